Background: an optimization exercise with open tools, aiming at small area. Do not read the settings as production practice.
At most, simulation tests tie the RTL to the original design; equivalence was not proved.
Order is by start time. A run may have started before the one above it ended, and the first run may already hold edits.
Some runs may be left out. An edit can pass the tests and still lose a function that they never use.
Only the layout flow was run in runs 1, 10, 11, 15, 16 and 21; the RTL was not checked for function there.
No activity file was given, so power comes from the tool's default toggle rates.

==> design/flow/design.v <==
module eclsensor (clk, rst, txd, rxd, ir_tx, ir_rx, led);
	parameter kClockHz = 25_000_000;	 
	parameter kSerialInvert = 1;		 
	parameter kBaudRate = 921600;		 
	parameter kModulationHz = 38000;	 
	parameter kBurstMicrosec = 2500;     
	parameter kQuietMicrosec = 500;      
	parameter kTxCount = 12;
	parameter kRxCount = 20;
	parameter kRxTimerNybbles = 4;
	parameter kRxTimerBits = kRxTimerNybbles * 4;
	output reg [kTxCount-1:0] ir_tx;
	input [kRxCount-1:0] ir_rx;
	output led;
	input clk;
	input rst;						 
	output reg txd;
	input rxd;
	assign led = 0;
	reg text_busy;
	reg [6:0] text_counter;
	reg [8:0] modulation_timer;
	reg modulation_state;
	wire modulation_next = !modulation_state;
	wire modulation_edge = modulation_timer == kClockHz / kModulationHz / 2;
	always @(posedge clk) begin
		if (rst) begin
			modulation_timer <= 0;
			modulation_state <= 0;
		end
		else if (modulation_edge) begin
			modulation_timer <= 0;
			modulation_state <= modulation_next;
		end
		else
			modulation_timer <= modulation_timer + 1'b1;
	end
	reg [11:0] cycle_timer;
	wire state_tx_modulating = cycle_timer < kBurstMicrosec * 2 * kModulationHz / 1000000;
	wire state_tx_end = modulation_edge && cycle_timer == (kBurstMicrosec + kQuietMicrosec) * 2 * kModulationHz / 1000000;
	always @(posedge clk)
		if (rst)
			cycle_timer <= 0;
		else if (modulation_edge) begin
			if (text_busy || state_tx_end)
				cycle_timer <= 1'b0;
			else
				cycle_timer <= cycle_timer + 1'b1;
		end
	reg [3:0] current_tx;
	wire [3:0] prev_tx = ~|current_tx ? kTxCount-1'b1 : current_tx-1'b1;
	wire state_tx_end_last = state_tx_end && current_tx == kTxCount-1;
	always @(posedge clk)
		if (rst)
			current_tx <= 0;
		else if (state_tx_end_last)
			current_tx <= 0;
		else if (state_tx_end)
			current_tx <= current_tx + 1'b1;
	always @(posedge clk)
		if (rst)
			ir_tx <= 0;
		else
			ir_tx <= (state_tx_modulating && !text_busy && modulation_state) << current_tx;
	reg [kRxCount-1:0] ir_rx_reg;
	always @(posedge clk)
		ir_rx_reg <= ir_rx;
	reg [kRxTimerBits-1:0] rx_counter[0:kRxCount-1];
	wire [kRxTimerBits-1:0] rx_counter_next[0:kRxCount-1];
	reg rx_nybble_strobe;   
	reg rx_clear;           
    wire [3:0] rx_nybble = rx_counter[0][kRxTimerBits-1:kRxTimerBits-4];
	genvar rx_i, bit_i;	
	generate
		for (rx_i = 0; rx_i < kRxCount; rx_i = rx_i + 1) begin: rx_i_block
			assign rx_counter_next[rx_i] = rx_counter[rx_i] + (!text_busy && !ir_rx_reg[rx_i]);
			for (bit_i = 0; bit_i < kRxTimerBits; bit_i = bit_i + 1) begin: bit_i_block
				always @(posedge clk)
					rx_counter[rx_i][bit_i] <=
						(rst || rx_clear) ? 1'b0 :
						rx_nybble_strobe ?
							(bit_i >= 4 ? rx_counter[rx_i][bit_i - 4] :
								(rx_i + 1 >= kRxCount) ? 1'b0 : rx_counter[rx_i + 1][bit_i + kRxTimerBits - 4]) :
						rx_counter_next[rx_i][bit_i];
			end
		end
	endgenerate
	reg [7:0] baud_timer;
	reg baud_edge;
	always @(posedge clk)
		if (rst) begin
			baud_edge <= 0;
			baud_timer <= 0;
		end
		else if (baud_timer == kClockHz / kBaudRate) begin
			baud_edge <= 1;
			baud_timer <= 0;
		end
		else begin
			baud_edge <= 0;
			baud_timer <= baud_timer + 1'b1;
		end
	reg [9:0] async_tx_reg;
	reg [3:0] async_tx_state;
	reg async_tx_busy;
	wire [7:0] async_tx_next_byte;      
	wire async_tx_request;  		    
	always @(posedge clk) begin
		if (rst) begin
			txd <= kSerialInvert[0] ^ 1'b1;
			async_tx_reg <= 0;
			async_tx_state <= 4'h0;
			async_tx_busy <= 1'b0;
		end
		else begin
		if (baud_edge) begin
			txd <= kSerialInvert[0] ^ (async_tx_busy ? async_tx_reg[0] : 1'b1);
		end
		if (!async_tx_busy && async_tx_request) begin
			async_tx_reg <= { 1'b1, async_tx_next_byte, 1'b0 };
			async_tx_state <= 4'h0;
			async_tx_busy <= 1'b1;
		end		
		else if (async_tx_busy && baud_edge) begin
			async_tx_reg <= { 1'b1, async_tx_reg[9:1] };
			async_tx_state <= async_tx_state + 1'b1;
			async_tx_busy <= async_tx_state != 9;
		end
		end
	end
	assign async_tx_request = !async_tx_busy && text_busy;
	assign async_tx_next_byte =
		text_counter == 2 + kRxTimerNybbles * kRxCount ? "A" + {3'b0, prev_tx} :
		text_counter == 0 ? "\n" :
		(rx_nybble < 8'd10 ?
			"0" + {4'b0, rx_nybble} :
			("a" - 8'd10) + {4'b0, rx_nybble});
	always @(posedge clk) begin
		if (rst) begin
			text_busy <= 1'b0;
			rx_nybble_strobe <= 0;
			rx_clear <= 0;
		end
		else if (!text_busy) begin
			if (state_tx_end) begin
				text_busy <= 1'b1;
			end
			text_counter <= 2 + kRxTimerNybbles * kRxCount;
			rx_nybble_strobe <= 0;
			rx_clear <= 0;
		end
		else if (text_counter != 0) begin
			if (async_tx_request) begin
				text_counter <= text_counter - 1'b1;
				rx_nybble_strobe <= 1;
			end
			else
				rx_nybble_strobe <= 0;
			rx_clear <= 0;
		end
 		else begin
			if (async_tx_request) begin
				text_busy <= 0;
				rx_clear <= 1;
			end
			rx_nybble_strobe <= 0;
		end
	end
endmodule
==> design/flow/run.sh <==
#!/bin/bash
# synth_recipe.tcl (not shown) runs the flow's synth.tcl, then flattens the netlist and writes it again
# the make line also repeats each setting of config.mk as NAME=value (left out here)
make -C /OpenROAD-flow-scripts/flow DESIGN_CONFIG=/design/flow/config.mk WORK_HOME=/design/flow/orfs CLKGATE_MAP_FILE= SYNTH_SCRIPT=/design/flow/synth_recipe.tcl finish
==> design/flow/config.mk <==
export PLATFORM = sky130hd
export DESIGN_NAME = eclsensor
export DESIGN_NICKNAME = eclsensor
export VERILOG_FILES = /design/flow/design.v
export SDC_FILE = /design/flow/constraint.sdc
export NUM_CORES = 4
export LEC_CHECK = 0
export CAP_MARGIN = 20
export CORE_MARGIN = 2
export CORE_UTILIZATION = 45
export PLACE_DENSITY = 0.6
export SLEW_MARGIN = 20
==> design/flow/constraint.sdc <==
create_clock -name core_clock -period 10.0 [get_ports {clk}]
set_input_delay 2.0000 -clock core_clock [delete_from_list [all_inputs] [get_ports {clk}]]
set_output_delay 2.0000 -clock core_clock [all_outputs]
set_load 0.01 [all_outputs]
==> results of run 1 <==
==> logic make-up after synthesis <==
family,after synthesis,share of synthesized area
AND/OR/NAND/NOR,836,0.210
AO/OA/AOI/OAI,584,0.161
flip-flops,413,0.421
XOR/XNOR,257,0.114
buffers and inverters,198,0.0378
adder cells (fa/ha/maj),53,0.0335
multiplexers,44,0.0224
other,1,0.000189
==> power breakdown <==
part	leakage (nW)	switching [mW]	internal (mW)
combinational	3.38	0.0667	0.0464
sequential	3.35	0.0214	1.68
clock	0.819	0.680	1.15
==> synth_stat cells, types with 14 or more instances <==
| cell | number |
|---|---|
| nor2_1 | 254 |
| xor2_1 | 142 |
| or3_1 | 16 |
| nor3b_1 | 19 |
| a31oi_1 | 14 |
| ha_1 | 53 |
| nand3_1 | 134 |
| and4_1 | 28 |
| o21ai_0 | 215 |
| dfxtp_1 | 406 |
| mux2i_1 | 42 |
| clkbuf_1 | 124 |
| a21oi_1 | 275 |
| nor3_1 | 58 |
| nor4_1 | 14 |
| and3_1 | 44 |
| nand4_1 | 64 |
| xnor2_1 | 115 |
| and2_1 | 19 |
| a211oi_1 | 24 |
| inv_1 | 59 |
| nand2_1 | 138 |
==> final cells by class <==
class	instances	area [sq um]	share of cell area
clock buffers	72	1450	0.0657
clock inverters	12	213	0.00962
inverters	59	229	0.0104
multi-input cells	1775	10700	0.486
flip-flops and latches	413	8340	0.377
well taps	585	732	0.0331
repair buffers	43	408	0.0184
==> layer usage <==
layer | global-route usage | vias up | share of wire
li1 | - | 8320 | -
met1 | 0.232 | 7448 | 0.50
met2 | 0.295 | 195 | 0.45
met3 | 0.0252 | 58 | 0.032
met4 | 0.0570 | 0 | 0.020
met5 | 0 | - | 0
==> through the flow <==
stage	std cells	hold WS, ps	worst slack (ps)
finish	2959	449	5630
global placement	2875	430	5040
detailed placement	2875	442	5010
floorplan	2386	418	6710
CTS	2959	452	5610
global route	2959	476	5390
==> cells in the final DEF, fill, tap and decap left out, types with 34 or more instances in the layout <==
| cell | netlist | routed |
|---|---|---|
| a21oi_1 | 275 | 275 |
| and3_1 | 44 | 44 |
| clkbuf_16 | 0 | 50 |
| clkdlybuf4s50_1 | 0 | 34 |
| dfxtp_1 | 406 | 404 |
| ha_1 | 53 | 53 |
| inv_1 | 59 | 58 |
| mux2i_1 | 42 | 42 |
| nand2_1 | 138 | 138 |
| nand3_1 | 134 | 134 |
| nand4_1 | 64 | 64 |
| nor2_1 | 254 | 253 |
| nor3_1 | 58 | 58 |
| o21ai_0 | 215 | 215 |
| xnor2_1 | 115 | 115 |
| xor2_1 | 142 | 142 |
==> path summary, 6_finish.rpt <==
kind | endpoint | slack, ps | cells past startpoint
max | rx_counter[9][10] | 5630 | 6
min | baud_timer[0] | 450 | 1
max reg2reg | rx_counter[13][10] | 6470 | 5
min reg2reg | baud_timer[0] | 450 | 1
==> run_results.csv, run 1 <==
group,metric,value,unit
cts,cts_num_sinks,413,
status,status,"timing/DRC/antenna clean",
cts,cts.path.max_buffers,3,
floorplanning,die_area,0.0457,sq mm
worst_setup_path,crit_path_start,"rst",
cts,insertion_delay,570,ps
logic_synthesis,yosysWarnings,2,
route,dr_total_vias,16000,
global_routing,grt_pass1_vias,15100,
timing,tns,0,ps
logic_synthesis,ys.flop_type,"dfxtp_1",
logic_synthesis,netlist_instances,2386,
finish,drive_gt1_frac,0.0425,
floorplanning,initial_utilization,0.458,
worst_setup_path,cp_slowest_stage_delay,890,ps
cts,post-cts-setup-buffer-count,0,
floorplanning,core.rowCount,76,
floorplanning,die_y,214,um
worst_setup_path,path_max_fanout,84,
cts,clk_pin_slew_worst_paths,60,ps
floorplanning,io_pins,37,
logic_synthesis,synth_area,0.0198,sq mm
global_routing,grt_max_degree,219,
worst_setup_path,critPathTopFamily,"buffers and inverters",
worst_setup_path,crit_arrival,4820,ps
cts,root_buffer,"clkbuf_16",
route,first_pass_iters,4,
worst_setup_path,crit_path_top_delay_cell,"or2_4",
worst_setup_path,timing.critical_path.mode_cell,"buf_4",
logic_synthesis,ys_seq_elements,413,
route,first_iter_violations,766,
timing,worst_slew_pin_slew,1080,ps
route,viasPerCell,5.41,
place,place_congestion,0.764,
worst_hold_path,min_path_type,"flip-flop to flip-flop",
timing,finalMaxSlewViolations,0,
worst_setup_path,path_buf_inv,3,
cts,ctsHoldBuffers,0,
worst_setup_path,required,10450,ps
global_routing,grt_overflow,0,
logic_synthesis,netlist_top_cells_area,"dfxtp_1 41%, a21oi_1 6.9%, xor2_1 6.3%",
worst_setup_path,worstSetupPathType,"input port to flip-flop",
logic_synthesis,syn_nets,2462,
route,remaining_drc_errors,0,
worst_setup_path,crit_chain,"clkdlybuf4s50_1 -> buf_4 -> or2_4 -> buf_4 -> a21oi_1 -> o21a_1",
worst_setup_path,r2r_start,"rx_nybble_strobe",
route,wl_per_cell,13.5,um
logic_synthesis,synth_cell_type_count,65,
timing,rsz0062_at_grt,"no",
finish,fill_cells,4113,
logic_synthesis,avgSynthCellArea,8.30,sq um
run,maxCapViolations,0,
global_routing,antenna_found_initial,0,
place,dp_hpwl,24300,um
timing,max_freq,229,MHz
floorplanning,dieWidth,214,um
timing,max-slew-margin-rel,0.280,
global_routing,track_usage,0.176,
logic_synthesis,synth_area_leader_cell,"dfxtp_1",
route,finalWirelength,40100,um
power,p_per_area,165,mW/mm^2
worst_hold_path,worstHoldStart,"baud_timer[0]",
finish,num_antenna_cells,0,
power,vdd_ir_drop_max,0.119,mV
power,p_total,3.64,mW
route,ant_nets,0,
worst_setup_path,start_kind,"input port",
finish,nNetsFinal,2416,
timing,setup_violations,0,
cts,cts_tree,"done",
timing,hold_violations,0,
timing,fin_crit,4370,ps
global_routing,grt_pass1_wl,68700,um
logic_synthesis,ys_seq_area_frac,0.421,
place,dpl_cell_area,0.0204,sq mm
finish,largest_reg_flops,320,
floorplanning,core,0.0433,sq mm
timing,clock_skew,16.1,ps
cts,cts.htree.levels,2,
finish,utilization,0.511,
logic_synthesis,async_flop_share,0,
place,io_buffers,34,
finish,area_delta_synth_final,11.6,%
worst_setup_path,critical_path.endpoint_type,"flip-flop",
cts,cts_resized,0,
finish,postLayoutCellArea,0.0221,sq mm
logic_synthesis,synth-edff-count,7,
timing,min_period_over_period,0.437,
cts,cts_made_buffers,48,
logic_synthesis,netlist.area_leader.share,0.410,
power,power_leakage,7.55,nW
==> inputs of run 2 (changes only) <==
==> design/flow/design.v (replaced) <==
module eclsensor (clk, rst, txd, rxd, ir_tx, ir_rx, led);
	output [11:0] ir_tx;
	input [19:0] ir_rx;
	output led;
	input clk;
	input rst;
	output reg txd;
	input rxd;
	assign led = 1'b0;
	reg [2:0] pre;
	reg [1:0] bdiv;
	reg [5:0] mdiv;
	wire pre_end = pre == 3'd6;
	wire modulation_edge = pre_end && mdiv == 6'd46;
	always @(posedge clk)
		if (rst) begin
			pre <= 3'd0;
			bdiv <= 2'd0;
			mdiv <= 6'd0;
		end else begin
			pre <= pre_end ? 3'd0 : pre + 1'b1;
			if (pre_end) begin
				bdiv <= bdiv + 1'b1;
				mdiv <= (mdiv == 6'd46) ? 6'd0 : mdiv + 1'b1;
			end
		end
	reg baud_edge;
	always @(posedge clk)
		baud_edge <= !rst && pre_end && bdiv == 2'd3;
	reg modulation_state;
	always @(posedge clk)
		if (rst)
			modulation_state <= 1'b0;
		else if (modulation_edge)
			modulation_state <= !modulation_state;
	reg text_busy;
	reg [7:0] cycle_timer;
	wire state_tx_modulating = cycle_timer < 8'd190;
	wire state_tx_end = modulation_edge && cycle_timer == 8'd228;
	always @(posedge clk)
		if (rst)
			cycle_timer <= 8'd0;
		else if (modulation_edge)
			cycle_timer <= (text_busy || state_tx_end) ? 8'd0 : cycle_timer + 1'b1;
	reg [3:0] current_tx;
	always @(posedge clk)
		if (rst)
			current_tx <= 4'd0;
		else if (state_tx_end)
			current_tx <= (current_tx == 4'd11) ? 4'd0 : current_tx + 1'b1;
	reg ir_on;
	always @(posedge clk)
		ir_on <= !rst && state_tx_modulating && !text_busy && modulation_state;
	genvar gi;
	generate
		for (gi = 0; gi < 12; gi = gi + 1) begin: tx_dec
			assign ir_tx[gi] = ir_on && current_tx == gi;
		end
	endgenerate
	reg [3:0] bs;
	reg [6:0] ci;         
	reg [3:0] dreg;       
	wire req = text_busy && bs == 4'd0;
	wire line_end = req && ci == 7'd82;
	wire is_letter = ci == 7'd1;
	wire [3:0] letter_lo = (current_tx == 4'd0) ? 4'd12 : current_tx;
	wire dig_alpha = dreg[3] && (dreg[2] || dreg[1]);
	wire [7:0] ch =
		!text_busy ? 8'h0a :
		is_letter ? {4'h4, letter_lo} :
		dig_alpha ? {4'h6, dreg - 4'd9} :
		{4'h3, dreg};
	reg bitval;
	always @(*)
		case (bs)
			4'd1: bitval = 1'b0;
			4'd2: bitval = ch[0];
			4'd3: bitval = ch[1];
			4'd4: bitval = ch[2];
			4'd5: bitval = ch[3];
			4'd6: bitval = ch[4];
			4'd7: bitval = ch[5];
			4'd8: bitval = ch[6];
			4'd9: bitval = ch[7];
			default: bitval = 1'b1;
		endcase
	always @(posedge clk)
		if (rst) begin
			bs <= 4'd0;
			txd <= 1'b0;
		end else begin
			if (baud_edge)
				txd <= !bitval;
			if (req)
				bs <= 4'd1;
			else if (baud_edge && bs != 4'd0)
				bs <= (bs == 4'd10) ? 4'd0 : bs + 1'b1;
		end
	always @(posedge clk)
		if (rst)
			text_busy <= 1'b0;
		else if (!text_busy)
			text_busy <= state_tx_end;
		else if (line_end)
			text_busy <= 1'b0;
	always @(posedge clk)
		if (!text_busy)
			ci <= 7'd0;
		else if (req)
			ci <= ci + 1'b1;
	wire cnt_en = !text_busy && !state_tx_end;
	wire lclr = text_busy && line_end;
	reg [3:0] ptr;
	reg clr;
	wire ptr_end = ptr == 4'd9;
	always @(posedge clk)
		if (rst || lclr) begin
			ptr <= 4'd0;
			clr <= 1'b1;
		end else begin
			ptr <= ptr_end ? 4'd0 : ptr + 1'b1;
			if (ptr_end)
				clr <= 1'b0;
		end
	reg [3:0] lcnt [0:19];
	reg [19:0] flag;
	genvar ri;
	generate
		for (ri = 0; ri < 20; ri = ri + 1) begin: rx
			wire ev = cnt_en && !ir_rx[ri];
			wire svc = ptr == (ri >> 1);
			always @(posedge clk) begin
				if (rst)
					lcnt[ri] <= {3'b000, !ir_rx[ri]};
				else if (lclr)
					lcnt[ri] <= 4'd0;
				else
					lcnt[ri] <= lcnt[ri] + ev;
				flag[ri] <= !rst && ((ev && lcnt[ri] == 4'hf) || (flag[ri] && !svc));
			end
		end
	endgenerate
	reg [11:0] ring_a [0:9];
	reg [11:0] ring_b [0:9];
	wire carry_a = flag[{ptr, 1'b0}];
	wire carry_b = flag[{ptr, 1'b1}];
	integer k;
	always @(posedge clk) begin
		for (k = 0; k < 9; k = k + 1) begin
			ring_a[k] <= ring_a[k + 1];
			ring_b[k] <= ring_b[k + 1];
		end
		ring_a[9] <= clr ? 12'd0 : ring_a[0] + carry_a;
		ring_b[9] <= clr ? 12'd0 : ring_b[0] + carry_b;
	end
	wire [15:0] word = ci[2] ? {ring_b[0], lcnt[{ptr, 1'b1}]} : {ring_a[0], lcnt[{ptr, 1'b0}]};
	reg [3:0] nyb;
	always @(*)
		case (ci[1:0])
			2'd0: nyb = word[15:12];
			2'd1: nyb = word[11:8];
			2'd2: nyb = word[7:4];
			default: nyb = word[3:0];
		endcase
	always @(posedge clk)
		if (text_busy && bs == 4'd10) begin
			if (ci[6] && ci[4])
				dreg <= 4'd0;
			else if (ptr == ci[6:3])
				dreg <= nyb;
		end
endmodule
==> run 2 against run 1 <==
Via count down 46%. Non-clock buffer count down 2. Total power is 9.6% lower. Final area is 31% lower. Global-route usage down 0.25 points. Setup slack better by 290 ps. Fmax up 7.1%. Clock power down 14%. Sequential share of layout area grew 14 points. Critical path depth decreased by 1. Largest cell class is now sequential cells. Largest power group is now sequential cells.
==> run_results.csv, run 2 <==
group,metric,value,unit
floorplanning,die_area,0.0307,sq mm
place,dp_hpwl,17400,um
worst_setup_path,worstSetupPathType,"flip-flop to output port",
floorplanning,die_y,175,um
power,power_leakage,5.71,nW
floorplanning,core.rowCount,62,
place,dpl_cell_area,0.0138,sq mm
worst_setup_path,rrSetupSlack,6740,ps
timing,max-slew-margin-rel,0.368,
timing,min_period_over_period,0.408,
logic_synthesis,syn_nets,1321,
logic_synthesis,synth.cells.most_frequent,"384 x dfxtp_1, 138 x nor2_1, 103 x nand2_1",
worst_hold_path,whs_endpoint,"ring_b[3][0]",
timing,rsz0062_at_grt,"no",
logic_synthesis,netlist_top_cells_area,"dfxtp_1 58%, ha_1 6.1%, nor2_1 3.9%",
cts,cts_num_sinks,388,
timing,hold_violations,0,
logic_synthesis,synth_area,0.0132,sq mm
logic_synthesis,avgSynthCellArea,10.7,sq um
logic_synthesis,async_flop_share,0,
logic_synthesis,yosysMostFrequentCell,"dfxtp_1",
worst_hold_path,min_path_type,"flip-flop to flip-flop",
logic_synthesis,synth_cell_type_count,64,
global_routing,grt_pass1_wl,42700,um
timing,fin_crit,4080,ps
finish,drive_gt1_frac,0.0659,
route,dr_total_vias,8616,
worst_setup_path,critical_path.endpoint_type,"output port",
route,first_pass_iters,5,
worst_setup_path,path_max_fanout,5,
timing,setup_violations,0,
finish,utilization,0.529,
floorplanning,core,0.0288,sq mm
logic_synthesis,yosysWarnings,4,
global_routing,track_usage,0.173,
worst_setup_path,path_buf_inv,2,
finish,mostFrequentLayoutCell,"dfxtp_1",
finish,num_antenna_cells,0,
cts,clk_pin_slew_worst_paths,60,ps
floorplanning,io_pins,37,
cts,cts_made_buffers,39,
worst_setup_path,cp_slowest_stage_delay,560,ps
place,place_congestion,0.879,
run,maxCapViolations,0,
timing,tns,0,ps
place,io_buffers,34,
timing,finalMaxSlewViolations,0,
global_routing,grt_max_degree,48,
timing,max_freq,245,MHz
cts,root_buffer,"clkbuf_16",
finish,fill_cells,2555,
worst_hold_path,min_path_cells,0,
global_routing,antenna_found_initial,0,
finish,nNetsFinal,1348,
route,remaining_drc_errors,0,
cts,post-cts-setup-buffer-count,0,
status,status,"timing/DRC/antenna clean",
timing,worst_slew_pin_slew,946,ps
cts,cts.htree.levels,2,
logic_synthesis,netlist_instances,1234,
logic_synthesis,netlist.area_leader.share,0.583,
cts,ctsHoldBuffers,0,
worst_setup_path,crit_path_top_delay_cell,"clkdlybuf4s50_1",
global_routing,grt_pass1_vias,8251,
power,p_per_area,216,mW/mm^2
logic_synthesis,ys_seq_elements,388,
floorplanning,initial_utilization,0.458,
finish,final_cell_mix,"384 x dfxtp_1, 138 x nor2_1, 103 x nand2_1, 64 x ha_1, 51 x nand3_1",
worst_setup_path,reg2regPathDepth,10,
finish,postLayoutCellArea,0.0152,sq mm
power,p_total,3.29,mW
route,wl_per_cell,15.7,um
worst_hold_path,worstHoldStart,"ring_b[4][0]",
worst_setup_path,r2r_end,"ring_b[9][10]",
route,first_iter_violations,471,
logic_synthesis,ys_seq_area_frac,0.592,
logic_synthesis,synth_area_leader_cell,"dfxtp_1",
floorplanning,dieWidth,175,um
worst_setup_path,start_kind,"flip-flop",
cts,cts_resized,0,
route,finalWirelength,26300,um
worst_setup_path,critPathTopFamily,"buffers and inverters",
worst_setup_path,crit_arrival,2080,ps
logic_synthesis,ys.flop_type,"dfxtp_1",
worst_setup_path,crit_chain,"inv_1 -> ha_1 -> nand2_1 -> nor3_1 -> clkdlybuf4s50_1",
route,ant_nets,0,
worst_setup_path,r2r_start,"ptr[0]",
route,viasPerCell,5.15,
worst_setup_path,required,8000,ps
power,vdd_ir_drop_max,0.168,mV
cts,insertion_delay,540,ps
timing,clock_skew,21.7,ps
cts,cts.path.max_buffers,3,
cts,cts_tree,"done",
global_routing,grt_overflow,0,
finish,area_delta_synth_final,15.5,%
logic_synthesis,synth-edff-count,4,
-- run 2: per-stage QoR --
| stage | setup slack [ps] | hold slack, ps | cells |
|---|---|---|---|
| global placement | 6290 | 310 | 1604 |
| global route | 5800 | 312 | 1673 |
| finish | 5920 | 310 | 1673 |
| detailed placement | 6300 | 312 | 1604 |
| CTS | 5900 | 311 | 1673 |
| floorplan | 7010 | 310 | 1234 |
-- run 2: area by class of cell --
cell class / instances / area (sq um) / share of cell area
Sequential cell: 388 / 7810 / 0.513
Timing Repair Buffer: 41 / 388 / 0.0255
Inverter: 19 / 71.3 / 0.00468
Multi-Input combinational cell: 772 / 5070 / 0.333
Clock inverter: 16 / 304 / 0.0200
Tap cell: 384 / 480 / 0.0315
Clock buffer: 53 / 1110 / 0.0729
-- run 2: cell families (layout without fill, tap and decap cells) --
kind of cell | count (synthesis) | in the layout | share of synthesized area
flip-flops | 388 | 388 | 0.592
multiplexers | 17 | 17 | 0.0168
other | 1 | 1 | 0.000284
XOR/XNOR | 86 | 86 | 0.0571
buffers and inverters | 74 | 129 | 0.0244
AO/OA/AOI/OAI | 165 | 165 | 0.0867
AND/OR/NAND/NOR | 439 | 439 | 0.162
adder cells (fa/ha/maj) | 64 | 64 | 0.0607
-- run 2: power by group --
| part | internal (mW) | switching [mW] |
|---|---|---|
| clock network | 0.967 | 0.599 |
| logic | 0.0506 | 0.0658 |
| registers | 1.57 | 0.0344 |
| total | 2.59 | 0.699 |
-- run 2: worst reg2reg max path, stage by stage (launching register included) --
cell	delay (ps)
dfxtp_1	830
mux4_2	640
mux2i_1	210
o22ai_1	170
ha_1	260
ha_1	210
and3_1	210
and3_1	230
nand3_1	110
xor2_1	160
nor2_1	80
-- run 2: routing by layer --
metal  global-route usage  vias up  wire length [um]
met5                    0        -                 0
met4               0.0569        0               578
met3               0.0313       41              1200
met2                0.261      176             11200
met1                0.251     4104             13300
li1                     -     4295                 -
-- run 2: worst max path at each step --
stage          slack [ps]  depth (start not counted)        end          start
2_1_floorplan        7010                          4   ir_tx[0]  current_tx[0]
3_3_place_gp         6290                          5        txd            rst
3_5_place_dp         6300                          4  baud_edge            rst
4_1_cts              5900                          5   ir_tx[0]  current_tx[0]
5_1_grt              5800                          5   ir_tx[0]  current_tx[0]
6_report             5920                          5   ir_tx[0]  current_tx[0]
==> inputs of run 3 (changes only) <==
--- a/design/flow/config.mk
+++ b/design/flow/config.mk
@@ -10,2 +10,3 @@
 export CORE_UTILIZATION = 45
+export CTS_BUF_LIST = sky130_fd_sc_hd__clkbuf_4
 export PLACE_DENSITY = 0.6
==> run 3 against run 2 <==
Highest routed layer unchanged. Clock-buffer cell count rose by 85. Register-to-register slack got worse by 20 ps. Utilization fell by 0.84 points. Synthesized cell count did not move. Setup slack got worse by 150 ps. Final area fell by 1.6%. Final cell count rose by 5.1%. Die area did not move. Via count rose by 3.7%. Critical path depth did not move. Largest power group unchanged.
==> run_results.csv, run 3 <==
group,metric,value,unit
global_routing,grt_max_degree,48,
timing,max_freq,236,MHz
global_routing,track_usage,0.178,
logic_synthesis,synth_cell_type_count,64,
worst_setup_path,reg2regPathDepth,10,
place,dpl_cell_area,0.0138,sq mm
finish,fill_cells,2623,
power,power_leakage,5.73,nW
logic_synthesis,async_flop_share,0,
floorplanning,die_y,175,um
logic_synthesis,avgSynthCellArea,10.7,sq um
logic_synthesis,syn_nets,1321,
global_routing,antenna_found_initial,1,
finish,nNetsFinal,1406,
worst_setup_path,critical_path.endpoint_type,"output port",
logic_synthesis,synth_area_leader_cell,"dfxtp_1",
cts,cts.htree.levels,3,
route,viasPerCell,5.08,
timing,fin_ws,5770,ps
worst_setup_path,start_kind,"flip-flop",
logic_synthesis,yosysMostFrequentCell,"dfxtp_1",
worst_hold_path,min_path_cells,0,
finish,postLayoutCellArea,0.0150,sq mm
finish,mostFrequentLayoutCell,"dfxtp_1",
worst_setup_path,r2r_start,"ptr[0]",
timing,hold_violations,0,
floorplanning,dieWidth,175,um
worst_hold_path,worstHoldStart,"ring_b[6][1]",
cts,clk_pin_slew_worst_paths,60,ps
run,maxCapViolations,0,
global_routing,grt_overflow,0,
cts,insertion_delay,720,ps
logic_synthesis,netlist_top_cells_area,"dfxtp_1 58%, ha_1 6.1%, nor2_1 3.9%",
route,wl_per_cell,15.1,um
worst_setup_path,rrSetupSlack,6720,ps
timing,finalMaxSlewViolations,0,
cts,cts_resized,0,
worst_setup_path,worstSetupPathType,"flip-flop to output port",
worst_setup_path,crit_arrival,2230,ps
timing,tns,0,ps
power,vdd_ir_drop_max,0.165,mV
route,first_iter_violations,461,
route,first_pass_iters,5,
timing,max-slew-margin-rel,0.371,
logic_synthesis,ys.flop_type,"dfxtp_1",
cts,cts.path.max_buffers,3,
floorplanning,core.rowCount,62,
logic_synthesis,netlist_instances,1234,
cts,cts_tree,"done",
logic_synthesis,synth-edff-count,4,
timing,setup_violations,0,
floorplanning,die_area,0.0307,sq mm
cts,cts_made_buffers,97,
route,dr_total_vias,8931,
place,dp_hpwl,17400,um
place,place_congestion,0.879,
place,placedCellCount,1604,
status,status,"timing/DRC/antenna clean",
worst_hold_path,whs_endpoint,"ring_b[5][1]",
cts,ctsHoldBuffers,0,
global_routing,grt_pass1_wl,43700,um
logic_synthesis,yosysWarnings,4,
floorplanning,core,0.0288,sq mm
timing,clock_skew,32.2,ps
worst_setup_path,path_max_fanout,5,
cts,post-cts-setup-buffer-count,0,
worst_setup_path,r2r_end,"ring_b[9][10]",
timing,min_period_over_period,0.423,
cts,root_buffer,"clkbuf_4",
finish,regArea,0.00781,sq mm
place,post-place-ws,6300,ps
power,p_total,2.97,mW
route,finalWirelength,26500,um
global_routing,grt_pass1_vias,8868,
timing,fin_crit,4230,ps
logic_synthesis,netlist.area_leader.share,0.583,
logic_synthesis,synth_area,0.0132,sq mm
logic_synthesis,synth.cells.most_frequent,"384 x dfxtp_1, 138 x nor2_1, 103 x nand2_1",
finish,final_cell_mix,"384 x dfxtp_1, 138 x nor2_1, 138 x clkbuf_4, 103 x nand2_1, 64 x ha_1",
finish,utilization,0.521,
worst_hold_path,min_path_type,"flip-flop to flip-flop",
logic_synthesis,ys_seq_elements,388,
cts,cts_num_sinks,388,
finish,area_delta_synth_final,13.7,%
worst_setup_path,required,8000,ps
timing,rsz0062_at_grt,"no",
timing,whs,313,ps
floorplanning,io_pins,37,
power,p_per_area,198,mW/mm^2
timing,worst_slew_pin_slew,942,ps
route,ant_nets,0,
logic_synthesis,ys_seq_area_frac,0.592,
finish,stdcell_count,1758,
route,remaining_drc_errors,0,
finish,drive_gt1_frac,0.124,
floorplanning,initial_utilization,0.458,
place,io_buffers,34,
finish,multi_input_area,0.00507,sq mm
run 3: per-layer routing:
| layer | global-route usage | share of wire | vias up |
|---|---|---|---|
| met4 | 0.0760 | 0.021 | 0 |
| li1 | - | - | 4459 |
| met1 | 0.246 | 0.49 | 4210 |
| met5 | 0 | 0 | - |
| met2 | 0.267 | 0.44 | 217 |
| met3 | 0.0396 | 0.053 | 45 |
run 3: worst max-delay path by stage:
| stage | startpoint | end | slack [ps] | depth (start not counted) |
|---|---|---|---|---|
| 4_1_cts | current_tx[0] | ir_tx[0] | 5690 | 5 |
| 6_report | current_tx[0] | ir_tx[0] | 5770 | 5 |
| 2_1_floorplan | current_tx[0] | ir_tx[0] | 7010 | 4 |
| 3_5_place_dp | rst | baud_edge | 6300 | 4 |
| 3_3_place_gp | rst | txd | 6290 | 5 |
| 5_1_grt | current_tx[0] | ir_tx[0] | 5590 | 5 |
run 3: kinds of logic (layout without fill, tap and decap cells):
family,Yosys count,after routing,share of synthesized area
XOR/XNOR,86,86,0.0571
buffers and inverters,74,213,0.0244
AO/OA/AOI/OAI,165,165,0.0867
AND/OR/NAND/NOR,439,439,0.162
flip-flops,388,388,0.592
adder cells (fa/ha/maj),64,64,0.0607
other,1,2,0.000284
multiplexers,17,17,0.0168
run 3: cell type report:
class	count	share of cell area
antenna	1	0.000167
clock inverter	15	0.00885
multi-input combinational	772	0.338
inverter	19	0.00476
tap	384	0.0321
clock buffer	138	0.0691
timing repair buffer	41	0.0259
sequential	388	0.521
run 3: where the power goes:
part           internal [mW]  switching, mW  total [mW]  leakage (nW)
Clock                  0.660          0.587        1.25         0.699
Sequential              1.57         0.0342        1.61          3.14
Combinational         0.0506         0.0656       0.116          1.90
Total                   2.29          0.686        2.97          5.73
run 3: worst max-delay path, stage by stage (launching register included):
cell,delay [ps]
dfxtp_1,350
inv_1,130
ha_1,240
nand2_1,120
nor3_1,140
clkdlybuf4s50_1,560
==> inputs of run 4 (changes only) <==
--- a/design/flow/config.mk
+++ b/design/flow/config.mk
@@ -10,3 +10,3 @@
 export CORE_UTILIZATION = 45
-export CTS_BUF_LIST = sky130_fd_sc_hd__clkbuf_4
+export CTS_BUF_LIST = sky130_fd_sc_hd__clkbuf_2
 export PLACE_DENSITY = 0.6
==> run 4 against run 3 <==
Sequential share of layout area up 1.1 points. Final area down 2.0%. Synthesized cell count unchanged. Critical path type unchanged. Largest cell class unchanged. Highest routed layer unchanged.
==> run_results.csv, run 4 <==
group,metric,value,unit
status,status,"timing/DRC/antenna clean",
cts,cts.htree.levels,3,
floorplanning,initial_utilization,0.458,
worst_setup_path,required,8000,ps
power,p_sw_frac,0.261,
logic_synthesis,synth_area_leader_cell,"dfxtp_1",
global_routing,track_usage,0.178,
logic_synthesis,syn_nets,1321,
worst_setup_path,worstSetupPathType,"flip-flop to output port",
logic_synthesis,avgSynthCellArea,10.7,sq um
finish,drive_gt1_frac,0.128,
logic_synthesis,ys_seq_area_frac,0.592,
worst_setup_path,critical_path.endpoint_type,"output port",
cts,root_buffer,"clkbuf_2",
logic_synthesis,netlist.area_leader.share,0.583,
logic_synthesis,ys.flop_type,"dfxtp_1",
timing,worst_slew_pin_slew,948,ps
route,ant_nets,0,
run,maxCapViolations,0,
logic_synthesis,synth-edff-count,4,
power,p_per_area,186,mW/mm^2
worst_hold_path,min_path_cells,0,
global_routing,grt_pass1_vias,8822,
logic_synthesis,netlist_instances,1234,
route,remaining_drc_errors,0,
floorplanning,core,0.0288,sq mm
worst_setup_path,r2r_end,"ring_b[9][10]",
logic_synthesis,netlist_top_cells_area,"dfxtp_1 58%, ha_1 6.1%, nor2_1 3.9%",
floorplanning,io_pins,37,
worst_setup_path,crit_chain,"inv_1 -> ha_1 -> nand2_1 -> nor3_1 -> clkdlybuf4s50_1",
route,viasPerCell,5.08,
logic_synthesis,synth.cells.most_frequent,"384 x dfxtp_1, 138 x nor2_1, 103 x nand2_1",
worst_setup_path,cp_slowest_stage_delay,560,ps
finish,final_cell_mix,"384 x dfxtp_1, 145 x clkbuf_2, 138 x nor2_1, 103 x nand2_1, 64 x ha_1",
route,dr_total_vias,8992,
global_routing,grt_max_degree,48,
cts,cts_tree,"done",
global_routing,grt_overflow,0,
logic_synthesis,synth_area,0.0132,sq mm
worst_hold_path,min_path_type,"flip-flop to flip-flop",
worst_setup_path,critPathTopFamily,"buffers and inverters",
finish,postLayoutCellArea,0.0147,sq mm
worst_setup_path,path_max_fanout,5,
power,combPwrFrac,0.043,
route,finalWirelength,26700,um
logic_synthesis,synth_cell_type_count,64,
cts,cts_resized,0,
finish,mostFrequentLayoutCell,"dfxtp_1",
worst_hold_path,whs_endpoint,"ring_a[5][7]",
worst_setup_path,rrSetupSlack,6730,ps
timing,clock_skew,60.2,ps
worst_setup_path,r2r_start,"ptr[0]",
power,vdd_ir_drop_max,0.122,mV
cts,cts_num_sinks,388,
global_routing,grt_pass1_wl,43700,um
timing,hold_violations,0,
timing,min_period_over_period,0.444,
power,internal_power,2.02,mW
floorplanning,die_area,0.0307,sq mm
worst_setup_path,reg2regPathDepth,10,
power,power_leakage,5.70,nW
power,switching_power,714,uW
power,power.share.clock,0.370,
cts,ctsHoldBuffers,0,
finish,area_delta_synth_final,11.4,%
timing,setup_violations,0,
cts,post-cts-setup-buffer-count,0,
logic_synthesis,yosysMostFrequentCell,"dfxtp_1",
finish,fill_cells,2698,
logic_synthesis,yosysWarnings,4,
place,dp_hpwl,17400,um
logic_synthesis,ys_seq_elements,388,
finish,multi_input_area,0.00507,sq mm
place,place_congestion,0.879,
route,first_pass_iters,5,
place,io_buffers,34,
floorplanning,die_y,175,um
global_routing,antenna_found_initial,1,
worst_setup_path,crit_path_top_delay_cell,"clkdlybuf4s50_1",
timing,rsz0062_at_grt,"no",
cts,insertion_delay,910,ps
logic_synthesis,async_flop_share,0,
floorplanning,dieWidth,175,um
cts,cts_made_buffers,96,
worst_hold_path,worstHoldStart,"ring_a[6][7]",
cts,cts.path.max_buffers,3,
finish,nNetsFinal,1405,
timing,fin_crit,4440,ps
route,first_iter_violations,453,
worst_setup_path,start_kind,"flip-flop",
timing,max_freq,225,MHz
timing,tns,0,ps
cts,clk_pin_slew_worst_paths,100,ps
timing,finalMaxSlewViolations,0,
worst_setup_path,path_buf_inv,2,
timing,max-slew-margin-rel,0.367,
route,wl_per_cell,15.1,um
floorplanning,core.rowCount,62,
finish,regArea,0.00781,sq mm
power,seqPwrFrac,0.587,
worst_setup_path,crit_arrival,2440,ps
place,dpl_cell_area,0.0138,sq mm
run 4: layout make-up:
class	count	area share
Sequential cell	388	0.531
Multi-Input combinational cell	772	0.345
Clock buffer	145	0.0494
Tap cell	384	0.0327
Timing Repair Buffer	41	0.0264
Clock inverter	21	0.00996
Inverter	19	0.00485
Antenna cell	1	0.000170
run 4: logic make-up (layout without fill, tap and decap cells):
kind of cell	Yosys count	in the layout	share of synthesized area
mux	17	17	0.0168
compound gates	165	165	0.0867
other cells	1	2	0.000284
xor+xnor	86	86	0.0571
simple gates	439	439	0.162
fa+ha+maj	64	64	0.0607
buf+inv	74	226	0.0244
flops	388	388	0.592
run 4: power by group through the flow:
stage | registers, mW | clock network [mW] | logic, mW
2_1_floorplan | 1.63 | 0 | 0.0848
3_3_place_gp | 1.64 | 0 | 0.113
3_5_place_dp | 1.64 | 0 | 0.116
4_1_cts | 1.61 | 1.06 | 0.118
5_1_grt | 1.61 | 1.15 | 0.134
6_report | 1.61 | 1.01 | 0.117
run 4: metal layers:
layer / GRT usage / vias to the layer above / routed length (um)
met4: 0.0740 / 0 / 676
met1: 0.248 / 4239 / 13100
met5: 0 / - / 0
met2: 0.267 / 238 / 11500
met3: 0.0370 / 57 / 1350
li1: - / 4458 / -
run 4: metrics by stage:
stage | std cells | hold WS (ps) | total power, mW | util | setup WS [ps]
after detailed placement | 1604 | 312 | 1.76 | 0.480 | 6300
after floorplan | 1234 | 310 | 1.71 | - | 7010
after global routing | 1771 | 268 | 2.89 | 0.510 | 5350
after CTS | 1770 | 268 | 2.79 | 0.510 | 5460
after global placement | 1604 | 310 | 1.75 | 0.480 | 6290
final | 1771 | 298 | 2.74 | 0.510 | 5560
run 4: worst max path at each step:
stage / cells past startpoint / endpoint / start / slack [ps]
after floorplan: 4 / ir_tx[0] / current_tx[0] / 7010
after global placement: 5 / txd / rst / 6290
after CTS: 5 / ir_tx[0] / current_tx[0] / 5460
after global routing: 5 / ir_tx[0] / current_tx[0] / 5350
after detailed placement: 4 / baud_edge / rst / 6300
final: 5 / ir_tx[0] / current_tx[0] / 5560
==> inputs of run 5 (changes only) <==
--- a/design/flow/config.mk
+++ b/design/flow/config.mk
@@ -9,5 +9,7 @@
 export CORE_MARGIN = 2
-export CORE_UTILIZATION = 45
-export CTS_BUF_LIST = sky130_fd_sc_hd__clkbuf_2
-export PLACE_DENSITY = 0.6
+export CORE_UTILIZATION = 65
+export CTS_BUF_LIST = sky130_fd_sc_hd__clkbuf_4 sky130_fd_sc_hd__clkbuf_8
+export CTS_CLUSTER_DIAMETER = 40
+export CTS_CLUSTER_SIZE = 12
+export PLACE_DENSITY = 0.75
 export SLEW_MARGIN = 20
==> run 5 against run 4 <==
Still clean. First-iteration DRC count rose by 33%. Routed wire length decreased by 4.3%. Total power up 0.23%. Combinational power is essentially flat. Utilization up 21 points. Synthesized cell count unchanged.
==> run_results.csv, run 5 <==
group,metric,value,unit
floorplanning,initial_utilization,0.656,
cts,cts_made_buffers,45,
logic_synthesis,synth_area_leader_cell,"dfxtp_1",
power,power_leakage,5.46,nW
timing,whs,316,ps
cts,cts_tree,"done",
logic_synthesis,synth_area,0.0132,sq mm
finish,drive_gt1_frac,0.0707,
cts,cts_num_sinks,388,
cts,ctsHoldBuffers,0,
logic_synthesis,avgSynthCellArea,10.7,sq um
finish,mostFrequentLayoutCell,"dfxtp_1",
floorplanning,core,0.0201,sq mm
timing,max-slew-margin-rel,0.384,
worst_setup_path,path_max_fanout,5,
worst_setup_path,crit_chain,"inv_1 -> ha_1 -> nand2_1 -> nor3_1 -> clkdlybuf4s50_1",
global_routing,grt_pass1_vias,8450,
route,dr_total_vias,8690,
finish,final_cell_mix,"384 x dfxtp_1, 138 x nor2_1, 103 x nand2_1, 64 x ha_1, 51 x nand3_1",
cts,insertion_delay,570,ps
logic_synthesis,syn_nets,1321,
route,first_pass_iters,5,
worst_setup_path,crit_arrival,2120,ps
timing,max_freq,243,MHz
route,top_layer_used,"met4",
cts,cts_resized,0,
logic_synthesis,netlist.area_leader.share,0.583,
cts,clk_pin_slew_worst_paths,70,ps
timing,setup_violations,0,
route,first_iter_violations,601,
worst_setup_path,crit_path_top_delay_cell,"clkdlybuf4s50_1",
run,maxCapViolations,0,
floorplanning,io_pins,37,
finish,num_antenna_cells,0,
floorplanning,die_y,146,um
power,power.share.clock,0.372,
timing,finalMaxSlewViolations,0,
place,dp_hpwl,16900,um
logic_synthesis,ys_seq_area_frac,0.592,
global_routing,grt_max_degree,48,
worst_setup_path,critical_path.endpoint_type,"output port",
route,remaining_drc_errors,0,
timing,min_period_over_period,0.412,
finish,nNetsFinal,1355,
place,post-place-ws,6380,ps
worst_setup_path,start_kind,"flip-flop",
timing,hold_violations,0,
route,finalWirelength,25500,um
floorplanning,die_area,0.0214,sq mm
logic_synthesis,yosysWarnings,4,
route,wl_per_cell,16.4,um
timing,fin_crit,4120,ps
worst_setup_path,required,8000,ps
power,combPwrFrac,0.043,
global_routing,track_usage,0.242,
timing,worst_slew_pin_slew,923,ps
power,p_sw_frac,0.230,
logic_synthesis,async_flop_share,0,
logic_synthesis,netlist_top_cells_area,"dfxtp_1 58%, ha_1 6.1%, nor2_1 3.9%",
power,p_per_area,189,mW/mm^2
finish,utilization,0.721,
logic_synthesis,yosysMostFrequentCell,"dfxtp_1",
place,place_congestion,0.922,
logic_synthesis,synth_cell_type_count,64,
route,met3_length,1490,um
power,seqPwrFrac,0.586,
power,vdd_ir_drop_max,0.189,mV
global_routing,grt_pass1_wl,42000,um
route,viasPerCell,5.58,
worst_setup_path,worstSetupPathType,"flip-flop to output port",
route,wl_met2,11400,um
cts,post-cts-setup-buffer-count,0,
timing,clock_skew,21.9,ps
timing,fin_ws,5880,ps
cts,cts.htree.levels,2,
timing,rsz0062_at_grt,"no",
floorplanning,dieWidth,146,um
timing,tns,0,ps
place,io_buffers,34,
finish,area_delta_synth_final,9.98,%
floorplanning,core.rowCount,52,
logic_synthesis,ys_seq_elements,388,
global_routing,grt_overflow,0,
power,internal_power,2.11,mW
power,switching_power,631,uW
route,ant_nets,0,
route,wl_met1,12000,um
global_routing,antenna_found_initial,1,
worst_setup_path,cp_slowest_stage_delay,570,ps
cts,cts.path.max_buffers,3,
finish,fill_cells,1452,
logic_synthesis,synth-edff-count,4,
logic_synthesis,netlist_instances,1234,
worst_hold_path,min_path_type,"flip-flop to flip-flop",
logic_synthesis,synth.cells.most_frequent,"384 x dfxtp_1, 138 x nor2_1, 103 x nand2_1",
logic_synthesis,ys.flop_type,"dfxtp_1",
cts,root_buffer,"clkbuf_8",
status,status,"timing/DRC/antenna clean",
==> run 5: cell types whose count changed in the layout (fill, tap and decap cells not counted), sizes merged <==
cell,change
buf,+1
diode,-1
clkinv,-10
bufinv,+1
clkinvlp,+3
clkbuf,-93
==> run 5: area by class of cell <==
class,instances,area (sq um),share of cell area
Clock buffer,52,684,0.0472
Inverter,19,71.3,0.00492
Clock inverter,15,149,0.0103
Tap cell,270,338,0.0233
Sequential cell,388,7810,0.538
Timing Repair Buffer,42,395,0.0273
Multi-Input combinational cell,772,5060,0.349
==> run 5: cells by family after synthesis <==
family | after synthesis | synth area share
flip-flops | 388 | 0.592
adder cells (fa/ha/maj) | 64 | 0.0607
AND/OR/NAND/NOR | 439 | 0.162
XOR/XNOR | 86 | 0.0571
other | 1 | 0.000284
AO/OA/AOI/OAI | 165 | 0.0867
multiplexers | 17 | 0.0168
buffers and inverters | 74 | 0.0244
==> run 5: critical path, delay by kind of cell (launching register included) <==
family / cells / cell delay [ps]
adder cells (fa/ha/maj): 1 / 240
AND/OR/NAND/NOR: 2 / 260
flip-flops: 1 / 360
buffers and inverters: 2 / 710
==> run 5: path summary, 6_finish.rpt <==
kind	start	endpoint	slack, ps	cells past startpoint
setup / recovery	current_tx[0]	ir_tx[0]	5880	5
hold / removal	ring_b[4][6]	ring_b[3][6]	320	0
setup reg to reg	ptr[0]	ring_a[9][8]	6780	10
hold reg to reg	ring_b[4][6]	ring_b[3][6]	320	0
==> run 5: power groups by stage <==
| stage | clock network (mW) | logic (mW) | registers [mW] |
|---|---|---|---|
| 3_3_place_gp | 0 | 0.112 | 1.64 |
| 3_5_place_dp | 0 | 0.116 | 1.64 |
| 4_1_cts | 1.05 | 0.117 | 1.61 |
| 2_1_floorplan | 0 | 0.0848 | 1.63 |
| 5_1_grt | 1.11 | 0.134 | 1.61 |
| 6_report | 1.02 | 0.117 | 1.61 |
==> run 5: per-layer routing <==
layer,GRT usage,vias to the layer above
met5,0,-
met2,0.380,217
met3,0.0478,49
met1,0.337,4120
met4,0.0888,0
li1,-,4304
==> run 5: stage by stage <==
step           std cells  area (sq um)  total power [mW]
3_5_place_dp        1491         13700              1.76
4_1_cts             1558         14500              2.77
6_report            1558         14500              2.74
2_1_floorplan       1234         13200              1.71
3_3_place_gp        1491         13700              1.75
5_1_grt             1558         14500              2.86
==> inputs of run 6 (changes only) <==
==> design/flow/config.mk (replaced) <==
export PLATFORM = sky130hd
export DESIGN_NAME = eclsensor
export DESIGN_NICKNAME = eclsensor
export VERILOG_FILES = /design/flow/design.v
export SDC_FILE = /design/flow/constraint.sdc
export NUM_CORES = 4
export LEC_CHECK = 0
export CAP_MARGIN = 20
export CORE_MARGIN = 2
export CORE_UTILIZATION = 45
export CTS_BUF_LIST = sky130_fd_sc_hd__clkbuf_8 sky130_fd_sc_hd__clkbuf_16
export CTS_CLUSTER_DIAMETER = 50
export CTS_CLUSTER_SIZE = 16
export PLACE_DENSITY = 0.6
export SLEW_MARGIN = 20
==> run 6 against run 5 <==
Still clean on timing, DRC and antenna. Global-route usage is 6.9 points lower. Via count is 0.87% lower. Setup slack better by 59 ps. Clock power is 33% higher. Non-clock buffer count is 1 lower. Sequential cell count stayed put. Final area is 3.4% higher.
==> run_results.csv, run 6 <==
group,metric,value,unit
status,status,"timing/DRC/antenna clean",
finish,drive_gt1_frac,0.0625,
global_routing,track_usage,0.173,
global_routing,grt_pass1_wl,42800,um
worst_hold_path,min_path_type,"flip-flop to flip-flop",
timing,rsz0062_at_grt,"no",
power,seqPwrFrac,0.522,
cts,root_buffer,"clkbuf_16",
place,dp_hpwl,17400,um
timing,worst_slew_pin_slew,967,ps
logic_synthesis,yosysMostFrequentCell,"dfxtp_1",
worst_setup_path,worstSetupPathType,"flip-flop to output port",
run,maxCapViolations,0,
timing,fin_ws,5940,ps
worst_setup_path,crit_arrival,2060,ps
place,placedCellCount,1604,
timing,fin_crit,4060,ps
route,ant_nets,0,
worst_setup_path,critical_path.endpoint_type,"output port",
timing,clock_skew,20.3,ps
global_routing,antenna_found_initial,0,
worst_setup_path,required,8000,ps
logic_synthesis,netlist.area_leader.share,0.583,
power,internal_power,2.37,mW
route,dr_total_vias,8614,
timing,max_freq,246,MHz
finish,multi_input_area,0.00507,sq mm
timing,tns,0,ps
route,first_iter_violations,444,
timing,hold_violations,0,
timing,max-slew-margin-rel,0.355,
worst_setup_path,start_kind,"flip-flop",
finish,num_antenna_cells,0,
route,finalWirelength,26100,um
place,post-place-ws,6300,ps
cts,cts.htree.levels,2,
power,vdd_ir_drop_max,0.149,mV
global_routing,grt_max_degree,48,
logic_synthesis,yosysWarnings,4,
cts,ctsHoldBuffers,0,
floorplanning,io_pins,37,
power,switching_power,715,uW
route,wl_per_cell,15.7,um
logic_synthesis,ys.flop_type,"dfxtp_1",
finish,nNetsFinal,1347,
cts,cts.path.max_buffers,3,
cts,clk_pin_slew_worst_paths,60,ps
finish,area_delta_synth_final,13.7,%
logic_synthesis,async_flop_share,0,
power,power_leakage,5.61,nW
global_routing,grt_pass1_vias,8248,
cts,cts_resized,0,
logic_synthesis,synth-edff-count,4,
power,p_total,3.08,mW
power,power.share.clock,0.441,
logic_synthesis,ys_seq_area_frac,0.592,
finish,final_cell_mix,"384 x dfxtp_1, 138 x nor2_1, 103 x nand2_1, 64 x ha_1, 51 x nand3_1",
logic_synthesis,synth_area,0.0132,sq mm
logic_synthesis,synth_cell_type_count,64,
floorplanning,die_area,0.0307,sq mm
floorplanning,die_y,175,um
global_routing,grt_overflow,0,
power,combPwrFrac,0.038,
floorplanning,dieWidth,175,um
logic_synthesis,netlist_top_cells_area,"dfxtp_1 58%, ha_1 6.1%, nor2_1 3.9%",
cts,cts_tree,"done",
place,place_congestion,0.879,
worst_hold_path,min_path_cells,0,
finish,regArea,0.00781,sq mm
timing,min_period_over_period,0.406,
finish,fill_cells,2571,
power,p_per_area,206,mW/mm^2
floorplanning,initial_utilization,0.458,
route,remaining_drc_errors,0,
worst_setup_path,reg2regPathDepth,10,
finish,mostFrequentLayoutCell,"dfxtp_1",
power,p_sw_frac,0.232,
route,first_pass_iters,5,
timing,finalMaxSlewViolations,0,
finish,stdcell_count,1663,
worst_setup_path,path_max_fanout,5,
logic_synthesis,syn_nets,1321,
cts,post-cts-setup-buffer-count,0,
logic_synthesis,synth_area_leader_cell,"dfxtp_1",
place,io_buffers,34,
logic_synthesis,netlist_instances,1234,
cts,cts_num_sinks,388,
route,viasPerCell,5.18,
logic_synthesis,synth.cells.most_frequent,"384 x dfxtp_1, 138 x nor2_1, 103 x nand2_1",
cts,insertion_delay,530,ps
cts,cts_made_buffers,38,
floorplanning,core,0.0288,sq mm
logic_synthesis,ys_seq_elements,388,
logic_synthesis,avgSynthCellArea,10.7,sq um
floorplanning,core.rowCount,62,
timing,setup_violations,0,
run 6: cell counts after synthesis:
Identical to the previous run, type by type.
run 6: metrics by stage:
stage / area (sq um) / hold slack (ps) / util
2_1_floorplan: 13200 / 310 / -
3_3_place_gp: 13800 / 310 / 0.480
3_5_place_dp: 13800 / 312 / 0.480
4_1_cts: 15000 / 309 / 0.521
5_1_grt: 15000 / 313 / 0.521
6_report: 15000 / 316 / 0.521
run 6: final cells by class:
class                      instances  share of cell area
timing repair buffer              41              0.0259
multi-input combinational        772               0.338
clock buffer                      38              0.0634
clock inverter                    21              0.0155
inverter                          19             0.00475
sequential                       388               0.520
tap                              384              0.0320
run 6: final timing paths:
| path | end | from | slack, ps |
|---|---|---|---|
| max | ir_tx[0] | current_tx[0] | 5940 |
| min | ring_b[3][0] | ring_b[4][0] | 320 |
| max reg2reg | ring_b[9][10] | ptr[0] | 6750 |
| min reg2reg | ring_b[3][0] | ring_b[4][0] | 320 |
run 6: power by group through the flow:
stage	Sequential (mW)	Combinational (mW)	Clock (mW)
3_3_place_gp	1.64	0.113	0
5_1_grt	1.61	0.134	1.46
2_1_floorplan	1.63	0.0848	0
4_1_cts	1.61	0.117	1.40
3_5_place_dp	1.64	0.116	0
6_report	1.61	0.116	1.36
run 6: metal layers:
| layer | routed length [um] | global-route usage |
|---|---|---|
| met2 | 11300 | 0.266 |
| met4 | 576 | 0.0514 |
| met1 | 13100 | 0.250 |
| met5 | 0 | 0 |
| met3 | 1190 | 0.0298 |
run 6: worst max-delay path: stages, from the launching register on:
cell	delay [ps]
dfxtp_1	350
inv_1	130
ha_1	240
nand2_1	120
nor3_1	150
clkdlybuf4s50_1	560
run 6: kinds of logic after synthesis:
group | count (synthesis) | synth area share
multiplexers | 17 | 0.0168
XOR/XNOR | 86 | 0.0571
AO/OA/AOI/OAI | 165 | 0.0867
AND/OR/NAND/NOR | 439 | 0.162
other | 1 | 0.000284
buffers and inverters | 74 | 0.0244
adder cells (fa/ha/maj) | 64 | 0.0607
flip-flops | 388 | 0.592
==> inputs of run 7 (changes only) <==
==> design/flow/flow/run.sh (new file) <==
#!/bin/bash
# Standard ORFS layout with two changes: clock tree synthesis without dummy
# load cells and with small clock buffers, and the smallest buffer on ports.
set -euo pipefail
export CTS_ARGS="-sink_clustering_enable -repair_clock_nets -dont_use_dummy_load -buf_list sky130_fd_sc_hd__clkbuf_2"
export BUFFER_PORTS_ARGS="-buffer_cell sky130_fd_sc_hd__buf_1"
bash standard.sh > standard.log 2>&1
==> design/flow/standard.sh (new file) <==
#!/bin/bash
# synth_recipe.tcl (not shown) runs the flow's synth.tcl, then flattens the netlist and writes it again
# the make line also repeats each setting of config.mk as NAME=value (left out here)
make -C /OpenROAD-flow-scripts/flow DESIGN_CONFIG=/design/flow/config.mk WORK_HOME=/design/flow/orfs CLKGATE_MAP_FILE= SYNTH_SCRIPT=/design/flow/synth_recipe.tcl "${@:-finish}"
--- a/design/flow/config.mk
+++ b/design/flow/config.mk
@@ -10,5 +10,2 @@
 export CORE_UTILIZATION = 45
-export CTS_BUF_LIST = sky130_fd_sc_hd__clkbuf_8 sky130_fd_sc_hd__clkbuf_16
-export CTS_CLUSTER_DIAMETER = 50
-export CTS_CLUSTER_SIZE = 16
 export PLACE_DENSITY = 0.6
removed: design/flow/run.sh
==> run 7 against run 6 <==
Still clean. Sequential cell count stayed put. Critical path depth stayed put. Global-route usage is 0.084 points lower. Utilization is 3.2 points lower. Final area is 6.1% lower. Setup slack better by 150 ps. Clock-buffer cell count is 55 higher.
==> run_results.csv, run 7 <==
group,metric,value,unit
cts,cts_num_sinks,388,
worst_setup_path,crit_arrival,1910,ps
route,wl_per_cell,15.3,um
timing,hold_violations,0,
timing,max-slew-margin-rel,0.354,
logic_synthesis,synth-compound-area-share,0.0867,
logic_synthesis,synth_cell_type_count,64,
logic_synthesis,ys.flop_type,"dfxtp_1",
cts,root_buffer,"clkbuf_2",
cts,ctsHoldBuffers,0,
floorplanning,initial_utilization,0.458,
logic_synthesis,ys_seq_elements,388,
logic_synthesis,synth_fa_ha_area_frac,0.0607,
finish,area_delta_synth_final,6.77,%
worst_setup_path,required,8000,ps
timing,fin_ws,6090,ps
power,p_per_area,175,mW/mm^2
global_routing,track_usage,0.172,
finish,utilization,0.489,
finish,fill_cells,2723,
cts,insertion_delay,880,ps
worst_hold_path,min_path_type,"flip-flop to flip-flop",
logic_synthesis,async_flop_share,0,
cts,cts.path.max_buffers,3,
floorplanning,dieWidth,175,um
floorplanning,die_area,0.0307,sq mm
place,io_buffers,34,
floorplanning,core,0.0288,sq mm
timing,setup_violations,0,
logic_synthesis,yosysWarnings,4,
global_routing,grt_pass1_wl,42000,um
timing,worst_slew_pin_slew,970,ps
global_routing,antenna_found_initial,1,
floorplanning,core.rowCount,62,
logic_synthesis,ys_seq_area_frac,0.592,
logic_synthesis,synth.cells.most_frequent,"384 x dfxtp_1, 138 x nor2_1, 103 x nand2_1",
finish,drive_gt1_frac,0.0883,
status,status,"timing/DRC/antenna clean",
cts,post-cts-setup-buffer-count,0,
floorplanning,io_pins,37,
route,viasPerCell,5.16,
route,first_iter_violations,403,
cts,cts_made_buffers,93,
power,vdd_ir_drop_max,0.121,mV
timing,clock_skew,120,ps
logic_synthesis,synth_area_leader_cell,"dfxtp_1",
logic_synthesis,yosysMostFrequentCell,"dfxtp_1",
route,first_pass_iters,6,
logic_synthesis,muxShareOfSynthArea,0.0168,
finish,nNetsFinal,1402,
logic_synthesis,synth_area,0.0132,sq mm
worst_setup_path,critical_path.endpoint_type,"output port",
power,power_leakage,5.34,nW
global_routing,grt_overflow,0,
route,ant_nets,0,
global_routing,grt_max_degree,48,
logic_synthesis,synth_xor_area_frac,0.0571,
cts,cts.htree.levels,3,
cts,cts_resized,0,
logic_synthesis,netlist_instances,1234,
place,place_congestion,0.879,
cts,cts_tree,"done",
finish,final_cell_mix,"384 x dfxtp_1, 138 x nor2_1, 103 x nand2_1, 94 x clkbuf_2, 64 x ha_1",
worst_hold_path,min_path_cells,0,
global_routing,grt_pass1_vias,8450,
route,finalWirelength,26000,um
timing,max_freq,256,MHz
route,dr_total_vias,8762,
logic_synthesis,synth-simple-area-share,0.162,
logic_synthesis,netlist_top_cells_area,"dfxtp_1 58%, ha_1 6.1%, nor2_1 3.9%",
timing,fin_crit,3910,ps
worst_setup_path,start_kind,"flip-flop",
timing,tns,0,ps
timing,whs,258,ps
timing,finalMaxSlewViolations,0,
logic_synthesis,netlist.area_leader.share,0.583,
finish,mostFrequentLayoutCell,"dfxtp_1",
floorplanning,die_y,175,um
logic_synthesis,synth_top_family_by_area,"simple AND/OR/NAND/NOR gates",
timing,min_period_over_period,0.391,
place,dp_hpwl,17100,um
route,remaining_drc_errors,0,
run,maxCapViolations,0,
worst_setup_path,reg2regPathDepth,10,
worst_setup_path,worstSetupPathType,"flip-flop to output port",
logic_synthesis,avgSynthCellArea,10.7,sq um
timing,rsz0062_at_grt,"no",
worst_setup_path,path_max_fanout,5,
cts,clk_pin_slew_worst_paths,90,ps
logic_synthesis,synth-edff-count,4,
logic_synthesis,syn_nets,1321,
place,post-place-ws,6330,ps
run 7: cell types whose count changed in the layout (fill, tap and decap cells not counted), moves of 3 or more:
cell / previous run / this run
clkbuf_2: 0 / 94
buf_1: 0 / 33
clkbuf_16: 38 / 0
inv_6: 4 / 0
inv_8: 4 / 0
clkdlybuf4s50_1: 33 / 0
clkinvlp_4: 3 / 0
run 7: critical path, stage by stage (launching register included):
cell and delay, ps:
dfxtp_1 350, inv_1 130, ha_1 240, nand2_1 120, nor3_1 140, buf_1 170
run 7: per-stage QoR:
| step | std cells | cell area (sq um) | power (mW) |
|---|---|---|---|
| detailed placement | 1604 | 13600 | 1.75 |
| CTS | 1697 | 14100 | 2.52 |
| global route | 1699 | 14100 | 2.60 |
| floorplan | 1234 | 13200 | 1.71 |
| global placement | 1604 | 13600 | 1.75 |
| finish | 1699 | 14100 | 2.47 |
run 7: cell type report:
cell class / instances / area, sq um / area share
antenna: 2 / 5.00 / 0.000355
multi-input combinational: 772 / 5070 / 0.360
sequential: 388 / 7810 / 0.554
inverter: 19 / 71.3 / 0.00506
clock buffer: 93 / 465 / 0.0331
tap: 384 / 480 / 0.0341
timing repair buffer: 41 / 181 / 0.0129
run 7: report_power, final:
part | total (mW) | switching (mW) | internal, mW
clock | 0.750 | 0.510 | 0.241
combinational | 0.110 | 0.0650 | 0.0453
sequential | 1.61 | 0.0339 | 1.57
total | 2.47 | 0.609 | 1.86
run 7: kinds of logic (layout without fill, tap and decap cells):
group | Yosys count | in the layout
buffers and inverters | 74 | 153
xor gates and xnor gates | 86 | 86
and+or+nand+nor | 439 | 439
DFF | 388 | 388
muxes | 17 | 17
AOI/OAI and AO/OA | 165 | 165
adders and majority gates | 64 | 64
other | 1 | 3
run 7: final timing paths:
| path | start | end | slack (ps) |
|---|---|---|---|
| min | ring_a[2][8] | ring_a[1][8] | 260 |
| min reg2reg | ring_a[2][8] | ring_a[1][8] | 260 |
| max reg2reg | ptr[0] | ring_b[9][10] | 6730 |
| max | current_tx[0] | ir_tx[0] | 6090 |
run 7: per-layer routing:
layer  global-route usage  up-vias  wire, um
met5                    0        -         0
met4               0.0733        0       639
met3               0.0442       58      1220
met2                0.255      187     11300
met1                0.238     4130     12900
li1                     -     4387         -
==> inputs of run 8 (changes only) <==
--- a/design/flow/flow/run.sh
+++ b/design/flow/flow/run.sh
@@ -4,3 +4,3 @@
 set -euo pipefail
-export CTS_ARGS="-sink_clustering_enable -repair_clock_nets -dont_use_dummy_load -buf_list sky130_fd_sc_hd__clkbuf_2"
+export CTS_ARGS="-sink_clustering_enable -repair_clock_nets -dont_use_dummy_load -buf_list sky130_fd_sc_hd__clkbuf_4 -sink_clustering_size 10 -sink_clustering_max_diameter 40"
 export BUFFER_PORTS_ARGS="-buffer_cell sky130_fd_sc_hd__buf_1"
==> run 8 against run 7 <==
Final cell count down 2.4%. Sequential cell count unchanged. First-iteration DRC count up 21%. Critical path type unchanged. Worst hold slack better by 11 ps. Largest power group unchanged. Critical path depth unchanged. Non-clock buffer count unchanged. Total power down 1.7%. Fmax up 2.7%. Setup slack better by 100 ps. Largest cell class unchanged. Clock power down 5.6%. Clock skew down 23 ps.
==> run_results.csv, run 8 <==
group,metric,value,unit
status,status,"timing/DRC/antenna clean",
timing,hold_violations,0,
cts,clk_pin_slew_worst_paths,90,ps
cts,cts.path.max_buffers,3,
worst_setup_path,required,8000,ps
worst_setup_path,crit_arrival,1810,ps
global_routing,track_usage,0.169,
floorplanning,io_pins,37,
global_routing,grt_overflow,0,
global_routing,grt_pass1_vias,8135,
worst_setup_path,path_max_fanout,5,
cts,post-cts-setup-buffer-count,0,
finish,fill_cells,2699,
logic_synthesis,synth_area,0.0132,sq mm
place,post-place-ws,6330,ps
floorplanning,dieWidth,175,um
place,dp_hpwl,17100,um
timing,finalMaxSlewViolations,0,
logic_synthesis,synth-edff-count,4,
place,dpl_cell_area,0.0136,sq mm
finish,multi_input_area,0.00507,sq mm
timing,min_period_over_period,0.381,
cts,cts.htree.levels,2,
timing,rsz0062_at_grt,"no",
finish,nNetsFinal,1362,
route,finalWirelength,25700,um
cts,insertion_delay,700,ps
power,vdd_ir_drop_max,0.124,mV
route,remaining_drc_errors,0,
worst_hold_path,min_path_type,"flip-flop to flip-flop",
logic_synthesis,yosysWarnings,4,
floorplanning,die_y,175,um
power,power_leakage,5.19,nW
timing,max_freq,263,MHz
cts,cts_num_sinks,388,
logic_synthesis,synth.cells.most_frequent,"384 x dfxtp_1, 138 x nor2_1, 103 x nand2_1",
global_routing,grt_pass1_wl,41400,um
logic_synthesis,netlist_instances,1234,
floorplanning,core,0.0288,sq mm
logic_synthesis,async_flop_share,0,
finish,regArea,0.00781,sq mm
cts,cts_tree,"done",
worst_setup_path,start_kind,"flip-flop",
route,first_pass_iters,5,
floorplanning,die_area,0.0307,sq mm
route,viasPerCell,5.17,
run,maxCapViolations,0,
global_routing,antenna_found_initial,1,
finish,mostFrequentLayoutCell,"dfxtp_1",
logic_synthesis,synth_cell_type_count,64,
floorplanning,initial_utilization,0.458,
finish,area_delta_synth_final,6.26,%
power,p_total,2.43,mW
worst_setup_path,worstSetupPathType,"flip-flop to output port",
place,io_buffers,34,
cts,cts_made_buffers,53,
logic_synthesis,synth_area_leader_cell,"dfxtp_1",
timing,setup_violations,0,
finish,drive_gt1_frac,0.0597,
finish,final_cell_mix,"384 x dfxtp_1, 138 x nor2_1, 103 x nand2_1, 64 x ha_1, 53 x clkbuf_4",
logic_synthesis,yosysMostFrequentCell,"dfxtp_1",
timing,fin_crit,3810,ps
timing,fin_ws,6190,ps
logic_synthesis,netlist_top_cells_area,"dfxtp_1 58%, ha_1 6.1%, nor2_1 3.9%",
global_routing,grt_max_degree,48,
timing,max-slew-margin-rel,0.366,
cts,ctsHoldBuffers,0,
finish,postLayoutCellArea,0.0140,sq mm
route,wl_per_cell,15.5,um
logic_synthesis,syn_nets,1321,
logic_synthesis,ys_seq_elements,388,
logic_synthesis,netlist.area_leader.share,0.583,
cts,root_buffer,"clkbuf_4",
place,place_congestion,0.879,
logic_synthesis,ys.flop_type,"dfxtp_1",
power,p_per_area,173,mW/mm^2
timing,clock_skew,96.1,ps
route,dr_total_vias,8574,
timing,tns,0,ps
timing,worst_slew_pin_slew,951,ps
logic_synthesis,avgSynthCellArea,10.7,sq um
cts,cts_resized,0,
floorplanning,core.rowCount,62,
route,ant_nets,0,
route,first_iter_violations,487,
logic_synthesis,ys_seq_area_frac,0.592,
worst_setup_path,critical_path.endpoint_type,"output port",
run 8: cell types whose count changed in the layout (fill, tap and decap cells not counted):
cell and delta:
clkbuf_2 -93, clkbuf_4 +53
run 8: where the power goes:
group / internal [mW] / switching [mW] / total (mW) / leakage [nW]
Sequential: 1.57 / 0.0339 / 1.61 / 3.14
Combinational: 0.0453 / 0.0647 / 0.110 / 1.81
Clock: 0.242 / 0.466 / 0.708 / 0.244
run 8: metrics by stage:
stage               utilization  hold slack [ps]  std cells
finish                    0.487              269       1659
global route              0.487              257       1659
CTS                       0.487              267       1657
detailed placement        0.473              312       1604
global placement          0.473              310       1604
floorplan                     -              310       1234
run 8: path summary, 6_finish.rpt:
path,from,slack (ps),depth (start not counted),to
worst max-delay path,current_tx[0],6190,5,ir_tx[0]
worst max register to register,ptr[0],6810,10,ring_a[9][8]
worst min-delay path,ring_a[8][4],270,0,ring_a[7][4]
worst min register to register,ring_a[8][4],270,0,ring_a[7][4]
run 8: area by class of cell:
| class | instances | share of cell area |
|---|---|---|
| Timing Repair Buffer | 41 | 0.0129 |
| Antenna cell | 2 | 0.000357 |
| Tap cell | 384 | 0.0343 |
| Multi-Input combinational cell | 772 | 0.362 |
| Clock buffer | 53 | 0.0284 |
| Sequential cell | 388 | 0.557 |
| Inverter | 19 | 0.00509 |
run 8: routing by layer:
metal  track usage  up-vias  wire (um)
met5             0        -          0
met3        0.0313       58       1170
li1              -     4297          -
met1         0.243     4046      12900
met2         0.251      173      10900
met4        0.0653        0        728
run 8: cell families (layout without fill, tap and decap cells):
kind of cell             after synthesis  count (layout)  synth area share
AND/OR/NAND/NOR                      439             439             0.162
flip-flops                           388             388             0.592
AO/OA/AOI/OAI                        165             165            0.0867
XOR/XNOR                              86              86            0.0571
buffers and inverters                 74             113            0.0244
adder cells (fa/ha/maj)               64              64            0.0607
multiplexers                          17              17            0.0168
other                                  1               3          0.000284
run 8: critical path: stages, from the launching register on:
cell and delay [ps]:
dfxtp_1 350, inv_1 130, ha_1 250, nand2_1 120, nor3_1 140, buf_1 170
==> inputs of run 9 (changes only) <==
==> design/flow/flow/run.sh (replaced) <==
#!/bin/bash
# Standard ORFS layout with these changes: clock tree synthesis without dummy
# load cells and with small clock buffers, the smallest buffer on ports,
# and downsizing of non-critical cells after global routing.
set -euo pipefail
export CTS_ARGS="-sink_clustering_enable -repair_clock_nets -dont_use_dummy_load -buf_list sky130_fd_sc_hd__clkbuf_4 -sink_clustering_size 10 -sink_clustering_max_diameter 40"
export BUFFER_PORTS_ARGS="-buffer_cell sky130_fd_sc_hd__buf_1"
export RECOVER_POWER=100
bash standard.sh > standard.log 2>&1
==> run 9 against run 8 <==
Clock power is essentially flat. Non-clock buffer count is the same. Die area is the same. Clock-buffer cell count is the same. Now fails the layout checks on max-capacitance violations, max-slew violations. Synthesized cell count is the same. Final area shrank 0.27%. Highest routed layer unchanged. Via count shrank 0.17%. Critical endpoint is now lcnt[7][2]. Sequential power is essentially flat.
==> run_results.csv, run 9 <==
group,metric,value,unit
finish,mostFrequentLayoutCell,"dfxtp_1",
worst_setup_path,crit_arrival,5720,ps
route,viasPerCell,5.16,
place,placedCellCount,1604,
route,top_layer_used,"met4",
logic_synthesis,avgSynthCellArea,10.7,sq um
finish,final_cell_mix,"384 x dfxtp_1, 138 x nor2_1, 103 x nand2_1, 64 x ha_1, 53 x clkbuf_4",
logic_synthesis,yosysMostFrequentCell,"dfxtp_1",
route,first_iter_violations,504,
cts,clk_pin_slew_worst_paths,90,ps
route,dr_total_vias,8559,
route,wl_met2,10900,um
place,io_buffers,34,
logic_synthesis,netlist.area_leader.share,0.583,
cts,cts_tree,"done",
worst_setup_path,cp_slowest_stage_delay,1740,ps
route,finalWirelength,25700,um
route,wl_met1,13100,um
logic_synthesis,async_flop_share,0,
global_routing,grt_overflow,0,
logic_synthesis,synth-edff-count,4,
power,vdd_ir_drop_max,0.124,mV
logic_synthesis,syn_nets,1321,
place,place_congestion,0.879,
run,maxCapViolations,3,
power,p_per_area,173,mW/mm^2
timing,fin_crit,5280,ps
finish,area_delta_synth_final,5.98,%
floorplanning,dieWidth,175,um
route,ant_nets,0,
timing,tns,0,ps
logic_synthesis,synth_area,0.0132,sq mm
route,wl_per_cell,15.5,um
timing,max_freq,189,MHz
finish,drive_gt1_frac,0.0550,
route,first_pass_iters,6,
worst_setup_path,critical_path.endpoint_type,"flip-flop",
finish,nNetsFinal,1362,
timing,clock_skew,95.3,ps
power,p_total,2.42,mW
worst_setup_path,crit_path_top_delay_cell,"clkbuf_1",
logic_synthesis,synth.cells.most_frequent,"384 x dfxtp_1, 138 x nor2_1, 103 x nand2_1",
logic_synthesis,netlist_top_cells_area,"dfxtp_1 58%, ha_1 6.1%, nor2_1 3.9%",
logic_synthesis,ys.flop_type,"dfxtp_1",
floorplanning,die_area,0.0307,sq mm
floorplanning,core.rowCount,62,
floorplanning,core,0.0288,sq mm
cts,cts.htree.levels,2,
status,status,"complete, but fails checks",
cts,cts_resized,0,
cts,root_buffer,"clkbuf_4",
logic_synthesis,ys_seq_elements,388,
global_routing,track_usage,0.169,
route,remaining_drc_errors,0,
finish,utilization,0.486,
finish,stdcell_count,1659,
timing,min_period_over_period,0.528,
worst_setup_path,crit_chain,"clkbuf_2 -> clkbuf_1 -> a41o_1 -> clkbuf_1 -> nor2_1",
worst_setup_path,required,10430,ps
logic_synthesis,yosysWarnings,4,
place,dp_hpwl,17100,um
timing,max-slew-margin-rel,-0.654,
power,power_leakage,5.17,nW
floorplanning,die_y,175,um
status,failed_checks,"max-capacitance violations, max-slew violations",
logic_synthesis,ys_seq_area_frac,0.592,
cts,insertion_delay,700,ps
worst_setup_path,timing.critical_path.mode_cell,"clkbuf_1",
logic_synthesis,synth_cell_type_count,64,
cts,ctsHoldBuffers,0,
timing,worst_slew_pin_slew,2480,ps
cts,cts_made_buffers,53,
floorplanning,initial_utilization,0.458,
timing,finalMaxSlewViolations,134,
cts,cts.path.max_buffers,3,
worst_setup_path,path_max_fanout,47,
route,met3_length,1060,um
worst_hold_path,min_path_type,"flip-flop to flip-flop",
global_routing,grt_pass1_vias,8135,
place,dpl_cell_area,0.0136,sq mm
cts,cts_num_sinks,388,
worst_setup_path,rrSetupSlack,6080,ps
logic_synthesis,synth_area_leader_cell,"dfxtp_1",
cts,post-cts-setup-buffer-count,0,
global_routing,grt_pass1_wl,41400,um
global_routing,grt_max_degree,48,
worst_setup_path,start_kind,"input port",
finish,postLayoutCellArea,0.0140,sq mm
worst_setup_path,worstSetupPathType,"input port to flip-flop",
timing,setup_violations,0,
logic_synthesis,netlist_instances,1234,
timing,rsz0062_at_grt,"no",
timing,hold_violations,0,
global_routing,antenna_found_initial,1,
floorplanning,io_pins,37,
==> run 9: changes by cell type in the layout (fill, tap and decap cells not counted), sizes merged <==
cell    before  now
clkbuf      54   58
buf         40   36
==> run 9: kinds of logic (layout without fill, tap and decap cells) <==
| logic type | after synthesis | count (layout) | synth area share |
|---|---|---|---|
| fa+ha+maj | 64 | 64 | 0.0607 |
| mux | 17 | 17 | 0.0168 |
| simple gates | 439 | 439 | 0.162 |
| other cells | 1 | 3 | 0.000284 |
| xor+xnor | 86 | 86 | 0.0571 |
| flops | 388 | 388 | 0.592 |
| buf+inv | 74 | 113 | 0.0244 |
| compound gates | 165 | 165 | 0.0867 |
==> run 9: critical path: cells and delay by family <==
family | cells | cell delay [ps]
AND/OR/NAND/NOR | 1 | 140
buffers and inverters | 3 | 3330
AO/OA/AOI/OAI | 1 | 220
==> run 9: where the power goes <==
| group | leakage, nW | internal (mW) | total [mW] | switching, mW |
|---|---|---|---|---|
| logic | 1.79 | 0.0448 | 0.109 | 0.0646 |
| clock network | 0.244 | 0.243 | 0.707 | 0.465 |
| registers | 3.14 | 1.57 | 1.61 | 0.0340 |
==> run 9: final timing paths <==
path	startpoint	to	depth (start not counted)
setup / recovery	rst	lcnt[7][2]	5
hold / removal	ring_a[8][4]	ring_a[7][4]	0
setup reg to reg	bs[1]	lcnt[7][2]	5
hold reg to reg	ring_a[8][4]	ring_a[7][4]	0
==> run 9: per-stage QoR <==
step           setup slack (ps)  hold slack, ps
2_1_floorplan              7010             310
3_3_place_gp               6330             310
3_5_place_dp               6330             312
4_1_cts                    6130             267
5_1_grt                    4310             257
6_report                   4720             269
==> run 9: metal layers <==
metal  GRT usage  up-vias
li1            -     4309
met1       0.243     4043
met2       0.251      149
met3      0.0313       58
met4      0.0653        0
met5           0        -
==> run 9: layout make-up <==
class	instances	area, sq um
Antenna cell	2	5.00
Clock buffer	53	398
Inverter	19	71.3
Tap cell	384	480
Fill cell	2707	14800
Sequential cell	388	7810
Multi-Input combinational cell	772	5050
Timing Repair Buffer	41	166
==> inputs of run 10 (changes only) <==
--- a/design/flow/design.v
+++ b/design/flow/design.v
@@ -111,13 +111,12 @@
 	wire cnt_en = !text_busy && !state_tx_end;
-	wire lclr = text_busy && line_end;
-	reg [3:0] ptr;
+	wire lclr = line_end;
+	reg [2:0] ptr;
 	reg clr;
-	wire ptr_end = ptr == 4'd9;
 	always @(posedge clk)
 		if (rst || lclr) begin
-			ptr <= 4'd0;
+			ptr <= 3'd0;
 			clr <= 1'b1;
 		end else begin
-			ptr <= ptr_end ? 4'd0 : ptr + 1'b1;
-			if (ptr_end)
+			ptr <= ptr + 1'b1;
+			if (ptr == 3'd7)
 				clr <= 1'b0;
@@ -125,3 +124,2 @@
 	reg [3:0] lcnt [0:19];
-	reg [19:0] flag;
 	genvar ri;
@@ -130,4 +128,3 @@
 			wire ev = cnt_en && !ir_rx[ri];
-			wire svc = ptr == (ri >> 1);
-			always @(posedge clk) begin
+			always @(posedge clk)
 				if (rst)
@@ -138,13 +135,13 @@
 					lcnt[ri] <= lcnt[ri] + ev;
-				flag[ri] <= !rst && ((ev && lcnt[ri] == 4'hf) || (flag[ri] && !svc));
-			end
 		end
 	endgenerate
-	reg [11:0] ring_a [0:9];
-	reg [11:0] ring_b [0:9];
-	wire carry_a = flag[{ptr, 1'b0}];
-	wire carry_b = flag[{ptr, 1'b1}];
+	reg [12:0] ring_a [0:7];
+	reg [12:0] ring_b [0:7];
+	reg [12:0] ring_c [0:3];
+	wire la = lcnt[{2'b00, ptr}][3];
+	wire lb = lcnt[{2'b01, ptr}][3];
+	wire lc = lcnt[{3'b100, ptr[1:0]}][3];
 	integer k;
 	always @(posedge clk) begin
-		for (k = 0; k < 9; k = k + 1) begin
+		for (k = 0; k < 7; k = k + 1) begin
 			ring_a[k] <= ring_a[k + 1];
@@ -152,6 +149,11 @@
 		end
-		ring_a[9] <= clr ? 12'd0 : ring_a[0] + carry_a;
-		ring_b[9] <= clr ? 12'd0 : ring_b[0] + carry_b;
+		for (k = 0; k < 3; k = k + 1)
+			ring_c[k] <= ring_c[k + 1];
+		ring_a[7] <= {clr ? 12'd0 : ring_a[0][12:1] + (ring_a[0][0] && !la), la};
+		ring_b[7] <= {clr ? 12'd0 : ring_b[0][12:1] + (ring_b[0][0] && !lb), lb};
+		ring_c[3] <= {clr ? 12'd0 : ring_c[0][12:1] + (ring_c[0][0] && !lc), lc};
 	end
-	wire [15:0] word = ci[2] ? {ring_b[0], lcnt[{ptr, 1'b1}]} : {ring_a[0], lcnt[{ptr, 1'b0}]};
+	wire [4:0] rsel = ci[6:2];
+	wire [12:0] rword = rsel[4] ? ring_c[0] : rsel[3] ? ring_b[0] : ring_a[0];
+	wire [15:0] word = {rword[12:1], lcnt[rsel]};
 	reg [3:0] nyb;
@@ -168,3 +170,3 @@
 				dreg <= 4'd0;
-			else if (ptr == ci[6:3])
+			else if (ptr == rsel[2:0])
 				dreg <= nyb;
==> design/flow/flow/run.sh (replaced) <==
#!/bin/bash
# Standard ORFS layout with two changes: clock tree synthesis without dummy
# load cells and with small clock buffers, and the smallest buffer on ports.
set -euo pipefail
export CTS_ARGS="-sink_clustering_enable -repair_clock_nets -dont_use_dummy_load -buf_list sky130_fd_sc_hd__clkbuf_4 -sink_clustering_size 10 -sink_clustering_max_diameter 40"
export BUFFER_PORTS_ARGS="-buffer_cell sky130_fd_sc_hd__buf_1"
bash standard.sh > standard.log 2>&1
==> run 10 against run 9 <==
Now clean on timing, DRC and antenna. Utilization shrank 0.060 points. Final cell count shrank 1.3%. Combinational power shrank 26%. Highest routed layer unchanged.
==> run_results.csv, run 10 <==
group,metric,value,unit
power,power.share.clock,0.288,
timing,tns,0,ps
logic_synthesis,yosysWarnings,5,
timing,min_period_over_period,0.381,
route,finalWirelength,23900,um
timing,hold_violations,0,
cts,cts_resized,0,
global_routing,grt_overflow,0,
finish,mostFrequentLayoutCell,"dfxtp_1",
cts,cts_made_buffers,51,
worst_setup_path,critical_path.endpoint_type,"output port",
finish,final_cell_mix,"383 x dfxtp_1, 153 x nor2_1, 73 x nand2_1, 68 x ha_1, 53 x nand3_1",
logic_synthesis,synth_cell_type_count,65,
route,first_pass_iters,6,
timing,fin_crit,3810,ps
global_routing,antenna_found_initial,2,
timing,setup_violations,0,
finish,area_delta_synth_final,6.39,%
timing,max_freq,263,MHz
finish,regArea,0.00779,sq mm
run,maxCapViolations,0,
route,dr_total_vias,8115,
logic_synthesis,ys.flop_type,"dfxtp_1",
logic_synthesis,synth-edff-count,4,
floorplanning,core.rowCount,62,
logic_synthesis,netlist.area_leader.share,0.588,
power,vdd_ir_drop_max,0.0699,mV
route,remaining_drc_errors,0,
timing,worst_slew_pin_slew,963,ps
route,wl_per_cell,14.6,um
timing,max-slew-margin-rel,0.357,
cts,cts.path.max_buffers,3,
cts,ctsHoldBuffers,0,
worst_setup_path,path_max_fanout,6,
logic_synthesis,avgSynthCellArea,10.8,sq um
floorplanning,io_pins,37,
logic_synthesis,ys_seq_area_frac,0.597,
floorplanning,die_y,174,um
status,status,"timing/DRC/antenna clean",
finish,drive_gt1_frac,0.0798,
logic_synthesis,synth_area,0.0131,sq mm
place,placedCellCount,1586,
logic_synthesis,yosysMostFrequentCell,"dfxtp_1",
finish,stdcell_count,1638,
route,ant_nets,0,
logic_synthesis,syn_nets,1300,
floorplanning,die_area,0.0304,sq mm
power,p_sw_frac,0.217,
logic_synthesis,async_flop_share,0,
place,io_buffers,34,
global_routing,track_usage,0.162,
cts,cts.htree.levels,2,
floorplanning,initial_utilization,0.456,
power,p_per_area,170,mW/mm^2
timing,rsz0062_at_grt,"no",
global_routing,grt_pass1_wl,39900,um
finish,fill_cells,2613,
logic_synthesis,netlist_top_cells_area,"dfxtp_1 59%, ha_1 6.5%, nor2_1 4.4%",
worst_setup_path,required,8000,ps
power,internal_power,1.85,mW
cts,clk_pin_slew_worst_paths,90,ps
place,dp_hpwl,16200,um
logic_synthesis,netlist_instances,1209,
global_routing,grt_pass1_vias,7833,
power,switching_power,512,uW
place,place_congestion,0.846,
finish,multi_input_area,0.00490,sq mm
route,first_iter_violations,497,
cts,cts_tree,"done",
cts,cts_num_sinks,387,
global_routing,grt_max_degree,43,
logic_synthesis,synth.cells.most_frequent,"383 x dfxtp_1, 153 x nor2_1, 73 x nand2_1",
worst_setup_path,crit_arrival,1810,ps
timing,finalMaxSlewViolations,0,
logic_synthesis,synth_area_leader_cell,"dfxtp_1",
logic_synthesis,ys_seq_elements,387,
timing,clock_skew,93.1,ps
route,viasPerCell,4.95,
worst_setup_path,crit_chain,"inv_1 -> ha_1 -> nand2_1 -> nor3_1 -> buf_1",
cts,insertion_delay,670,ps
worst_setup_path,start_kind,"flip-flop",
floorplanning,core,0.0286,sq mm
cts,post-cts-setup-buffer-count,0,
power,p_total,2.36,mW
power,combPwrFrac,0.034,
floorplanning,dieWidth,174,um
power,seqPwrFrac,0.678,
power,power_leakage,5.36,nW
worst_setup_path,worstSetupPathType,"flip-flop to output port",
cts,root_buffer,"clkbuf_4",
worst_setup_path,crit_path_top_delay_cell,"dfxtp_1",
finish,nNetsFinal,1346,
worst_hold_path,min_path_type,"flip-flop to flip-flop",
worst_setup_path,cp_slowest_stage_delay,360,ps
## run 10: cell count changes after synthesis, sizes merged, moves of 8 or more
cell | before | now
clkbuf | 32 | 22
inv | 19 | 31
mux2 | 1 | 22
nand2 | 104 | 75
nand4 | 31 | 15
nor2 | 138 | 155
o21ai | 33 | 41
o31a | 15 | 1
## run 10: cell type report
| type | count | area share |
|---|---|---|
| inverters | 31 | 0.00838 |
| multi-input cells | 739 | 0.353 |
| well taps | 384 | 0.0346 |
| clock buffers | 51 | 0.0276 |
| flip-flops and latches | 387 | 0.561 |
| repair buffers | 45 | 0.0157 |
| diodes | 1 | 0.000180 |
## run 10: power by group through the flow
stage | Sequential (mW) | Clock [mW] | Combinational (mW)
floorplan | 1.62 | 0 | 0.0637
global placement | 1.63 | 0 | 0.0787
detailed placement | 1.63 | 0 | 0.0812
CTS | 1.60 | 0.724 | 0.0818
global route | 1.60 | 0.782 | 0.0966
finish | 1.60 | 0.679 | 0.0803
## run 10: cell families (layout without fill, tap and decap cells)
kind of cell,count (synthesis),after routing,share of synthesized area
and+or+nand+nor,395,395,0.144
buffers and inverters,83,127,0.0281
other,1,2,0.000287
DFF,387,387,0.597
adders and majority gates,68,68,0.0652
xor gates and xnor gates,94,94,0.0631
AOI/OAI and AO/OA,144,144,0.0695
muxes,37,37,0.0334
## run 10: critical path, delay by kind of cell, from the launching register on
kind          cells  cell delay [ps]
flops             1              360
buf+inv           2              290
simple gates      2              280
fa+ha+maj         1              240
## run 10: final timing paths
| check | from | to | slack (ps) | cells after the start |
|---|---|---|---|---|
| setup / recovery | current_tx[0] | ir_tx[0] | 6190 | 5 |
| hold / removal | ring_c[2][4] | ring_c[1][4] | 300 | 0 |
| setup reg to reg | ptr[1] | ring_a[7][11] | 7000 | 14 |
| hold reg to reg | ring_c[2][4] | ring_c[1][4] | 300 | 0 |
## run 10: layer usage
| metal | up-vias | GRT usage | routed length (um) |
|---|---|---|---|
| li1 | 4161 | - | - |
| met1 | 3737 | 0.230 | 12000 |
| met2 | 170 | 0.250 | 10300 |
| met3 | 47 | 0.0311 | 1170 |
| met4 | 0 | 0.0518 | 476 |
| met5 | - | 0 | 0 |
## run 10: metrics by stage
stage	utilization	hold slack (ps)	worst slack, ps	area [sq um]
detailed placement	0.472	312	6530	13500
global route	0.485	306	6050	13900
floorplan	-	310	7000	13100
finish	0.485	298	6190	13900
CTS	0.485	303	6140	13900
global placement	0.471	309	6590	13500
==> inputs of run 11 (changes only) <==
--- a/design/flow/design.v
+++ b/design/flow/design.v
@@ -44,8 +44,8 @@
 			cycle_timer <= (text_busy || state_tx_end) ? 8'd0 : cycle_timer + 1'b1;
-	reg [3:0] current_tx;
+	reg [3:0] tx_num;
 	always @(posedge clk)
 		if (rst)
-			current_tx <= 4'd0;
+			tx_num <= 4'd12;
 		else if (state_tx_end)
-			current_tx <= (current_tx == 4'd11) ? 4'd0 : current_tx + 1'b1;
+			tx_num <= (tx_num == 4'd12) ? 4'd1 : tx_num + 1'b1;
 	reg ir_on;
@@ -56,3 +56,3 @@
 		for (gi = 0; gi < 12; gi = gi + 1) begin: tx_dec
-			assign ir_tx[gi] = ir_on && current_tx == gi;
+			assign ir_tx[gi] = ir_on && tx_num == (gi == 0 ? 12 : gi);
 		end
@@ -65,3 +65,2 @@
 	wire is_letter = ci == 7'd1;
-	wire [3:0] letter_lo = (current_tx == 4'd0) ? 4'd12 : current_tx;
 	wire dig_alpha = dreg[3] && (dreg[2] || dreg[1]);
@@ -69,3 +68,3 @@
 		!text_busy ? 8'h0a :
-		is_letter ? {4'h4, letter_lo} :
+		is_letter ? {4'h4, tx_num} :
 		dig_alpha ? {4'h6, dreg - 4'd9} :
@@ -111,15 +110,20 @@
 	wire cnt_en = !text_busy && !state_tx_end;
-	wire lclr = line_end;
-	reg [2:0] ptr;
+	wire lclr = text_busy && line_end;
+	reg [3:0] ptr;
+	reg h;
 	reg clr;
+	wire ptr_end = ptr == 4'd9;
 	always @(posedge clk)
 		if (rst || lclr) begin
-			ptr <= 3'd0;
+			ptr <= 4'd0;
+			h <= 1'b0;
 			clr <= 1'b1;
 		end else begin
-			ptr <= ptr + 1'b1;
-			if (ptr == 3'd7)
+			ptr <= ptr_end ? 4'd0 : ptr + 1'b1;
+			if (ptr_end) begin
+				h <= !h;
 				clr <= 1'b0;
+			end
 		end
-	reg [3:0] lcnt [0:19];
+	reg [4:0] lcnt [0:19];
 	genvar ri;
@@ -130,5 +134,5 @@
 				if (rst)
-					lcnt[ri] <= {3'b000, !ir_rx[ri]};
+					lcnt[ri] <= {4'b0000, !ir_rx[ri]};
 				else if (lclr)
-					lcnt[ri] <= 4'd0;
+					lcnt[ri] <= 5'd0;
 				else
@@ -137,23 +141,16 @@
 	endgenerate
-	reg [12:0] ring_a [0:7];
-	reg [12:0] ring_b [0:7];
-	reg [12:0] ring_c [0:3];
-	wire la = lcnt[{2'b00, ptr}][3];
-	wire lb = lcnt[{2'b01, ptr}][3];
-	wire lc = lcnt[{3'b100, ptr[1:0]}][3];
+	reg [11:0] ring [0:19];
+	wire le = lcnt[{ptr, 1'b0}][4];
+	wire lo = lcnt[{ptr, 1'b1}][4];
+	wire l0 = h ? lo : le;
+	wire l1 = h ? le : lo;
 	integer k;
 	always @(posedge clk) begin
-		for (k = 0; k < 7; k = k + 1) begin
-			ring_a[k] <= ring_a[k + 1];
-			ring_b[k] <= ring_b[k + 1];
-		end
-		for (k = 0; k < 3; k = k + 1)
-			ring_c[k] <= ring_c[k + 1];
-		ring_a[7] <= {clr ? 12'd0 : ring_a[0][12:1] + (ring_a[0][0] && !la), la};
-		ring_b[7] <= {clr ? 12'd0 : ring_b[0][12:1] + (ring_b[0][0] && !lb), lb};
-		ring_c[3] <= {clr ? 12'd0 : ring_c[0][12:1] + (ring_c[0][0] && !lc), lc};
+		for (k = 0; k < 19; k = k + 1)
+			if (k != 9)
+				ring[k] <= ring[k + 1];
+		ring[19] <= clr ? 12'd0 : {ring[0][11:1] + (ring[0][0] && !l0), l0};
+		ring[9] <= clr ? 12'd0 : {ring[10][11:1] + (ring[10][0] && !l1), l1};
 	end
-	wire [4:0] rsel = ci[6:2];
-	wire [12:0] rword = rsel[4] ? ring_c[0] : rsel[3] ? ring_b[0] : ring_a[0];
-	wire [15:0] word = {rword[12:1], lcnt[rsel]};
+	wire [15:0] word = {ring[0], lcnt[{ptr, h}][3:0]};
 	reg [3:0] nyb;
@@ -170,3 +167,3 @@
 				dreg <= 4'd0;
-			else if (ptr == rsel[2:0])
+			else if ({ptr, h} == ci[6:2])
 				dreg <= nyb;
==> run 11 against run 10 <==
Still clean on timing, DRC and antenna. Sequential power barely moved. Clock-buffer cell count did not move. Register-to-register slack got worse by 860 ps. Sequential cell count rose by 2. Setup slack got worse by 51 ps. Utilization fell by 0.13 points. Synthesized cell count rose by 1.2%. Final cell count rose by 0.85%.
==> run_results.csv, run 11 <==
group,metric,value,unit
logic_synthesis,yosysMostFrequentCell,"dfxtp_1",
place,place_congestion,0.917,
power,p_per_area,174,mW/mm^2
logic_synthesis,synth_area_leader_cell,"dfxtp_1",
timing,worst_slew_pin_slew,1010,ps
timing,min_period_over_period,0.386,
worst_setup_path,crit_arrival,4400,ps
finish,stdcell_count,1652,
logic_synthesis,ys_seq_area_frac,0.599,
logic_synthesis,netlist_top_cells_area,"dfxtp_1 59%, ha_1 6.1%, nor2_1 4.3%",
logic_synthesis,async_flop_share,0,
timing,max_freq,259,MHz
logic_synthesis,syn_nets,1311,
route,dr_total_vias,8299,
route,wl_per_cell,15.0,um
finish,mostFrequentLayoutCell,"dfxtp_1",
cts,cts.htree.levels,2,
timing,whs,262,ps
finish,postLayoutCellArea,0.0138,sq mm
floorplanning,core,0.0286,sq mm
logic_synthesis,netlist_instances,1224,
cts,cts_num_sinks,389,
power,power_leakage,5.21,nW
finish,nNetsFinal,1355,
route,remaining_drc_errors,0,
floorplanning,io_pins,37,
route,first_iter_violations,549,
route,first_pass_iters,5,
timing,tns,0,ps
route,finalWirelength,24700,um
worst_setup_path,critical_path.endpoint_type,"flip-flop",
global_routing,antenna_found_initial,1,
logic_synthesis,avgSynthCellArea,10.7,sq um
floorplanning,die_area,0.0304,sq mm
place,placedCellCount,1599,
cts,post-cts-setup-buffer-count,0,
cts,cts_tree,"done",
place,dp_hpwl,16500,um
cts,insertion_delay,700,ps
place,post-place-ws,6090,ps
global_routing,grt_pass1_wl,41000,um
finish,largest-register,"ring",
power,p_total,2.41,mW
timing,clock_skew,102,ps
floorplanning,die_y,174,um
floorplanning,initial_utilization,0.456,
global_routing,grt_max_degree,65,
finish,largest_reg_flops,240,
worst_hold_path,min_path_type,"flip-flop to flip-flop",
cts,cts_resized,0,
worst_setup_path,path_max_fanout,31,
place,io_buffers,34,
route,top_layer_used,"met4",
route,wl_met2,10700,um
logic_synthesis,synth_area,0.0131,sq mm
floorplanning,core.rowCount,62,
cts,ctsHoldBuffers,0,
finish,final_cell_mix,"385 x dfxtp_1, 149 x nor2_1, 77 x nand2_1, 70 x nand3_1, 64 x ha_1",
route,wl_met1,12300,um
timing,finalMaxSlewViolations,0,
cts,cts.path.max_buffers,3,
global_routing,grt_overflow,0,
cts,cts_made_buffers,51,
worst_setup_path,required,10540,ps
logic_synthesis,netlist.area_leader.share,0.590,
cts,root_buffer,"clkbuf_4",
finish,drive_gt1_frac,0.0624,
global_routing,grt_pass1_vias,7974,
cts,clk_pin_slew_worst_paths,100,ps
place,dpl_cell_area,0.0135,sq mm
route,ant_nets,0,
run,maxCapViolations,0,
timing,fin_ws,6140,ps
finish,area_delta_synth_final,6.03,%
logic_synthesis,ys_seq_elements,389,
finish,fill_cells,2687,
global_routing,track_usage,0.166,
logic_synthesis,synth.cells.most_frequent,"385 x dfxtp_1, 149 x nor2_1, 78 x nand2_1",
route,met3_length,1050,um
finish,utilization,0.484,
floorplanning,dieWidth,174,um
logic_synthesis,yosysWarnings,3,
logic_synthesis,synth-edff-count,4,
logic_synthesis,synth_cell_type_count,64,
worst_setup_path,start_kind,"flip-flop",
logic_synthesis,ys.flop_type,"dfxtp_1",
timing,rsz0062_at_grt,"no",
timing,fin_crit,3860,ps
timing,setup_violations,0,
worst_setup_path,worstSetupPathType,"flip-flop to flip-flop",
timing,hold_violations,0,
power,vdd_ir_drop_max,0.0976,mV
route,viasPerCell,5.02,
timing,max-slew-margin-rel,0.326,
status,status,"timing/DRC/antenna clean",
[run 11: worst max-delay path, cell delays in order (launching register included)]
cell      delay (ps)
dfxtp_1          310
buf_4            330
clkinv_1         410
ha_1             480
nor4b_1          370
a32o_1           200
a22oi_1           80
and2_1           230
mux2i_1          180
nor2b_1           80
ha_1             200
ha_1             300
and3_1           250
nand3_1          110
xor2_1           150
nor2_1            50
[run 11: cells by family (layout without fill, tap and decap cells)]
logic type | count (synthesis) | count (layout) | synth area share
multiplexers | 14 | 14 | 0.0113
buffers and inverters | 68 | 110 | 0.0263
other | 1 | 3 | 0.000287
AO/OA/AOI/OAI | 163 | 163 | 0.0798
XOR/XNOR | 96 | 96 | 0.0644
adder cells (fa/ha/maj) | 64 | 64 | 0.0613
flip-flops | 389 | 389 | 0.599
AND/OR/NAND/NOR | 429 | 429 | 0.157
[run 11: worst paths after layout]
| path | slack (ps) | endpoint | cells after the start | startpoint |
|---|---|---|---|---|
| worst max-delay path | 6140 | ring[9][11] | 15 | ptr[1] |
| worst min-delay path | 260 | ring[3][4] | 0 | ring[4][4] |
| worst max register to register | 6140 | ring[9][11] | 15 | ptr[1] |
| worst min register to register | 260 | ring[3][4] | 0 | ring[4][4] |
[run 11: layout make-up]
type / instances / area, sq um / share of cell area
Timing Repair Buffer: 41 / 180 / 0.0130
Inverter: 18 / 67.6 / 0.00488
Clock buffer: 51 / 383 / 0.0277
Tap cell: 384 / 480 / 0.0347
Multi-Input combinational cell: 767 / 4900 / 0.354
Sequential cell: 389 / 7830 / 0.565
Antenna cell: 2 / 5.00 / 0.000361
[run 11: report_power, final]
| group | internal, mW | total (mW) | leakage, nW | switching [mW] |
|---|---|---|---|---|
| Clock | 0.234 | 0.693 | 0.235 | 0.459 |
| Sequential | 1.58 | 1.60 | 3.15 | 0.0243 |
| Combinational | 0.0462 | 0.114 | 1.83 | 0.0676 |
| Total | 1.86 | 2.41 | 5.21 | 0.551 |
[run 11: layer usage]
metal  global-route usage  vias to the layer above
li1                     -                     4239
met5                    0                        -
met3               0.0322                       57
met2                0.256                      144
met4               0.0637                        0
met1                0.232                     3859
==> inputs of run 12 (changes only) <==
--- a/design/flow/design.v
+++ b/design/flow/design.v
@@ -44,8 +44,8 @@
 			cycle_timer <= (text_busy || state_tx_end) ? 8'd0 : cycle_timer + 1'b1;
-	reg [3:0] tx_num;
+	reg [3:0] current_tx;
 	always @(posedge clk)
 		if (rst)
-			tx_num <= 4'd12;
+			current_tx <= 4'd0;
 		else if (state_tx_end)
-			tx_num <= (tx_num == 4'd12) ? 4'd1 : tx_num + 1'b1;
+			current_tx <= (current_tx == 4'd11) ? 4'd0 : current_tx + 1'b1;
 	reg ir_on;
@@ -56,3 +56,3 @@
 		for (gi = 0; gi < 12; gi = gi + 1) begin: tx_dec
-			assign ir_tx[gi] = ir_on && tx_num == (gi == 0 ? 12 : gi);
+			assign ir_tx[gi] = ir_on && current_tx == gi;
 		end
@@ -65,2 +65,3 @@
 	wire is_letter = ci == 7'd1;
+	wire [3:0] letter_lo = (current_tx == 4'd0) ? 4'd12 : current_tx;
 	wire dig_alpha = dreg[3] && (dreg[2] || dreg[1]);
@@ -68,3 +69,3 @@
 		!text_busy ? 8'h0a :
-		is_letter ? {4'h4, tx_num} :
+		is_letter ? {4'h4, letter_lo} :
 		dig_alpha ? {4'h6, dreg - 4'd9} :
@@ -112,3 +113,2 @@
 	reg [3:0] ptr;
-	reg h;
 	reg clr;
@@ -118,3 +118,2 @@
 			ptr <= 4'd0;
-			h <= 1'b0;
 			clr <= 1'b1;
@@ -122,6 +121,4 @@
 			ptr <= ptr_end ? 4'd0 : ptr + 1'b1;
-			if (ptr_end) begin
-				h <= !h;
+			if (ptr_end)
 				clr <= 1'b0;
-			end
 		end
@@ -141,16 +138,16 @@
 	endgenerate
-	reg [11:0] ring [0:19];
-	wire le = lcnt[{ptr, 1'b0}][4];
-	wire lo = lcnt[{ptr, 1'b1}][4];
-	wire l0 = h ? lo : le;
-	wire l1 = h ? le : lo;
+	reg [11:0] ring_a [0:9];
+	reg [11:0] ring_b [0:9];
+	wire la = lcnt[{ptr, 1'b0}][4];
+	wire lb = lcnt[{ptr, 1'b1}][4];
 	integer k;
 	always @(posedge clk) begin
-		for (k = 0; k < 19; k = k + 1)
-			if (k != 9)
-				ring[k] <= ring[k + 1];
-		ring[19] <= clr ? 12'd0 : {ring[0][11:1] + (ring[0][0] && !l0), l0};
-		ring[9] <= clr ? 12'd0 : {ring[10][11:1] + (ring[10][0] && !l1), l1};
+		for (k = 0; k < 9; k = k + 1) begin
+			ring_a[k] <= ring_a[k + 1];
+			ring_b[k] <= ring_b[k + 1];
+		end
+		ring_a[9] <= clr ? 12'd0 : {ring_a[0][11:1] + (ring_a[0][0] && !la), la};
+		ring_b[9] <= clr ? 12'd0 : {ring_b[0][11:1] + (ring_b[0][0] && !lb), lb};
 	end
-	wire [15:0] word = {ring[0], lcnt[{ptr, h}][3:0]};
+	wire [15:0] word = ci[2] ? {ring_b[0], lcnt[{ptr, 1'b1}][3:0]} : {ring_a[0], lcnt[{ptr, 1'b0}][3:0]};
 	reg [3:0] nyb;
@@ -167,3 +164,3 @@
 				dreg <= 4'd0;
-			else if ({ptr, h} == ci[6:2])
+			else if (ptr == ci[6:3])
 				dreg <= nyb;
==> run 12 against run 11 <==
Non-clock buffer count grew 1. Routed wire length fell by 3.1%. Final area is 0.57% lower. First-iteration DRC count is 25% lower. Still clean. Clock-buffer cell count unchanged. Synthesized cell count down 2.9%. Setup slack improved by 50 ps.
==> run_results.csv, run 12 <==
group,metric,value,unit
place,dpl_cell_area,0.0134,sq mm
floorplanning,dieWidth,173,um
timing,clock_skew,82.7,ps
worst_setup_path,path_buf_inv,2,
floorplanning,die_area,0.0301,sq mm
timing,min_period_over_period,0.381,
place,place_congestion,0.828,
finish,stdcell_count,1617,
status,status,"timing/DRC/antenna clean",
logic_synthesis,yosysWarnings,4,
timing,worst_slew_pin_slew,948,ps
power,power_leakage,5.16,nW
global_routing,track_usage,0.161,
worst_setup_path,cp_slowest_stage_delay,360,ps
floorplanning,io_pins,37,
finish,postLayoutCellArea,0.0138,sq mm
logic_synthesis,ys_seq_elements,388,
logic_synthesis,ys_seq_area_frac,0.604,
power,vdd_ir_drop_max,0.0980,mV
cts,insertion_delay,670,ps
floorplanning,core.rowCount,62,
route,wl_per_cell,14.8,um
logic_synthesis,synth_area_leader_cell,"dfxtp_1",
worst_setup_path,required,8000,ps
logic_synthesis,synth_area,0.0129,sq mm
finish,nNetsFinal,1321,
cts,root_buffer,"clkbuf_4",
worst_hold_path,min_path_type,"flip-flop to flip-flop",
route,first_pass_iters,5,
logic_synthesis,synth-edff-count,4,
global_routing,antenna_found_initial,1,
route,ant_nets,0,
finish,mostFrequentLayoutCell,"dfxtp_1",
floorplanning,die_y,173,um
cts,post-cts-setup-buffer-count,0,
logic_synthesis,ys.flop_type,"dfxtp_1",
cts,cts.path.max_buffers,3,
logic_synthesis,netlist.area_leader.share,0.595,
floorplanning,core,0.0285,sq mm
run,maxCapViolations,0,
logic_synthesis,netlist_instances,1189,
logic_synthesis,netlist_top_cells_area,"dfxtp_1 60%, ha_1 6.2%, xor2_1 4.3%",
timing,max-slew-margin-rel,0.367,
floorplanning,initial_utilization,0.454,
timing,tns,0,ps
worst_setup_path,crit_cells,5,
route,viasPerCell,5.03,
cts,cts_made_buffers,51,
logic_synthesis,yosysMostFrequentCell,"dfxtp_1",
cts,cts.htree.levels,2,
place,dp_hpwl,15500,um
logic_synthesis,synth_cell_type_count,67,
cts,cts_tree,"done",
logic_synthesis,synth.cells.most_frequent,"384 x dfxtp_1, 140 x nor2_1, 75 x nand3_1",
route,first_iter_violations,410,
worst_hold_path,min_path_cells,0,
finish,area_delta_synth_final,6.57,%
finish,drive_gt1_frac,0.0617,
finish,final_cell_mix,"384 x dfxtp_1, 140 x nor2_1, 75 x nand3_1, 66 x nand2_1",
worst_setup_path,crit_path_top_delay_cell,"dfxtp_1",
global_routing,grt_pass1_wl,39700,um
global_routing,grt_overflow,0,
timing,rsz0062_at_grt,"no",
global_routing,grt_max_degree,63,
timing,hold_violations,0,
power,p_per_area,174,mW/mm^2
timing,fin_crit,3810,ps
cts,cts_resized,0,
cts,clk_pin_slew_worst_paths,90,ps
timing,max_freq,263,MHz
cts,cts_num_sinks,388,
worst_setup_path,reg2regPathDepth,12,
place,io_buffers,34,
logic_synthesis,syn_nets,1276,
worst_setup_path,start_kind,"flip-flop",
route,finalWirelength,23900,um
global_routing,grt_pass1_vias,7886,
worst_setup_path,worstSetupPathType,"flip-flop to output port",
worst_setup_path,crit_chain,"inv_1 -> ha_1 -> nand2_1 -> nor3_1 -> buf_1",
logic_synthesis,async_flop_share,0,
worst_setup_path,crit_arrival,1810,ps
worst_setup_path,critical_path.endpoint_type,"output port",
timing,setup_violations,0,
worst_setup_path,path_max_fanout,5,
worst_setup_path,rrSetupSlack,6400,ps
worst_setup_path,critPathTopFamily,"flip-flops",
logic_synthesis,avgSynthCellArea,10.9,sq um
route,dr_total_vias,8135,
cts,ctsHoldBuffers,0,
place,placedCellCount,1565,
timing,finalMaxSlewViolations,0,
route,remaining_drc_errors,0,
run 12: changes by cell type after synthesis, sizes merged, moves of 5 or more:
cell and change:
a221oi +15, a21oi -11, o21ai -11, nand2 -10
nor2 -10, and3 -9, a211oi +5, nand3 +5
run 12: layout make-up:
type / count / area (sq um)
diodes: 1 / 2.50
clock buffers: 51 / 383
repair buffers: 42 / 188
well taps: 384 / 480
flip-flops and latches: 388 / 7810
inverters: 21 / 78.8
fillers: 2668 / 14700
multi-input cells: 730 / 4830
run 12: worst paths after layout:
kind,start,to
max,current_tx[0],ir_tx[0]
min,ring_a[8][6],ring_a[7][6]
max reg2reg,ptr[0],ring_a[9][9]
min reg2reg,ring_a[8][6],ring_a[7][6]
run 12: routing by layer:
layer | GRT usage | routed length, um | up-vias
li1 | - | - | 4147
met1 | 0.226 | 11800 | 3754
met2 | 0.249 | 10400 | 189
met3 | 0.0292 | 1180 | 45
met4 | 0.0629 | 637 | 0
met5 | 0 | 0 | -
run 12: kinds of logic after synthesis:
family,count (synthesis),synth area share
AOI/OAI and AO/OA,160,0.0858
xor gates and xnor gates,101,0.0685
adders and majority gates,64,0.0620
buffers and inverters,71,0.0237
DFF,388,0.604
muxes,9,0.00726
other,1,0.000290
and+or+nand+nor,395,0.148
run 12: power breakdown:
group / switching (mW) / total, mW / internal (mW) / leakage, nW
Combinational: 0.0655 / 0.110 / 0.0442 / 1.79
Sequential: 0.0229 / 1.60 / 1.57 / 3.14
Clock: 0.452 / 0.685 / 0.234 / 0.235
run 12: stage by stage:
stage	power [mW]	hold slack, ps	setup slack (ps)	utilization
final	2.39	289	6190	0.484
after global routing	2.52	291	5950	0.484
after CTS	2.43	278	6150	0.483
after detailed placement	1.74	312	6390	0.470
after global placement	1.74	310	6360	0.470
after floorplan	1.71	310	7010	-
==> inputs of run 13 (changes only) <==
--- a/design/flow/design.v
+++ b/design/flow/design.v
@@ -12,4 +12,4 @@
 	reg [5:0] mdiv;
-	wire pre_end = pre == 3'd6;
-	wire modulation_edge = pre_end && mdiv == 6'd46;
+	wire pre_end = pre[2] && pre[1];               
+	wire modulation_edge = pre_end && mdiv[5] && mdiv[3:1] == 3'b111;   
 	always @(posedge clk)
@@ -23,3 +23,3 @@
 				bdiv <= bdiv + 1'b1;
-				mdiv <= (mdiv == 6'd46) ? 6'd0 : mdiv + 1'b1;
+				mdiv <= (mdiv[5] && mdiv[3:1] == 3'b111) ? 6'd0 : mdiv + 1'b1;
 			end
@@ -38,3 +38,3 @@
 	wire state_tx_modulating = cycle_timer < 8'd190;
-	wire state_tx_end = modulation_edge && cycle_timer == 8'd228;
+	wire state_tx_end = modulation_edge && cycle_timer[7:5] == 3'b111 && cycle_timer[2];   
 	always @(posedge clk)
@@ -42,10 +42,13 @@
 			cycle_timer <= 8'd0;
-		else if (modulation_edge)
-			cycle_timer <= (text_busy || state_tx_end) ? 8'd0 : cycle_timer + 1'b1;
-	reg [3:0] current_tx;
+		else if (state_tx_end)
+			cycle_timer <= 8'd0;
+		else if (modulation_edge && !text_busy)
+			cycle_timer <= cycle_timer + 1'b1;
+	reg [3:0] tx_num;
+	wire tx_num_12 = tx_num[3] && tx_num[2];         
 	always @(posedge clk)
 		if (rst)
-			current_tx <= 4'd0;
+			tx_num <= 4'd12;
 		else if (state_tx_end)
-			current_tx <= (current_tx == 4'd11) ? 4'd0 : current_tx + 1'b1;
+			tx_num <= tx_num_12 ? 4'd1 : tx_num + 1'b1;
 	reg ir_on;
@@ -53,8 +56,15 @@
 		ir_on <= !rst && state_tx_modulating && !text_busy && modulation_state;
-	genvar gi;
-	generate
-		for (gi = 0; gi < 12; gi = gi + 1) begin: tx_dec
-			assign ir_tx[gi] = ir_on && current_tx == gi;
-		end
-	endgenerate
+	wire [3:0] t = tx_num;
+	assign ir_tx[0]  = ir_on &&  t[3] &&  t[2];
+	assign ir_tx[1]  = ir_on && !t[3] && !t[2] && !t[1] &&  t[0];
+	assign ir_tx[2]  = ir_on && !t[3] && !t[2] &&  t[1] && !t[0];
+	assign ir_tx[3]  = ir_on && !t[3] && !t[2] &&  t[1] &&  t[0];
+	assign ir_tx[4]  = ir_on && !t[3] &&  t[2] && !t[1] && !t[0];
+	assign ir_tx[5]  = ir_on && !t[3] &&  t[2] && !t[1] &&  t[0];
+	assign ir_tx[6]  = ir_on && !t[3] &&  t[2] &&  t[1] && !t[0];
+	assign ir_tx[7]  = ir_on && !t[3] &&  t[2] &&  t[1] &&  t[0];
+	assign ir_tx[8]  = ir_on &&  t[3] && !t[2] && !t[1] && !t[0];
+	assign ir_tx[9]  = ir_on &&  t[3] && !t[2] && !t[1] &&  t[0];
+	assign ir_tx[10] = ir_on &&  t[3] && !t[2] &&  t[1] && !t[0];
+	assign ir_tx[11] = ir_on &&  t[3] && !t[2] &&  t[1] &&  t[0];
 	reg [3:0] bs;
@@ -63,5 +73,4 @@
 	wire req = text_busy && bs == 4'd0;
-	wire line_end = req && ci == 7'd82;
-	wire is_letter = ci == 7'd1;
-	wire [3:0] letter_lo = (current_tx == 4'd0) ? 4'd12 : current_tx;
+	wire line_end = req && ci[6] && ci[4] && ci[1];   
+	wire is_letter = ci[6:1] == 6'd0;               
 	wire dig_alpha = dreg[3] && (dreg[2] || dreg[1]);
@@ -69,3 +78,3 @@
 		!text_busy ? 8'h0a :
-		is_letter ? {4'h4, letter_lo} :
+		is_letter ? {4'h4, tx_num} :
 		dig_alpha ? {4'h6, dreg - 4'd9} :
@@ -96,3 +105,3 @@
 			else if (baud_edge && bs != 4'd0)
-				bs <= (bs == 4'd10) ? 4'd0 : bs + 1'b1;
+				bs <= (bs[3] && bs[1]) ? 4'd0 : bs + 1'b1;     
 		end
@@ -114,3 +123,3 @@
 	reg clr;
-	wire ptr_end = ptr == 4'd9;
+	wire ptr_end = ptr[3] && ptr[0];                
 	always @(posedge clk)
@@ -161,3 +170,3 @@
 	always @(posedge clk)
-		if (text_busy && bs == 4'd10) begin
+		if (text_busy && bs[3] && bs[1]) begin
 			if (ci[6] && ci[4])
==> run 13 against run 12 <==
Still clean on timing, DRC and antenna. Largest power group unchanged. Synthesized area down 1.7%. Clock-buffer cell count up 2. Highest routed layer unchanged. Utilization up 0.53 points. Largest cell class unchanged. Combinational power about the same. Fmax up 4.1%. Critical endpoint is now ir_tx[8].
==> run_results.csv, run 13 <==
group,metric,value,unit
logic_synthesis,synth_cell_type_count,64,
logic_synthesis,netlist_top_cells_area,"dfxtp_1 61%, ha_1 6.1%, xor2_1 4.5%",
cts,insertion_delay,680,ps
place,post-place-ws,6350,ps
logic_synthesis,yosysWarnings,4,
finish,final_cell_mix,"384 x dfxtp_1, 139 x nor2_1, 78 x nand3_1, 67 x nand2_1, 65 x xor2_1",
route,viasPerCell,5.04,
route,first_pass_iters,7,
timing,fin_ws,6340,ps
finish,area_delta_synth_final,6.90,%
logic_synthesis,async_flop_share,0,
cts,cts_resized,0,
route,first_iter_violations,414,
route,wl_per_cell,14.6,um
worst_setup_path,critPathTopFamily,"flip-flops",
floorplanning,die_y,172,um
timing,rsz0062_at_grt,"no",
global_routing,grt_pass1_vias,7596,
power,p_total,2.41,mW
finish,drive_gt1_frac,0.0636,
floorplanning,io_pins,37,
run,maxCapViolations,0,
timing,min_period_over_period,0.366,
power,combPwrFrac,0.046,
power,power.share.clock,0.292,
logic_synthesis,syn_nets,1247,
floorplanning,dieWidth,172,um
worst_setup_path,crit_arrival,1660,ps
place,dpl_cell_area,0.0132,sq mm
logic_synthesis,ys.flop_type,"dfxtp_1",
global_routing,antenna_found_initial,1,
timing,max_freq,273,MHz
floorplanning,core.rowCount,61,
place,io_buffers,34,
timing,finalMaxSlewViolations,0,
power,vdd_ir_drop_max,0.0843,mV
timing,worst_slew_pin_slew,974,ps
timing,max-slew-margin-rel,0.351,
power,p_per_area,177,mW/mm^2
worst_setup_path,crit_path_top_delay_cell,"dfxtp_1",
cts,cts.htree.levels,2,
worst_setup_path,worstSetupPathType,"flip-flop to output port",
worst_setup_path,rrSetupSlack,6510,ps
place,dp_hpwl,14900,um
floorplanning,core,0.0278,sq mm
worst_setup_path,path_buf_inv,1,
global_routing,grt_pass1_wl,38100,um
cts,root_buffer,"clkbuf_4",
cts,cts_tree,"done",
route,ant_nets,0,
cts,cts_made_buffers,53,
logic_synthesis,synth_area_leader_cell,"dfxtp_1",
global_routing,grt_overflow,0,
floorplanning,die_area,0.0296,sq mm
route,dr_total_vias,8002,
cts,ctsHoldBuffers,0,
finish,postLayoutCellArea,0.0136,sq mm
worst_hold_path,worstHoldStart,"ring_b[7][4]",
logic_synthesis,ys_seq_elements,388,
logic_synthesis,synth-edff-count,4,
logic_synthesis,yosysMostFrequentCell,"dfxtp_1",
logic_synthesis,synth.cells.most_frequent,"384 x dfxtp_1, 139 x nor2_1, 78 x nand3_1",
place,place_congestion,0.839,
power,switching_power,548,uW
timing,tns,0,ps
worst_setup_path,crit_path_start,"tx_num[3]",
worst_setup_path,cp_slowest_stage_delay,480,ps
logic_synthesis,synth_area,0.0127,sq mm
logic_synthesis,avgSynthCellArea,10.9,sq um
route,remaining_drc_errors,0,
logic_synthesis,netlist_instances,1162,
floorplanning,initial_utilization,0.457,
power,internal_power,1.86,mW
logic_synthesis,netlist.area_leader.share,0.605,
timing,hold_violations,0,
cts,cts.path.max_buffers,3,
status,status,"timing/DRC/antenna clean",
cts,cts_num_sinks,388,
worst_hold_path,min_path_type,"flip-flop to flip-flop",
route,finalWirelength,23200,um
power,seqPwrFrac,0.662,
worst_setup_path,critical_path.endpoint_type,"output port",
cts,post-cts-setup-buffer-count,0,
power,power_leakage,5.19,nW
timing,setup_violations,0,
timing,fin_crit,3660,ps
global_routing,grt_max_degree,63,
worst_setup_path,required,8000,ps
global_routing,track_usage,0.162,
power,p_sw_frac,0.228,
worst_setup_path,path_max_fanout,9,
worst_setup_path,crit_chain,"nand3_1 -> nor3_1 -> buf_1",
finish,nNetsFinal,1297,
finish,mostFrequentLayoutCell,"dfxtp_1",
logic_synthesis,ys_seq_area_frac,0.615,
finish,utilization,0.489,
timing,clock_skew,77.7,ps
finish,fill_cells,2585,
cts,clk_pin_slew_worst_paths,100,ps
worst_setup_path,r2r_start,"ptr[0]",
worst_setup_path,start_kind,"flip-flop",
run 13: cell count changes in the layout (fill, tap and decap cells not counted), sizes merged, moves of 4 or more:
cell,change
a221oi,-10
and3,+8
a22oi,+7
or3,-5
nand4,-6
nor3b,-5
mux2i,-4
nor3,-8
a311oi,+7
inv,-7
run 13: kinds of logic after synthesis:
family | count (synthesis) | synth area share
other cells | 1 | 0.000295
simple gates | 384 | 0.143
compound gates | 159 | 0.0861
flops | 388 | 0.615
fa+ha+maj | 62 | 0.0611
xor+xnor | 100 | 0.0689
buf+inv | 63 | 0.0222
mux | 5 | 0.00423
run 13: path summary, 6_finish.rpt:
check / cells past startpoint / to
max: 3 / ir_tx[8]
min: 0 / ring_b[6][4]
max reg2reg: 12 / ring_a[9][11]
min reg2reg: 0 / ring_b[6][4]
run 13: power groups by stage:
stage               combinational (mW)  clock (mW)  sequential (mW)
finish                           0.110       0.704             1.59
global route                     0.129       0.804             1.60
CTS                              0.112       0.744             1.59
detailed placement               0.110           0             1.63
global placement                 0.109           0             1.63
floorplan                       0.0813           0             1.62
run 13: cell type report:
type,instances,area (sq um),share of cell area
Sequential cell,388,7810,0.575
Clock buffer,53,398,0.0293
Tap cell,378,473,0.0348
Multi-Input combinational cell,711,4650,0.342
Antenna cell,1,2.50,0.000184
Inverter,14,52.6,0.00387
Timing Repair Buffer,44,203,0.0149
run 13: per-stage QoR:
step           cells  hold WS (ps)
6_report        1589           299
5_1_grt         1589           303
4_1_cts         1588           302
3_5_place_dp    1535           312
3_3_place_gp    1535           310
2_1_floorplan   1162           310
run 13: routing by layer:
metal  track usage  wire length, um  vias to the layer above  share of wire
met2         0.246             9790                      170           0.42
met5             0                0                        -              0
met1         0.231            11800                     3699           0.51
met3        0.0323             1130                       53          0.049
li1              -                -                     4080              -
met4        0.0504              497                        0          0.021
==> inputs of run 14 (changes only) <==
--- a/design/flow/design.v
+++ b/design/flow/design.v
@@ -70,13 +70,8 @@
 	reg [3:0] bs;
-	reg [6:0] ci;         
-	reg [3:0] dreg;       
+	reg [6:0] ci;
+	reg dbit;             
 	wire req = text_busy && bs == 4'd0;
-	wire line_end = req && ci[6] && ci[4] && ci[1];   
-	wire is_letter = ci[6:1] == 6'd0;               
-	wire dig_alpha = dreg[3] && (dreg[2] || dreg[1]);
-	wire [7:0] ch =
-		!text_busy ? 8'h0a :
-		is_letter ? {4'h4, tx_num} :
-		dig_alpha ? {4'h6, dreg - 4'd9} :
-		{4'h3, dreg};
+	wire line_end = req && ci[6] && !ci[5] && ci[4] && ci[0];   
+	wire is_letter = ci == 7'd0;
+	wire [7:0] ch = !text_busy ? 8'h0a : {4'h4, tx_num};
 	reg bitval;
@@ -95,2 +90,3 @@
 		endcase
+	wire digit_data = text_busy && !is_letter && bs != 4'd1 && !(bs[3] && bs[1]) && bs != 4'd0;
 	always @(posedge clk)
@@ -101,3 +97,3 @@
 			if (baud_edge)
-				txd <= !bitval;
+				txd <= !(digit_data ? dbit : bitval);
 			if (req)
@@ -116,3 +112,3 @@
 		if (!text_busy)
-			ci <= 7'd0;
+			ci <= 7'd127;
 		else if (req)
@@ -169,9 +165,21 @@
 		endcase
+	wire zero_digit = ci[6] && ci[4];
+	wire [3:0] n = zero_digit ? 4'd0 : nyb;
+	wire alpha = n[3] && (n[2] || n[1]);
+	wire [7:0] dch = alpha ? {4'h6, n - 4'd9} : {4'h3, n};
+	reg dsel;
+	always @(*)
+		case (bs[2:0])
+			3'd2: dsel = dch[0];
+			3'd3: dsel = dch[1];
+			3'd4: dsel = dch[2];
+			3'd5: dsel = dch[3];
+			3'd6: dsel = dch[4];
+			3'd7: dsel = dch[5];
+			3'd0: dsel = dch[6];    
+			default: dsel = dch[7];  
+		endcase
 	always @(posedge clk)
-		if (text_busy && bs[3] && bs[1]) begin
-			if (ci[6] && ci[4])
-				dreg <= 4'd0;
-			else if (ptr == ci[6:3])
-				dreg <= nyb;
-		end
+		if (zero_digit || ptr == ci[6:3])
+			dbit <= dsel;
 endmodule
==> run 14 against run 13 <==
Combinational power increased by 4%. Clock power decreased by 3%. Utilization decreased by 0.36 points. Largest power group unchanged. Fmax decreased by 4.8%. Final cell count increased by 0.13%. Critical path type unchanged. Via count decreased by 0.45%. Critical path depth unchanged. Synthesized cell count increased by 0.69%. Register-to-register slack got worse by 110 ps. Sequential cell count decreased by 3.
==> run_results.csv, run 14 <==
group,metric,value,unit
global_routing,grt_pass1_vias,7447,
worst_setup_path,start_kind,"flip-flop",
logic_synthesis,synth_area_leader_cell,"dfxtp_1",
route,wl_per_cell,14.2,um
timing,clock_skew,81.7,ps
route,first_iter_violations,426,
logic_synthesis,synth.cells.most_frequent,"384 x dfxtp_1, 145 x nor2_1, 79 x nand2_1",
global_routing,antenna_found_initial,1,
logic_synthesis,avgSynthCellArea,10.8,sq um
floorplanning,io_pins,37,
cts,post-cts-setup-buffer-count,0,
worst_setup_path,cp_slowest_stage_delay,530,ps
logic_synthesis,netlist_instances,1170,
cts,insertion_delay,680,ps
worst_setup_path,critical_path.endpoint_type,"output port",
power,p_per_area,176,mW/mm^2
worst_hold_path,worstHoldStart,"ring_a[1][9]",
worst_setup_path,crit_chain,"or3b_2 -> nor2_1 -> buf_1",
power,power.share.clock,0.288,
cts,cts_tree,"done",
timing,hold_violations,0,
logic_synthesis,netlist_top_cells_area,"dfxtp_1 61%, ha_1 6.3%, xor2_1 4.3%",
finish,nNetsFinal,1300,
power,internal_power,1.84,mW
global_routing,grt_pass1_wl,36900,um
place,dp_hpwl,14800,um
logic_synthesis,yosysWarnings,4,
finish,mostFrequentLayoutCell,"dfxtp_1",
finish,fill_cells,2619,
timing,tns,0,ps
floorplanning,die_y,172,um
status,status,"timing/DRC/antenna clean",
power,seqPwrFrac,0.665,
route,finalWirelength,22600,um
floorplanning,initial_utilization,0.457,
cts,cts.path.max_buffers,3,
timing,fin_crit,3840,ps
worst_setup_path,worstSetupPathType,"flip-flop to output port",
place,io_buffers,34,
finish,postLayoutCellArea,0.0135,sq mm
logic_synthesis,syn_nets,1257,
global_routing,grt_overflow,0,
route,remaining_drc_errors,0,
worst_setup_path,path_buf_inv,1,
worst_hold_path,whs_endpoint,"ring_a[0][9]",
timing,max_freq,260,MHz
floorplanning,core.rowCount,61,
power,switching_power,539,uW
worst_setup_path,rrSetupSlack,6400,ps
worst_setup_path,critPathTopFamily,"simple AND/OR/NAND/NOR gates",
route,viasPerCell,5.01,
worst_setup_path,path_max_fanout,9,
route,ant_nets,0,
floorplanning,core,0.0278,sq mm
global_routing,track_usage,0.156,
cts,cts_resized,0,
route,first_pass_iters,5,
place,dpl_cell_area,0.0131,sq mm
power,power_leakage,5.21,nW
logic_synthesis,netlist.area_leader.share,0.606,
global_routing,grt_max_degree,63,
finish,final_cell_mix,"384 x dfxtp_1, 144 x nor2_1, 79 x nand2_1, 64 x ha_1",
timing,rsz0062_at_grt,"no",
worst_setup_path,r2r_start,"ptr[0]",
cts,cts.htree.levels,2,
worst_setup_path,reg2regPathDepth,13,
finish,area_delta_synth_final,6.20,%
route,dr_total_vias,7966,
power,vdd_ir_drop_max,0.0876,mV
logic_synthesis,ys_seq_elements,385,
power,combPwrFrac,0.048,
timing,min_period_over_period,0.384,
floorplanning,dieWidth,172,um
worst_setup_path,required,8000,ps
cts,ctsHoldBuffers,0,
power,p_total,2.38,mW
timing,finalMaxSlewViolations,0,
logic_synthesis,async_flop_share,0,
timing,setup_violations,0,
place,placedCellCount,1538,
run,maxCapViolations,0,
power,p_sw_frac,0.227,
cts,clk_pin_slew_worst_paths,90,ps
cts,cts_num_sinks,385,
worst_setup_path,crit_arrival,1840,ps
logic_synthesis,synth_area,0.0127,sq mm
timing,whs,278,ps
logic_synthesis,ys_seq_area_frac,0.608,
finish,stdcell_count,1591,
logic_synthesis,synth_cell_type_count,57,
worst_setup_path,r2r_end,"dbit",
worst_hold_path,min_path_type,"flip-flop to flip-flop",
logic_synthesis,yosysMostFrequentCell,"dfxtp_1",
cts,root_buffer,"clkbuf_4",
logic_synthesis,synth-edff-count,1,
place,place_congestion,0.808,
logic_synthesis,ys.flop_type,"dfxtp_1",
finish,drive_gt1_frac,0.0603,
timing,worst_slew_pin_slew,897,ps
worst_setup_path,crit_path_top_delay_cell,"or3b_2",
cts,cts_made_buffers,51,
floorplanning,die_area,0.0296,sq mm
timing,max-slew-margin-rel,0.401,
worst_hold_path,min_path_cells,0,
run 14: final cells by class:
cell class / count / area, sq um / area share
tap: 378 / 473 / 0.0351
antenna: 2 / 5.00 / 0.000371
multi-input combinational: 722 / 4670 / 0.347
timing repair buffer: 42 / 188 / 0.0139
sequential: 385 / 7720 / 0.572
clock buffer: 51 / 383 / 0.0284
inverter: 11 / 41.3 / 0.00306
run 14: kinds of logic after synthesis:
group	Yosys count	share of synthesized area
XOR/XNOR	95	0.0655
AO/OA/AOI/OAI	167	0.0896
buffers and inverters	63	0.0241
AND/OR/NAND/NOR	382	0.139
adder cells (fa/ha/maj)	64	0.0631
other	1	0.000295
multiplexers	13	0.0105
flip-flops	385	0.608
run 14: metal layers:
metal	global-route usage	vias to the layer above	routed length, um
met3	0.0314	37	1010
met1	0.221	3709	11600
met4	0.0512	0	444
li1	-	4073	-
met2	0.240	147	9600
met5	0	-	0
run 14: worst max path at each step:
stage / startpoint / endpoint / slack [ps] / cells past startpoint
CTS: tx_num[2] / ir_tx[2] / 6100 / 3
global route: tx_num[2] / ir_tx[2] / 6020 / 3
finish: tx_num[2] / ir_tx[2] / 6160 / 3
detailed placement: rst / cycle_timer[1] / 6330 / 5
floorplan: tx_num[2] / ir_tx[2] / 6880 / 3
global placement: rst / cycle_timer[1] / 6330 / 5
run 14: power by group through the flow:
stage | combinational [mW] | clock, mW | sequential (mW)
2_1_floorplan | 0.0873 | 0 | 1.61
3_3_place_gp | 0.112 | 0 | 1.61
3_5_place_dp | 0.114 | 0 | 1.62
4_1_cts | 0.115 | 0.724 | 1.58
5_1_grt | 0.131 | 0.787 | 1.58
6_report | 0.114 | 0.684 | 1.58
run 14: worst register-to-register path, cell delays in order (launching register included):
cell       delay [ps]
dfxtp_1           470
inv_1             130
ha_1              500
a222oi_1          450
nand3_1           180
a22oi_1           390
nor2_1             90
o2111ai_2         210
a21boi_2          220
ha_1              160
nand2_1            60
mux2i_1           130
a311oi_1          270
o21ai_1            90
run 14: per-stage QoR:
stage                     worst slack, ps   util
after floorplan                      6880      -
final                                6160  0.485
after CTS                            6100  0.485
after global routing                 6020  0.485
after detailed placement             6330  0.471
after global placement               6330  0.471
==> inputs of run 15 (changes only) <==
--- a/design/flow/design.v
+++ b/design/flow/design.v
@@ -26,5 +26,3 @@
 		end
-	reg baud_edge;
-	always @(posedge clk)
-		baud_edge <= !rst && pre_end && bdiv == 2'd3;
+	wire baud_edge = pre == 3'd0 && bdiv == 2'd0;
 	reg modulation_state;
@@ -36,12 +34,6 @@
 	reg text_busy;
-	reg [7:0] cycle_timer;
-	wire state_tx_modulating = cycle_timer < 8'd190;
-	wire state_tx_end = modulation_edge && cycle_timer[7:5] == 3'b111 && cycle_timer[2];   
-	always @(posedge clk)
-		if (rst)
-			cycle_timer <= 8'd0;
-		else if (state_tx_end)
-			cycle_timer <= 8'd0;
-		else if (modulation_edge && !text_busy)
-			cycle_timer <= cycle_timer + 1'b1;
+	reg [7:0] cnt;
+	wire [6:0] ci = cnt[6:0];
+	wire state_tx_modulating = cnt < 8'd190;
+	wire state_tx_end = modulation_edge && !text_busy && cnt[7:5] == 3'b111 && cnt[2];   
 	reg [3:0] tx_num;
@@ -70,3 +62,2 @@
 	reg [3:0] bs;
-	reg [6:0] ci;
 	reg dbit;             
@@ -111,6 +102,8 @@
 	always @(posedge clk)
-		if (!text_busy)
-			ci <= 7'd127;
-		else if (req)
-			ci <= ci + 1'b1;
+		if (rst)
+			cnt <= 8'd0;
+		else if (state_tx_end)
+			cnt <= 8'd255;
+		else if (text_busy ? req : modulation_edge)
+			cnt <= line_end ? 8'd0 : cnt + 1'b1;
 	wire cnt_en = !text_busy && !state_tx_end;
==> run 15 against run 14 <==
Total power hardly changed. Routed wire length is 7.1% higher. Highest routed layer unchanged. First-iteration DRC count is 33% higher. Non-clock buffer count is 1 lower. Final cell count is 0.19% higher. Sequential cell count is 8 lower. Synthesized area is 0.34% higher. Utilization is 0.15 points lower. Register-to-register slack worse by 90 ps. Combinational power is 18% higher. Via count is 1.7% higher. Still clean. Clock-buffer cell count stayed put.
==> run_results.csv, run 15 <==
group,metric,value,unit
logic_synthesis,yosysWarnings,4,
worst_setup_path,path_max_fanout,10,
worst_hold_path,min_path_cells,0,
finish,utilization,0.484,
worst_setup_path,required,8000,ps
worst_setup_path,r2r_start,"pre[1]",
finish,nNetsFinal,1304,
floorplanning,core.rowCount,61,
global_routing,grt_pass1_wl,38800,um
timing,tns,0,ps
timing,hold_violations,0,
finish,drive_gt1_frac,0.0675,
worst_setup_path,critical_path.endpoint_type,"output port",
cts,cts_made_buffers,51,
logic_synthesis,ys.flop_type,"dfxtp_1",
logic_synthesis,synth-edff-count,1,
timing,finalMaxSlewViolations,0,
logic_synthesis,ys_seq_elements,377,
global_routing,antenna_found_initial,1,
logic_synthesis,syn_nets,1266,
worst_setup_path,r2r_end,"lcnt[16][4]",
cts,root_buffer,"clkbuf_4",
cts,cts_tree,"done",
cts,clk_pin_slew_worst_paths,90,ps
worst_setup_path,crit_arrival,1840,ps
finish,mostFrequentLayoutCell,"dfxtp_1",
timing,rsz0062_at_grt,"no",
worst_setup_path,reg2regPathDepth,12,
logic_synthesis,avgSynthCellArea,10.8,sq um
logic_synthesis,synth_area,0.0127,sq mm
worst_hold_path,worstHoldStart,"ring_b[7][3]",
cts,ctsHoldBuffers,0,
worst_setup_path,crit_chain,"or3b_2 -> nor2_1 -> buf_1",
logic_synthesis,synth_cell_type_count,71,
finish,final_cell_mix,"376 x dfxtp_1, 134 x nor2_1, 69 x nand2_1, 67 x nand3_1, 64 x ha_1",
route,remaining_drc_errors,0,
timing,fin_crit,3840,ps
worst_setup_path,crit_path_top_delay_cell,"or3b_2",
logic_synthesis,netlist_instances,1179,
global_routing,grt_pass1_vias,7565,
logic_synthesis,netlist_top_cells_area,"dfxtp_1 59%, ha_1 6.3%, nor2_1 4.0%",
worst_hold_path,whs_endpoint,"ring_b[6][3]",
logic_synthesis,synth.cells.most_frequent,"376 x dfxtp_1, 135 x nor2_1, 69 x nand2_1",
route,wl_per_cell,15.2,um
global_routing,track_usage,0.166,
cts,insertion_delay,680,ps
worst_setup_path,cp_slowest_stage_delay,530,ps
route,finalWirelength,24200,um
logic_synthesis,ys_seq_area_frac,0.593,
cts,cts.htree.levels,2,
power,vdd_ir_drop_max,0.0755,mV
worst_hold_path,min_path_type,"flip-flop to flip-flop",
timing,min_period_over_period,0.384,
status,status,"timing/DRC/antenna clean",
timing,max-slew-margin-rel,0.260,
place,place_congestion,0.859,
global_routing,grt_overflow,0,
timing,worst_slew_pin_slew,1110,ps
logic_synthesis,async_flop_share,0,
place,io_buffers,34,
cts,post-cts-setup-buffer-count,0,
route,first_iter_violations,565,
floorplanning,core,0.0279,sq mm
place,dp_hpwl,15700,um
timing,setup_violations,0,
floorplanning,die_area,0.0297,sq mm
global_routing,grt_max_degree,63,
cts,cts_resized,0,
power,p_per_area,176,mW/mm^2
run,maxCapViolations,0,
route,dr_total_vias,8100,
floorplanning,die_y,172,um
timing,max_freq,260,MHz
cts,cts.path.max_buffers,3,
worst_setup_path,worstSetupPathType,"flip-flop to output port",
logic_synthesis,synth_area_leader_cell,"dfxtp_1",
timing,clock_skew,68.6,ps
logic_synthesis,netlist.area_leader.share,0.591,
floorplanning,io_pins,37,
cts,cts_num_sinks,377,
worst_setup_path,start_kind,"flip-flop",
finish,area_delta_synth_final,5.80,%
power,power_leakage,5.20,nW
floorplanning,dieWidth,172,um
floorplanning,initial_utilization,0.457,
logic_synthesis,yosysMostFrequentCell,"dfxtp_1",
route,ant_nets,0,
route,first_pass_iters,5,
route,viasPerCell,5.08,
worst_setup_path,rrSetupSlack,6310,ps
==> run 15: changes by cell type after synthesis, sizes merged, moves of 6 or more <==
cell	change
a22oi	+9
dfxtp	-8
inv	+12
mux2i	+16
nand2	-10
nor2	-10
nor3	+7
xnor2	-7
xor2	-6
==> run 15: area by class of cell <==
class,instances,area (sq um)
multi-input combinational,723,4790
timing repair buffer,41,181
tap,378,473
inverter,23,86.3
fill,2612,14400
sequential,377,7560
clock buffer,51,383
antenna,1,2.50
==> run 15: worst max path at each step <==
stage / from / end / slack, ps
final: tx_num[2] / ir_tx[3] / 6160
after CTS: tx_num[2] / ir_tx[3] / 6100
after floorplan: tx_num[2] / ir_tx[2] / 6870
after global placement: rst / ptr[1] / 6220
after global routing: pre[1] / lcnt[16][4] / 5950
after detailed placement: rst / lcnt[19][3] / 6200
==> run 15: worst max-delay path: cells and delay by family, from the launching register on <==
| family | cells | cell delay (ps) |
|---|---|---|
| simple gates | 2 | 660 |
| flops | 1 | 400 |
| buf+inv | 1 | 160 |
==> run 15: cells by family after synthesis <==
group                      synth area share
AOI/OAI and AO/OA                    0.0939
muxes                                0.0234
adders and majority gates            0.0629
buffers and inverters                0.0308
other                              0.000294
and+or+nand+nor                       0.139
DFF                                   0.593
xor gates and xnor gates             0.0564
==> run 15: layer usage <==
| layer | track usage | part of all wire | wire length (um) | vias to the layer above |
|---|---|---|---|---|
| met5 | 0 | 0 | 0 | - |
| li1 | - | - | - | 4101 |
| met4 | 0.0526 | 0.020 | 483 | 0 |
| met3 | 0.0307 | 0.046 | 1120 | 42 |
| met2 | 0.251 | 0.42 | 10300 | 169 |
| met1 | 0.240 | 0.51 | 12400 | 3788 |
==> run 15: through the flow <==
step                hold WS (ps)  setup WS (ps)  total power, mW  std cells  cell area, sq um
floorplan                    310           6870             1.69       1179             12700
global placement             310           6220             1.73       1542             13100
detailed placement           312           6200             1.73       1542             13100
CTS                          270           6100             2.42       1593             13500
global route                 268           5950             2.50       1594             13500
finish                       271           6160             2.38       1594             13500
==> run 15: power breakdown <==
| group | internal (mW) | total, mW | switching, mW |
|---|---|---|---|
| combinational | 0.0557 | 0.134 | 0.0782 |
| sequential | 1.53 | 1.56 | 0.0286 |
| clock | 0.234 | 0.679 | 0.445 |
| total | 1.82 | 2.38 | 0.551 |
==> inputs of run 16 (changes only) <==
--- a/design/flow/design.v
+++ b/design/flow/design.v
@@ -138,4 +138,14 @@
 	reg [11:0] ring_b [0:9];
-	wire la = lcnt[{ptr, 1'b0}][4];
-	wire lb = lcnt[{ptr, 1'b1}][4];
+	reg [4:0] loc_a, loc_b;
+	integer j;
+	always @(*) begin
+		loc_a = 5'd0;
+		loc_b = 5'd0;
+		for (j = 0; j < 10; j = j + 1) begin
+			loc_a = loc_a | (lcnt[2 * j] & {5{ptr == j}});
+			loc_b = loc_b | (lcnt[2 * j + 1] & {5{ptr == j}});
+		end
+	end
+	wire la = loc_a[4];
+	wire lb = loc_b[4];
 	integer k;
@@ -149,3 +159,3 @@
 	end
-	wire [15:0] word = ci[2] ? {ring_b[0], lcnt[{ptr, 1'b1}][3:0]} : {ring_a[0], lcnt[{ptr, 1'b0}][3:0]};
+	wire [15:0] word = ci[2] ? {ring_b[0], loc_b[3:0]} : {ring_a[0], loc_a[3:0]};
 	reg [3:0] nyb;
==> run 16 against run 15 <==
Worst hold slack lost 23 ps. Final area shrank 1.3%. Non-clock buffer count grew 2. Synthesized cell count shrank 1.3%. Register-to-register slack is essentially flat. Combinational power shrank 16%. Sequential share of layout area grew 0.73 points. Critical path depth is the same. Setup slack gained 13 ps. Largest power group unchanged. First-iteration DRC count shrank 33%.
==> run_results.csv, run 16 <==
group,metric,value,unit
global_routing,antenna_found_initial,1,
logic_synthesis,ys_seq_area_frac,0.604,
floorplanning,core.rowCount,61,
power,p_per_area,175,mW/mm^2
cts,insertion_delay,680,ps
floorplanning,die_y,171,um
finish,stdcell_count,1576,
power,power_leakage,5.12,nW
route,first_iter_violations,380,
logic_synthesis,synth_cell_type_count,65,
worst_setup_path,required,8000,ps
timing,max-slew-margin-rel,0.342,
logic_synthesis,netlist.area_leader.share,0.601,
worst_setup_path,critical_path.endpoint_type,"output port",
logic_synthesis,ys_seq_elements,377,
global_routing,grt_pass1_vias,7564,
logic_synthesis,syn_nets,1251,
logic_synthesis,async_flop_share,0,
cts,cts_made_buffers,51,
worst_setup_path,worstSetupPathType,"flip-flop to output port",
route,wl_per_cell,15.1,um
route,ant_nets,0,
global_routing,track_usage,0.167,
cts,cts_resized,0,
finish,final_cell_mix,"376 x dfxtp_1, 123 x nor2_1, 74 x nand2_1, 67 x nand3_1, 64 x ha_1",
floorplanning,dieWidth,171,um
worst_setup_path,path_max_fanout,9,
place,placedCellCount,1524,
place,dp_hpwl,15700,um
global_routing,grt_overflow,0,
logic_synthesis,synth_area_leader_cell,"dfxtp_1",
finish,area_delta_synth_final,6.28,%
finish,nNetsFinal,1286,
power,vdd_ir_drop_max,0.0744,mV
place,io_buffers,34,
timing,min_period_over_period,0.383,
timing,clock_skew,88.2,ps
global_routing,grt_pass1_wl,38800,um
logic_synthesis,yosysWarnings,4,
finish,drive_gt1_frac,0.0618,
timing,setup_violations,0,
route,finalWirelength,23700,um
logic_synthesis,avgSynthCellArea,10.8,sq um
logic_synthesis,ys.flop_type,"dfxtp_1",
timing,tns,0,ps
timing,rsz0062_at_grt,"no",
cts,cts_num_sinks,377,
floorplanning,initial_utilization,0.454,
timing,finalMaxSlewViolations,0,
status,status,"timing/DRC/antenna clean",
logic_synthesis,yosysMostFrequentCell,"dfxtp_1",
floorplanning,core,0.0276,sq mm
worst_hold_path,min_path_type,"flip-flop to flip-flop",
logic_synthesis,synth.cells.most_frequent,"376 x dfxtp_1, 123 x nor2_1, 75 x nand2_1",
route,remaining_drc_errors,0,
logic_synthesis,netlist_top_cells_area,"dfxtp_1 60%, ha_1 6.4%, nor2_1 3.7%",
timing,fin_crit,3830,ps
logic_synthesis,synth_area,0.0125,sq mm
logic_synthesis,synth-edff-count,1,
cts,cts.htree.levels,2,
cts,clk_pin_slew_worst_paths,90,ps
logic_synthesis,netlist_instances,1164,
cts,root_buffer,"clkbuf_4",
cts,cts_tree,"done",
worst_setup_path,start_kind,"flip-flop",
worst_setup_path,crit_arrival,1830,ps
timing,max_freq,261,MHz
cts,post-cts-setup-buffer-count,0,
timing,worst_slew_pin_slew,986,ps
run,maxCapViolations,0,
route,first_pass_iters,7,
cts,cts.path.max_buffers,3,
place,place_congestion,0.818,
floorplanning,die_area,0.0292,sq mm
global_routing,grt_max_degree,70,
cts,ctsHoldBuffers,0,
route,dr_total_vias,8105,
timing,hold_violations,0,
finish,mostFrequentLayoutCell,"dfxtp_1",
floorplanning,io_pins,37,
route,viasPerCell,5.14,
## run 16: final cells by class
| class | count | area [sq um] |
|---|---|---|
| Timing Repair Buffer | 43 | 195 |
| Tap cell | 378 | 473 |
| Fill cell | 2580 | 14300 |
| Inverter | 17 | 63.8 |
| Multi-Input combinational cell | 709 | 4630 |
| Clock buffer | 51 | 383 |
| Sequential cell | 377 | 7560 |
| Antenna cell | 1 | 2.50 |
## run 16: worst max-delay path: stages (launching register included)
cell	delay, ps
dfxtp_1	380
or3b_2	520
nor2_1	110
buf_1	160
## run 16: path summary, 6_finish.rpt
check | from | to | slack [ps] | depth (start not counted)
setup / recovery | tx_num[2] | ir_tx[2] | 6170 | 3
hold / removal | ring_a[1][0] | ring_a[0][0] | 250 | 0
setup reg to reg | ptr[0] | dbit | 6310 | 11
hold reg to reg | ring_a[1][0] | ring_a[0][0] | 250 | 0
## run 16: layer usage
| layer | routed length, um | share of wire | vias to the layer above | global-route usage |
|---|---|---|---|---|
| met5 | 0 | 0 | - | 0 |
| met4 | 433 | 0.018 | 0 | 0.0498 |
| met3 | 1250 | 0.053 | 39 | 0.0363 |
| met2 | 10200 | 0.43 | 175 | 0.251 |
| met1 | 11800 | 0.50 | 3799 | 0.240 |
| li1 | - | - | 4092 | - |
## run 16: power breakdown
part / switching, mW / total, mW / internal (mW)
combinational: 0.0670 / 0.112 / 0.0445
sequential: 0.0214 / 1.55 / 1.53
clock: 0.438 / 0.672 / 0.234
total: 0.526 / 2.33 / 1.81
## run 16: logic make-up after synthesis
group,count (synthesis),synth area share
AOI/OAI and AO/OA,190,0.101
DFF,377,0.604
muxes,12,0.0103
and+or+nand+nor,364,0.138
xor gates and xnor gates,78,0.0546
other,1,0.000300
adders and majority gates,64,0.0640
buffers and inverters,78,0.0278
## run 16: through the flow
stage / total power, mW / setup WS (ps) / hold WS, ps / instance area, sq um / utilization
after floorplan: 1.66 / 6880 / 310 / 12500 / -
after global placement: 1.69 / 5960 / 310 / 12900 / 0.469
final: 2.33 / 6170 / 248 / 13300 / 0.483
after detailed placement: 1.70 / 5950 / 312 / 12900 / 0.469
after CTS: 2.38 / 6120 / 233 / 13300 / 0.483
after global routing: 2.45 / 5970 / 235 / 13300 / 0.483
==> inputs of run 17 (changes only) <==
--- a/design/flow/design.v
+++ b/design/flow/design.v
@@ -122,2 +122,4 @@
 		end
+	wire keep = !(rst || lclr);
+	wire cnt_en_r = cnt_en || rst;
 	reg [4:0] lcnt [0:19];
@@ -126,10 +128,5 @@
 		for (ri = 0; ri < 20; ri = ri + 1) begin: rx
-			wire ev = cnt_en && !ir_rx[ri];
+			wire ev = cnt_en_r && !ir_rx[ri];
 			always @(posedge clk)
-				if (rst)
-					lcnt[ri] <= {4'b0000, !ir_rx[ri]};
-				else if (lclr)
-					lcnt[ri] <= 5'd0;
-				else
-					lcnt[ri] <= lcnt[ri] + ev;
+				lcnt[ri] <= (lcnt[ri] & {5{keep}}) + ev;
 		end
==> run 17 against run 16 <==
Final cell count is 1.5% lower. Sequential share of layout area is 0.12 points higher. Combinational power decreased by 15%. Worst hold slack lost 3.4 ps. First-iteration DRC count increased by 32%. Clock-buffer cell count decreased by 1. Non-clock buffer count stayed put. Synthesized area fell by 0.24%. Largest power group unchanged. Highest routed layer unchanged.
==> run_results.csv, run 17 <==
group,metric,value,unit
status,status,"timing/DRC/antenna clean",
logic_synthesis,async_flop_share,0,
logic_synthesis,netlist_top_cells_area,"dfxtp_1 60%, ha_1 6.4%, xor2_1 3.9%",
worst_hold_path,min_path_cells,0,
route,ant_nets,0,
timing,clock_skew,119,ps
place,place_congestion,0.787,
logic_synthesis,ys.flop_type,"dfxtp_1",
logic_synthesis,synth.cells.most_frequent,"376 x dfxtp_1, 127 x nor2_1, 70 x nand3_1",
global_routing,grt_max_degree,64,
logic_synthesis,synth_area,0.0125,sq mm
worst_setup_path,crit_arrival,1800,ps
logic_synthesis,ys_seq_elements,377,
logic_synthesis,avgSynthCellArea,11.0,sq um
cts,root_buffer,"clkbuf_4",
logic_synthesis,yosysMostFrequentCell,"dfxtp_1",
route,viasPerCell,5.00,
global_routing,grt_overflow,0,
logic_synthesis,synth_area_leader_cell,"dfxtp_1",
timing,max-slew-margin-rel,0.317,
run,maxCapViolations,0,
cts,ctsHoldBuffers,0,
timing,finalMaxSlewViolations,0,
place,dp_hpwl,14900,um
cts,cts.htree.levels,2,
worst_setup_path,required,8000,ps
logic_synthesis,synth-edff-count,1,
timing,hold_violations,0,
place,io_buffers,34,
power,power_leakage,5.01,nW
place,placedCellCount,1502,
timing,setup_violations,0,
timing,min_period_over_period,0.380,
route,wl_per_cell,14.5,um
power,p_per_area,175,mW/mm^2
cts,clk_pin_slew_worst_paths,110,ps
cts,cts_num_sinks,377,
worst_hold_path,whs_endpoint,"ring_b[1][0]",
worst_setup_path,start_kind,"flip-flop",
cts,insertion_delay,700,ps
finish,fill_cells,2488,
worst_setup_path,worstSetupPathType,"flip-flop to output port",
logic_synthesis,netlist_instances,1138,
worst_hold_path,worstHoldStart,"ring_b[2][0]",
timing,fin_crit,3800,ps
timing,max_freq,263,MHz
floorplanning,initial_utilization,0.461,
logic_synthesis,ys_seq_area_frac,0.605,
finish,mostFrequentLayoutCell,"dfxtp_1",
route,finalWirelength,22500,um
worst_setup_path,critical_path.endpoint_type,"output port",
cts,post-cts-setup-buffer-count,0,
cts,cts_resized,0,
worst_setup_path,reg2regPathDepth,12,
cts,cts_tree,"done",
timing,worst_slew_pin_slew,1020,ps
worst_setup_path,rrSetupSlack,6460,ps
route,dr_total_vias,7765,
finish,nNetsFinal,1269,
floorplanning,core,0.0271,sq mm
cts,cts_made_buffers,50,
floorplanning,dieWidth,171,um
finish,stdcell_count,1553,
floorplanning,core.rowCount,60,
worst_setup_path,r2r_end,"lcnt[17][4]",
timing,rsz0062_at_grt,"no",
logic_synthesis,yosysWarnings,4,
finish,final_cell_mix,"376 x dfxtp_1, 126 x nor2_1, 70 x nand3_1, 64 x ha_1, 59 x nand2_1",
floorplanning,die_y,171,um
power,vdd_ir_drop_max,0.119,mV
floorplanning,die_area,0.0291,sq mm
global_routing,antenna_found_initial,1,
cts,cts.path.max_buffers,3,
logic_synthesis,syn_nets,1225,
route,remaining_drc_errors,0,
logic_synthesis,synth_cell_type_count,67,
route,first_iter_violations,502,
global_routing,track_usage,0.158,
finish,drive_gt1_frac,0.0669,
floorplanning,io_pins,37,
global_routing,grt_pass1_vias,7296,
worst_setup_path,path_max_fanout,4,
finish,area_delta_synth_final,6.31,%
timing,tns,0,ps
worst_setup_path,r2r_start,"bs[0]",
worst_hold_path,min_path_type,"flip-flop to flip-flop",
route,first_pass_iters,7,
logic_synthesis,netlist.area_leader.share,0.603,
global_routing,grt_pass1_wl,37000,um
-- run 17: changes by cell type after synthesis, moves of 6 or more --
cell,before,now
and2_1,1,41
and3_1,34,11
nand2_1,75,59
o21ai_0,38,23
o22ai_1,22,8
a22o_1,8,1
nand2b_1,5,12
clkbuf_1,32,26
inv_1,16,22
-- run 17: layer usage --
metal	vias to the layer above	GRT usage	wire length (um)
li1	3957	-	-
met1	3632	0.228	11500
met2	130	0.238	9440
met3	46	0.0335	992
met4	0	0.0509	514
met5	-	0	0
-- run 17: cell families (layout without fill, tap and decap cells) --
group,after synthesis,after routing,synth area share
adder cells (fa/ha/maj),64,64,0.0641
other,1,2,0.000300
buffers and inverters,74,116,0.0276
flip-flops,377,377,0.605
multiplexers,16,16,0.0133
XOR/XNOR,84,84,0.0589
AND/OR/NAND/NOR,373,373,0.146
AO/OA/AOI/OAI,149,149,0.0846
-- run 17: stage by stage --
step,cell area (sq um),utilization,power [mW],setup WS [ps],hold slack (ps)
3_3_place_gp,12900,0.476,1.68,6000,310
3_5_place_dp,12900,0.476,1.69,5980,312
2_1_floorplan,12500,-,1.66,6370,310
6_report,13300,0.490,2.32,6200,244
4_1_cts,13300,0.490,2.36,6120,209
5_1_grt,13300,0.490,2.44,6030,222
-- run 17: critical path: stages (launching register included) --
cell,delay (ps)
dfxtp_1,380
or3b_2,490
nor2_1,120
buf_1,150
-- run 17: layout make-up --
type                       count  area, sq um  area share
sequential                   377         7560       0.569
multi-input combinational    687         4590       0.346
tap                          372          465      0.0351
timing repair buffer          43          195      0.0147
antenna                        1         2.50    0.000189
clock buffer                  50          375      0.0283
inverter                      23         86.3     0.00650
-- run 17: how the worst max path moves through the flow --
stage / startpoint / endpoint / depth (start not counted)
after floorplan: rst / lcnt[18][4] / 9
after global placement: rst / lcnt[17][4] / 10
after detailed placement: rst / lcnt[17][4] / 10
after CTS: ir_on / ir_tx[2] / 3
after global routing: ir_on / ir_tx[2] / 3
final: ir_on / ir_tx[2] / 3
-- run 17: report_power, final --
part | internal [mW] | switching [mW]
Clock | 0.229 | 0.438
Combinational | 0.0383 | 0.0570
Sequential | 1.53 | 0.0239
Total | 1.80 | 0.519
==> inputs of run 18 (changes only) <==
==> design/flow/flow/run.sh (replaced) <==
#!/bin/bash
# Standard ORFS layout with two changes: clock tree synthesis without dummy
# load cells and with small clock buffers, and the smallest buffer on ports.
set -euo pipefail
export CTS_ARGS="-sink_clustering_enable -repair_clock_nets -dont_use_dummy_load -buf_list sky130_fd_sc_hd__clkbuf_4 -sink_clustering_size 12 -sink_clustering_max_diameter 40"
export BUFFER_PORTS_ARGS="-buffer_cell sky130_fd_sc_hd__buf_1"
bash standard.sh > standard.log 2>&1
==> run 18 against run 17 <==
Clock skew fell by 24 ps. Combinational power hardly changed. Synthesized cell count unchanged. Global-route usage down 0.12 points. Die area is the same. Clock-buffer cell count decreased by 4. Via count rose by 0.22%. Sequential cell count did not move. First-iteration DRC count increased by 0.40%. Critical endpoint is now ir_tx[3]. Largest cell class unchanged.
==> run_results.csv, run 18 <==
group,metric,value,unit
route,finalWirelength,22400,um
timing,max_freq,263,MHz
floorplanning,initial_utilization,0.461,
place,io_buffers,34,
logic_synthesis,ys_seq_area_frac,0.605,
worst_setup_path,critical_path.endpoint_type,"output port",
floorplanning,core.rowCount,60,
timing,worst_slew_pin_slew,1030,ps
floorplanning,dieWidth,171,um
floorplanning,die_area,0.0291,sq mm
logic_synthesis,netlist_top_cells_area,"dfxtp_1 60%, ha_1 6.4%, xor2_1 3.9%",
timing,finalMaxSlewViolations,0,
worst_setup_path,required,8000,ps
cts,cts.path.max_buffers,3,
cts,cts_num_sinks,377,
logic_synthesis,synth-simple-area-share,0.146,
route,remaining_drc_errors,0,
logic_synthesis,synth_xor_area_frac,0.0589,
route,first_pass_iters,5,
logic_synthesis,synth_area,0.0125,sq mm
logic_synthesis,synth_top_family_by_area,"simple AND/OR/NAND/NOR gates",
cts,insertion_delay,680,ps
worst_setup_path,path_buf_inv,1,
logic_synthesis,avgSynthCellArea,11.0,sq um
finish,area_delta_synth_final,6.07,%
logic_synthesis,netlist_instances,1138,
timing,rsz0062_at_grt,"no",
logic_synthesis,yosysWarnings,4,
route,wl_met1,11300,um
logic_synthesis,synth-edff-count,1,
place,place_congestion,0.787,
route,dr_total_vias,7782,
worst_setup_path,start_kind,"flip-flop",
logic_synthesis,async_flop_share,0,
logic_synthesis,synth_area_leader_cell,"dfxtp_1",
cts,ctsHoldBuffers,0,
cts,post-cts-setup-buffer-count,0,
timing,fin_crit,3800,ps
power,power_leakage,4.99,nW
worst_setup_path,path_max_fanout,4,
global_routing,grt_pass1_wl,36800,um
finish,final_cell_mix,"376 x dfxtp_1, 126 x nor2_1, 70 x nand3_1, 64 x ha_1, 59 x nand2_1",
worst_hold_path,min_path_type,"flip-flop to flip-flop",
floorplanning,core,0.0271,sq mm
floorplanning,io_pins,37,
timing,setup_violations,0,
logic_synthesis,syn_nets,1225,
cts,cts_made_buffers,46,
logic_synthesis,synth.cells.most_frequent,"376 x dfxtp_1, 127 x nor2_1, 70 x nand3_1",
route,first_iter_violations,504,
timing,tns,0,ps
timing,fin_ws,6200,ps
power,vdd_ir_drop_max,0.111,mV
logic_synthesis,ys_seq_elements,377,
run,maxCapViolations,0,
floorplanning,die_y,171,um
logic_synthesis,synth_fa_ha_area_frac,0.0641,
cts,cts_resized,0,
cts,cts_tree,"done",
logic_synthesis,ys.flop_type,"dfxtp_1",
power,p_per_area,173,mW/mm^2
global_routing,grt_overflow,0,
route,ant_nets,0,
global_routing,grt_max_degree,64,
worst_setup_path,worstSetupPathType,"flip-flop to output port",
place,dp_hpwl,14900,um
finish,mostFrequentLayoutCell,"dfxtp_1",
logic_synthesis,netlist.area_leader.share,0.603,
logic_synthesis,muxShareOfSynthArea,0.0133,
route,met3_length,1150,um
worst_setup_path,critPathTopFamily,"simple AND/OR/NAND/NOR gates",
logic_synthesis,yosysMostFrequentCell,"dfxtp_1",
place,post-place-ws,5980,ps
route,viasPerCell,5.02,
worst_setup_path,crit_arrival,1800,ps
finish,drive_gt1_frac,0.0638,
timing,min_period_over_period,0.380,
cts,root_buffer,"clkbuf_4",
finish,nNetsFinal,1265,
global_routing,track_usage,0.157,
worst_setup_path,crit_chain,"or3b_2 -> nor2_1 -> buf_1",
timing,max-slew-margin-rel,0.313,
worst_setup_path,crit_path_top_delay_cell,"or3b_2",
route,top_layer_used,"met4",
logic_synthesis,synth_cell_type_count,67,
timing,clock_skew,95.6,ps
global_routing,grt_pass1_vias,7264,
route,wl_per_cell,14.5,um
finish,fill_cells,2490,
cts,clk_pin_slew_worst_paths,110,ps
route,wl_met2,9500,um
logic_synthesis,synth-compound-area-share,0.0846,
status,status,"timing/DRC/antenna clean",
cts,cts.htree.levels,2,
worst_setup_path,cp_slowest_stage_delay,490,ps
timing,hold_violations,0,
global_routing,antenna_found_initial,1,
==> run 18: changes by cell type in the layout (fill, tap and decap cells not counted) <==
cell	before	now
clkbuf_4	50	46
==> run 18: path summary, 6_finish.rpt <==
kind,from,cells past startpoint,to,slack (ps)
worst min-delay path,ring_b[2][0],0,ring_b[1][0],270
worst max register to register,bs[0],12,lcnt[17][4],6460
worst max-delay path,ir_on,3,ir_tx[3],6200
worst min register to register,ring_b[2][0],0,ring_b[1][0],270
==> run 18: per-stage QoR <==
| step | cells | power, mW | hold WS [ps] | cell area (sq um) | utilization |
|---|---|---|---|---|---|
| 5_1_grt | 1549 | 2.41 | 260 | 13200 | 0.489 |
| 4_1_cts | 1548 | 2.34 | 245 | 13200 | 0.489 |
| 3_5_place_dp | 1502 | 1.69 | 312 | 12900 | 0.476 |
| 2_1_floorplan | 1138 | 1.66 | 310 | 12500 | - |
| 3_3_place_gp | 1502 | 1.68 | 310 | 12900 | 0.476 |
| 6_report | 1549 | 2.30 | 266 | 13200 | 0.489 |
==> run 18: report_power, final <==
group	switching (mW)	internal [mW]
registers	0.0239	1.53
logic	0.0569	0.0383
clock network	0.433	0.212
total	0.514	1.78
==> run 18: cell families after synthesis <==
family | count (synthesis)
AOI/OAI and AO/OA | 149
other | 1
xor gates and xnor gates | 84
adders and majority gates | 64
buffers and inverters | 74
muxes | 16
DFF | 377
and+or+nand+nor | 373
==> run 18: area by class of cell <==
cell class,count,area [sq um],area share
Timing Repair Buffer,43,195,0.0147
Tap cell,372,465,0.0351
Clock buffer,46,345,0.0261
Inverter,23,86.3,0.00652
Multi-Input combinational cell,687,4590,0.347
Sequential cell,377,7560,0.571
Antenna cell,1,2.50,0.000189
==> run 18: metal layers <==
layer	track usage	vias up
met5	0	-
li1	-	3946
met4	0.0505	0
met2	0.238	150
met3	0.0317	45
met1	0.226	3641
==> inputs of run 19 (changes only) <==
==> design/flow/flow/run.sh (replaced) <==
#!/bin/bash
# Standard ORFS layout with two changes: clock tree synthesis without dummy
# load cells and with small clock buffers, and the smallest buffer on ports.
set -euo pipefail
export CTS_ARGS="-sink_clustering_enable -repair_clock_nets -dont_use_dummy_load -buf_list sky130_fd_sc_hd__clkbuf_4 -sink_clustering_size 10 -sink_clustering_max_diameter 40"
export BUFFER_PORTS_ARGS="-buffer_cell sky130_fd_sc_hd__buf_1"
bash standard.sh > standard.log 2>&1
--- a/design/flow/config.mk
+++ b/design/flow/config.mk
@@ -9,4 +9,4 @@
 export CORE_MARGIN = 2
-export CORE_UTILIZATION = 45
-export PLACE_DENSITY = 0.6
+export CORE_UTILIZATION = 65
+export PLACE_DENSITY = 0.8
 export SLEW_MARGIN = 20
==> run 19 against run 18 <==
Still clean. Sequential cell count did not move. Clock-buffer cell count is 1 higher. Die area decreased by 30%. Critical path type unchanged. Largest cell class unchanged. Highest routed layer unchanged. Final cell count is 8.8% lower. First-iteration DRC count fell by 14%. Global-route usage increased by 6.6 points.
==> run_results.csv, run 19 <==
group,metric,value,unit
status,status,"timing/DRC/antenna clean",
floorplanning,io_pins,37,
global_routing,grt_pass1_wl,36300,um
finish,final_cell_mix,"376 x dfxtp_1, 126 x nor2_1, 70 x nand3_1, 64 x ha_1, 59 x nand2_1",
floorplanning,core.rowCount,50,
place,dp_hpwl,14700,um
power,p_per_area,176,mW/mm^2
logic_synthesis,netlist_top_cells_area,"dfxtp_1 60%, ha_1 6.4%, xor2_1 3.9%",
logic_synthesis,synth_cell_type_count,67,
finish,area_delta_synth_final,4.77,%
route,remaining_drc_errors,0,
cts,cts_made_buffers,47,
route,wl_per_cell,15.4,um
floorplanning,die_y,143,um
logic_synthesis,netlist_instances,1138,
route,dr_total_vias,7940,
logic_synthesis,syn_nets,1225,
finish,nNetsFinal,1266,
cts,ctsHoldBuffers,0,
logic_synthesis,synth_area,0.0125,sq mm
power,vdd_ir_drop_max,0.135,mV
place,place_congestion,0.844,
logic_synthesis,yosysWarnings,4,
timing,whs,325,ps
timing,fin_crit,3800,ps
cts,cts.path.max_buffers,3,
logic_synthesis,async_flop_share,0,
finish,mostFrequentLayoutCell,"dfxtp_1",
route,viasPerCell,5.62,
worst_setup_path,start_kind,"flip-flop",
run,maxCapViolations,0,
floorplanning,die_area,0.0203,sq mm
place,io_buffers,34,
worst_hold_path,min_path_type,"flip-flop to flip-flop",
timing,finalMaxSlewViolations,0,
route,first_iter_violations,433,
logic_synthesis,yosysMostFrequentCell,"dfxtp_1",
logic_synthesis,synth_area_leader_cell,"dfxtp_1",
worst_setup_path,crit_arrival,1800,ps
floorplanning,dieWidth,143,um
cts,cts_resized,0,
finish,stdcell_count,1413,
cts,insertion_delay,660,ps
timing,rsz0062_at_grt,"no",
worst_setup_path,worstSetupPathType,"flip-flop to output port",
route,ant_nets,0,
timing,max-slew-margin-rel,0.366,
logic_synthesis,ys_seq_area_frac,0.605,
route,finalWirelength,21800,um
global_routing,grt_max_degree,64,
worst_setup_path,rrSetupSlack,6540,ps
worst_setup_path,required,8000,ps
timing,setup_violations,0,
worst_setup_path,reg2regPathDepth,11,
cts,clk_pin_slew_worst_paths,100,ps
floorplanning,core,0.0188,sq mm
timing,hold_violations,0,
power,power_leakage,5.00,nW
global_routing,grt_overflow,0,
cts,cts_num_sinks,377,
global_routing,grt_pass1_vias,7626,
cts,cts_tree,"done",
worst_setup_path,critical_path.endpoint_type,"output port",
cts,root_buffer,"clkbuf_4",
timing,max_freq,263,MHz
logic_synthesis,netlist.area_leader.share,0.603,
timing,tns,0,ps
timing,worst_slew_pin_slew,949,ps
worst_setup_path,crit_path_start,"tx_num[2]",
timing,clock_skew,63.3,ps
global_routing,antenna_found_initial,1,
cts,post-cts-setup-buffer-count,0,
route,first_pass_iters,5,
cts,cts.htree.levels,2,
global_routing,track_usage,0.223,
floorplanning,initial_utilization,0.665,
worst_hold_path,min_path_cells,0,
worst_setup_path,r2r_end,"dbit",
logic_synthesis,ys_seq_elements,377,
logic_synthesis,avgSynthCellArea,11.0,sq um
logic_synthesis,synth.cells.most_frequent,"376 x dfxtp_1, 127 x nor2_1, 70 x nand3_1",
worst_setup_path,path_max_fanout,9,
place,placedCellCount,1364,
worst_setup_path,crit_path_end,"ir_tx[3]",
finish,drive_gt1_frac,0.0646,
finish,fill_cells,1406,
timing,min_period_over_period,0.380,
worst_setup_path,r2r_start,"ptr[0]",
logic_synthesis,synth-edff-count,1,
logic_synthesis,ys.flop_type,"dfxtp_1",
-- run 19: cell counts after synthesis --
Identical to the previous run, type by type.
-- run 19: report_power, final --
| part | total [mW] | switching (mW) | leakage, nW | internal, mW |
|---|---|---|---|---|
| logic | 0.0960 | 0.0575 | 1.73 | 0.0386 |
| clock network | 0.645 | 0.428 | 0.216 | 0.217 |
| registers | 1.56 | 0.0224 | 3.05 | 1.53 |
-- run 19: cell families (layout without fill, tap and decap cells) --
logic type / Yosys count / in the layout / share of synthesized area
DFF: 377 / 377 / 0.605
and+or+nand+nor: 373 / 373 / 0.146
AOI/OAI and AO/OA: 149 / 149 / 0.0846
xor gates and xnor gates: 84 / 84 / 0.0589
buffers and inverters: 74 / 113 / 0.0276
adders and majority gates: 64 / 64 / 0.0641
muxes: 16 / 16 / 0.0133
other: 1 / 3 / 0.000300
-- run 19: layout make-up --
type,count,area (sq um),area share
tap,234,293,0.0224
multi-input combinational,687,4590,0.351
inverter,23,86.3,0.00660
sequential,377,7560,0.578
antenna,2,5.00,0.000383
timing repair buffer,43,195,0.0149
clock buffer,47,353,0.0270
-- run 19: worst min path at each step --
stage / start / endpoint
finish: ring_a[1][6] / ring_a[0][6]
floorplan: ring_a[1][0] / ring_a[0][0]
global route: ring_b[1][4] / ring_b[0][4]
global placement: ring_a[1][5] / ring_a[0][5]
CTS: ring_b[4][4] / ring_b[3][4]
detailed placement: ring_a[2][10] / ring_a[1][10]
-- run 19: layer usage --
layer,share of wire,up-vias,track usage
met5,0,-,0
met4,0.025,0,0.0834
met3,0.050,47,0.0400
met2,0.45,202,0.354
met1,0.47,3747,0.308
li1,-,3944,-
-- run 19: stage by stage --
stage           util  cell area (sq um)  total power [mW]  worst slack [ps]
2_1_floorplan      -              12500              1.66              6370
3_3_place_gp   0.678              12700              1.68              6050
3_5_place_dp   0.678              12700              1.69              6020
4_1_cts        0.697              13100              2.32              6160
5_1_grt        0.697              13100              2.40              6110
6_report       0.697              13100              2.30              6200
-- run 19: worst max-delay path: stages, from the launching register on --
cell     delay [ps]
dfxtp_1         390
or3b_2          520
nor2_1          110
buf_1           150
==> inputs of run 20 (changes only) <==
--- a/design/flow/design.v
+++ b/design/flow/design.v
@@ -111,2 +111,3 @@
 	reg [3:0] ptr;
+	reg h;
 	reg clr;
@@ -116,2 +117,3 @@
 			ptr <= 4'd0;
+			h <= 1'b0;
 			clr <= 1'b1;
@@ -119,4 +121,6 @@
 			ptr <= ptr_end ? 4'd0 : ptr + 1'b1;
-			if (ptr_end)
+			if (ptr_end) begin
+				h <= !h;
 				clr <= 1'b0;
+			end
 		end
@@ -133,26 +137,25 @@
 	endgenerate
-	reg [11:0] ring_a [0:9];
-	reg [11:0] ring_b [0:9];
-	reg [4:0] loc_a, loc_b;
+	reg [11:0] ring [0:19];
+	reg [4:0] loc_e, loc_o;
 	integer j;
 	always @(*) begin
-		loc_a = 5'd0;
-		loc_b = 5'd0;
+		loc_e = 5'd0;
+		loc_o = 5'd0;
 		for (j = 0; j < 10; j = j + 1) begin
-			loc_a = loc_a | (lcnt[2 * j] & {5{ptr == j}});
-			loc_b = loc_b | (lcnt[2 * j + 1] & {5{ptr == j}});
+			loc_e = loc_e | (lcnt[2 * j] & {5{ptr == j}});
+			loc_o = loc_o | (lcnt[2 * j + 1] & {5{ptr == j}});
 		end
 	end
-	wire la = loc_a[4];
-	wire lb = loc_b[4];
+	wire [4:0] loc0 = h ? loc_o : loc_e;    
+	wire l10 = h ? loc_e[4] : loc_o[4];     
+	wire l0 = loc0[4];
 	integer k;
 	always @(posedge clk) begin
-		for (k = 0; k < 9; k = k + 1) begin
-			ring_a[k] <= ring_a[k + 1];
-			ring_b[k] <= ring_b[k + 1];
-		end
-		ring_a[9] <= clr ? 12'd0 : {ring_a[0][11:1] + (ring_a[0][0] && !la), la};
-		ring_b[9] <= clr ? 12'd0 : {ring_b[0][11:1] + (ring_b[0][0] && !lb), lb};
+		for (k = 0; k < 19; k = k + 1)
+			if (k != 9)
+				ring[k] <= ring[k + 1];
+		ring[19] <= clr ? 12'd0 : {ring[0][11:1] + (ring[0][0] && !l0), l0};
+		ring[9] <= clr ? 12'd0 : {ring[10][11:1] + (ring[10][0] && !l10), l10};
 	end
-	wire [15:0] word = ci[2] ? {ring_b[0], loc_b[3:0]} : {ring_a[0], loc_a[3:0]};
+	wire [15:0] word = {ring[0], loc0[3:0]};
 	reg [3:0] nyb;
@@ -182,3 +185,3 @@
 	always @(posedge clk)
-		if (zero_digit || ptr == ci[6:3])
+		if (zero_digit || {ptr, h} == ci[6:2])
 			dbit <= dsel;
==> design/flow/flow/run.sh (replaced) <==
#!/bin/bash
# Standard ORFS layout with two changes: clock tree synthesis without dummy
# load cells and with small clock buffers, and the smallest buffer on ports.
set -euo pipefail
export CTS_ARGS="-sink_clustering_enable -repair_clock_nets -dont_use_dummy_load -buf_list sky130_fd_sc_hd__clkbuf_4 -sink_clustering_size 12 -sink_clustering_max_diameter 40"
export BUFFER_PORTS_ARGS="-buffer_cell sky130_fd_sc_hd__buf_1"
bash standard.sh > standard.log 2>&1
--- a/design/flow/config.mk
+++ b/design/flow/config.mk
@@ -9,4 +9,4 @@
 export CORE_MARGIN = 2
-export CORE_UTILIZATION = 65
-export PLACE_DENSITY = 0.8
+export CORE_UTILIZATION = 45
+export PLACE_DENSITY = 0.6
 export SLEW_MARGIN = 20
==> run 20 against run 19 <==
Critical path depth did not move. Critical endpoint is now ir_tx[2]. Utilization down 21 points. Clock skew increased by 63 ps. Routed wire length grew 1.5%. Fmax rose by 1.8%. Die area rose by 42%. First-iteration DRC count fell by 6.2%. Final area rose by 0.12%. Sequential share of layout area is 0.081 points higher. Sequential power is essentially flat. Sequential cell count up 1.
==> run_results.csv, run 20 <==
group,metric,value,unit
finish,mostFrequentLayoutCell,"dfxtp_1",
finish,multi_input_area,0.00447,sq mm
place,dp_hpwl,14500,um
power,vdd_ir_drop_max,0.136,mV
timing,finalMaxSlewViolations,0,
worst_setup_path,r2r_start,"ptr[0]",
status,status,"timing/DRC/antenna clean",
worst_hold_path,min_path_cells,0,
timing,max-slew-margin-rel,0.334,
finish,largest-register,"ring",
place,place_congestion,0.752,
route,finalWirelength,22100,um
finish,final_cell_mix,"377 x dfxtp_1, 118 x nor2_1, 68 x nand3_1, 67 x nand2_1, 64 x ha_1",
global_routing,use_met2,0.255,
logic_synthesis,async_flop_share,0,
logic_synthesis,yosysWarnings,3,
route,remaining_drc_errors,0,
worst_setup_path,crit_path_start,"tx_num[2]",
global_routing,grt_busiest_layer,"met2",
worst_setup_path,crit_arrival,1730,ps
finish,largest_reg_flops,240,
finish,area_delta_synth_final,5.81,%
floorplanning,core,0.0270,sq mm
logic_synthesis,ys_seq_area_frac,0.612,
worst_setup_path,path_max_fanout,9,
floorplanning,initial_utilization,0.459,
finish,utilization,0.486,
worst_setup_path,r2r_end,"ring[9][11]",
cts,cts.htree.levels,2,
timing,max_freq,268,MHz
logic_synthesis,synth_area,0.0124,sq mm
timing,clock_skew,126,ps
worst_setup_path,start_kind,"flip-flop",
cts,ctsHoldBuffers,0,
cts,cts_resized,0,
power,p_total,2.31,mW
logic_synthesis,ys.flop_type,"dfxtp_1",
timing,tns,0,ps
floorplanning,die_y,170,um
global_routing,met3_usage,0.0307,
finish,drive_gt1_frac,0.0648,
cts,post-cts-setup-buffer-count,0,
logic_synthesis,netlist_top_cells_area,"dfxtp_1 61%, ha_1 6.5%, xor2_1 3.8%",
route,first_pass_iters,7,
logic_synthesis,avgSynthCellArea,10.9,sq um
logic_synthesis,synth.cells.most_frequent,"377 x dfxtp_1, 118 x nor2_1, 68 x nand3_1",
worst_setup_path,required,8000,ps
cts,cts_tree,"done",
logic_synthesis,synth_area_leader_cell,"dfxtp_1",
worst_setup_path,worstSetupPathType,"flip-flop to output port",
worst_setup_path,reg2regPathDepth,14,
global_routing,grt_pass1_vias,7454,
cts,cts_num_sinks,378,
route,dr_total_vias,7685,
worst_setup_path,crit_path_end,"ir_tx[2]",
timing,setup_violations,0,
cts,clk_pin_slew_worst_paths,110,ps
finish,fill_cells,2553,
worst_setup_path,critical_path.endpoint_type,"output port",
run,maxCapViolations,0,
worst_hold_path,min_path_type,"flip-flop to flip-flop",
floorplanning,dieWidth,170,um
timing,hold_violations,0,
logic_synthesis,synth_cell_type_count,66,
finish,regArea,0.00758,sq mm
logic_synthesis,ys_seq_elements,378,
cts,cts.path.max_buffers,3,
floorplanning,core.rowCount,60,
timing,worst_slew_pin_slew,998,ps
global_routing,grt_use_met1,0.217,
logic_synthesis,syn_nets,1220,
route,viasPerCell,5.07,
finish,nNetsFinal,1261,
global_routing,track_usage,0.159,
power,p_per_area,177,mW/mm^2
route,ant_nets,0,
logic_synthesis,netlist_instances,1133,
global_routing,antenna_found_initial,1,
timing,min_period_over_period,0.373,
floorplanning,die_area,0.0288,sq mm
timing,fin_crit,3730,ps
floorplanning,io_pins,37,
power,power_leakage,5.02,nW
worst_setup_path,rrSetupSlack,6390,ps
cts,cts_made_buffers,47,
logic_synthesis,netlist.area_leader.share,0.610,
timing,rsz0062_at_grt,"no",
place,io_buffers,34,
cts,root_buffer,"clkbuf_4",
global_routing,grt_pass1_wl,36900,um
global_routing,grt_max_degree,64,
cts,insertion_delay,690,ps
route,first_iter_violations,406,
logic_synthesis,synth-edff-count,1,
route,wl_per_cell,14.6,um
global_routing,grt_overflow,0,
logic_synthesis,yosysMostFrequentCell,"dfxtp_1",
[run 20: changes by cell type in the layout (fill, tap and decap cells not counted), moves of 5 or more]
cell | previous run | this run
a31oi_1 | 5 | 18
nor2_1 | 126 | 118
nand2_1 | 59 | 67
a21oi_1 | 44 | 55
inv_1 | 22 | 14
nand3b_1 | 8 | 3
nand2b_1 | 12 | 4
a22o_1 | 1 | 10
[run 20: kinds of logic (layout without fill, tap and decap cells)]
family	Yosys count	count (layout)	share of synthesized area
mux	10	10	0.00869
other cells	1	3	0.000303
buf+inv	69	108	0.0275
xor+xnor	82	82	0.0580
compound gates	165	165	0.0883
simple gates	364	364	0.140
flops	378	378	0.612
fa+ha+maj	64	64	0.0647
[run 20: power by group]
group          internal (mW)  switching [mW]
Clock                  0.216           0.439
Combinational         0.0389          0.0576
Sequential              1.54          0.0231
Total                   1.79           0.520
[run 20: how the worst min path moves through the flow]
stage / from / to / slack, ps
2_1_floorplan: ring[1][0] / ring[0][0] / 310
4_1_cts: ring[18][10] / ring[17][10] / 230
6_report: ring[1][2] / ring[0][2] / 240
3_5_place_dp: ring[11][6] / ring[10][6] / 310
5_1_grt: ring[1][2] / ring[0][2] / 230
3_3_place_gp: ring[4][11] / ring[3][11] / 310
[run 20: worst max-delay path, cell delays in order, from the launching register on]
cell,delay (ps)
dfxtp_1,390
or3b_2,530
nor2_1,110
buf_1,160
[run 20: through the flow]
step | cell area, sq um | hold slack, ps | instances | setup WS, ps
2_1_floorplan | 12400 | 310 | 1133 | 6650
3_3_place_gp | 12700 | 310 | 1465 | 5980
3_5_place_dp | 12700 | 312 | 1465 | 5980
4_1_cts | 13100 | 227 | 1512 | 6210
5_1_grt | 13100 | 228 | 1514 | 6030
6_report | 13100 | 238 | 1515 | 6270
[run 20: layout make-up]
class | instances | area share
Clock buffer | 47 | 0.0269
Antenna cell | 2 | 0.000382
Sequential cell | 378 | 0.579
Inverter | 17 | 0.00487
Tap cell | 341 | 0.0326
Timing Repair Buffer | 44 | 0.0153
Multi-Input combinational cell | 686 | 0.341
[run 20: layer usage]
| layer | vias up | share of wire | wire length, um |
|---|---|---|---|
| li1 | 3925 | - | - |
| met1 | 3571 | 0.49 | 10900 |
| met2 | 136 | 0.44 | 9680 |
| met3 | 53 | 0.044 | 964 |
| met4 | 0 | 0.024 | 537 |
| met5 | - | 0 | 0 |
==> inputs of run 21 (changes only) <==
--- a/design/flow/design.v
+++ b/design/flow/design.v
@@ -138,2 +138,13 @@
 	reg [11:0] ring [0:19];
+	wire [9:0] slot;
+	assign slot[0] = !ptr[3] && ptr[2:0] == 3'd0;
+	assign slot[1] = !ptr[3] && ptr[2:0] == 3'd1;
+	assign slot[2] = ptr[2:0] == 3'd2;
+	assign slot[3] = ptr[2:0] == 3'd3;
+	assign slot[4] = ptr[2:0] == 3'd4;
+	assign slot[5] = ptr[2:0] == 3'd5;
+	assign slot[6] = ptr[2:0] == 3'd6;
+	assign slot[7] = ptr[2:0] == 3'd7;
+	assign slot[8] = ptr[3] && !ptr[0];
+	assign slot[9] = ptr[3] && ptr[0];
 	reg [4:0] loc_e, loc_o;
@@ -144,4 +155,4 @@
 		for (j = 0; j < 10; j = j + 1) begin
-			loc_e = loc_e | (lcnt[2 * j] & {5{ptr == j}});
-			loc_o = loc_o | (lcnt[2 * j + 1] & {5{ptr == j}});
+			loc_e = loc_e | (lcnt[2 * j] & {5{slot[j]}});
+			loc_o = loc_o | (lcnt[2 * j + 1] & {5{slot[j]}});
 		end
@@ -170,4 +181,10 @@
 	wire [3:0] n = zero_digit ? 4'd0 : nyb;
-	wire alpha = n[3] && (n[2] || n[1]);
-	wire [7:0] dch = alpha ? {4'h6, n - 4'd9} : {4'h3, n};
+	reg [7:0] dch;        
+	always @(*)
+		case (n)
+			4'd0: dch = "0";   4'd1: dch = "1";   4'd2: dch = "2";   4'd3: dch = "3";
+			4'd4: dch = "4";   4'd5: dch = "5";   4'd6: dch = "6";   4'd7: dch = "7";
+			4'd8: dch = "8";   4'd9: dch = "9";   4'd10: dch = "a";  4'd11: dch = "b";
+			4'd12: dch = "c";  4'd13: dch = "d";  4'd14: dch = "e";  default: dch = "f";
+		endcase
 	reg dsel;
==> run 21 against run 20 <==
Sequential cell count did not move. Non-clock buffer count fell by 3. Final cell count fell by 0.79%. Synthesized cell count fell by 0.88%. Clock power rose by 1%. Total power barely moved. Combinational power fell by 11%.
==> run_results.csv, run 21 <==
group,metric,value,unit
timing,rsz0062_at_grt,"no",
finish,largest-register,"ring",
worst_setup_path,worstSetupPathType,"flip-flop to flip-flop",
timing,clock_skew,100,ps
logic_synthesis,async_flop_share,0,
global_routing,grt_pass1_vias,7104,
route,ant_nets,0,
finish,drive_gt1_frac,0.0672,
power,vdd_ir_drop_max,0.0858,mV
global_routing,antenna_found_initial,1,
power,power_leakage,5.06,nW
cts,root_buffer,"clkbuf_4",
worst_setup_path,crit_path_top_delay_cell,"dfxtp_1",
worst_setup_path,crit_path_start,"ptr[0]",
logic_synthesis,synth_area,0.0124,sq mm
route,wl_per_cell,14.7,um
global_routing,grt_max_degree,63,
place,place_congestion,0.784,
worst_setup_path,r2r_end,"dbit",
finish,nNetsFinal,1253,
timing,worst_slew_pin_slew,979,ps
cts,clk_pin_slew_worst_paths,110,ps
floorplanning,die_y,170,um
logic_synthesis,syn_nets,1213,
logic_synthesis,netlist.area_leader.share,0.609,
floorplanning,initial_utilization,0.459,
cts,cts_made_buffers,47,
worst_setup_path,rrSetupSlack,6000,ps
status,status,"timing/DRC/antenna clean",
timing,setup_violations,0,
global_routing,grt_overflow,0,
floorplanning,core,0.0270,sq mm
worst_setup_path,crit_arrival,4340,ps
logic_synthesis,synth.cells.most_frequent,"377 x dfxtp_1, 123 x nor2_1, 68 x nand3_1",
worst_setup_path,critical_path.endpoint_type,"flip-flop",
timing,max-slew-margin-rel,0.346,
floorplanning,die_area,0.0289,sq mm
worst_setup_path,reg2regPathDepth,12,
timing,finalMaxSlewViolations,0,
floorplanning,io_pins,37,
finish,final_cell_mix,"377 x dfxtp_1, 121 x nor2_1, 68 x nand3_1, 67 x nand2_1, 67 x ha_1",
cts,ctsHoldBuffers,0,
timing,tns,0,ps
global_routing,grt_pass1_wl,36100,um
finish,mostFrequentLayoutCell,"dfxtp_1",
timing,min_period_over_period,0.400,
place,dp_hpwl,14600,um
logic_synthesis,ys.flop_type,"dfxtp_1",
logic_synthesis,yosysMostFrequentCell,"dfxtp_1",
floorplanning,core.rowCount,60,
worst_setup_path,start_kind,"flip-flop",
place,io_buffers,34,
worst_setup_path,required,10340,ps
logic_synthesis,netlist_instances,1123,
logic_synthesis,synth_cell_type_count,77,
cts,post-cts-setup-buffer-count,0,
logic_synthesis,netlist_top_cells_area,"dfxtp_1 61%, ha_1 6.8%, xor2_1 3.7%",
cts,cts_num_sinks,378,
timing,whs,274,ps
finish,utilization,0.486,
worst_setup_path,cp_slowest_stage_delay,820,ps
power,p_per_area,176,mW/mm^2
logic_synthesis,avgSynthCellArea,11.0,sq um
route,viasPerCell,5.04,
timing,fin_crit,4000,ps
cts,cts.htree.levels,2,
global_routing,track_usage,0.157,
worst_setup_path,crit_path_end,"dbit",
route,first_pass_iters,4,
worst_hold_path,min_path_type,"flip-flop to flip-flop",
cts,cts.path.max_buffers,3,
route,first_iter_violations,367,
cts,cts_resized,0,
logic_synthesis,synth-edff-count,1,
timing,max_freq,250,MHz
run,maxCapViolations,0,
worst_setup_path,r2r_start,"ptr[0]",
route,dr_total_vias,7576,
logic_synthesis,ys_seq_elements,378,
route,finalWirelength,22200,um
cts,insertion_delay,690,ps
worst_setup_path,crit_chain,"inv_1 -> ha_1 -> buf_4 -> a22oi_1 -> o211ai_1 -> nor4_2 -> nor4_4 -> inv_1 -> ha_1 -> a221oi_1 -> a211oi_1 -> or4b_1",
route,remaining_drc_errors,0,
timing,hold_violations,0,
worst_setup_path,path_max_fanout,20,
logic_synthesis,synth_area_leader_cell,"dfxtp_1",
logic_synthesis,yosysWarnings,3,
power,p_total,2.31,mW
cts,cts_tree,"done",
floorplanning,dieWidth,170,um
finish,fill_cells,2505,
finish,area_delta_synth_final,5.93,%
finish,largest_reg_flops,240,
logic_synthesis,ys_seq_area_frac,0.611,
## run 21: changes by cell type after synthesis, sizes merged, moves of 6 or more
cell	delta
buf	-12
o21ai	-6
a22o	-6
nor3	+7
a21oi	-21
a31oi	-14
clkbuf	+10
## run 21: worst max-delay path: cells and delay by family, from the launching register on
kind            cells  cell delay (ps)
compound gates      4              810
fa+ha+maj           2              480
buf+inv             3              460
flops               1              820
simple gates        3             1150
## run 21: worst min path at each step
stage               depth (start not counted)            to  slack, ps         start
floorplan                                   0    ring[0][0]        310    ring[1][0]
global placement                            0   ring[15][4]        310   ring[16][4]
detailed placement                          0    ring[0][9]        310    ring[1][9]
CTS                                         0  ring[12][11]        290  ring[13][11]
global route                                0  ring[12][11]        260  ring[13][11]
finish                                      0  ring[12][11]        270  ring[13][11]
## run 21: metrics by stage
step / area (sq um) / instances / setup WS (ps)
global placement: 12800 / 1455 / 5970
finish: 13100 / 1503 / 6000
detailed placement: 12800 / 1455 / 5960
CTS: 13100 / 1502 / 6020
floorplan: 12400 / 1123 / 6570
global route: 13100 / 1503 / 5720
## run 21: cell type report
| cell class | instances | area, sq um | share of cell area |
|---|---|---|---|
| Antenna cell | 1 | 2.50 | 0.000191 |
| Timing Repair Buffer | 41 | 180 | 0.0137 |
| Tap cell | 341 | 427 | 0.0325 |
| Sequential cell | 378 | 7580 | 0.577 |
| Inverter | 18 | 67.6 | 0.00515 |
| Clock buffer | 47 | 353 | 0.0269 |
| Multi-Input combinational cell | 677 | 4520 | 0.345 |
## run 21: logic make-up (layout without fill, tap and decap cells)
kind of cell / Yosys count / count (layout) / share of synthesized area
AOI/OAI and AO/OA: 128 / 128 / 0.0707
adders and majority gates: 67 / 67 / 0.0676
buffers and inverters: 68 / 106 / 0.0257
other: 1 / 2 / 0.000303
muxes: 13 / 13 / 0.0116
and+or+nand+nor: 383 / 383 / 0.153
xor gates and xnor gates: 85 / 85 / 0.0601
DFF: 378 / 378 / 0.611
## run 21: power breakdown
part / switching [mW] / leakage [nW] / internal (mW) / total, mW
Sequential: 0.0236 / 3.06 / 1.54 / 1.56
Clock: 0.447 / 0.216 / 0.216 / 0.663
Combinational: 0.0499 / 1.78 / 0.0362 / 0.0860
## run 21: metal layers
layer	track usage	routed length, um	vias to the layer above
met5	0	0	-
met4	0.0554	564	0
met3	0.0330	912	48
met2	0.239	9450	115
met1	0.222	11200	3541
li1	-	-	3872
==> inputs of run 22 (changes only) <==
--- a/design/flow/design.v
+++ b/design/flow/design.v
@@ -123,3 +123,4 @@
 				h <= !h;
-				clr <= 1'b0;
+				if (h)
+					clr <= 1'b0;
 			end
@@ -138,13 +139,2 @@
 	reg [11:0] ring [0:19];
-	wire [9:0] slot;
-	assign slot[0] = !ptr[3] && ptr[2:0] == 3'd0;
-	assign slot[1] = !ptr[3] && ptr[2:0] == 3'd1;
-	assign slot[2] = ptr[2:0] == 3'd2;
-	assign slot[3] = ptr[2:0] == 3'd3;
-	assign slot[4] = ptr[2:0] == 3'd4;
-	assign slot[5] = ptr[2:0] == 3'd5;
-	assign slot[6] = ptr[2:0] == 3'd6;
-	assign slot[7] = ptr[2:0] == 3'd7;
-	assign slot[8] = ptr[3] && !ptr[0];
-	assign slot[9] = ptr[3] && ptr[0];
 	reg [4:0] loc_e, loc_o;
@@ -155,4 +145,4 @@
 		for (j = 0; j < 10; j = j + 1) begin
-			loc_e = loc_e | (lcnt[2 * j] & {5{slot[j]}});
-			loc_o = loc_o | (lcnt[2 * j + 1] & {5{slot[j]}});
+			loc_e = loc_e | (lcnt[2 * j] & {5{ptr == j}});
+			loc_o = loc_o | (lcnt[2 * j + 1] & {5{ptr == j}});
 		end
@@ -167,3 +157,3 @@
 				ring[k] <= ring[k + 1];
-		ring[19] <= clr ? 12'd0 : {ring[0][11:1] + (ring[0][0] && !l0), l0};
+		ring[19] <= {clr ? 11'd0 : ring[0][11:1] + (ring[0][0] && !l0), l0};
 		ring[9] <= clr ? 12'd0 : {ring[10][11:1] + (ring[10][0] && !l10), l10};
@@ -181,10 +171,4 @@
 	wire [3:0] n = zero_digit ? 4'd0 : nyb;
-	reg [7:0] dch;        
-	always @(*)
-		case (n)
-			4'd0: dch = "0";   4'd1: dch = "1";   4'd2: dch = "2";   4'd3: dch = "3";
-			4'd4: dch = "4";   4'd5: dch = "5";   4'd6: dch = "6";   4'd7: dch = "7";
-			4'd8: dch = "8";   4'd9: dch = "9";   4'd10: dch = "a";  4'd11: dch = "b";
-			4'd12: dch = "c";  4'd13: dch = "d";  4'd14: dch = "e";  default: dch = "f";
-		endcase
+	wire alpha = n[3] && (n[2] || n[1]);
+	wire [7:0] dch = alpha ? {4'h6, n - 4'd9} : {4'h3, n};
 	reg dsel;
==> run 22 against run 21 <==
Global-route usage grew 0.16 points. Via count grew 0.88%. Total power shrank 0.19%. Largest cell class unchanged. Routed wire length shrank 0.85%. Register-to-register slack gained 330 ps. Synthesized cell count grew 0.36%. Sequential power is essentially flat. Setup slack gained 190 ps. Worst hold slack lost 1.4 ps. Still clean.
==> run_results.csv, run 22 <==
group,metric,value,unit
status,status,"timing/DRC/antenna clean",
cts,cts.path.max_buffers,3,
global_routing,antenna_found_initial,1,
place,post-place-ws,5650,ps
worst_hold_path,min_path_type,"flip-flop to flip-flop",
finish,utilization,0.485,
cts,cts_made_buffers,46,
logic_synthesis,synth_area,0.0124,sq mm
timing,finalMaxSlewViolations,0,
worst_setup_path,crit_chain,"or3b_2 -> nor2_1 -> buf_1",
place,dpl_cell_area,0.0127,sq mm
floorplanning,die_y,170,um
worst_setup_path,crit_arrival,1820,ps
global_routing,grt_pass1_wl,37000,um
route,first_pass_iters,5,
worst_setup_path,critPathTopFamily,"simple AND/OR/NAND/NOR gates",
route,ant_nets,0,
run,maxCapViolations,0,
cts,root_buffer,"clkbuf_4",
power,vdd_ir_drop_max,0.0823,mV
floorplanning,io_pins,37,
worst_setup_path,required,8000,ps
cts,cts.htree.levels,2,
timing,max-slew-margin-rel,0.272,
logic_synthesis,ys.flop_type,"dfxtp_1",
global_routing,grt_pass1_vias,7444,
logic_synthesis,yosysWarnings,3,
worst_setup_path,cp_slowest_stage_delay,530,ps
worst_setup_path,path_buf_inv,1,
finish,area_delta_synth_final,5.70,%
logic_synthesis,async_flop_share,0,
logic_synthesis,ys_seq_elements,378,
finish,final_cell_mix,"377 x dfxtp_1, 116 x nor2_1, 72 x nand3_1, 67 x nand2_1, 64 x ha_1",
timing,setup_violations,0,
floorplanning,core.rowCount,60,
timing,max_freq,262,MHz
timing,tns,0,ps
finish,nNetsFinal,1254,
logic_synthesis,synth.cells.most_frequent,"377 x dfxtp_1, 118 x nor2_1, 72 x nand3_1",
route,dr_total_vias,7643,
logic_synthesis,synth_cell_type_count,68,
power,p_per_area,176,mW/mm^2
logic_synthesis,yosysMostFrequentCell,"dfxtp_1",
global_routing,track_usage,0.159,
timing,worst_slew_pin_slew,1080,ps
place,placedCellCount,1460,
route,wl_per_cell,14.6,um
logic_synthesis,netlist_instances,1127,
timing,hold_violations,0,
finish,stdcell_count,1508,
logic_synthesis,synth_area_leader_cell,"dfxtp_1",
cts,insertion_delay,670,ps
logic_synthesis,synth-edff-count,1,
finish,mostFrequentLayoutCell,"dfxtp_1",
floorplanning,die_area,0.0288,sq mm
timing,rsz0062_at_grt,"no",
cts,cts_resized,0,
cts,ctsHoldBuffers,0,
worst_setup_path,path_max_fanout,9,
floorplanning,core,0.0270,sq mm
route,remaining_drc_errors,0,
cts,cts_tree,"done",
place,place_congestion,0.768,
place,dp_hpwl,14400,um
route,first_iter_violations,398,
cts,clk_pin_slew_worst_paths,110,ps
worst_setup_path,critical_path.endpoint_type,"output port",
finish,largest-register,"ring",
finish,drive_gt1_frac,0.0549,
floorplanning,initial_utilization,0.459,
power,p_total,2.31,mW
timing,whs,273,ps
timing,min_period_over_period,0.382,
timing,fin_crit,3820,ps
cts,cts_num_sinks,378,
finish,largest_reg_flops,240,
logic_synthesis,netlist.area_leader.share,0.610,
floorplanning,dieWidth,170,um
timing,clock_skew,109,ps
global_routing,grt_overflow,0,
finish,postLayoutCellArea,0.0131,sq mm
logic_synthesis,netlist_top_cells_area,"dfxtp_1 61%, ha_1 6.5%, xor2_1 3.8%",
timing,fin_ws,6180,ps
logic_synthesis,ys_seq_area_frac,0.613,
route,viasPerCell,5.07,
logic_synthesis,avgSynthCellArea,11.0,sq um
route,finalWirelength,22000,um
worst_setup_path,crit_path_top_delay_cell,"or3b_2",
place,io_buffers,34,
logic_synthesis,syn_nets,1214,
worst_setup_path,worstSetupPathType,"flip-flop to output port",
cts,post-cts-setup-buffer-count,0,
global_routing,grt_max_degree,64,
power,power_leakage,4.96,nW
worst_setup_path,start_kind,"flip-flop",
-- run 22: final cells by class --
cell class              count  area [sq um]
repair buffers             42           188
well taps                 341           427
flip-flops and latches    378          7580
fillers                  2504         13900
clock buffers              46           345
multi-input cells         681          4470
diodes                      2          5.00
inverters                  18          67.6
-- run 22: layer usage --
metal | wire length [um] | vias to the layer above | global-route usage | share of wire
met2 | 9510 | 138 | 0.249 | 0.43
met4 | 527 | 0 | 0.0539 | 0.024
met5 | 0 | - | 0 | 0
met1 | 10900 | 3555 | 0.221 | 0.50
met3 | 985 | 48 | 0.0308 | 0.045
li1 | - | 3902 | - | -
-- run 22: worst paths after layout --
path                            startpoint           end  slack, ps  depth (start not counted)
worst max register to register      ptr[0]  ring[19][11]       6330                         12
worst min-delay path            ring[2][5]    ring[1][5]        270                          0
worst max-delay path             tx_num[2]      ir_tx[3]       6180                          3
worst min register to register  ring[2][5]    ring[1][5]        270                          0
-- run 22: logic make-up after synthesis --
family	after synthesis	share of synthesized area
other	1	0.000303
adder cells (fa/ha/maj)	64	0.0647
XOR/XNOR	82	0.0581
buffers and inverters	68	0.0276
flip-flops	378	0.613
AND/OR/NAND/NOR	370	0.144
multiplexers	10	0.00840
AO/OA/AOI/OAI	154	0.0839
-- run 22: where the power goes --
part           leakage, nW  internal [mW]  total, mW  switching (mW)
registers             3.06           1.54       1.56          0.0224
clock network        0.212          0.212      0.645           0.433
logic                 1.69         0.0392     0.0987          0.0595
total                 4.96           1.79       2.31           0.515
==> inputs of run 23 (changes only) <==
==> design/flow/flow/run.sh (replaced) <==
#!/bin/bash
# Standard ORFS layout with two changes: clock tree synthesis without dummy
# load cells and with small clock buffers, and the smallest buffer on ports.
set -euo pipefail
export CTS_ARGS="-sink_clustering_enable -repair_clock_nets -dont_use_dummy_load -buf_list sky130_fd_sc_hd__clkbuf_4 -sink_clustering_size 10 -sink_clustering_max_diameter 40"
export BUFFER_PORTS_ARGS="-buffer_cell sky130_fd_sc_hd__buf_1"
bash standard.sh > standard.log 2>&1
==> run 23 against run 22 <==
Still clean. Sequential power barely moved. Clock power grew 3.1%. Total power increased by 0.82%. Synthesized cell count unchanged. Routed wire length about the same. Largest power group unchanged.
==> run_results.csv, run 23 <==
group,metric,value,unit
status,status,"timing/DRC/antenna clean",
route,wl_per_cell,14.6,um
route,wl_met1,10900,um
cts,cts_resized,0,
power,internal_power,1.80,mW
power,seqPwrFrac,0.672,
global_routing,antenna_found_initial,1,
worst_setup_path,crit_arrival,1820,ps
power,switching_power,521,uW
route,viasPerCell,5.06,
cts,clk_pin_slew_worst_paths,100,ps
finish,largest-register,"ring",
finish,utilization,0.486,
logic_synthesis,muxShareOfSynthArea,0.00840,
place,placedCellCount,1460,
logic_synthesis,yosysWarnings,3,
cts,cts_made_buffers,49,
global_routing,grt_pass1_wl,37200,um
route,wl_met2,9570,um
worst_hold_path,min_path_type,"flip-flop to flip-flop",
timing,worst_slew_pin_slew,1110,ps
logic_synthesis,netlist.area_leader.share,0.610,
finish,area_delta_synth_final,5.89,%
route,dr_total_vias,7643,
cts,cts.path.max_buffers,3,
power,p_per_area,178,mW/mm^2
power,combPwrFrac,0.042,
worst_setup_path,path_max_fanout,9,
place,io_buffers,34,
worst_setup_path,path_buf_inv,1,
worst_setup_path,required,8000,ps
route,top_layer_used,"met4",
worst_setup_path,rrSetupSlack,6360,ps
timing,max-slew-margin-rel,0.251,
logic_synthesis,ys_seq_elements,378,
logic_synthesis,netlist_instances,1127,
power,vdd_ir_drop_max,0.0834,mV
timing,min_period_over_period,0.382,
timing,setup_violations,0,
global_routing,grt_pass1_vias,7476,
global_routing,grt_overflow,0,
finish,largest_reg_flops,240,
global_routing,track_usage,0.160,
logic_synthesis,async_flop_share,0,
floorplanning,die_area,0.0288,sq mm
cts,post-cts-setup-buffer-count,0,
timing,max_freq,261,MHz
cts,ctsHoldBuffers,0,
global_routing,grt_max_degree,64,
power,power.share.clock,0.286,
logic_synthesis,synth.cells.most_frequent,"377 x dfxtp_1, 118 x nor2_1, 72 x nand3_1",
cts,insertion_delay,710,ps
logic_synthesis,synth_fa_ha_area_frac,0.0647,
logic_synthesis,synth-simple-area-share,0.144,
logic_synthesis,ys.flop_type,"dfxtp_1",
finish,nNetsFinal,1257,
logic_synthesis,ys_seq_area_frac,0.613,
finish,drive_gt1_frac,0.0574,
cts,cts_tree,"done",
route,ant_nets,0,
worst_setup_path,worstSetupPathType,"flip-flop to output port",
worst_setup_path,critical_path.endpoint_type,"output port",
logic_synthesis,netlist_top_cells_area,"dfxtp_1 61%, ha_1 6.5%, xor2_1 3.8%",
finish,final_cell_mix,"377 x dfxtp_1, 116 x nor2_1, 72 x nand3_1, 67 x nand2_1, 64 x ha_1",
cts,root_buffer,"clkbuf_4",
logic_synthesis,synth-edff-count,1,
floorplanning,die_y,170,um
floorplanning,core,0.0270,sq mm
floorplanning,dieWidth,170,um
route,finalWirelength,22000,um
route,first_iter_violations,405,
floorplanning,initial_utilization,0.459,
route,met3_length,922,um
logic_synthesis,syn_nets,1214,
route,remaining_drc_errors,0,
logic_synthesis,synth_area,0.0124,sq mm
timing,fin_crit,3820,ps
route,first_pass_iters,5,
finish,mostFrequentLayoutCell,"dfxtp_1",
timing,finalMaxSlewViolations,0,
timing,tns,0,ps
worst_setup_path,crit_chain,"or3b_2 -> nor2_1 -> buf_1",
place,place_congestion,0.768,
worst_setup_path,crit_path_start,"tx_num[2]",
logic_synthesis,avgSynthCellArea,11.0,sq um
place,dp_hpwl,14400,um
logic_synthesis,synth_area_leader_cell,"dfxtp_1",
worst_setup_path,critPathTopFamily,"simple AND/OR/NAND/NOR gates",
cts,cts_num_sinks,378,
timing,rsz0062_at_grt,"no",
finish,stdcell_count,1511,
worst_setup_path,start_kind,"flip-flop",
logic_synthesis,yosysMostFrequentCell,"dfxtp_1",
logic_synthesis,synth_top_family_by_area,"simple AND/OR/NAND/NOR gates",
timing,hold_violations,0,
floorplanning,io_pins,37,
power,power_leakage,4.97,nW
worst_setup_path,cp_slowest_stage_delay,530,ps
power,p_sw_frac,0.224,
worst_setup_path,r2r_start,"ptr[0]",
logic_synthesis,synth_cell_type_count,68,
timing,clock_skew,123,ps
floorplanning,core.rowCount,60,
worst_setup_path,crit_path_top_delay_cell,"or3b_2",
logic_synthesis,synth-compound-area-share,0.0839,
worst_hold_path,worstHoldStart,"ring[2][1]",
run,maxCapViolations,0,
cts,cts.htree.levels,2,
logic_synthesis,synth_xor_area_frac,0.0581,
==> run 23: cell counts after synthesis <==
Identical to the previous run, type by type.
==> run 23: layout make-up <==
| class | instances | area, sq um |
|---|---|---|
| sequential | 378 | 7580 |
| inverter | 18 | 67.6 |
| antenna | 2 | 5.00 |
| clock buffer | 49 | 368 |
| multi-input combinational | 681 | 4470 |
| timing repair buffer | 42 | 188 |
| tap | 341 | 427 |
| fill | 2485 | 13900 |
==> run 23: path summary, 6_finish.rpt <==
check	end	cells past startpoint
max	ir_tx[3]	3
min	ring[1][1]	0
max reg2reg	dbit	11
min reg2reg	ring[1][1]	0
==> run 23: worst reg2reg max path, delay by kind of cell (launching register included) <==
| family | cells | cell delay, ps |
|---|---|---|
| compound gates | 6 | 1490 |
| fa+ha+maj | 2 | 790 |
| simple gates | 1 | 510 |
| flops | 1 | 500 |
| buf+inv | 2 | 170 |
==> run 23: routing by layer <==
metal	vias up	GRT usage
li1	3919	-
met1	3533	0.222
met2	141	0.248
met3	50	0.0287
met4	0	0.0628
met5	-	0
==> run 23: power by group through the flow <==
stage          sequential, mW  combinational (mW)  clock [mW]
3_3_place_gp             1.60              0.0965           0
6_report                 1.56              0.0985       0.665
2_1_floorplan            1.59              0.0757           0
4_1_cts                  1.56               0.101       0.704
3_5_place_dp             1.60               0.100           0
5_1_grt                  1.57               0.112       0.770
==> run 23: logic make-up after synthesis <==
kind of cell	count (synthesis)
xor+xnor	82
buf+inv	68
flops	378
simple gates	370
fa+ha+maj	64
other cells	1
mux	10
compound gates	154
==> run 23: through the flow <==
| step | hold WS [ps] | area [sq um] | setup WS [ps] | power, mW |
|---|---|---|---|---|
| CTS | 187 | 13100 | 6120 | 2.37 |
| detailed placement | 312 | 12700 | 5650 | 1.70 |
| finish | 222 | 13100 | 6180 | 2.33 |
| floorplan | 310 | 12400 | 6370 | 1.67 |
| global placement | 310 | 12700 | 5660 | 1.69 |
| global route | 201 | 13100 | 6030 | 2.45 |
==> inputs of run 24 (changes only) <==
--- a/design/flow/config.mk
+++ b/design/flow/config.mk
@@ -9,4 +9,4 @@
 export CORE_MARGIN = 2
-export CORE_UTILIZATION = 45
-export PLACE_DENSITY = 0.6
+export CORE_UTILIZATION = 65
+export PLACE_DENSITY = 0.8
 export SLEW_MARGIN = 20
==> run 24 against run 23 <==
Critical endpoint unchanged. Register-to-register slack about the same. Setup slack worse by 10 ps. Via count up 1.7%. Non-clock buffer count unchanged. Critical path depth unchanged. Utilization up 21 points. Combinational power down 2.2%. Synthesized area unchanged. Global-route usage up 6.1 points.
==> run_results.csv, run 24 <==
group,metric,value,unit
route,remaining_drc_errors,0,
logic_synthesis,syn_nets,1214,
floorplanning,dieWidth,142,um
floorplanning,die_area,0.0201,sq mm
global_routing,antenna_found_initial,1,
route,first_pass_iters,7,
timing,rsz0062_at_grt,"no",
finish,drive_gt1_frac,0.0557,
worst_setup_path,start_kind,"flip-flop",
route,viasPerCell,5.55,
worst_setup_path,cp_slowest_stage_delay,520,ps
timing,hold_violations,0,
finish,fill_cells,1386,
logic_synthesis,synth_cell_type_count,68,
power,vdd_ir_drop_max,0.108,mV
timing,tns,0,ps
finish,largest_reg_flops,240,
logic_synthesis,ys_seq_elements,378,
cts,clk_pin_slew_worst_paths,100,ps
global_routing,grt_pass1_wl,35900,um
logic_synthesis,ys_seq_area_frac,0.613,
finish,largest-register,"ring",
logic_synthesis,async_flop_share,0,
place,dp_hpwl,14300,um
floorplanning,io_pins,37,
worst_setup_path,reg2regPathDepth,9,
cts,post-cts-setup-buffer-count,0,
logic_synthesis,netlist_instances,1127,
worst_hold_path,min_path_cells,0,
route,dr_total_vias,7774,
timing,min_period_over_period,0.384,
worst_setup_path,critPathTopFamily,"simple AND/OR/NAND/NOR gates",
timing,clock_skew,105,ps
worst_setup_path,worstSetupPathType,"flip-flop to output port",
timing,max_freq,261,MHz
worst_setup_path,crit_cells,3,
cts,insertion_delay,700,ps
global_routing,grt_pass1_vias,7542,
logic_synthesis,avgSynthCellArea,11.0,sq um
floorplanning,core,0.0187,sq mm
logic_synthesis,netlist_top_cells_area,"dfxtp_1 61%, ha_1 6.5%, xor2_1 3.8%",
worst_setup_path,crit_path_top_delay_cell,"or3b_2",
worst_setup_path,path_max_fanout,9,
logic_synthesis,synth_area_leader_cell,"dfxtp_1",
logic_synthesis,synth_area,0.0124,sq mm
place,post-place-ws,6040,ps
logic_synthesis,netlist.area_leader.share,0.610,
worst_hold_path,min_path_type,"flip-flop to flip-flop",
logic_synthesis,yosysMostFrequentCell,"dfxtp_1",
logic_synthesis,ys.flop_type,"dfxtp_1",
power,power_leakage,4.96,nW
logic_synthesis,synth-edff-count,1,
worst_setup_path,required,8000,ps
finish,area_delta_synth_final,4.65,%
timing,max-slew-margin-rel,0.272,
cts,root_buffer,"clkbuf_4",
global_routing,grt_max_degree,64,
global_routing,track_usage,0.221,
floorplanning,die_y,142,um
cts,cts_num_sinks,378,
place,place_congestion,0.785,
finish,stdcell_count,1401,
worst_setup_path,path_buf_inv,1,
timing,fin_ws,6160,ps
route,ant_nets,0,
cts,cts_resized,0,
timing,finalMaxSlewViolations,0,
logic_synthesis,yosysWarnings,3,
cts,cts.htree.levels,2,
run,maxCapViolations,0,
logic_synthesis,synth.cells.most_frequent,"377 x dfxtp_1, 118 x nor2_1, 72 x nand3_1",
route,wl_per_cell,15.3,um
cts,cts_tree,"done",
place,placedCellCount,1353,
global_routing,grt_overflow,0,
finish,nNetsFinal,1255,
finish,mostFrequentLayoutCell,"dfxtp_1",
status,status,"timing/DRC/antenna clean",
cts,cts.path.max_buffers,3,
worst_setup_path,crit_arrival,1840,ps
cts,cts_made_buffers,47,
cts,ctsHoldBuffers,0,
floorplanning,initial_utilization,0.661,
worst_setup_path,crit_chain,"or3b_2 -> nor2_1 -> buf_1",
route,first_iter_violations,474,
timing,setup_violations,0,
timing,worst_slew_pin_slew,1090,ps
worst_setup_path,critical_path.endpoint_type,"output port",
power,p_per_area,178,mW/mm^2
finish,final_cell_mix,"377 x dfxtp_1, 117 x nor2_1, 72 x nand3_1, 67 x nand2_1, 64 x ha_1",
floorplanning,core.rowCount,50,
route,finalWirelength,21500,um
timing,fin_crit,3840,ps
place,io_buffers,34,
## run 24: cell types whose count changed in the layout (fill, tap and decap cells not counted), sizes merged
cell	delta
clkbuf	-2
diode	-1
## run 24: cells by family (layout without fill, tap and decap cells)
logic type               Yosys count  after routing  synth area share
buffers and inverters             68            107            0.0276
XOR/XNOR                          82             82            0.0581
AND/OR/NAND/NOR                  370            370             0.144
adder cells (fa/ha/maj)           64             64            0.0647
multiplexers                      10             10           0.00840
AO/OA/AOI/OAI                    154            154            0.0839
other                              1              2          0.000303
flip-flops                       378            378             0.613
## run 24: worst register-to-register path, stage by stage, from the launching register on
cell       delay (ps)
dfxtp_1           480
ha_1              940
a222oi_1          380
a21oi_1           220
a211oi_1          100
a211o_2           360
ha_1              280
a21boi_0           80
o2bb2ai_1         130
a2111o_1          400
## run 24: layout make-up
cell class	count	area, sq um	area share
sequential	378	7580	0.585
multi-input combinational	681	4460	0.345
clock buffer	47	353	0.0273
tap	234	293	0.0226
timing repair buffer	42	188	0.0145
inverter	18	67.6	0.00522
antenna	1	2.50	0.000193
## run 24: report_power, final
part / switching, mW / internal, mW
Combinational: 0.0574 / 0.0389
Clock: 0.434 / 0.216
Sequential: 0.0228 / 1.54
## run 24: worst paths after layout
check,startpoint,endpoint,slack (ps)
max,tx_num[2],ir_tx[3],6160
min reg2reg,ring[3][2],ring[2][2],230
max reg2reg,ptr[0],dbit,6360
min,ring[3][2],ring[2][2],230
## run 24: stage by stage
step | total power, mW | utilization | hold WS [ps] | area [sq um]
finish | 2.31 | 0.692 | 232 | 12900
floorplan | 1.67 | - | 310 | 12400
global placement | 1.69 | 0.673 | 310 | 12600
detailed placement | 1.69 | 0.673 | 312 | 12600
global route | 2.41 | 0.692 | 220 | 12900
CTS | 2.34 | 0.692 | 215 | 12900
## run 24: layer usage
layer,global-route usage,vias up,share of wire
li1,-,3901,-
met1,0.297,3664,0.47
met2,0.365,170,0.47
met3,0.0407,39,0.043
met4,0.0716,0,0.020
met5,0,-,0
==> inputs of run 25 (changes only) <==
--- a/design/flow/design.v
+++ b/design/flow/design.v
@@ -37,3 +37,3 @@
 	wire state_tx_modulating = cnt < 8'd190;
-	wire state_tx_end = modulation_edge && !text_busy && cnt[7:5] == 3'b111 && cnt[2];   
+	wire state_tx_end = modulation_edge && cnt[7:5] == 3'b111 && cnt[2];   
 	reg [3:0] tx_num;
@@ -64,3 +64,3 @@
 	wire req = text_busy && bs == 4'd0;
-	wire line_end = req && ci[6] && !ci[5] && ci[4] && ci[0];   
+	wire line_end = req && ci[6] && ci[4] && ci[1];    
 	wire is_letter = ci == 7'd0;
@@ -102,8 +102,6 @@
 	always @(posedge clk)
-		if (rst)
+		if (rst || state_tx_end || line_end)
 			cnt <= 8'd0;
-		else if (state_tx_end)
-			cnt <= 8'd255;
-		else if (text_busy ? req : modulation_edge)
-			cnt <= line_end ? 8'd0 : cnt + 1'b1;
+		else if (text_busy ? baud_edge && bs[3] && bs[1] : modulation_edge)
+			cnt <= cnt + 1'b1;
 	wire cnt_en = !text_busy && !state_tx_end;
==> run 25 against run 24 <==
Utilization grew 0.062 points. Setup slack improved by 25 ps. Fmax grew 0.65%. Synthesized cell count down 2.5%. Clock power up 0.8%. Clock skew is 15 ps lower. Synthesized area is 0.87% lower. Via count is 1.5% lower. Non-clock buffer count shrank 2. Combinational power rose by 3.2%.
==> run_results.csv, run 25 <==
group,metric,value,unit
cts,clk_pin_slew_worst_paths,90,ps
logic_synthesis,netlist.area_leader.share,0.616,
worst_setup_path,rrSetupSlack,6330,ps
worst_setup_path,crit_arrival,1810,ps
worst_hold_path,min_path_cells,0,
floorplanning,core.rowCount,50,
route,wl_per_cell,15.7,um
floorplanning,io_pins,37,
route,finalWirelength,21600,um
timing,whs,305,ps
worst_setup_path,reg2regPathDepth,8,
cts,post-cts-setup-buffer-count,0,
logic_synthesis,synth_top_family_by_area,"simple AND/OR/NAND/NOR gates",
worst_hold_path,whs_endpoint,"ring[3][0]",
logic_synthesis,netlist_top_cells_area,"dfxtp_1 62%, ha_1 6.5%, xor2_1 4.1%",
timing,hold_violations,0,
worst_setup_path,r2r_start,"ptr[0]",
logic_synthesis,syn_nets,1186,
timing,fin_ws,6190,ps
timing,clock_skew,90.6,ps
finish,final_cell_mix,"377 x dfxtp_1, 121 x nor2_1, 64 x ha_1, 61 x nand3_1, 60 x nand2_1",
floorplanning,initial_utilization,0.660,
power,p_per_area,180,mW/mm^2
worst_setup_path,worstSetupPathType,"flip-flop to output port",
finish,nNetsFinal,1230,
logic_synthesis,synth_area,0.0123,sq mm
global_routing,track_usage,0.224,
timing,rsz0062_at_grt,"no",
cts,cts_resized,0,
cts,cts_made_buffers,47,
logic_synthesis,synth-simple-area-share,0.146,
global_routing,antenna_found_initial,2,
place,post-place-ws,5940,ps
timing,setup_violations,0,
floorplanning,die_area,0.0200,sq mm
logic_synthesis,ys.flop_type,"dfxtp_1",
route,ant_nets,0,
logic_synthesis,ys_seq_elements,378,
timing,tns,0,ps
timing,max-slew-margin-rel,0.304,
place,io_buffers,34,
cts,insertion_delay,680,ps
logic_synthesis,async_flop_share,0,
floorplanning,die_y,141,um
power,vdd_ir_drop_max,0.130,mV
logic_synthesis,synth.cells.most_frequent,"377 x dfxtp_1, 121 x nor2_1, 64 x ha_1",
finish,area_delta_synth_final,4.96,%
run,maxCapViolations,0,
route,first_iter_violations,447,
finish,largest_reg_flops,240,
floorplanning,dieWidth,141,um
cts,cts.path.max_buffers,3,
place,dp_hpwl,14400,um
route,first_pass_iters,5,
logic_synthesis,netlist_instances,1099,
power,power_leakage,4.97,nW
timing,worst_slew_pin_slew,1040,ps
logic_synthesis,synth-compound-area-share,0.0751,
worst_setup_path,path_max_fanout,9,
place,place_congestion,0.831,
logic_synthesis,synth-edff-count,1,
finish,largest-register,"ring",
timing,fin_crit,3810,ps
cts,cts_num_sinks,378,
logic_synthesis,avgSynthCellArea,11.2,sq um
logic_synthesis,yosysWarnings,3,
worst_hold_path,min_path_type,"flip-flop to flip-flop",
logic_synthesis,synth_xor_area_frac,0.0629,
floorplanning,core,0.0186,sq mm
cts,ctsHoldBuffers,0,
finish,drive_gt1_frac,0.0552,
logic_synthesis,ys_seq_area_frac,0.618,
finish,mostFrequentLayoutCell,"dfxtp_1",
worst_setup_path,r2r_end,"dbit",
worst_setup_path,required,8000,ps
logic_synthesis,synth_area_leader_cell,"dfxtp_1",
route,dr_total_vias,7654,
global_routing,grt_max_degree,65,
global_routing,grt_pass1_wl,36200,um
route,remaining_drc_errors,0,
status,status,"timing/DRC/antenna clean",
logic_synthesis,muxShareOfSynthArea,0.00908,
timing,min_period_over_period,0.381,
logic_synthesis,yosysMostFrequentCell,"dfxtp_1",
cts,cts_tree,"done",
global_routing,grt_pass1_vias,7515,
worst_hold_path,worstHoldStart,"ring[4][0]",
worst_setup_path,critical_path.endpoint_type,"output port",
timing,max_freq,262,MHz
cts,cts.htree.levels,2,
timing,finalMaxSlewViolations,0,
route,viasPerCell,5.56,
logic_synthesis,synth_fa_ha_area_frac,0.0653,
cts,root_buffer,"clkbuf_4",
worst_setup_path,start_kind,"flip-flop",
logic_synthesis,synth_cell_type_count,64,
global_routing,grt_overflow,0,
-- run 25: cell types whose count changed in the layout (fill, tap and decap cells not counted), sizes merged, moves of 4 or more --
cell / previous run / this run
xor2: 53 / 58
a22o: 1 / 5
nand3: 72 / 61
o21ai: 26 / 15
a21oi: 51 / 41
nand2: 67 / 60
-- run 25: kinds of logic after synthesis --
logic type / after synthesis
compound gates: 132
simple gates: 365
xor+xnor: 88
mux: 11
fa+ha+maj: 64
flops: 378
buf+inv: 60
other cells: 1
-- run 25: worst max-delay path, stage by stage, from the launching register on --
cell and delay [ps]:
dfxtp_1 400, or3b_2 520, nor2_1 110, buf_1 160
-- run 25: worst max-delay path by stage --
stage / startpoint / cells after the start / to / slack, ps
after global routing: ptr[0] / 8 / dbit / 6010
after CTS: tx_num[2] / 3 / ir_tx[2] / 6150
after detailed placement: rst / 10 / lcnt[19][4] / 5940
after floorplan: rst / 8 / lcnt[4][4] / 6420
after global placement: rst / 10 / lcnt[19][4] / 6010
final: tx_num[2] / 3 / ir_tx[3] / 6190
-- run 25: area by class of cell --
type	instances	area [sq um]
repair buffers	40	173
diodes	1	2.50
multi-input cells	661	4420
inverters	15	56.3
well taps	234	293
clock buffers	47	353
flip-flops and latches	378	7580
fillers	1405	5710
-- run 25: metal layers --
metal,share of wire,track usage,wire (um),vias to the layer above
li1,-,-,-,3803
met1,0.47,0.315,10200,3606
met2,0.45,0.355,9770,207
met3,0.055,0.0445,1200,38
met4,0.019,0.0674,413,0
met5,0,0,0,-
-- run 25: metrics by stage --
stage | cell area, sq um | total power [mW] | cells | utilization
2_1_floorplan | 12300 | 1.66 | 1099 | -
3_3_place_gp | 12500 | 1.69 | 1328 | 0.674
3_5_place_dp | 12500 | 1.70 | 1328 | 0.674
4_1_cts | 12900 | 2.34 | 1375 | 0.693
5_1_grt | 12900 | 2.41 | 1376 | 0.693
6_report | 12900 | 2.32 | 1376 | 0.693
-- run 25: power breakdown --
group	leakage [nW]	total, mW	switching, mW	internal, mW
combinational	1.69	0.0994	0.0594	0.0400
clock	0.216	0.656	0.440	0.217
sequential	3.06	1.56	0.0229	1.54
total	4.97	2.32	0.522	1.80
==> inputs of run 26 (changes only) <==
--- a/design/flow/design.v
+++ b/design/flow/design.v
@@ -156,3 +156,3 @@
 		ring[19] <= {clr ? 11'd0 : ring[0][11:1] + (ring[0][0] && !l0), l0};
-		ring[9] <= clr ? 12'd0 : {ring[10][11:1] + (ring[10][0] && !l10), l10};
+		ring[9] <= {ring[10][11:1] + (ring[10][0] && !l10), l10};
 	end
==> run 26 against run 25 <==
Sequential share of layout area is 0.11 points higher. Critical path depth unchanged. Worst hold slack worse by 37 ps. Fmax about the same. Routed wire length shrank 2.3%. Sequential power about the same. Critical endpoint unchanged. Still clean. Setup slack better by 3.2 ps. Critical path type unchanged.
==> run_results.csv, run 26 <==
group,metric,value,unit
global_routing,antenna_found_initial,1,
floorplanning,die_area,0.0200,sq mm
timing,rsz0062_at_grt,"no",
cts,cts.path.max_buffers,3,
worst_setup_path,crit_arrival,1810,ps
logic_synthesis,synth_area,0.0122,sq mm
timing,finalMaxSlewViolations,0,
cts,cts.htree.levels,2,
finish,area_delta_synth_final,4.92,%
power,vdd_ir_drop_max,0.133,mV
timing,max-slew-margin-rel,0.333,
timing,hold_violations,0,
logic_synthesis,netlist.area_leader.share,0.616,
place,placedCellCount,1320,
worst_setup_path,crit_path_top_delay_cell,"or3b_2",
worst_setup_path,worstSetupPathType,"flip-flop to output port",
route,first_pass_iters,6,
logic_synthesis,netlist_instances,1089,
logic_synthesis,ys_seq_area_frac,0.619,
cts,cts_made_buffers,46,
logic_synthesis,yosysMostFrequentCell,"dfxtp_1",
cts,cts_num_sinks,378,
logic_synthesis,synth_cell_type_count,67,
route,finalWirelength,21100,um
timing,tns,0,ps
cts,root_buffer,"clkbuf_4",
logic_synthesis,avgSynthCellArea,11.2,sq um
worst_setup_path,path_buf_inv,1,
timing,fin_crit,3810,ps
route,dr_total_vias,7555,
finish,stdcell_count,1368,
timing,worst_slew_pin_slew,1000,ps
logic_synthesis,async_flop_share,0,
floorplanning,initial_utilization,0.659,
place,io_buffers,34,
logic_synthesis,ys_seq_elements,378,
finish,multi_input_area,0.00437,sq mm
finish,largest-register,"ring",
power,p_total,2.32,mW
cts,clk_pin_slew_worst_paths,90,ps
finish,largest_reg_flops,240,
cts,post-cts-setup-buffer-count,0,
power,power_leakage,5.04,nW
finish,mostFrequentLayoutCell,"dfxtp_1",
finish,drive_gt1_frac,0.0601,
cts,ctsHoldBuffers,0,
place,place_congestion,0.841,
worst_setup_path,critical_path.endpoint_type,"output port",
global_routing,grt_overflow,0,
status,status,"timing/DRC/antenna clean",
logic_synthesis,ys.flop_type,"dfxtp_1",
timing,max_freq,263,MHz
worst_setup_path,cp_slowest_stage_delay,530,ps
cts,insertion_delay,670,ps
logic_synthesis,synth.cells.most_frequent,"377 x dfxtp_1, 111 x nor2_1, 64 x ha_1",
logic_synthesis,yosysWarnings,3,
cts,cts_resized,0,
route,remaining_drc_errors,0,
timing,min_period_over_period,0.381,
worst_setup_path,required,8000,ps
place,dpl_cell_area,0.0125,sq mm
run,maxCapViolations,0,
floorplanning,io_pins,37,
global_routing,track_usage,0.215,
route,first_iter_violations,415,
worst_setup_path,critPathTopFamily,"simple AND/OR/NAND/NOR gates",
worst_setup_path,path_max_fanout,9,
finish,fill_cells,1419,
logic_synthesis,netlist_top_cells_area,"dfxtp_1 62%, ha_1 6.5%, xor2_1 4.1%",
cts,cts_tree,"done",
global_routing,grt_pass1_wl,34800,um
floorplanning,core,0.0186,sq mm
place,dp_hpwl,14200,um
route,wl_per_cell,15.4,um
finish,regArea,0.00758,sq mm
timing,setup_violations,0,
floorplanning,core.rowCount,50,
worst_setup_path,start_kind,"flip-flop",
finish,postLayoutCellArea,0.0128,sq mm
power,p_per_area,180,mW/mm^2
timing,clock_skew,70.7,ps
floorplanning,die_y,141,um
timing,fin_ws,6190,ps
finish,utilization,0.691,
worst_hold_path,min_path_type,"flip-flop to flip-flop",
timing,whs,268,ps
route,ant_nets,0,
finish,final_cell_mix,"377 x dfxtp_1, 111 x nor2_1, 64 x ha_1, 63 x nand3_1, 61 x nand2_1",
global_routing,grt_max_degree,46,
route,viasPerCell,5.52,
global_routing,grt_pass1_vias,7358,
logic_synthesis,synth_area_leader_cell,"dfxtp_1",
floorplanning,dieWidth,141,um
finish,nNetsFinal,1221,
logic_synthesis,syn_nets,1176,
logic_synthesis,synth-edff-count,1,
worst_setup_path,crit_chain,"or3b_2 -> nor2_1 -> buf_1",
place,post-place-ws,5650,ps
[run 26: changes by cell type in the layout (fill, tap and decap cells not counted), moves of 5 or more]
| cell | change |
|---|---|
| inv_1 | +5 |
| o21ai_0 | +6 |
| a22oi_1 | +6 |
| a31oi_1 | +5 |
| nor2_1 | -10 |
| a21oi_1 | -8 |
| xnor2_1 | +5 |
[run 26: final cells by class]
class                      instances  area share
antenna                            2    0.000390
clock buffer                      46      0.0269
inverter                          20     0.00584
multi-input combinational        647       0.340
sequential                       378       0.590
tap                              234      0.0228
timing repair buffer              41      0.0140
[run 26: power breakdown]
part / internal [mW] / switching [mW] / leakage [nW]
Clock: 0.212 / 0.434 / 0.212
Sequential: 1.55 / 0.0253 / 3.06
Combinational: 0.0405 / 0.0592 / 1.76
Total: 1.80 / 0.519 / 5.04
[run 26: final timing paths]
check / depth (start not counted) / endpoint / slack [ps] / startpoint
max: 3 / ir_tx[3] / 6190 / tx_num[2]
min: 0 / ring[13][11] / 270 / ring[14][11]
max reg2reg: 12 / ring[19][11] / 6480 / ptr[0]
min reg2reg: 0 / ring[13][11] / 270 / ring[14][11]
[run 26: layer usage]
layer  global-route usage  vias up  routed length, um
met3               0.0439       39               1140
met5                    0        -                  0
met1                0.302     3550              10000
li1                     -     3769                  -
met2                0.333      197               9410
met4               0.0779        0                499
[run 26: cell families after synthesis]
group	after synthesis	synth area share
flip-flops	378	0.619
AND/OR/NAND/NOR	347	0.139
AO/OA/AOI/OAI	135	0.0786
XOR/XNOR	92	0.0658
adder cells (fa/ha/maj)	64	0.0654
buffers and inverters	64	0.0254
multiplexers	8	0.00664
other	1	0.000306
[run 26: worst register-to-register path: cells and delay by family (launching register included)]
family                   cells  cell delay, ps
adder cells (fa/ha/maj)      3            1270
flip-flops                   1             530
XOR/XNOR                     1             140
AND/OR/NAND/NOR              4             450
AO/OA/AOI/OAI                3             600
multiplexers                 1             410
==> inputs of run 27 (changes only) <==
--- a/design/flow/config.mk
+++ b/design/flow/config.mk
@@ -7,3 +7,3 @@
 export LEC_CHECK = 0
-export CAP_MARGIN = 20
+export CAP_MARGIN = 0
 export CORE_MARGIN = 2
@@ -11,2 +11,2 @@
 export PLACE_DENSITY = 0.8
-export SLEW_MARGIN = 20
+export SLEW_MARGIN = 0
==> run 27 against run 26 <==
Final area is the same. Clock power is essentially flat. Non-clock buffer count is the same. Clock skew is the same. Routed wire length is the same. Final cell count is the same. Sequential cell count is the same. Sequential share of layout area is the same. Via count is the same. Clock-buffer cell count is the same.
==> run_results.csv, run 27 <==
group,metric,value,unit
power,p_total,2.32,mW
global_routing,grt_overflow,0,
global_routing,grt_max_degree,46,
global_routing,grt_use_met1,0.302,
run,maxCapViolations,0,
logic_synthesis,synth-edff-count,1,
route,wl_per_cell,15.4,um
worst_setup_path,reg2regPathDepth,12,
global_routing,met3_usage,0.0439,
worst_setup_path,path_buf_inv,1,
worst_hold_path,min_path_cells,0,
cts,root_buffer,"clkbuf_4",
timing,worst_slew_pin_slew,1000,ps
logic_synthesis,ys_seq_area_frac,0.619,
logic_synthesis,async_flop_share,0,
cts,insertion_delay,670,ps
route,ant_nets,0,
floorplanning,initial_utilization,0.659,
worst_hold_path,min_path_type,"flip-flop to flip-flop",
cts,cts_num_sinks,378,
cts,clk_pin_slew_worst_paths,90,ps
logic_synthesis,netlist.area_leader.share,0.616,
worst_hold_path,worstHoldStart,"ring[14][11]",
logic_synthesis,synth_area_leader_cell,"dfxtp_1",
floorplanning,io_pins,37,
global_routing,grt_pass1_vias,7358,
timing,max-slew-margin-rel,0.333,
timing,max_freq,263,MHz
global_routing,grt_busiest_layer,"met2",
cts,cts.htree.levels,2,
worst_setup_path,worstSetupPathType,"flip-flop to output port",
finish,largest_reg_flops,240,
place,dp_hpwl,14200,um
floorplanning,core.rowCount,50,
worst_setup_path,r2r_start,"ptr[0]",
cts,post-cts-setup-buffer-count,0,
timing,setup_violations,0,
logic_synthesis,synth_cell_type_count,67,
worst_setup_path,crit_path_top_delay_cell,"or3b_2",
timing,min_period_over_period,0.381,
finish,drive_gt1_frac,0.0601,
worst_setup_path,rrSetupSlack,6480,ps
place,place_congestion,0.841,
timing,tns,0,ps
timing,rsz0062_at_grt,"no",
timing,finalMaxSlewViolations,0,
worst_setup_path,cp_slowest_stage_delay,530,ps
logic_synthesis,netlist_instances,1089,
finish,utilization,0.691,
worst_setup_path,path_max_fanout,9,
route,remaining_drc_errors,0,
global_routing,use_met2,0.333,
worst_setup_path,start_kind,"flip-flop",
logic_synthesis,synth_area,0.0122,sq mm
finish,area_delta_synth_final,4.92,%
global_routing,antenna_found_initial,1,
route,first_iter_violations,415,
worst_setup_path,critPathTopFamily,"simple AND/OR/NAND/NOR gates",
cts,cts_resized,0,
timing,clock_skew,70.7,ps
floorplanning,die_area,0.0200,sq mm
route,viasPerCell,5.52,
finish,largest-register,"ring",
route,dr_total_vias,7555,
global_routing,track_usage,0.215,
finish,nNetsFinal,1221,
logic_synthesis,yosysMostFrequentCell,"dfxtp_1",
cts,cts_made_buffers,46,
cts,cts.path.max_buffers,3,
floorplanning,dieWidth,141,um
logic_synthesis,yosysWarnings,3,
global_routing,grt_pass1_wl,34800,um
worst_setup_path,r2r_end,"ring[19][11]",
cts,ctsHoldBuffers,0,
logic_synthesis,ys.flop_type,"dfxtp_1",
finish,mostFrequentLayoutCell,"dfxtp_1",
logic_synthesis,synth.cells.most_frequent,"377 x dfxtp_1, 111 x nor2_1, 64 x ha_1",
worst_setup_path,required,8000,ps
place,io_buffers,34,
floorplanning,die_y,141,um
logic_synthesis,netlist_top_cells_area,"dfxtp_1 62%, ha_1 6.5%, xor2_1 4.1%",
logic_synthesis,avgSynthCellArea,11.2,sq um
timing,fin_crit,3810,ps
timing,hold_violations,0,
cts,cts_tree,"done",
logic_synthesis,syn_nets,1176,
worst_setup_path,crit_arrival,1810,ps
floorplanning,core,0.0186,sq mm
worst_hold_path,whs_endpoint,"ring[13][11]",
power,power_leakage,5.04,nW
power,p_per_area,180,mW/mm^2
route,finalWirelength,21100,um
worst_setup_path,critical_path.endpoint_type,"output port",
status,status,"timing/DRC/antenna clean",
route,first_pass_iters,6,
power,vdd_ir_drop_max,0.133,mV
worst_setup_path,crit_chain,"or3b_2 -> nor2_1 -> buf_1",
logic_synthesis,ys_seq_elements,378,
finish,final_cell_mix,"377 x dfxtp_1, 111 x nor2_1, 64 x ha_1, 63 x nand3_1, 61 x nand2_1",
-- run 27: cell counts after synthesis --
Identical to the previous run, type by type.
-- run 27: final cells by class --
cell class	count	area, sq um
Tap cell	234	293
Inverter	20	75.1
Sequential cell	378	7580
Clock buffer	46	345
Timing Repair Buffer	41	180
Fill cell	1419	5730
Multi-Input combinational cell	647	4370
Antenna cell	2	5.00
-- run 27: power by group --
part	internal [mW]	total [mW]	switching, mW
combinational	0.0405	0.0998	0.0592
clock	0.212	0.646	0.434
sequential	1.55	1.57	0.0253
total	1.80	2.32	0.519
-- run 27: worst max path at each step --
stage                          from          to  slack (ps)  cells past startpoint
after global routing      tx_num[3]    ir_tx[1]        6090                      3
after detailed placement        rst  lcnt[7][4]        5650                     10
after floorplan                 rst  lcnt[4][4]        6480                      8
final                     tx_num[2]    ir_tx[3]        6190                      3
after global placement          rst  lcnt[7][4]        5660                     10
after CTS                 tx_num[2]    ir_tx[2]        6140                      3
-- run 27: logic make-up after synthesis --
logic type,count (synthesis),share of synthesized area
AOI/OAI and AO/OA,135,0.0786
and+or+nand+nor,347,0.139
DFF,378,0.619
xor gates and xnor gates,92,0.0658
other,1,0.000306
buffers and inverters,64,0.0254
muxes,8,0.00664
adders and majority gates,64,0.0654
-- run 27: routing by layer --
metal / share of wire / up-vias
li1: - / 3769
met1: 0.48 / 3550
met2: 0.45 / 197
met3: 0.054 / 39
met4: 0.024 / 0
met5: 0 / -
-- run 27: stage by stage --
stage                     setup WS [ps]  std cells  instance area (sq um)  hold slack [ps]
after global routing               6090       1367                  12800              248
after floorplan                    6480       1089                  12200              310
after detailed placement           5650       1320                  12500              312
after global placement             5660       1320                  12500              310
after CTS                          6140       1366                  12800              258
final                              6190       1368                  12800              268

[what the ideal ports hide]
The results above use ideal ports. As a check the final layouts listed here were re-extracted and re-timed, cells and wires unchanged.
Step 1 sets driving cells, clkbuf_16 on the clock port and buf_2 on the other inputs (assumed; they add their load-dependent delay and slew).
Step 2 moves the port delays by t, midway between the first and last clock arrival at a register: inputs arrive t later, outputs are due t later. That takes back most of the time a late clock gives input paths.
Slacks: no drivers / after step 1 / after step 2; pairs: no drivers / after step 1.
run	shift t [ns]	setup slack, ns	worst data-port slew with drivers (ns)
run 1	0.617	5.630 / 5.657 / 5.040	0.03
run 2	0.579	5.920 / 5.869 / 6.320	0.06
run 3	0.740	5.768 / 5.727 / 6.316	0.06
run 4	0.916	5.559 / 5.520 / 6.348	0.06
run 5	0.607	5.883 / 5.836 / 6.323	0.06
run 6	0.575	5.942 / 5.892 / 6.338	0.06
run 7	0.854	6.089 / 6.045 / 6.265	0.07
run 8	0.698	6.191 / 6.147 / 6.309	0.07
run 9	0.693	4.716 / 4.737 / 4.045	0.07
run 10	0.668	6.193 / 6.152 / 6.566	0.06
run 11	0.690	6.142 / 6.132 / 6.142	0.07
run 12	0.673	6.192 / 6.150 / 6.400	0.05
run 13	0.685	6.341 / 6.300 / 6.344	0.07
run 14	0.684	6.158 / 6.115 / 6.320	0.05
run 15	0.680	6.158 / 6.111 / 6.226	0.05
run 16	0.675	6.170 / 6.131 / 5.960	0.07
run 17	0.680	6.201 / 6.163 / 5.933	0.03
run 18	0.672	6.205 / 6.167 / 5.938	0.03
run 19	0.666	6.199 / 6.161 / 5.992	0.03
run 20	0.655	6.267 / 6.228 / 5.997	0.04
run 21	0.684	5.997 / 5.997 / 5.963	0.03
run 22	0.657	6.182 / 6.138 / 5.956	0.03
run 23	0.688	6.175 / 6.132 / 5.950	0.03
run 24	0.690	6.165 / 6.123 / 5.984	0.03
run 25	0.672	6.190 / 6.151 / 5.971	0.03
run 26	0.672	6.193 / 6.152 / 5.613	0.03
run 27	0.672	6.193 / 6.152 / 5.613	0.03
The setup slack of run 9, which loses most, moves by +0.021 ns with the drivers and by -0.671 ns with both steps.
